From an optimization exercise on the open Yosys and OpenROAD flow, aimed at small area; shortcuts taken in it are not production practice. The RTL was checked by simulation tests, not by an equivalence proof against the original design. Runs are listed by start time; runs that overlapped did not see each other's results, and the first one shown may already differ from the original design. Some runs may be left out. An edit can pass the tests and still lose a function that they never use.

**design/flow/config.mk**
```make
export PLATFORM = sky130hd
export DESIGN_NAME = nano_trigger
export DESIGN_NICKNAME = nano_trigger
export VERILOG_FILES = /design/flow/design.v
export SDC_FILE = /design/flow/constraint.sdc
export NUM_CORES = 4
export LEC_CHECK = 0
export CAP_MARGIN = 20
export CORE_MARGIN = 2
export CORE_UTILIZATION = 40
export SLEW_MARGIN = 20
export SYNTH_HIERARCHICAL = 1
```
**design/flow/constraint.sdc**
```tcl
create_clock -name core_clock -period 18.0 [get_ports {clk}]
set_input_delay 3.6000 -clock core_clock [delete_from_list [all_inputs] [get_ports {clk}]]
set_output_delay 3.6000 -clock core_clock [all_outputs]
set_load 0.01 [all_outputs]
```
**design/flow/design.v**
```verilog
`timescale 1ns / 1ps
module neuron (
    input clk,
    input rst,
    input [3:0] x1_one,
    input [3:0] x1_two,
    input [3:0] x1_nz,
    input [3:0] x1_neg,
    input [3:0] x2_one,
    input [3:0] x2_two,
    input [3:0] x2_nz,
    input [3:0] x2_neg,
    input [7:0] w1,
    input [7:0] w2,
    input [7:0] b,
    output reg [8:0] y
);
    reg [8:0] u;
    reg [8:0] r;
    wire n0 = (~(x1_one[0] & w1[0])) ^ x1_neg[0];
    wire n1 = (~((x1_one[0] & w1[1]) | (x1_two[0] & w1[0]))) ^ x1_neg[0];
    wire n2 = (~((x1_one[0] & w1[2]) | (x1_two[0] & w1[1]))) ^ x1_neg[0];
    wire n3 = (~((x1_one[0] & w1[3]) | (x1_two[0] & w1[2]))) ^ x1_neg[0];
    wire n4 = (~((x1_one[0] & w1[4]) | (x1_two[0] & w1[3]))) ^ x1_neg[0];
    wire n5 = (~((x1_one[0] & w1[5]) | (x1_two[0] & w1[4]))) ^ x1_neg[0];
    wire n6 = (~((x1_one[0] & w1[6]) | (x1_two[0] & w1[5]))) ^ x1_neg[0];
    wire n7 = (~((x1_one[0] & w1[7]) | (x1_two[0] & w1[6]))) ^ x1_neg[0];
    wire n8 = (x1_nz[0] & w1[7]) ^ x1_neg[0];
    wire n9 = ~x1_neg[0];
    wire n10 = (~(x1_one[1] & w1[0])) ^ x1_neg[1];
    wire n11 = (~((x1_one[1] & w1[1]) | (x1_two[1] & w1[0]))) ^ x1_neg[1];
    wire n12 = (~((x1_one[1] & w1[2]) | (x1_two[1] & w1[1]))) ^ x1_neg[1];
    wire n13 = (~((x1_one[1] & w1[3]) | (x1_two[1] & w1[2]))) ^ x1_neg[1];
    wire n14 = (~((x1_one[1] & w1[4]) | (x1_two[1] & w1[3]))) ^ x1_neg[1];
    wire n15 = (~((x1_one[1] & w1[5]) | (x1_two[1] & w1[4]))) ^ x1_neg[1];
    wire n16 = (~((x1_one[1] & w1[6]) | (x1_two[1] & w1[5]))) ^ x1_neg[1];
    wire n17 = (~((x1_one[1] & w1[7]) | (x1_two[1] & w1[6]))) ^ x1_neg[1];
    wire n18 = (x1_nz[1] & w1[7]) ^ x1_neg[1];
    wire n19 = ~x1_neg[1];
    wire n20 = (~(x1_one[2] & w1[0])) ^ x1_neg[2];
    wire n21 = (~((x1_one[2] & w1[1]) | (x1_two[2] & w1[0]))) ^ x1_neg[2];
    wire n22 = (~((x1_one[2] & w1[2]) | (x1_two[2] & w1[1]))) ^ x1_neg[2];
    wire n23 = (~((x1_one[2] & w1[3]) | (x1_two[2] & w1[2]))) ^ x1_neg[2];
    wire n24 = (~((x1_one[2] & w1[4]) | (x1_two[2] & w1[3]))) ^ x1_neg[2];
    wire n25 = (~((x1_one[2] & w1[5]) | (x1_two[2] & w1[4]))) ^ x1_neg[2];
    wire n26 = (~((x1_one[2] & w1[6]) | (x1_two[2] & w1[5]))) ^ x1_neg[2];
    wire n27 = (~((x1_one[2] & w1[7]) | (x1_two[2] & w1[6]))) ^ x1_neg[2];
    wire n28 = (x1_nz[2] & w1[7]) ^ x1_neg[2];
    wire n29 = ~x1_neg[2];
    wire n30 = (~(x1_one[3] & w1[0])) ^ x1_neg[3];
    wire n31 = (~((x1_one[3] & w1[1]) | (x1_two[3] & w1[0]))) ^ x1_neg[3];
    wire n32 = (~((x1_one[3] & w1[2]) | (x1_two[3] & w1[1]))) ^ x1_neg[3];
    wire n33 = (~((x1_one[3] & w1[3]) | (x1_two[3] & w1[2]))) ^ x1_neg[3];
    wire n34 = (~((x1_one[3] & w1[4]) | (x1_two[3] & w1[3]))) ^ x1_neg[3];
    wire n35 = (~((x1_one[3] & w1[5]) | (x1_two[3] & w1[4]))) ^ x1_neg[3];
    wire n36 = (~((x1_one[3] & w1[6]) | (x1_two[3] & w1[5]))) ^ x1_neg[3];
    wire n37 = (~((x1_one[3] & w1[7]) | (x1_two[3] & w1[6]))) ^ x1_neg[3];
    wire n38 = (x1_nz[3] & w1[7]) ^ x1_neg[3];
    wire n39 = ~x1_neg[3];
    wire n40 = (~(x2_one[0] & w2[0])) ^ x2_neg[0];
    wire n41 = (~((x2_one[0] & w2[1]) | (x2_two[0] & w2[0]))) ^ x2_neg[0];
    wire n42 = (~((x2_one[0] & w2[2]) | (x2_two[0] & w2[1]))) ^ x2_neg[0];
    wire n43 = (~((x2_one[0] & w2[3]) | (x2_two[0] & w2[2]))) ^ x2_neg[0];
    wire n44 = (~((x2_one[0] & w2[4]) | (x2_two[0] & w2[3]))) ^ x2_neg[0];
    wire n45 = (~((x2_one[0] & w2[5]) | (x2_two[0] & w2[4]))) ^ x2_neg[0];
    wire n46 = (~((x2_one[0] & w2[6]) | (x2_two[0] & w2[5]))) ^ x2_neg[0];
    wire n47 = (~((x2_one[0] & w2[7]) | (x2_two[0] & w2[6]))) ^ x2_neg[0];
    wire n48 = (x2_nz[0] & w2[7]) ^ x2_neg[0];
    wire n49 = ~x2_neg[0];
    wire n50 = (~(x2_one[1] & w2[0])) ^ x2_neg[1];
    wire n51 = (~((x2_one[1] & w2[1]) | (x2_two[1] & w2[0]))) ^ x2_neg[1];
    wire n52 = (~((x2_one[1] & w2[2]) | (x2_two[1] & w2[1]))) ^ x2_neg[1];
    wire n53 = (~((x2_one[1] & w2[3]) | (x2_two[1] & w2[2]))) ^ x2_neg[1];
    wire n54 = (~((x2_one[1] & w2[4]) | (x2_two[1] & w2[3]))) ^ x2_neg[1];
    wire n55 = (~((x2_one[1] & w2[5]) | (x2_two[1] & w2[4]))) ^ x2_neg[1];
    wire n56 = (~((x2_one[1] & w2[6]) | (x2_two[1] & w2[5]))) ^ x2_neg[1];
    wire n57 = (~((x2_one[1] & w2[7]) | (x2_two[1] & w2[6]))) ^ x2_neg[1];
    wire n58 = (x2_nz[1] & w2[7]) ^ x2_neg[1];
    wire n59 = ~x2_neg[1];
    wire n60 = (~(x2_one[2] & w2[0])) ^ x2_neg[2];
    wire n61 = (~((x2_one[2] & w2[1]) | (x2_two[2] & w2[0]))) ^ x2_neg[2];
    wire n62 = (~((x2_one[2] & w2[2]) | (x2_two[2] & w2[1]))) ^ x2_neg[2];
    wire n63 = (~((x2_one[2] & w2[3]) | (x2_two[2] & w2[2]))) ^ x2_neg[2];
    wire n64 = (~((x2_one[2] & w2[4]) | (x2_two[2] & w2[3]))) ^ x2_neg[2];
    wire n65 = (~((x2_one[2] & w2[5]) | (x2_two[2] & w2[4]))) ^ x2_neg[2];
    wire n66 = (~((x2_one[2] & w2[6]) | (x2_two[2] & w2[5]))) ^ x2_neg[2];
    wire n67 = (~((x2_one[2] & w2[7]) | (x2_two[2] & w2[6]))) ^ x2_neg[2];
    wire n68 = (x2_nz[2] & w2[7]) ^ x2_neg[2];
    wire n69 = ~x2_neg[2];
    wire n70 = (~(x2_one[3] & w2[0])) ^ x2_neg[3];
    wire n71 = (~((x2_one[3] & w2[1]) | (x2_two[3] & w2[0]))) ^ x2_neg[3];
    wire n72 = (~((x2_one[3] & w2[2]) | (x2_two[3] & w2[1]))) ^ x2_neg[3];
    wire n73 = (~((x2_one[3] & w2[3]) | (x2_two[3] & w2[2]))) ^ x2_neg[3];
    wire n74 = (~((x2_one[3] & w2[4]) | (x2_two[3] & w2[3]))) ^ x2_neg[3];
    wire n75 = (~((x2_one[3] & w2[5]) | (x2_two[3] & w2[4]))) ^ x2_neg[3];
    wire n76 = (~((x2_one[3] & w2[6]) | (x2_two[3] & w2[5]))) ^ x2_neg[3];
    wire n77 = (~((x2_one[3] & w2[7]) | (x2_two[3] & w2[6]))) ^ x2_neg[3];
    wire n78 = (x2_nz[3] & w2[7]) ^ x2_neg[3];
    wire n79 = ~x2_neg[3];
    wire n80 = ~(~n9 & ~n0);
    wire n81 = ~(~n1 & ~n80);
    wire n82, n83;
    fa_cell u_n82 (.a(n19), .b(n2), .c(n10), .s(n82), .co(n83));
    wire n84 = ~(~n81 & ~n82);
    wire n85, n86;
    fa_cell u_n85 (.a(n3), .b(n11), .c(n83), .s(n85), .co(n86));
    wire n87 = ~(~n84 & ~n85);
    wire n88, n89;
    fa_cell u_n88 (.a(n29), .b(n4), .c(n12), .s(n88), .co(n89));
    wire n90, n91;
    fa_cell u_n90 (.a(n20), .b(n88), .c(n86), .s(n90), .co(n91));
    wire n92 = ~(~n87 & ~n90);
    wire n93, n94;
    fa_cell u_n93 (.a(n5), .b(n13), .c(n21), .s(n93), .co(n94));
    wire n95, n96;
    fa_cell u_n95 (.a(n89), .b(n93), .c(n91), .s(n95), .co(n96));
    wire n97 = ~(~n92 & ~n95);
    wire n98, n99;
    fa_cell u_n98 (.a(n39), .b(n6), .c(n14), .s(n98), .co(n99));
    wire n100, n101;
    fa_cell u_n100 (.a(n22), .b(n30), .c(n94), .s(n100), .co(n101));
    wire n102, n103;
    fa_cell u_n102 (.a(n98), .b(n100), .c(n96), .s(n102), .co(n103));
    wire n104 = ~(~n97 & ~n102);
    wire n105 = ~(~n49 & ~n40);
    wire n106 = ~(~n41 & ~n105);
    wire n107, n108;
    fa_cell u_n107 (.a(n59), .b(n42), .c(n50), .s(n107), .co(n108));
    wire n109 = ~(~n106 & ~n107);
    wire n110, n111;
    fa_cell u_n110 (.a(n43), .b(n51), .c(n108), .s(n110), .co(n111));
    wire n112 = ~(~n109 & ~n110);
    wire n113, n114;
    fa_cell u_n113 (.a(n69), .b(n44), .c(n52), .s(n113), .co(n114));
    wire n115, n116;
    fa_cell u_n115 (.a(n60), .b(n113), .c(n111), .s(n115), .co(n116));
    wire n117 = ~(~n112 & ~n115);
    wire n118, n119;
    fa_cell u_n118 (.a(n45), .b(n53), .c(n61), .s(n118), .co(n119));
    wire n120, n121;
    fa_cell u_n120 (.a(n114), .b(n118), .c(n116), .s(n120), .co(n121));
    wire n122 = ~(~n117 & ~n120);
    wire n123, n124;
    fa_cell u_n123 (.a(n79), .b(n46), .c(n54), .s(n123), .co(n124));
    wire n125, n126;
    fa_cell u_n125 (.a(n62), .b(n70), .c(n119), .s(n125), .co(n126));
    wire n127, n128;
    fa_cell u_n127 (.a(n123), .b(n125), .c(n121), .s(n127), .co(n128));
    wire n129 = ~(~n122 & ~n127);
    wire n130, n131;
    ha_cell u_n130 (.a(n7), .b(n15), .s(n130), .co(n131));
    wire n132, n133;
    fa_cell u_n132 (.a(n23), .b(n31), .c(n47), .s(n132), .co(n133));
    wire n134, n135;
    fa_cell u_n134 (.a(n55), .b(n63), .c(n71), .s(n134), .co(n135));
    wire n136, n137;
    fa_cell u_n136 (.a(n130), .b(n99), .c(n124), .s(n136), .co(n137));
    wire n138, n139;
    fa_cell u_n138 (.a(n132), .b(n134), .c(n101), .s(n138), .co(n139));
    wire n140, n141;
    fa_cell u_n140 (.a(n126), .b(n136), .c(n138), .s(n140), .co(n141));
    wire n142, n143;
    fa_cell u_n142 (.a(n140), .b(n103), .c(n128), .s(n142), .co(n143));
    wire n144, n145;
    fa_cell u_n144 (.a(n104), .b(n129), .c(n142), .s(n144), .co(n145));
    wire n146, n147;
    ha_cell u_n146 (.a(n8), .b(n16), .s(n146), .co(n147));
    wire n148, n149;
    fa_cell u_n148 (.a(n24), .b(n32), .c(n48), .s(n148), .co(n149));
    wire n150, n151;
    fa_cell u_n150 (.a(n56), .b(n64), .c(n72), .s(n150), .co(n151));
    wire n152, n153;
    fa_cell u_n152 (.a(n131), .b(n146), .c(n133), .s(n152), .co(n153));
    wire n154, n155;
    fa_cell u_n154 (.a(n135), .b(n148), .c(n150), .s(n154), .co(n155));
    wire n156, n157;
    fa_cell u_n156 (.a(n137), .b(n152), .c(n154), .s(n156), .co(n157));
    wire n158, n159;
    fa_cell u_n158 (.a(n139), .b(n156), .c(n141), .s(n158), .co(n159));
    wire n160, n161;
    fa_cell u_n160 (.a(n158), .b(n143), .c(n145), .s(n160), .co(n161));
    wire n162, n163;
    fa_cell u_n162 (.a(n17), .b(n25), .c(n33), .s(n162), .co(n163));
    wire n164, n165;
    fa_cell u_n164 (.a(n57), .b(n65), .c(n73), .s(n164), .co(n165));
    wire n166, n167;
    fa_cell u_n166 (.a(n147), .b(n149), .c(n151), .s(n166), .co(n167));
    wire n168, n169;
    fa_cell u_n168 (.a(n162), .b(n164), .c(n153), .s(n168), .co(n169));
    wire n170, n171;
    fa_cell u_n170 (.a(n155), .b(n166), .c(n168), .s(n170), .co(n171));
    wire n172, n173;
    fa_cell u_n172 (.a(n157), .b(n170), .c(n159), .s(n172), .co(n173));
    wire n174 = ~(~n172 & ~n161);
    wire n175 = ~(~n172 ^ ~n161);
    wire n176, n177;
    ha_cell u_n176 (.a(n18), .b(n26), .s(n176), .co(n177));
    wire n178, n179;
    fa_cell u_n178 (.a(n34), .b(n58), .c(n66), .s(n178), .co(n179));
    wire n180, n181;
    fa_cell u_n180 (.a(n74), .b(n176), .c(n163), .s(n180), .co(n181));
    wire n182, n183;
    fa_cell u_n182 (.a(n165), .b(n178), .c(n167), .s(n182), .co(n183));
    wire n184, n185;
    fa_cell u_n184 (.a(n180), .b(n169), .c(n182), .s(n184), .co(n185));
    wire n186, n187;
    fa_cell u_n186 (.a(n171), .b(n184), .c(n173), .s(n186), .co(n187));
    wire n188 = ~(~n186 & ~n174);
    wire n189 = ~(~n186 ^ ~n174);
    wire n190, n191;
    fa_cell u_n190 (.a(n27), .b(n35), .c(n67), .s(n190), .co(n191));
    wire n192, n193;
    fa_cell u_n192 (.a(n75), .b(n177), .c(n179), .s(n192), .co(n193));
    wire n194, n195;
    fa_cell u_n194 (.a(n190), .b(n181), .c(n192), .s(n194), .co(n195));
    wire n196, n197;
    fa_cell u_n196 (.a(n183), .b(n194), .c(n185), .s(n196), .co(n197));
    wire n198, n199;
    fa_cell u_n198 (.a(n196), .b(n187), .c(n188), .s(n198), .co(n199));
    wire n200, n201;
    ha_cell u_n200 (.a(n28), .b(n36), .s(n200), .co(n201));
    wire n202, n203;
    fa_cell u_n202 (.a(n68), .b(n76), .c(n200), .s(n202), .co(n203));
    wire n204, n205;
    fa_cell u_n204 (.a(n191), .b(n193), .c(n202), .s(n204), .co(n205));
    wire n206, n207;
    fa_cell u_n206 (.a(n195), .b(n204), .c(n197), .s(n206), .co(n207));
    wire n208 = ~(~n206 & ~n199);
    wire n209 = ~(~n206 ^ ~n199);
    wire n210, n211;
    fa_cell u_n210 (.a(n37), .b(n77), .c(n201), .s(n210), .co(n211));
    wire n212, n213;
    fa_cell u_n212 (.a(n203), .b(n210), .c(n205), .s(n212), .co(n213));
    wire n214, n215;
    fa_cell u_n214 (.a(n212), .b(n207), .c(n208), .s(n214), .co(n215));
    wire n216, n217;
    ha_cell u_n216 (.a(n38), .b(n78), .s(n216), .co(n217));
    wire n218, n219;
    fa_cell u_n218 (.a(n216), .b(n211), .c(n213), .s(n218), .co(n219));
    wire n220 = ~(~n218 & ~n215);
    wire n221 = ~(~n218 ^ ~n215);
    wire n222, n223;
    fa_cell u_n222 (.a(n217), .b(n219), .c(n220), .s(n222), .co(n223));
    wire [8:0] u_next = {n222, n221, n214, n209, n198, n189, n175, n160, n144};
    wire n224 = ~(b[0] | ~u[0]);
    wire n225 = b[0] ^ ~u[0];
    wire n226, n227;
    fa_cell u_n226 (.a(~b[1]), .b(u[1]), .c(n224), .s(n226), .co(n227));
    wire n228, n229;
    fa_cell u_n228 (.a(~b[2]), .b(u[2]), .c(n227), .s(n228), .co(n229));
    wire n230, n231;
    fa_cell u_n230 (.a(~b[3]), .b(u[3]), .c(n229), .s(n230), .co(n231));
    wire n232, n233;
    fa_cell u_n232 (.a(~b[4]), .b(u[4]), .c(n231), .s(n232), .co(n233));
    wire n234, n235;
    fa_cell u_n234 (.a(~b[5]), .b(u[5]), .c(n233), .s(n234), .co(n235));
    wire n236, n237;
    fa_cell u_n236 (.a(~b[6]), .b(u[6]), .c(n235), .s(n236), .co(n237));
    wire n238, n239;
    ha_cell u_n238 (.a(b[7]), .b(u[7]), .s(n238), .co(n239));
    wire n240 = ~(~n238 & ~n237);
    wire n241 = ~(~n238 ^ ~n237);
    wire n242, n243;
    fa_cell u_n242 (.a(~u[8]), .b(n239), .c(n240), .s(n242), .co(n243));
    wire [8:0] r_next = {(~n242 & ~n243), (~n241 & ~n243), (~n236 & ~n243), (~n234 & ~n243), (~n232 & ~n243), (~n230 & ~n243), (~n228 & ~n243), (~n226 & ~n243), (~n225 & ~n243)};
    always @(posedge clk or posedge rst) begin
        if (rst) begin
            u <= 9'd0;
            r <= 9'd0;
            y <= 9'd0;
        end else begin
            u <= u_next;
            r <= r_next;
            y <= r;
        end
    end
endmodule
module fa_cell (
    input a,
    input b,
    input c,
    output s,
    output co
);
    assign s = a ^ b ^ c;
    assign co = (a & b) | (a & c) | (b & c);
endmodule
module ha_cell (
    input a,
    input b,
    output s,
    output co
);
    assign s = a ^ b;
    assign co = a & b;
endmodule
`timescale 1ns / 1ps
module layer_1 (
    input clk,
    input rst,
    input [7:0] input_energy,
    input [7:0] input_isol,
    input [7:0] w1_1,
    input [7:0] w1_2,
    input [7:0] b1,
    input [7:0] w2_1,
    input [7:0] w2_2,
    input [7:0] b2,
    input [7:0] w3_1,
    input [7:0] w3_2,
    input [7:0] b3,
    output [8:0] n1_out,
    output [8:0] n2_out,
    output [8:0] n3_out
);
    wire [3:0] e_one, e_two, e_nz, e_neg, i_one, i_two, i_nz, i_neg;
    booth_enc EE (.x(input_energy), .one(e_one), .two(e_two), .nz(e_nz), .neg(e_neg));
    booth_enc EI (.x(input_isol), .one(i_one), .two(i_two), .nz(i_nz), .neg(i_neg));
    neuron N1 (.clk(clk), .rst(rst), .x1_one(e_one), .x1_two(e_two), .x1_nz(e_nz), .x1_neg(e_neg),
               .x2_one(i_one), .x2_two(i_two), .x2_nz(i_nz), .x2_neg(i_neg), .w1(w1_1), .w2(w1_2), .b(b1), .y(n1_out));
    neuron N2 (.clk(clk), .rst(rst), .x1_one(e_one), .x1_two(e_two), .x1_nz(e_nz), .x1_neg(e_neg),
               .x2_one(i_one), .x2_two(i_two), .x2_nz(i_nz), .x2_neg(i_neg), .w1(w2_1), .w2(w2_2), .b(b2), .y(n2_out));
    neuron N3 (.clk(clk), .rst(rst), .x1_one(e_one), .x1_two(e_two), .x1_nz(e_nz), .x1_neg(e_neg),
               .x2_one(i_one), .x2_two(i_two), .x2_nz(i_nz), .x2_neg(i_neg), .w1(w3_1), .w2(w3_2), .b(b3), .y(n3_out));
endmodule
module booth_enc (
    input [7:0] x,
    output [3:0] one,
    output [3:0] two,
    output [3:0] nz,
    output [3:0] neg
);
    wire [8:0] xe = {x, 1'b0};
    genvar k;
    generate
        for (k = 0; k < 4; k = k + 1) begin : dig
            wire hi = xe[2*k+2] ^ xe[2*k+1];
            assign one[k] = xe[2*k+1] ^ xe[2*k];
            assign two[k] = hi & ~one[k];
            assign nz[k] = hi | one[k];
            assign neg[k] = xe[2*k+2];
        end
    endgenerate
endmodule
`timescale 1ns / 1ps
module layer_2 (
    input [8:0] n1,
    input [8:0] n2,
    input [8:0] n3,
    input [7:0] w1,
    input [7:0] w2,
    input [7:0] w3,
    input [7:0] b,
    output trigger
);
    wire m0 = ~(n1[0] & w1[0]);
    wire m1 = ~(n1[0] & w1[1]);
    wire m2 = ~(n1[0] & w1[2]);
    wire m3 = ~(n1[0] & w1[3]);
    wire m4 = ~(n1[0] & w1[4]);
    wire m5 = ~(n1[0] & w1[5]);
    wire m6 = ~(n1[0] & w1[6]);
    wire m7 = n1[0] & w1[7];
    wire m8 = ~(n1[1] & w1[0]);
    wire m9 = ~(n1[1] & w1[1]);
    wire m10 = ~(n1[1] & w1[2]);
    wire m11 = ~(n1[1] & w1[3]);
    wire m12 = ~(n1[1] & w1[4]);
    wire m13 = ~(n1[1] & w1[5]);
    wire m14 = ~(n1[1] & w1[6]);
    wire m15 = n1[1] & w1[7];
    wire m16 = ~(n1[2] & w1[0]);
    wire m17 = ~(n1[2] & w1[1]);
    wire m18 = ~(n1[2] & w1[2]);
    wire m19 = ~(n1[2] & w1[3]);
    wire m20 = ~(n1[2] & w1[4]);
    wire m21 = ~(n1[2] & w1[5]);
    wire m22 = ~(n1[2] & w1[6]);
    wire m23 = n1[2] & w1[7];
    wire m24 = ~(n1[3] & w1[0]);
    wire m25 = ~(n1[3] & w1[1]);
    wire m26 = ~(n1[3] & w1[2]);
    wire m27 = ~(n1[3] & w1[3]);
    wire m28 = ~(n1[3] & w1[4]);
    wire m29 = ~(n1[3] & w1[5]);
    wire m30 = ~(n1[3] & w1[6]);
    wire m31 = n1[3] & w1[7];
    wire m32 = ~(n1[4] & w1[0]);
    wire m33 = ~(n1[4] & w1[1]);
    wire m34 = ~(n1[4] & w1[2]);
    wire m35 = ~(n1[4] & w1[3]);
    wire m36 = ~(n1[4] & w1[4]);
    wire m37 = ~(n1[4] & w1[5]);
    wire m38 = ~(n1[4] & w1[6]);
    wire m39 = n1[4] & w1[7];
    wire m40 = ~(n1[5] & w1[0]);
    wire m41 = ~(n1[5] & w1[1]);
    wire m42 = ~(n1[5] & w1[2]);
    wire m43 = ~(n1[5] & w1[3]);
    wire m44 = ~(n1[5] & w1[4]);
    wire m45 = ~(n1[5] & w1[5]);
    wire m46 = ~(n1[5] & w1[6]);
    wire m47 = n1[5] & w1[7];
    wire m48 = ~(n1[6] & w1[0]);
    wire m49 = ~(n1[6] & w1[1]);
    wire m50 = ~(n1[6] & w1[2]);
    wire m51 = ~(n1[6] & w1[3]);
    wire m52 = ~(n1[6] & w1[4]);
    wire m53 = ~(n1[6] & w1[5]);
    wire m54 = ~(n1[6] & w1[6]);
    wire m55 = n1[6] & w1[7];
    wire m56 = ~(n1[7] & w1[0]);
    wire m57 = ~((n1[7] & w1[1]) | (n1[8] & w1[0]));
    wire m58 = ~((n1[7] & w1[2]) | (n1[8] & w1[1]));
    wire m59 = ~((n1[7] & w1[3]) | (n1[8] & w1[2]));
    wire m60 = ~((n1[7] & w1[4]) | (n1[8] & w1[3]));
    wire m61 = ~((n1[7] & w1[5]) | (n1[8] & w1[4]));
    wire m62 = ~((n1[7] & w1[6]) | (n1[8] & w1[5]));
    wire m63 = ~((n1[7] & w1[7]) | (n1[8] & w1[6]));
    wire m64 = (n1[7] | n1[8]) & w1[7];
    wire m65 = ~(n2[0] & w2[0]);
    wire m66 = ~(n2[0] & w2[1]);
    wire m67 = ~(n2[0] & w2[2]);
    wire m68 = ~(n2[0] & w2[3]);
    wire m69 = ~(n2[0] & w2[4]);
    wire m70 = ~(n2[0] & w2[5]);
    wire m71 = ~(n2[0] & w2[6]);
    wire m72 = n2[0] & w2[7];
    wire m73 = ~(n2[1] & w2[0]);
    wire m74 = ~(n2[1] & w2[1]);
    wire m75 = ~(n2[1] & w2[2]);
    wire m76 = ~(n2[1] & w2[3]);
    wire m77 = ~(n2[1] & w2[4]);
    wire m78 = ~(n2[1] & w2[5]);
    wire m79 = ~(n2[1] & w2[6]);
    wire m80 = n2[1] & w2[7];
    wire m81 = ~(n2[2] & w2[0]);
    wire m82 = ~(n2[2] & w2[1]);
    wire m83 = ~(n2[2] & w2[2]);
    wire m84 = ~(n2[2] & w2[3]);
    wire m85 = ~(n2[2] & w2[4]);
    wire m86 = ~(n2[2] & w2[5]);
    wire m87 = ~(n2[2] & w2[6]);
    wire m88 = n2[2] & w2[7];
    wire m89 = ~(n2[3] & w2[0]);
    wire m90 = ~(n2[3] & w2[1]);
    wire m91 = ~(n2[3] & w2[2]);
    wire m92 = ~(n2[3] & w2[3]);
    wire m93 = ~(n2[3] & w2[4]);
    wire m94 = ~(n2[3] & w2[5]);
    wire m95 = ~(n2[3] & w2[6]);
    wire m96 = n2[3] & w2[7];
    wire m97 = ~(n2[4] & w2[0]);
    wire m98 = ~(n2[4] & w2[1]);
    wire m99 = ~(n2[4] & w2[2]);
    wire m100 = ~(n2[4] & w2[3]);
    wire m101 = ~(n2[4] & w2[4]);
    wire m102 = ~(n2[4] & w2[5]);
    wire m103 = ~(n2[4] & w2[6]);
    wire m104 = n2[4] & w2[7];
    wire m105 = ~(n2[5] & w2[0]);
    wire m106 = ~(n2[5] & w2[1]);
    wire m107 = ~(n2[5] & w2[2]);
    wire m108 = ~(n2[5] & w2[3]);
    wire m109 = ~(n2[5] & w2[4]);
    wire m110 = ~(n2[5] & w2[5]);
    wire m111 = ~(n2[5] & w2[6]);
    wire m112 = n2[5] & w2[7];
    wire m113 = ~(n2[6] & w2[0]);
    wire m114 = ~(n2[6] & w2[1]);
    wire m115 = ~(n2[6] & w2[2]);
    wire m116 = ~(n2[6] & w2[3]);
    wire m117 = ~(n2[6] & w2[4]);
    wire m118 = ~(n2[6] & w2[5]);
    wire m119 = ~(n2[6] & w2[6]);
    wire m120 = n2[6] & w2[7];
    wire m121 = ~(n2[7] & w2[0]);
    wire m122 = ~((n2[7] & w2[1]) | (n2[8] & w2[0]));
    wire m123 = ~((n2[7] & w2[2]) | (n2[8] & w2[1]));
    wire m124 = ~((n2[7] & w2[3]) | (n2[8] & w2[2]));
    wire m125 = ~((n2[7] & w2[4]) | (n2[8] & w2[3]));
    wire m126 = ~((n2[7] & w2[5]) | (n2[8] & w2[4]));
    wire m127 = ~((n2[7] & w2[6]) | (n2[8] & w2[5]));
    wire m128 = ~((n2[7] & w2[7]) | (n2[8] & w2[6]));
    wire m129 = (n2[7] | n2[8]) & w2[7];
    wire m130 = ~(n3[0] & w3[0]);
    wire m131 = ~(n3[0] & w3[1]);
    wire m132 = ~(n3[0] & w3[2]);
    wire m133 = ~(n3[0] & w3[3]);
    wire m134 = ~(n3[0] & w3[4]);
    wire m135 = ~(n3[0] & w3[5]);
    wire m136 = ~(n3[0] & w3[6]);
    wire m137 = n3[0] & w3[7];
    wire m138 = ~(n3[1] & w3[0]);
    wire m139 = ~(n3[1] & w3[1]);
    wire m140 = ~(n3[1] & w3[2]);
    wire m141 = ~(n3[1] & w3[3]);
    wire m142 = ~(n3[1] & w3[4]);
    wire m143 = ~(n3[1] & w3[5]);
    wire m144 = ~(n3[1] & w3[6]);
    wire m145 = n3[1] & w3[7];
    wire m146 = ~(n3[2] & w3[0]);
    wire m147 = ~(n3[2] & w3[1]);
    wire m148 = ~(n3[2] & w3[2]);
    wire m149 = ~(n3[2] & w3[3]);
    wire m150 = ~(n3[2] & w3[4]);
    wire m151 = ~(n3[2] & w3[5]);
    wire m152 = ~(n3[2] & w3[6]);
    wire m153 = n3[2] & w3[7];
    wire m154 = ~(n3[3] & w3[0]);
    wire m155 = ~(n3[3] & w3[1]);
    wire m156 = ~(n3[3] & w3[2]);
    wire m157 = ~(n3[3] & w3[3]);
    wire m158 = ~(n3[3] & w3[4]);
    wire m159 = ~(n3[3] & w3[5]);
    wire m160 = ~(n3[3] & w3[6]);
    wire m161 = n3[3] & w3[7];
    wire m162 = ~(n3[4] & w3[0]);
    wire m163 = ~(n3[4] & w3[1]);
    wire m164 = ~(n3[4] & w3[2]);
    wire m165 = ~(n3[4] & w3[3]);
    wire m166 = ~(n3[4] & w3[4]);
    wire m167 = ~(n3[4] & w3[5]);
    wire m168 = ~(n3[4] & w3[6]);
    wire m169 = n3[4] & w3[7];
    wire m170 = ~(n3[5] & w3[0]);
    wire m171 = ~(n3[5] & w3[1]);
    wire m172 = ~(n3[5] & w3[2]);
    wire m173 = ~(n3[5] & w3[3]);
    wire m174 = ~(n3[5] & w3[4]);
    wire m175 = ~(n3[5] & w3[5]);
    wire m176 = ~(n3[5] & w3[6]);
    wire m177 = n3[5] & w3[7];
    wire m178 = ~(n3[6] & w3[0]);
    wire m179 = ~(n3[6] & w3[1]);
    wire m180 = ~(n3[6] & w3[2]);
    wire m181 = ~(n3[6] & w3[3]);
    wire m182 = ~(n3[6] & w3[4]);
    wire m183 = ~(n3[6] & w3[5]);
    wire m184 = ~(n3[6] & w3[6]);
    wire m185 = n3[6] & w3[7];
    wire m186 = ~(n3[7] & w3[0]);
    wire m187 = ~((n3[7] & w3[1]) | (n3[8] & w3[0]));
    wire m188 = ~((n3[7] & w3[2]) | (n3[8] & w3[1]));
    wire m189 = ~((n3[7] & w3[3]) | (n3[8] & w3[2]));
    wire m190 = ~((n3[7] & w3[4]) | (n3[8] & w3[3]));
    wire m191 = ~((n3[7] & w3[5]) | (n3[8] & w3[4]));
    wire m192 = ~((n3[7] & w3[6]) | (n3[8] & w3[5]));
    wire m193 = ~((n3[7] & w3[7]) | (n3[8] & w3[6]));
    wire m194 = (n3[7] | n3[8]) & w3[7];
    wire m195 = ~(~m1 & ~m8);
    wire m196, m197;
    fa_cell u_m196 (.a(m2), .b(m9), .c(m16), .s(m196), .co(m197));
    wire m198 = ~(~m195 & ~m196);
    wire m199, m200;
    fa_cell u_m199 (.a(m3), .b(m10), .c(m17), .s(m199), .co(m200));
    wire m201, m202;
    fa_cell u_m201 (.a(m24), .b(m197), .c(m199), .s(m201), .co(m202));
    wire m203 = ~(~m198 & ~m201);
    wire m204, m205;
    fa_cell u_m204 (.a(m4), .b(m11), .c(m18), .s(m204), .co(m205));
    wire m206, m207;
    fa_cell u_m206 (.a(m25), .b(m32), .c(m200), .s(m206), .co(m207));
    wire m208, m209;
    fa_cell u_m208 (.a(m204), .b(m202), .c(m206), .s(m208), .co(m209));
    wire m210 = ~(~m203 & ~m208);
    wire m211, m212;
    fa_cell u_m211 (.a(m5), .b(m12), .c(m19), .s(m211), .co(m212));
    wire m213, m214;
    fa_cell u_m213 (.a(m26), .b(m33), .c(m40), .s(m213), .co(m214));
    wire m215, m216;
    fa_cell u_m215 (.a(m205), .b(m211), .c(m213), .s(m215), .co(m216));
    wire m217, m218;
    fa_cell u_m217 (.a(m207), .b(m215), .c(m209), .s(m217), .co(m218));
    wire m219 = ~(~m210 & ~m217);
    wire m220, m221;
    fa_cell u_m220 (.a(m6), .b(m13), .c(m20), .s(m220), .co(m221));
    wire m222, m223;
    fa_cell u_m222 (.a(m27), .b(m34), .c(m41), .s(m222), .co(m223));
    wire m224, m225;
    fa_cell u_m224 (.a(m48), .b(m212), .c(m214), .s(m224), .co(m225));
    wire m226, m227;
    fa_cell u_m226 (.a(m220), .b(m222), .c(m216), .s(m226), .co(m227));
    wire m228, m229;
    fa_cell u_m228 (.a(m224), .b(m226), .c(m218), .s(m228), .co(m229));
    wire m230 = ~(~m219 & ~m228);
    wire m231 = ~(~m66 & ~m73);
    wire m232, m233;
    fa_cell u_m232 (.a(m67), .b(m74), .c(m81), .s(m232), .co(m233));
    wire m234 = ~(~m231 & ~m232);
    wire m235, m236;
    fa_cell u_m235 (.a(m68), .b(m75), .c(m82), .s(m235), .co(m236));
    wire m237, m238;
    fa_cell u_m237 (.a(m89), .b(m233), .c(m235), .s(m237), .co(m238));
    wire m239 = ~(~m234 & ~m237);
    wire m240, m241;
    fa_cell u_m240 (.a(m69), .b(m76), .c(m83), .s(m240), .co(m241));
    wire m242, m243;
    fa_cell u_m242 (.a(m90), .b(m97), .c(m236), .s(m242), .co(m243));
    wire m244, m245;
    fa_cell u_m244 (.a(m240), .b(m238), .c(m242), .s(m244), .co(m245));
    wire m246 = ~(~m239 & ~m244);
    wire m247, m248;
    fa_cell u_m247 (.a(m70), .b(m77), .c(m84), .s(m247), .co(m248));
    wire m249, m250;
    fa_cell u_m249 (.a(m91), .b(m98), .c(m105), .s(m249), .co(m250));
    wire m251, m252;
    fa_cell u_m251 (.a(m241), .b(m247), .c(m249), .s(m251), .co(m252));
    wire m253, m254;
    fa_cell u_m253 (.a(m243), .b(m251), .c(m245), .s(m253), .co(m254));
    wire m255 = ~(~m246 & ~m253);
    wire m256, m257;
    fa_cell u_m256 (.a(m71), .b(m78), .c(m85), .s(m256), .co(m257));
    wire m258, m259;
    fa_cell u_m258 (.a(m92), .b(m99), .c(m106), .s(m258), .co(m259));
    wire m260, m261;
    fa_cell u_m260 (.a(m113), .b(m248), .c(m250), .s(m260), .co(m261));
    wire m262, m263;
    fa_cell u_m262 (.a(m256), .b(m258), .c(m252), .s(m262), .co(m263));
    wire m264, m265;
    fa_cell u_m264 (.a(m260), .b(m262), .c(m254), .s(m264), .co(m265));
    wire m266 = ~(~m255 & ~m264);
    wire m267 = ~(~m131 & ~m138);
    wire m268, m269;
    fa_cell u_m268 (.a(m132), .b(m139), .c(m146), .s(m268), .co(m269));
    wire m270 = ~(~m267 & ~m268);
    wire m271, m272;
    fa_cell u_m271 (.a(m133), .b(m140), .c(m147), .s(m271), .co(m272));
    wire m273, m274;
    fa_cell u_m273 (.a(m154), .b(m269), .c(m271), .s(m273), .co(m274));
    wire m275 = ~(~m270 & ~m273);
    wire m276, m277;
    fa_cell u_m276 (.a(m134), .b(m141), .c(m148), .s(m276), .co(m277));
    wire m278, m279;
    fa_cell u_m278 (.a(m155), .b(m162), .c(m272), .s(m278), .co(m279));
    wire m280, m281;
    fa_cell u_m280 (.a(m276), .b(m274), .c(m278), .s(m280), .co(m281));
    wire m282 = ~(~m275 & ~m280);
    wire m283, m284;
    fa_cell u_m283 (.a(m135), .b(m142), .c(m149), .s(m283), .co(m284));
    wire m285, m286;
    fa_cell u_m285 (.a(m156), .b(m163), .c(m170), .s(m285), .co(m286));
    wire m287, m288;
    fa_cell u_m287 (.a(m277), .b(m283), .c(m285), .s(m287), .co(m288));
    wire m289, m290;
    fa_cell u_m289 (.a(m279), .b(m287), .c(m281), .s(m289), .co(m290));
    wire m291 = ~(~m282 & ~m289);
    wire m292, m293;
    fa_cell u_m292 (.a(m136), .b(m143), .c(m150), .s(m292), .co(m293));
    wire m294, m295;
    fa_cell u_m294 (.a(m157), .b(m164), .c(m171), .s(m294), .co(m295));
    wire m296, m297;
    fa_cell u_m296 (.a(m178), .b(m284), .c(m286), .s(m296), .co(m297));
    wire m298, m299;
    fa_cell u_m298 (.a(m292), .b(m294), .c(m288), .s(m298), .co(m299));
    wire m300, m301;
    fa_cell u_m300 (.a(m296), .b(m298), .c(m290), .s(m300), .co(m301));
    wire m302 = ~(~m291 & ~m300);
    wire m303, m304;
    fa_cell u_m303 (.a(~b[0]), .b(m7), .c(m14), .s(m303), .co(m304));
    wire m305, m306;
    fa_cell u_m305 (.a(m21), .b(m28), .c(m35), .s(m305), .co(m306));
    wire m307, m308;
    fa_cell u_m307 (.a(m42), .b(m49), .c(m56), .s(m307), .co(m308));
    wire m309, m310;
    fa_cell u_m309 (.a(m72), .b(m79), .c(m86), .s(m309), .co(m310));
    wire m311, m312;
    fa_cell u_m311 (.a(m93), .b(m100), .c(m107), .s(m311), .co(m312));
    wire m313, m314;
    fa_cell u_m313 (.a(m114), .b(m121), .c(m137), .s(m313), .co(m314));
    wire m315, m316;
    fa_cell u_m315 (.a(m144), .b(m151), .c(m158), .s(m315), .co(m316));
    wire m317, m318;
    fa_cell u_m317 (.a(m165), .b(m172), .c(m179), .s(m317), .co(m318));
    wire m319, m320;
    fa_cell u_m319 (.a(m186), .b(m221), .c(m223), .s(m319), .co(m320));
    wire m321, m322;
    fa_cell u_m321 (.a(m257), .b(m259), .c(m293), .s(m321), .co(m322));
    wire m323, m324;
    fa_cell u_m323 (.a(m295), .b(m303), .c(m305), .s(m323), .co(m324));
    wire m325, m326;
    fa_cell u_m325 (.a(m307), .b(m309), .c(m311), .s(m325), .co(m326));
    wire m327, m328;
    fa_cell u_m327 (.a(m313), .b(m315), .c(m317), .s(m327), .co(m328));
    wire m329, m330;
    fa_cell u_m329 (.a(m225), .b(m261), .c(m297), .s(m329), .co(m330));
    wire m331, m332;
    fa_cell u_m331 (.a(m319), .b(m321), .c(m323), .s(m331), .co(m332));
    wire m333, m334;
    fa_cell u_m333 (.a(m325), .b(m327), .c(m227), .s(m333), .co(m334));
    wire m335, m336;
    fa_cell u_m335 (.a(m263), .b(m299), .c(m329), .s(m335), .co(m336));
    wire m337, m338;
    fa_cell u_m337 (.a(m331), .b(m333), .c(m335), .s(m337), .co(m338));
    wire m339, m340;
    fa_cell u_m339 (.a(m229), .b(m265), .c(m301), .s(m339), .co(m340));
    wire m341, m342;
    fa_cell u_m341 (.a(m337), .b(m230), .c(m266), .s(m341), .co(m342));
    wire m343 = (m302 & m339) | (m302 & m341) | (m339 & m341);
    wire m344 = ~(b[1] | ~m15);
    wire m345 = b[1] ^ ~m15;
    wire m346, m347;
    fa_cell u_m346 (.a(m22), .b(m29), .c(m36), .s(m346), .co(m347));
    wire m348, m349;
    fa_cell u_m348 (.a(m43), .b(m50), .c(m57), .s(m348), .co(m349));
    wire m350, m351;
    fa_cell u_m350 (.a(m80), .b(m87), .c(m94), .s(m350), .co(m351));
    wire m352, m353;
    fa_cell u_m352 (.a(m101), .b(m108), .c(m115), .s(m352), .co(m353));
    wire m354, m355;
    fa_cell u_m354 (.a(m122), .b(m145), .c(m152), .s(m354), .co(m355));
    wire m356, m357;
    fa_cell u_m356 (.a(m159), .b(m166), .c(m173), .s(m356), .co(m357));
    wire m358, m359;
    fa_cell u_m358 (.a(m180), .b(m187), .c(m345), .s(m358), .co(m359));
    wire m360, m361;
    fa_cell u_m360 (.a(m304), .b(m306), .c(m308), .s(m360), .co(m361));
    wire m362, m363;
    fa_cell u_m362 (.a(m310), .b(m312), .c(m314), .s(m362), .co(m363));
    wire m364, m365;
    fa_cell u_m364 (.a(m316), .b(m318), .c(m346), .s(m364), .co(m365));
    wire m366, m367;
    fa_cell u_m366 (.a(m348), .b(m350), .c(m352), .s(m366), .co(m367));
    wire m368, m369;
    fa_cell u_m368 (.a(m354), .b(m356), .c(m320), .s(m368), .co(m369));
    wire m370, m371;
    fa_cell u_m370 (.a(m322), .b(m358), .c(m324), .s(m370), .co(m371));
    wire m372, m373;
    fa_cell u_m372 (.a(m326), .b(m328), .c(m360), .s(m372), .co(m373));
    wire m374, m375;
    fa_cell u_m374 (.a(m362), .b(m364), .c(m366), .s(m374), .co(m375));
    wire m376, m377;
    fa_cell u_m376 (.a(m330), .b(m368), .c(m332), .s(m376), .co(m377));
    wire m378, m379;
    fa_cell u_m378 (.a(m370), .b(m372), .c(m374), .s(m378), .co(m379));
    wire m380, m381;
    fa_cell u_m380 (.a(m334), .b(m336), .c(m376), .s(m380), .co(m381));
    wire m382, m383;
    fa_cell u_m382 (.a(m378), .b(m338), .c(m380), .s(m382), .co(m383));
    wire m384, m385;
    fa_cell u_m384 (.a(m340), .b(m342), .c(m382), .s(m384), .co(m385));
    wire m386 = ~(~m343 & ~m384);
    wire m387, m388;
    fa_cell u_m387 (.a(~b[2]), .b(m23), .c(m30), .s(m387), .co(m388));
    wire m389, m390;
    fa_cell u_m389 (.a(m37), .b(m44), .c(m51), .s(m389), .co(m390));
    wire m391, m392;
    fa_cell u_m391 (.a(m58), .b(m88), .c(m95), .s(m391), .co(m392));
    wire m393, m394;
    fa_cell u_m393 (.a(m102), .b(m109), .c(m116), .s(m393), .co(m394));
    wire m395, m396;
    fa_cell u_m395 (.a(m123), .b(m153), .c(m160), .s(m395), .co(m396));
    wire m397, m398;
    fa_cell u_m397 (.a(m167), .b(m174), .c(m181), .s(m397), .co(m398));
    wire m399, m400;
    fa_cell u_m399 (.a(m188), .b(m344), .c(m347), .s(m399), .co(m400));
    wire m401, m402;
    fa_cell u_m401 (.a(m349), .b(m351), .c(m353), .s(m401), .co(m402));
    wire m403, m404;
    fa_cell u_m403 (.a(m355), .b(m357), .c(m387), .s(m403), .co(m404));
    wire m405, m406;
    fa_cell u_m405 (.a(m389), .b(m391), .c(m393), .s(m405), .co(m406));
    wire m407, m408;
    fa_cell u_m407 (.a(m395), .b(m397), .c(m359), .s(m407), .co(m408));
    wire m409, m410;
    fa_cell u_m409 (.a(m361), .b(m363), .c(m365), .s(m409), .co(m410));
    wire m411, m412;
    fa_cell u_m411 (.a(m367), .b(m399), .c(m401), .s(m411), .co(m412));
    wire m413, m414;
    fa_cell u_m413 (.a(m403), .b(m405), .c(m369), .s(m413), .co(m414));
    wire m415, m416;
    fa_cell u_m415 (.a(m407), .b(m371), .c(m373), .s(m415), .co(m416));
    wire m417, m418;
    fa_cell u_m417 (.a(m375), .b(m409), .c(m411), .s(m417), .co(m418));
    wire m419, m420;
    fa_cell u_m419 (.a(m413), .b(m415), .c(m377), .s(m419), .co(m420));
    wire m421, m422;
    fa_cell u_m421 (.a(m417), .b(m379), .c(m381), .s(m421), .co(m422));
    wire m423, m424;
    fa_cell u_m423 (.a(m419), .b(m383), .c(m421), .s(m423), .co(m424));
    wire m425 = (m385 & m423) | (m385 & m386) | (m423 & m386);
    wire m426, m427;
    fa_cell u_m426 (.a(~b[3]), .b(m31), .c(m38), .s(m426), .co(m427));
    wire m428, m429;
    fa_cell u_m428 (.a(m45), .b(m52), .c(m59), .s(m428), .co(m429));
    wire m430, m431;
    fa_cell u_m430 (.a(m96), .b(m103), .c(m110), .s(m430), .co(m431));
    wire m432, m433;
    fa_cell u_m432 (.a(m117), .b(m124), .c(m161), .s(m432), .co(m433));
    wire m434, m435;
    fa_cell u_m434 (.a(m168), .b(m175), .c(m182), .s(m434), .co(m435));
    wire m436, m437;
    fa_cell u_m436 (.a(m189), .b(m388), .c(m390), .s(m436), .co(m437));
    wire m438, m439;
    fa_cell u_m438 (.a(m392), .b(m394), .c(m396), .s(m438), .co(m439));
    wire m440, m441;
    fa_cell u_m440 (.a(m398), .b(m426), .c(m428), .s(m440), .co(m441));
    wire m442, m443;
    fa_cell u_m442 (.a(m430), .b(m432), .c(m434), .s(m442), .co(m443));
    wire m444, m445;
    fa_cell u_m444 (.a(m400), .b(m402), .c(m404), .s(m444), .co(m445));
    wire m446, m447;
    fa_cell u_m446 (.a(m406), .b(m436), .c(m438), .s(m446), .co(m447));
    wire m448, m449;
    fa_cell u_m448 (.a(m440), .b(m442), .c(m408), .s(m448), .co(m449));
    wire m450, m451;
    fa_cell u_m450 (.a(m410), .b(m412), .c(m444), .s(m450), .co(m451));
    wire m452, m453;
    fa_cell u_m452 (.a(m446), .b(m414), .c(m448), .s(m452), .co(m453));
    wire m454, m455;
    fa_cell u_m454 (.a(m416), .b(m418), .c(m450), .s(m454), .co(m455));
    wire m456, m457;
    fa_cell u_m456 (.a(m452), .b(m420), .c(m454), .s(m456), .co(m457));
    wire m458, m459;
    fa_cell u_m458 (.a(m422), .b(m456), .c(m424), .s(m458), .co(m459));
    wire m460 = ~(~m458 & ~m425);
    wire m461, m462;
    fa_cell u_m461 (.a(~b[4]), .b(m39), .c(m46), .s(m461), .co(m462));
    wire m463, m464;
    fa_cell u_m463 (.a(m53), .b(m60), .c(m104), .s(m463), .co(m464));
    wire m465, m466;
    fa_cell u_m465 (.a(m111), .b(m118), .c(m125), .s(m465), .co(m466));
    wire m467, m468;
    fa_cell u_m467 (.a(m169), .b(m176), .c(m183), .s(m467), .co(m468));
    wire m469, m470;
    fa_cell u_m469 (.a(m190), .b(m427), .c(m429), .s(m469), .co(m470));
    wire m471, m472;
    fa_cell u_m471 (.a(m431), .b(m433), .c(m435), .s(m471), .co(m472));
    wire m473, m474;
    fa_cell u_m473 (.a(m461), .b(m463), .c(m465), .s(m473), .co(m474));
    wire m475, m476;
    fa_cell u_m475 (.a(m467), .b(m437), .c(m439), .s(m475), .co(m476));
    wire m477, m478;
    fa_cell u_m477 (.a(m441), .b(m443), .c(m469), .s(m477), .co(m478));
    wire m479, m480;
    fa_cell u_m479 (.a(m471), .b(m473), .c(m445), .s(m479), .co(m480));
    wire m481, m482;
    fa_cell u_m481 (.a(m447), .b(m475), .c(m477), .s(m481), .co(m482));
    wire m483, m484;
    fa_cell u_m483 (.a(m449), .b(m479), .c(m451), .s(m483), .co(m484));
    wire m485, m486;
    fa_cell u_m485 (.a(m481), .b(m453), .c(m455), .s(m485), .co(m486));
    wire m487, m488;
    fa_cell u_m487 (.a(m483), .b(m457), .c(m485), .s(m487), .co(m488));
    wire m489 = (m487 & m459) | (m487 & m460) | (m459 & m460);
    wire m490, m491;
    fa_cell u_m490 (.a(~b[5]), .b(m47), .c(m54), .s(m490), .co(m491));
    wire m492, m493;
    fa_cell u_m492 (.a(m61), .b(m112), .c(m119), .s(m492), .co(m493));
    wire m494, m495;
    fa_cell u_m494 (.a(m126), .b(m177), .c(m184), .s(m494), .co(m495));
    wire m496, m497;
    fa_cell u_m496 (.a(m191), .b(m462), .c(m464), .s(m496), .co(m497));
    wire m498, m499;
    fa_cell u_m498 (.a(m466), .b(m468), .c(m490), .s(m498), .co(m499));
    wire m500, m501;
    fa_cell u_m500 (.a(m492), .b(m494), .c(m470), .s(m500), .co(m501));
    wire m502, m503;
    fa_cell u_m502 (.a(m472), .b(m474), .c(m496), .s(m502), .co(m503));
    wire m504, m505;
    fa_cell u_m504 (.a(m498), .b(m476), .c(m478), .s(m504), .co(m505));
    wire m506, m507;
    fa_cell u_m506 (.a(m500), .b(m502), .c(m480), .s(m506), .co(m507));
    wire m508, m509;
    fa_cell u_m508 (.a(m504), .b(m482), .c(m484), .s(m508), .co(m509));
    wire m510, m511;
    fa_cell u_m510 (.a(m506), .b(m486), .c(m508), .s(m510), .co(m511));
    wire m512 = (m488 & m510) | (m488 & m489) | (m510 & m489);
    wire m513, m514;
    fa_cell u_m513 (.a(~b[6]), .b(m55), .c(m62), .s(m513), .co(m514));
    wire m515, m516;
    fa_cell u_m515 (.a(m120), .b(m127), .c(m185), .s(m515), .co(m516));
    wire m517, m518;
    fa_cell u_m517 (.a(m192), .b(m491), .c(m493), .s(m517), .co(m518));
    wire m519, m520;
    fa_cell u_m519 (.a(m495), .b(m513), .c(m515), .s(m519), .co(m520));
    wire m521, m522;
    fa_cell u_m521 (.a(m497), .b(m499), .c(m517), .s(m521), .co(m522));
    wire m523, m524;
    fa_cell u_m523 (.a(m519), .b(m501), .c(m503), .s(m523), .co(m524));
    wire m525, m526;
    fa_cell u_m525 (.a(m521), .b(m505), .c(m523), .s(m525), .co(m526));
    wire m527, m528;
    fa_cell u_m527 (.a(m507), .b(m525), .c(m509), .s(m527), .co(m528));
    wire m529 = (m511 & m527) | (m511 & m512) | (m527 & m512);
    wire m530, m531;
    fa_cell u_m530 (.a(b[7]), .b(m63), .c(m128), .s(m530), .co(m531));
    wire m532, m533;
    fa_cell u_m532 (.a(m193), .b(m514), .c(m516), .s(m532), .co(m533));
    wire m534, m535;
    fa_cell u_m534 (.a(m530), .b(m518), .c(m520), .s(m534), .co(m535));
    wire m536, m537;
    fa_cell u_m536 (.a(m532), .b(m522), .c(m534), .s(m536), .co(m537));
    wire m538, m539;
    fa_cell u_m538 (.a(m524), .b(m536), .c(m526), .s(m538), .co(m539));
    wire m540 = (m538 & m528) | (m538 & m529) | (m528 & m529);
    wire m541, m542;
    ha_cell u_m541 (.a(m64), .b(m129), .s(m541), .co(m542));
    wire m543, m544;
    fa_cell u_m543 (.a(m194), .b(m541), .c(m531), .s(m543), .co(m544));
    wire m545, m546;
    fa_cell u_m545 (.a(m533), .b(m543), .c(m535), .s(m545), .co(m546));
    wire m547, m548;
    fa_cell u_m547 (.a(m545), .b(m537), .c(m539), .s(m547), .co(m548));
    wire m549 = ~(~m547 & ~m540);
    wire m550, m551;
    ha_cell u_m550 (.a(m542), .b(m544), .s(m550), .co(m551));
    wire m552, m553;
    fa_cell u_m552 (.a(m550), .b(m546), .c(m548), .s(m552), .co(m553));
    wire m554 = ~(~m552 & ~m549);
    wire m555 = (m551 & m553) | (m551 & m554) | (m553 & m554);
    assign trigger = ~m555;
endmodule
`timescale 1ns / 1ps
module nano_trigger (
    input clk,
    input rst,
    input signed [7:0] energy,
    input signed [7:0] isol,
    input signed [7:0] w1_1,
    input signed [7:0] w1_2,
    input signed [7:0] b1,
    input signed [7:0] w2_1,
    input signed [7:0] w2_2,
    input signed [7:0] b2,
    input signed [7:0] w3_1,
    input signed [7:0] w3_2,
    input signed [7:0] b3,
    input signed [7:0] l2_w1,
    input signed [7:0] l2_w2,
    input signed [7:0] l2_w3,
    input signed [7:0] l2_b,
    output trigger
);
    wire [8:0] l1_n1;
    wire [8:0] l1_n2;
    wire [8:0] l1_n3;
    layer_1 L1 (
        .clk(clk),
        .rst(rst),
        .input_energy(energy),
        .input_isol(isol),
        .w1_1(w1_1), .w1_2(w1_2), .b1(b1),
        .w2_1(w2_1), .w2_2(w2_2), .b2(b2),
        .w3_1(w3_1), .w3_2(w3_2), .b3(b3),
        .n1_out(l1_n1),
        .n2_out(l1_n2),
        .n3_out(l1_n3)
    );
    layer_2 L2 (
        .n1(l1_n1),
        .n2(l1_n2),
        .n3(l1_n3),
        .w1(l2_w1), .w2(l2_w2), .w3(l2_w3), .b(l2_b),
        .trigger(trigger)
    );
endmodule
```
**design/flow/run.sh**
```bash
#!/bin/bash
# synth_recipe.tcl (not shown) runs the flow's synth.tcl, then flattens the netlist and writes it again
# the make line also repeats each setting of config.mk as NAME=value (left out here)
make -C /OpenROAD-flow-scripts/flow DESIGN_CONFIG=/design/flow/config.mk WORK_HOME=/design/flow/orfs CLKGATE_MAP_FILE= SYNTH_SCRIPT=/design/flow/synth_recipe.tcl finish
```
==> reports/metrics.cfg, run 1 <==
[synth]
netlist_area_um2=15700
yosysWarnings=7
synth_top_cell_by_area=fa_1
synth-seq-area-share=0.129
synthCells=1415
synth_nets=1928
synth-seq-cells=81
synth_edf_count=0
netlist.area_leader.share=0.450
ys_types=40
avgSynthCellArea_um2=11.1
synth_flop_cell=dfrtp_1
async_flop_share=1.00
synth.area.top_cells=fa_1 45%, dfrtp_1 13%, xnor2_1 9.4%, a22oi_1 7.5%, nand2_1 4.5%

[clock_tree]
ctsHoldBuffers=0
cts_sinks=81
cts_tree=built
worst_skew_pair.late_latency_ps=330
htree_levels=3
cts-resized-gates=0
cts_buffers=9
cts-root-buf=clkbuf_16
cts_setup_buffers=0
clk_pin_slew_ps=60
clock_path_buffers=2

[detailed_routing]
wirelength_um=37600
num_vias=10300
antenna_left=0
first_pass_iters=5
wl_per_cell_um=19.1
drt_iter0_drc=613
remaining_drc_errors=0
viasPerCell=5.23

[floorplanning]
die_area_um2=40800
fp.dieH_um=202
start_util=0.406
num_rows=72
ios=123
die_w_um=202
core_area_um2=38600

[timing]
tightest_slew_ps=963
finalCritPeriodShare=0.726
clock_skew_ps=5.46
rsz0062_at_grt=false
slew_headroom=0.357
setup_ws_ps=4930
fin_crit_ps=13070
tns_ps=0
finalHoldViolations=0
fmax_ghz=0.0765
slew_viol_final=0
setup_viol=0

[critical_path]
crit_type=in -> out
slowest_stage=clkdlybuf4s50_1
crit_path_end_kind=output pin
arrival_ps=9470
critPathBufInv=2
start_kind=primary input
max_stage_delay_ps=690
cp.required_ps=14400
cp_cell_sequence=clkdlybuf4s50_1 > nand2_1 > fa_1 > fa_1 > fa_1 > fa_1 > fa_1 > nor4_1 > nand3_1 > fa_1 > fa_1 > or2_2 > a2111oi_2 > nor2_1 > o211ai_2 > clkdlybuf4s50_1
cp_top_family=adder cells
crit_top_cell=fa_1
cp_max_fo=9

[global_route]
grt_pass1_wl_um=61100
grt_max_degree=32
antenna_found_initial=0
track_usage=0.191
grt_remaining_overflow=0
grt_pass1_vias=11200

[placed_design]
gp_congestion=0.927
pre_cts_ws_ps=4910
placed_cells=1956
port_buffers=122
hpwl_um=31800

[cells_and_area]
area_growth_syn_to_layout_pct=9.51
antenna_cells=0
drive_gt1_frac=0.0653
final_cells=1972
post-route-util=0.444
fin_nets=1962

[run_status]
status=complete, no violations

[hold_path]
min_path_type=reg -> reg

[run]
maxCapViolations=0

## flip-flops by register name (all words and copies together), names as in the netlist
| name | count |
|---|---|
| L1.N2.u | 9 |
| L1.N2.y | 9 |
| L1.N3.u | 9 |
| L1.N1.u | 9 |
| L1.N1.y | 9 |
| L1.N3.r | 9 |
| L1.N1.r | 9 |
| L1.N3.y | 9 |
| L1.N2.r | 9 |
## cell families after synthesis
| group | synth area share |
|---|---|
| AOI/OAI and AO/OA | 0.110 |
| xor gates and xnor gates | 0.117 |
| adders and majority gates | 0.481 |
| buffers and inverters | 0.0815 |
| DFF | 0.129 |
| and+or+nand+nor | 0.0809 |
## worst paths after layout
kind | start | end | slack, ps | depth (start not counted)
max in group asynchronous | rst | L1.N1.u[7]$_DFF_PP0_ | 13420 | 2
hold reg to reg | L1.N1.r[7]$_DFF_PP0_ | L1.N1.y[7]$_DFF_PP0_ | 350 | 0
min in group asynchronous | rst | L1.N2.u[7]$_DFF_PP0_ | 3860 | 2
hold / removal | L1.N1.r[7]$_DFF_PP0_ | L1.N1.y[7]$_DFF_PP0_ | 350 | 0
setup reg to reg | L1.N2.u[0]$_DFF_PP0_ | L1.N2.r[3]$_DFF_PP0_ | 14150 | 12
setup / recovery | l2_w1[2] | trigger | 4930 | 16
## synth_stat cells, types with 8 or more instances
library cell  number
clkbuf_1          30
inv_1             91
ha_1              39
a22oi_2           27
xor2_1            42
dfrtp_1           81
nor2_1            40
fa_1             352
buf_6             46
nand2_1          188
xnor2_1          168
and2_1            20
buf_4             13
a22oi_1          157
buf_2             27
nor4_1             8
inv_2             18
nand2b_1           8
## area by class of cell
type	instances	area (um2)
inverter	109	409
multi-input combinational	1108	12400
tap	518	648
sequential	81	2030
fill	3701	21500
clock buffer	9	225
timing repair buffer	140	1360
clock inverter	7	76.3
## worst register-to-register path, stage by stage, from the launching register on
cell     delay [ps]
dfrtp_1         360
ha_1            190
fa_1            380
fa_1            390
fa_1            380
fa_1            390
fa_1            390
fa_1            390
inv_1            70
ha_1            130
inv_1            40
fa_1            500
nor2_1          160
## metrics by stage
stage / instance area (um2) / hold slack [ps]
floorplan: 15700 / 331
global placement: 16900 / 332
detailed placement: 16900 / 335
CTS: 17200 / 350
global route: 17200 / 359
finish: 17200 / 348
## per-layer routing
metal  routed length, um  global-route usage  vias up
li1                    -                   -     4599
met1               15400               0.249     5385
met2               19800               0.348      297
met3                1690              0.0150       27
met4                 660              0.0420        0
met5                   0                   0        -
## placed cells by master (no fill, tap or decap), types with 6 or more instances in the layout
master | Yosys | layout
inv_1 | 91 | 89
xnor2_1 | 168 | 168
nor3_1 | 6 | 6
and2_1 | 20 | 20
nand2_1 | 188 | 188
inv_2 | 18 | 18
clkdlybuf4s50_1 | 0 | 122
buf_4 | 13 | 18
dfrtp_1 | 81 | 81
nand2b_1 | 8 | 8
xor2_2 | 0 | 6
a22oi_2 | 27 | 27
xor2_1 | 42 | 36
ha_1 | 39 | 39
nor4_1 | 8 | 8
nor2_1 | 40 | 40
and3_1 | 6 | 6
clkbuf_16 | 0 | 9
fa_1 | 352 | 352
o2111ai_1 | 6 | 6
a21oi_1 | 6 | 6
a22oi_1 | 157 | 157
## modules after synthesis (local to each module, per instance), a selection
| module | times used | cells inside | flip-flops and latches |
|---|---|---|---|
| fa_cell | 352 | 1 | 0 |
| booth_enc | 2 | 30 | 0 |
| ha_cell | 20 | 1 | 0 |
| neuron | 3 | 245 | 27 |
| layer_2 | 1 | 248 | 0 |
Power of run 1 is not shown: the default activity estimate is doubtful for this run.
==> run 2, diff against run 1 <==
--- a/design/flow/config.mk
+++ b/design/flow/config.mk
@@ -8,5 +8,6 @@
 export CAP_MARGIN = 20
 export CORE_MARGIN = 2
 export CORE_UTILIZATION = 40
+export CTS_BUF_LIST = sky130_fd_sc_hd__clkbuf_8
 export SLEW_MARGIN = 20
 export SYNTH_HIERARCHICAL = 1
==> run 2 against run 1 <==
  * Still clean on timing, DRC and antenna
  * Synthesized cell count did not move
  * First-iteration DRC count is 4.9% lower
  * Global-route usage about the same
  * Design area down 0.59%
  * Sequential share of layout area up 0.070 points
  * Register-to-register slack about the same
  * Flip-flop and latch count unchanged
  * Via count down 0.13%
  * Non-clock buffer count stayed put
  * Worst hold slack gained 4.7 ps
  * Critical path type unchanged
==> reports/metrics.cfg, run 2 <==
[run_status]
status=complete, no violations

[synth]
synth_edf_count=0  ; unchanged
netlist_area_um2=15700  ; unchanged
synth.area.top_cells=fa_1 45%, dfrtp_1 13%, xnor2_1 9.4%, a22oi_1 7.5%, nand2_1 4.5%
avgSynthCellArea_um2=11.1  ; unchanged
synth_top_cell_by_area=fa_1
synthCells=1415  ; unchanged
yosysMostFrequentCell=fa_1
synth_flop_cell=dfrtp_1
async_flop_share=1.00  ; unchanged
synth-seq-area-share=0.129  ; unchanged
synth_common_cells=352 x fa_1, 188 x nand2_1, 168 x xnor2_1
synth-seq-cells=81  ; unchanged
synth_nets=1928  ; unchanged
yosysWarnings=7  ; unchanged
ys_types=40  ; unchanged
netlist.area_leader.share=0.450  ; unchanged

[global_route]
grt_pass1_wl_um=61000  ; -0.17%
grt_max_degree=32  ; unchanged
antenna_found_initial=0  ; unchanged
grt_remaining_overflow=0  ; unchanged
grt_pass1_vias=11200  ; -0.063%
track_usage=0.192  ; about the same

[floorplanning]
num_rows=72  ; unchanged
core_area_um2=38600  ; unchanged
start_util=0.406  ; unchanged
die_w_um=202  ; unchanged
die_area_um2=40800  ; unchanged
fp.dieH_um=202  ; unchanged
ios=123  ; unchanged

[clock_tree]
clk_pin_slew_ps=90  ; +30 ps
cts_tree=built
cts-root-buf=clkbuf_8
cts_buffers=9  ; unchanged
cts_setup_buffers=0  ; unchanged
htree_levels=3  ; unchanged
worst_skew_pair.late_latency_ps=360  ; +30 ps
cts_sinks=81  ; unchanged
clock_path_buffers=2  ; unchanged
cts-resized-gates=0  ; unchanged
ctsHoldBuffers=0  ; unchanged

[placed_design]
hpwl_um=31800  ; unchanged
port_buffers=122  ; unchanged
gp_congestion=0.927  ; unchanged

[timing]
finalHoldViolations=0  ; unchanged
fmax_ghz=0.0765  ; about the same
fin_crit_ps=13080  ; +6.86 ps
slew_viol_final=0  ; unchanged
finalCritPeriodShare=0.726  ; about the same
tns_ps=0  ; unchanged
tightest_slew_ps=966  ; +3.27 ps
clock_skew_ps=7.11  ; +1.66 ps
slew_headroom=0.355  ; -0.00218
rsz0062_at_grt=false
setup_viol=0  ; unchanged

[hold_path]
min_path_type=reg -> reg
hold-path-cell-count=0  ; unchanged

[critical_path]
max_stage_delay_ps=700  ; about the same
start_kind=primary input
crit_path_end_kind=output pin
slowest_stage=clkdlybuf4s50_1
cp_max_fo=9  ; unchanged
cp_cell_sequence=clkdlybuf4s50_1 > nand2_1 > fa_1 > fa_1 > fa_1 > fa_1 > fa_1 > nor4_1 > nand3_1 > fa_1 > fa_1 > or2_2 > a2111oi_2 > nor2_1 > o211ai_2 > clkdlybuf4s50_1
reg2reg_depth=12  ; unchanged
cp_num_cells=16  ; unchanged
crit_type=in -> out
crit_top_cell=fa_1
arrival_ps=9480  ; about the same
cp.required_ps=14400  ; about the same
cp_top_family=adder cells
critPathBufInv=2  ; unchanged

[cells_and_area]
drive_gt1_frac=0.0653  ; unchanged
layout_common_cells=352 x fa_1, 188 x nand2_1, 168 x xnor2_1
final_common_cell=fa_1
antenna_cells=0  ; unchanged
area_growth_syn_to_layout_pct=8.87
fin_nets=1962  ; unchanged

[detailed_routing]
wirelength_um=37600  ; +0.11%
wl_per_cell_um=19.1  ; +0.11%
remaining_drc_errors=0  ; unchanged
num_vias=10300  ; -0.13%
drt_iter0_drc=583  ; -4.9%
first_pass_iters=5  ; unchanged
antenna_left=0  ; unchanged
viasPerCell=5.22  ; -0.13%

[run]
maxCapViolations=0  ; unchanged

## run 2: path summary, 6_finish.rpt
path	startpoint	end	slack (ps)
max	l2_w1[2]	trigger	4920
min	L1.N1.r[7]$_DFF_PP0_	L1.N1.y[7]$_DFF_PP0_	350
max reg2reg	L1.N2.u[0]$_DFF_PP0_	L1.N2.r[4]$_DFF_PP0_	14150
min reg2reg	L1.N1.r[7]$_DFF_PP0_	L1.N1.y[7]$_DFF_PP0_	350
max in group asynchronous	rst	L1.N1.r[1]$_DFF_PP0_	13450
min in group asynchronous	rst	L1.N2.u[7]$_DFF_PP0_	3810
## run 2: layout make-up
type | instances | area [um2]
fill | 3713 | 21600
multi-input combinational | 1108 | 12400
sequential | 81 | 2030
timing repair buffer | 140 | 1360
tap | 518 | 648
inverter | 109 | 409
clock buffer | 9 | 124
clock inverter | 7 | 76.3
## run 2: per-layer routing
| layer | vias up | part of all wire | track usage | wire length, um |
|---|---|---|---|---|
| met5 | - | 0 | 0 | 0 |
| met4 | 0 | 0.025 | 0.0530 | 950 |
| met3 | 44 | 0.046 | 0.0161 | 1720 |
| met2 | 325 | 0.52 | 0.344 | 19500 |
| met1 | 5332 | 0.41 | 0.248 | 15400 |
| li1 | 4594 | - | - | - |
## run 2: kinds of logic (layout without fill, tap and decap cells)
| logic type | Yosys count | in the layout | share of synthesized area |
|---|---|---|---|
| simple gates | 294 | 294 | 0.0809 |
| compound gates | 213 | 213 | 0.110 |
| flops | 81 | 81 | 0.129 |
| fa+ha+maj | 391 | 391 | 0.481 |
| xor+xnor | 210 | 210 | 0.117 |
| buf+inv | 226 | 265 | 0.0815 |
## run 2: Yosys stat by module (local to each module, per instance), a selection
module | times used | flops+latches | cells inside | area [um2]
neuron | 3 | 27 | 245 | 2270
fa_cell | 352 | 0 | 1 | 20.0
ha_cell | 20 | 0 | 1 | 12.5
layer_2 | 1 | 0 | 248 | 1160
booth_enc | 2 | 0 | 30 | 195
## run 2: per-stage QoR
stage,worst slack (ps),instances,hold WS [ps],util,area (um2)
after floorplan,6160,1415,331,-,15700
after detailed placement,4910,1956,335,0.436,16900
after CTS,4900,1972,355,0.442,17100
after global routing,4550,1972,365,0.442,17100
after global placement,4950,1956,332,0.436,16900
final,4920,1972,353,0.442,17100
Power of run 2 is not shown: the default activity estimate is doubtful for this run.
==> run 3, diff against run 2 <==
==> design/flow/flow/run.sh (new file) <==
#!/bin/bash
# The standard layout (standard.sh), with the input and output port
# buffers made from the smallest buffer cell instead of the one buffer_ports
# picks by default.  The full make output goes to standard_flow.log here.
set -euo pipefail
bash standard.sh "BUFFER_PORTS_ARGS=-buffer_cell sky130_fd_sc_hd__buf_1" finish > standard_flow.log 2>&1
==> design/flow/standard.sh (new file) <==
#!/bin/bash
# synth_recipe.tcl (not shown) runs the flow's synth.tcl, then flattens the netlist and writes it again
# the make line also repeats each setting of config.mk as NAME=value (left out here)
make -C /OpenROAD-flow-scripts/flow DESIGN_CONFIG=/design/flow/config.mk WORK_HOME=/design/flow/orfs CLKGATE_MAP_FILE= SYNTH_SCRIPT=/design/flow/synth_recipe.tcl "${@:-finish}"
--- a/design/flow/config.mk
+++ b/design/flow/config.mk
@@ -8,6 +8,5 @@
 export CAP_MARGIN = 20
 export CORE_MARGIN = 2
 export CORE_UTILIZATION = 40
-export CTS_BUF_LIST = sky130_fd_sc_hd__clkbuf_8
 export SLEW_MARGIN = 20
 export SYNTH_HIERARCHICAL = 1
removed: design/flow/run.sh
==> run 3 against run 2 <==
  * Critical endpoint unchanged
  * Routed wire length decreased by 0.41%
  * Final cell count grew 0.15%
  * Sequential share of layout area increased by 0.45 points
  * Area after synthesis unchanged
  * Highest routed layer is now met5
  * Synthesized cell count unchanged
  * Utilization fell by 1.6 points
  * Clock-buffer cell count is the same
  * Die area did not move
  * Non-clock buffer count grew 3
==> reports/metrics.cfg, run 3 <==
[run_status]
status=complete, no violations

[timing]
setup_ws_ps=5650  ; +731 ps
rsz0062_at_grt=false
holdWs_ps=347  ; -6.09 ps
clock_skew_ps=6.33  ; -0.789 ps
fmax_ghz=0.0810  ; +5.9%
setup_viol=0  ; unchanged
finalCritPeriodShare=0.686  ; -0.0406
tns_ps=0  ; unchanged
finalHoldViolations=0  ; unchanged
tightest_slew_ps=921  ; -45.5 ps
slew_headroom=0.382  ; +0.0272
slew_viol_final=0  ; unchanged
fin_crit_ps=12350  ; -731 ps

[floorplanning]
core_area_um2=38600  ; unchanged
num_rows=72  ; unchanged
fp.dieH_um=202  ; unchanged
die_w_um=202  ; unchanged
ios=123  ; unchanged
die_area_um2=40800  ; unchanged
start_util=0.406  ; unchanged

[clock_tree]
cts_buffers=9  ; unchanged
worst_skew_pair.late_latency_ps=340  ; -20 ps
ctsHoldBuffers=0  ; unchanged
cts-root-buf=clkbuf_16
cts_tree=built
cts_sinks=81  ; unchanged
clk_pin_slew_ps=60  ; -30 ps
cts_setup_buffers=0  ; unchanged
cts-resized-gates=0  ; unchanged
clock_path_buffers=2  ; unchanged
htree_levels=3  ; unchanged

[detailed_routing]
wl_per_cell_um=19.0  ; -0.56%
first_pass_iters=6  ; +1
num_vias=10300  ; +0.20%
wl_met2_um=19900  ; +2.0%
met3_length_um=1850  ; +7.8%
drt_iter0_drc=679  ; +16%
drt-met1-wl_um=15000  ; -2.4%
viasPerCell=5.22  ; about the same
top_layer=met5
antenna_left=0  ; unchanged
remaining_drc_errors=0  ; unchanged
wirelength_um=37500  ; -0.41%

[cells_and_area]
area_growth_syn_to_layout_pct=4.87
fillCellCount=3760  ; +1.3%
antenna_cells=0  ; unchanged
drive_gt1_frac=0.0686  ; +0.00330
layout_common_cells=352 x fa_1, 188 x nand2_1, 168 x xnor2_1
fin_nets=1965  ; +0.15%
ff_latch_area_um2=2030  ; unchanged
final_common_cell=fa_1
multiInputGateArea_um2=12400  ; unchanged

[synth]
async_flop_share=1.00  ; unchanged
synth_common_cells=352 x fa_1, 188 x nand2_1, 168 x xnor2_1
synthCells=1415  ; unchanged
avgSynthCellArea_um2=11.1  ; unchanged
netlist.area_leader.share=0.450  ; unchanged
synth_top_cell_by_area=fa_1
yosysWarnings=7  ; unchanged
synth_edf_count=0  ; unchanged
netlist_area_um2=15700  ; unchanged
yosysMostFrequentCell=fa_1
synth.area.top_cells=fa_1 45%, dfrtp_1 13%, xnor2_1 9.4%, a22oi_1 7.5%, nand2_1 4.5%
synth_flop_cell=dfrtp_1
synth_nets=1928  ; unchanged
synth-seq-cells=81  ; unchanged
ys_types=40  ; unchanged
synth-seq-area-share=0.129  ; unchanged

[critical_path]
arrival_ps=8750  ; -730 ps
start_kind=primary input
worstSetupStartpoint=l2_w1[3]
crit_type=in -> out
r2r_start=L1.N2.u[0]$_DFF_PP0_
crit_path_end_kind=output pin
cp.required_ps=14400  ; about the same
cp_max_fo=9  ; unchanged

[placed_design]
pre_cts_ws_ps=5690  ; +786 ps
hpwl_um=31900  ; +0.20%
port_buffers=122  ; unchanged
gp_congestion=0.917  ; -1.1%

[global_route]
grt_remaining_overflow=0  ; unchanged
track_usage=0.191  ; -0.000287
grt_pass1_wl_um=61100  ; +0.24%
grt_max_degree=32  ; unchanged
antenna_found_initial=1  ; +1
grt_pass1_vias=11300  ; +0.87%

[run]
maxCapViolations=0  ; unchanged

[hold_path]
min_path_type=reg -> reg
min-delay-start=L1.N1.r[5]$_DFF_PP0_

run 3: cell counts after synthesis:
Identical to the previous run, type by type.
run 3: cells by family (layout without fill, tap and decap cells):
kind of cell | count (synthesis) | count (layout) | synth area share
flops | 81 | 81 | 0.129
simple gates | 294 | 294 | 0.0809
xor+xnor | 210 | 210 | 0.117
compound gates | 213 | 213 | 0.110
buf+inv | 226 | 268 | 0.0815
fa+ha+maj | 391 | 391 | 0.481
run 3: area by class of cell:
cell class              count  area share
clock buffers               9      0.0137
inverters                 109      0.0249
flip-flops and latches     81       0.123
well taps                 518      0.0394
clock inverters             7     0.00480
repair buffers            143      0.0381
multi-input cells        1108       0.756
run 3: per-stage QoR:
step / utilization / instances / instance area, um2
final: 0.425 / 1975 / 16400
after CTS: 0.425 / 1974 / 16400
after floorplan: - / 1415 / 15700
after detailed placement: 0.417 / 1958 / 16100
after global placement: 0.417 / 1958 / 16100
after global routing: 0.425 / 1975 / 16400
run 3: modules after synthesis, one instance, submodules excluded, a selection:
module / area, um2 / cells / copies in the design
layer_2: 1160 / 248 / 1
booth_enc: 195 / 30 / 2
ha_cell: 12.5 / 1 / 20
neuron: 2270 / 245 / 3
fa_cell: 20.0 / 1 / 352
run 3: path summary, 6_finish.rpt:
| kind | to | slack [ps] | cells past startpoint |
|---|---|---|---|
| worst max register to register | L1.N2.r[7]$_DFF_PP0_ | 14120 | 12 |
| max in group asynchronous | L1.N2.u[8]$_DFF_PP0_ | 13870 | 2 |
| worst min register to register | L1.N1.y[5]$_DFF_PP0_ | 350 | 0 |
| min in group asynchronous | L1.N3.r[7]$_DFF_PP0_ | 3360 | 2 |
| worst max-delay path | trigger | 5650 | 16 |
| worst min-delay path | L1.N1.y[5]$_DFF_PP0_ | 350 | 0 |
run 3: worst max-delay path, cell delays in order:
cell and delay [ps]:
buf_1 370, nand2_1 160, fa_1 510, fa_1 400
fa_1 420, fa_1 390, fa_1 430, nor4_1 290
nand3_1 170, fa_1 440, fa_1 490, or2_2 300
a2111oi_2 350, nor2_1 100, o211ai_2 150, buf_1 180
run 3: routing by layer:
layer  GRT usage  vias to the layer above
li1            -                     4599
met1       0.246                     5378
met2       0.347                      304
met3      0.0213                       33
met4      0.0412                        2
met5           0                        -
Power of run 3 is not shown: the default activity estimate is doubtful for this run.
==> run 4, diff against run 3 <==
--- a/design/flow/config.mk
+++ b/design/flow/config.mk
@@ -8,5 +8,6 @@
 export CAP_MARGIN = 20
 export CORE_MARGIN = 2
 export CORE_UTILIZATION = 40
+export CTS_BUF_LIST = sky130_fd_sc_hd__clkbuf_8
 export SLEW_MARGIN = 20
 export SYNTH_HIERARCHICAL = 1
==> run 4 against run 3 <==
  * Final cell count unchanged
  * Still clean on timing, DRC and antenna
  * Clock-buffer cell count is the same
  * Non-clock buffer count unchanged
==> reports/metrics.cfg, run 4 <==
[run_status]
status=complete, no violations

[floorplanning]
num_rows=72  ; unchanged
fp.dieH_um=202  ; unchanged
core_area_um2=38600  ; unchanged
ios=123  ; unchanged
die_w_um=202  ; unchanged
die_area_um2=40800  ; unchanged
start_util=0.406  ; unchanged

[synth]
async_flop_share=1.00  ; unchanged
synth-seq-area-share=0.129  ; unchanged
synth_common_cells=352 x fa_1, 188 x nand2_1, 168 x xnor2_1
yosysWarnings=7  ; unchanged
synth_top_cell_by_area=fa_1
synth.area.top_cells=fa_1 45%, dfrtp_1 13%, xnor2_1 9.4%, a22oi_1 7.5%, nand2_1 4.5%
synth_flop_cell=dfrtp_1
synth_edf_count=0  ; unchanged
synth_nets=1928  ; unchanged
synth-seq-cells=81  ; unchanged
netlist.area_leader.share=0.450  ; unchanged
ys_types=40  ; unchanged
synthCells=1415  ; unchanged
netlist_area_um2=15700  ; unchanged
avgSynthCellArea_um2=11.1  ; unchanged
yosysMostFrequentCell=fa_1

[cells_and_area]
antenna_cells=0  ; unchanged
area_growth_syn_to_layout_pct=4.22
post-route-util=0.423  ; -0.00262
final_common_cell=fa_1
drive_gt1_frac=0.0686  ; unchanged
layout_common_cells=352 x fa_1, 188 x nand2_1, 168 x xnor2_1
fin_nets=1965  ; unchanged
fillCellCount=3774  ; +0.37%
stdcell_area_um2=16300  ; -0.62%

[clock_tree]
cts_tree=built
worst_skew_pair.late_latency_ps=360  ; +20 ps
cts_setup_buffers=0  ; unchanged
cts_sinks=81  ; unchanged
htree_levels=3  ; unchanged
cts_buffers=9  ; unchanged
cts-root-buf=clkbuf_8
clock_path_buffers=2  ; unchanged
ctsHoldBuffers=0  ; unchanged
cts-resized-gates=0  ; unchanged
clk_pin_slew_ps=90  ; +30 ps

[hold_path]
min_to=L1.N1.y[5]$_DFF_PP0_
hold-path-cell-count=0  ; unchanged
min-delay-start=L1.N1.r[5]$_DFF_PP0_
min_path_type=reg -> reg

[timing]
rsz0062_at_grt=false
finalCritPeriodShare=0.684  ; -0.00148
tns_ps=0  ; unchanged
finalHoldViolations=0  ; unchanged
tightest_slew_ps=924  ; +2.62 ps
fin_crit_ps=12320  ; -26.6 ps
slew_viol_final=0  ; unchanged
setup_viol=0  ; unchanged
clock_skew_ps=9.20  ; +2.88 ps
fmax_ghz=0.0812  ; +0.22%
slew_headroom=0.380  ; -0.00176

[global_route]
antenna_found_initial=1  ; unchanged
grt_remaining_overflow=0  ; unchanged
track_usage=0.191  ; about the same
grt_max_degree=32  ; unchanged
grt_pass1_wl_um=60900  ; -0.34%
grt_pass1_vias=11200  ; -0.32%

[placed_design]
port_buffers=122  ; unchanged
place_area_um2=16100  ; unchanged
hpwl_um=31900  ; unchanged
gp_congestion=0.917  ; unchanged

[critical_path]
cp_max_fo=9  ; unchanged
crit_type=in -> out
reg2reg_depth=12  ; unchanged
r2r_start=L1.N2.u[0]$_DFF_PP0_
start_kind=primary input
worstReg2RegEnd=L1.N2.r[7]$_DFF_PP0_
arrival_ps=8720  ; -30 ps
cp.required_ps=14400  ; about the same
crit_path_end_kind=output pin
worstSetupStartpoint=l2_w1[2]
ff2ff_setup_slack_ps=14110  ; about the same

[detailed_routing]
drt_iter0_drc=708  ; +4.3%
wl_per_cell_um=19.0  ; about the same
remaining_drc_errors=0  ; unchanged
viasPerCell=5.23  ; +0.22%
num_vias=10300  ; +0.22%
first_pass_iters=6  ; unchanged
antenna_left=0  ; unchanged
wirelength_um=37500  ; about the same

[run]
maxCapViolations=0  ; unchanged

-- run 4: cell counts after synthesis --
Identical to the previous run, type by type.
-- run 4: kinds of logic after synthesis --
logic type | share of synthesized area
xor gates and xnor gates | 0.117
buffers and inverters | 0.0815
adders and majority gates | 0.481
DFF | 0.129
and+or+nand+nor | 0.0809
AOI/OAI and AO/OA | 0.110
-- run 4: modules after synthesis (local to each module, per instance), excerpt --
module	cells	area [um2]	times used
neuron	245	2270	3
layer_2	248	1160	1
booth_enc	30	195	2
fa_cell	1	20.0	352
ha_cell	1	12.5	20
-- run 4: worst max path at each step --
stage,depth (start not counted),endpoint,slack [ps]
finish,16,trigger,5680
global route,16,trigger,5330
CTS,16,trigger,5680
detailed placement,16,trigger,5690
global placement,16,trigger,5710
floorplan,15,trigger,6160
-- run 4: layout make-up --
cell class	instances	area, um2	share of cell area
repair buffers	143	626	0.0383
inverters	109	409	0.0250
multi-input cells	1108	12400	0.761
flip-flops and latches	81	2030	0.124
clock inverters	7	78.8	0.00483
well taps	518	648	0.0397
clock buffers	9	124	0.00758
-- run 4: layer usage --
layer,vias up,wire (um),track usage
li1,4598,-,-
met5,-,13,0
met1,5391,15100,0.247
met2,311,19700,0.342
met4,2,820,0.0512
met3,37,1840,0.0216
-- run 4: worst max-delay path, stage by stage --
cell and delay (ps):
buf_1 360, nand2_1 160, fa_1 470, fa_1 430
fa_1 420, fa_1 390, fa_1 430, nor4_1 290
nand3_1 170, fa_1 440, fa_1 490, or2_2 300
a2111oi_2 350, nor2_1 100, o211ai_2 150, buf_1 180
-- run 4: stage by stage --
step | worst slack, ps | hold slack [ps] | cells
4_1_cts | 5680 | 354 | 1974
3_3_place_gp | 5710 | 333 | 1958
5_1_grt | 5330 | 355 | 1975
6_report | 5680 | 352 | 1975
3_5_place_dp | 5690 | 335 | 1958
2_1_floorplan | 6160 | 331 | 1415
Power of run 4 is not shown: the default activity estimate is doubtful for this run.
==> run 5, diff against run 4 <==
==> design/flow/flow/run.sh (replaced) <==
#!/bin/bash
# The standard layout (standard.sh) with two changes: the input and
# output port buffers use the smallest buffer cell, and clock tree synthesis
# adds no dummy loads.  The full make output goes to standard_flow.log here.
set -euo pipefail
bash standard.sh \
  "BUFFER_PORTS_ARGS=-buffer_cell sky130_fd_sc_hd__buf_1" \
  "CTS_ARGS=-sink_clustering_enable -repair_clock_nets -buf_list sky130_fd_sc_hd__clkbuf_8 -dont_use_dummy_load" \
  finish > standard_flow.log 2>&1
==> run 5 against run 4 <==
  * Maximum frequency about the same
  * Sequential share of layout area increased by 0.060 points
  * Synthesized cell count is the same
  * Critical path type unchanged
  * Critical endpoint unchanged
==> reports/metrics.cfg, run 5 <==
[run_status]
status=complete, no violations

[synth]
synth.area.top_cells=fa_1 45%, dfrtp_1 13%, xnor2_1 9.4%, a22oi_1 7.5%, nand2_1 4.5%
avgSynthCellArea_um2=11.1  ; unchanged
synth-seq-area-share=0.129  ; unchanged
synth_common_cells=352 x fa_1, 188 x nand2_1, 168 x xnor2_1
yosysWarnings=7  ; unchanged
synth_edf_count=0  ; unchanged
synth_top_cell_by_area=fa_1
synthCells=1415  ; unchanged
synth_nets=1928  ; unchanged
synth-seq-cells=81  ; unchanged
ys_types=40  ; unchanged
async_flop_share=1.00  ; unchanged
netlist.area_leader.share=0.450  ; unchanged
yosysMostFrequentCell=fa_1
netlist_area_um2=15700  ; unchanged
synth_flop_cell=dfrtp_1

[hold_path]
min-delay-start=L1.N1.r[5]$_DFF_PP0_
min_path_type=reg -> reg

[run]
maxCapViolations=0  ; unchanged

[detailed_routing]
antenna_left=0  ; unchanged
drt_iter0_drc=644  ; -9.0%
wirelength_um=37500  ; +0.11%
wl_per_cell_um=19.1  ; +0.47%
num_vias=10400  ; +0.13%
first_pass_iters=5  ; -1
viasPerCell=5.26  ; +0.48%
remaining_drc_errors=0  ; unchanged

[critical_path]
cp.required_ps=14400  ; about the same
cp_max_fo=9  ; unchanged
critPathBufInv=2  ; unchanged
r2r_start=L1.N2.u[0]$_DFF_PP0_
cp_top_family=adder cells
max_stage_delay_ps=510  ; +20 ps
cp_cell_sequence=buf_1 > nand2_1 > fa_1 > fa_1 > fa_1 > fa_1 > fa_1 > nor4_1 > nand3_1 > fa_1 > fa_1 > or2_2 > a2111oi_2 > nor2_1 > o211ai_2 > buf_1
crit_type=in -> out
crit_path_end_kind=output pin
slowest_stage=fa_1
worstSetupStartpoint=l2_w1[3]
arrival_ps=8730  ; about the same
crit_top_cell=fa_1
start_kind=primary input

[floorplanning]
core_area_um2=38600  ; unchanged
start_util=0.406  ; unchanged
num_rows=72  ; unchanged
fp.dieH_um=202  ; unchanged
die_area_um2=40800  ; unchanged
ios=123  ; unchanged
die_w_um=202  ; unchanged

[clock_tree]
cts_tree=built
htree_levels=3  ; unchanged
worst_skew_pair.late_latency_ps=360  ; about the same
cts_sinks=81  ; unchanged
clock_path_buffers=2  ; unchanged
clk_pin_slew_ps=70  ; -20 ps
cts-resized-gates=0  ; unchanged
ctsHoldBuffers=0  ; unchanged
cts-root-buf=clkbuf_8
cts_setup_buffers=0  ; unchanged
cts_buffers=9  ; unchanged

[global_route]
antenna_found_initial=1  ; unchanged
grt_max_degree=32  ; unchanged
grt_remaining_overflow=0  ; unchanged
grt_pass1_vias=11300  ; +0.089%
grt_pass1_wl_um=61000  ; about the same
track_usage=0.191  ; about the same

[cells_and_area]
fillCellCount=3782  ; +0.21%
antenna_cells=0  ; unchanged
ff_latch_area_um2=2030  ; unchanged
layout_common_cells=352 x fa_1, 188 x nand2_1, 168 x xnor2_1
multiInputGateArea_um2=12400  ; unchanged
final_common_cell=fa_1
drive_gt1_frac=0.0641  ; -0.00450
area_growth_syn_to_layout_pct=3.72
fin_nets=1965  ; unchanged

[timing]
setup_viol=0  ; unchanged
finalHoldViolations=0  ; unchanged
holdWs_ps=339  ; -12.9 ps
fmax_ghz=0.0811  ; about the same
fin_crit_ps=12330  ; +9.28 ps
tightest_slew_ps=923  ; -0.920 ps
slew_viol_final=0  ; unchanged
finalCritPeriodShare=0.685  ; about the same
tns_ps=0  ; unchanged
slew_headroom=0.381  ; +0.000617
clock_skew_ps=26.3  ; +17.1 ps
rsz0062_at_grt=false

[placed_design]
port_buffers=122  ; unchanged
gp_congestion=0.917  ; unchanged
hpwl_um=31900  ; unchanged

-- run 5: cell counts after synthesis --
Identical to the previous run, type by type.
-- run 5: metrics by stage --
step / utilization / cells / worst slack, ps / cell area, um2
floorplan: - / 1415 / 6160 / 15700
global placement: 0.417 / 1958 / 5710 / 16100
detailed placement: 0.417 / 1958 / 5690 / 16100
CTS: 0.420 / 1967 / 5680 / 16200
global route: 0.421 / 1968 / 5330 / 16300
finish: 0.421 / 1968 / 5670 / 16300
-- run 5: path summary, 6_finish.rpt --
path / endpoint / slack (ps) / cells past startpoint
setup / recovery: trigger / 5670 / 16
hold / removal: L1.N1.y[5]$_DFF_PP0_ / 340 / 0
setup reg to reg: L1.N2.r[7]$_DFF_PP0_ / 14120 / 12
hold reg to reg: L1.N1.y[5]$_DFF_PP0_ / 340 / 0
max in group asynchronous: L1.N2.r[2]$_DFF_PP0_ / 13860 / 2
min in group asynchronous: L1.N3.r[7]$_DFF_PP0_ / 3330 / 2
-- run 5: per-module statistics from Yosys, one instance, submodules excluded, a selection --
module | cells inside | flip-flops and latches | cell area (um2) | times used
neuron | 245 | 27 | 2270 | 3
layer_2 | 248 | 0 | 1160 | 1
booth_enc | 30 | 0 | 195 | 2
fa_cell | 1 | 0 | 20.0 | 352
ha_cell | 1 | 0 | 12.5 | 20
-- run 5: layer usage --
layer / global-route usage / vias to the layer above / wire length (um)
li1: - / 4589 / -
met3: 0.0211 / 52 / 1900
met4: 0.0504 / 2 / 913
met2: 0.342 / 330 / 19700
met5: 0 / - / 13
met1: 0.247 / 5379 / 15000
-- run 5: cells by family after synthesis --
| kind of cell | share of synthesized area |
|---|---|
| compound gates | 0.110 |
| fa+ha+maj | 0.481 |
| simple gates | 0.0809 |
| buf+inv | 0.0815 |
| xor+xnor | 0.117 |
| flops | 0.129 |
-- run 5: final cells by class --
type / count / area share
Multi-Input combinational cell: 1108 / 0.764
Sequential cell: 81 / 0.125
Tap cell: 518 / 0.0399
Timing Repair Buffer: 143 / 0.0385
Inverter: 109 / 0.0252
Clock buffer: 9 / 0.00762
-- run 5: worst register-to-register path, stage by stage, from the launching register on --
cell and delay [ps]:
dfrtp_1 370, ha_1 190, fa_1 380, fa_1 410, fa_1 400, fa_1 390, fa_1 390, fa_1 360
inv_1 70, ha_1 140, inv_1 50, fa_1 500, nor2b_1 160
Power of run 5 is not shown: the default activity estimate is doubtful for this run.
==> run 6, diff against run 5 <==
==> design/flow/config.mk (replaced) <==
export PLATFORM = sky130hd
export DESIGN_NAME = nano_trigger
export DESIGN_NICKNAME = nano_trigger
export VERILOG_FILES = /design/flow/design.v
export SDC_FILE = /design/flow/constraint.sdc
export NUM_CORES = 4
export LEC_CHECK = 0
export CAP_MARGIN = 10
export CORE_MARGIN = 2
export CORE_UTILIZATION = 60
export CTS_BUF_LIST = sky130_fd_sc_hd__clkbuf_8
export SLEW_MARGIN = 10
export SYNTH_HIERARCHICAL = 1
==> run 6 against run 5 <==
  * Still clean on timing, DRC and antenna
  * Clock skew is 9.2 ps lower
  * Flip-flop and latch count stayed put
  * Utilization is 20 points higher
  * Clock-buffer cell count stayed put
  * First-iteration DRC count is 4.3% lower
  * Synthesized cell count stayed put
  * Die area is 33% lower
  * Critical path type unchanged
  * Largest cell class unchanged
==> reports/metrics.cfg, run 6 <==
[run_status]
status=complete, no violations

[synth]
yosysWarnings=7  ; unchanged
synth_nets=1928  ; unchanged
synth-seq-cells=81  ; unchanged
async_flop_share=1.00  ; unchanged
synth.area.top_cells=fa_1 45%, dfrtp_1 13%, xnor2_1 9.4%, a22oi_1 7.5%, nand2_1 4.5%
avgSynthCellArea_um2=11.1  ; unchanged
synth-seq-area-share=0.129  ; unchanged
ys_types=40  ; unchanged
netlist.area_leader.share=0.450  ; unchanged
yosysMostFrequentCell=fa_1
synth_edf_count=0  ; unchanged
synthCells=1415  ; unchanged
synth_top_cell_by_area=fa_1
synth_common_cells=352 x fa_1, 188 x nand2_1, 168 x xnor2_1
netlist_area_um2=15700  ; unchanged
synth_flop_cell=dfrtp_1

[critical_path]
crit_end=trigger
max_stage_delay_ps=510  ; about the same
cp_cell_sequence=buf_1 > nand2_1 > fa_1 > fa_1 > fa_1 > fa_1 > fa_1 > nor4_1 > nand3_1 > fa_1 > fa_1 > or2_2 > a2111oi_2 > nor2_1 > o211ai_2 > buf_1
reg2reg_depth=12  ; unchanged
cp_top_family=adder cells
slowest_stage=fa_1
arrival_ps=8740  ; about the same
crit_top_cell=fa_1
cp_max_fo=9  ; unchanged
start_kind=primary input
critPathBufInv=2  ; unchanged
crit_type=in -> out
crit_path_end_kind=output pin
worstSetupStartpoint=l2_w2[3]
cp_num_cells=16  ; unchanged
worstReg2RegEnd=L1.N1.r[0]$_DFF_PP0_
cp.required_ps=14400  ; about the same
r2r_start=L1.N1.u[0]$_DFF_PP0_
ff2ff_setup_slack_ps=14130  ; about the same

[floorplanning]
fp.dieH_um=166  ; -18%
ios=123  ; unchanged
die_area_um2=27400  ; -33%
die_w_um=166  ; -18%
start_util=0.607  ; +0.201
num_rows=59  ; -18%
core_area_um2=25800  ; -33%

[cells_and_area]
multiInputGateArea_um2=12400  ; unchanged
area_growth_syn_to_layout_pct=2.12
fin_nets=1963  ; -0.10%
antenna_cells=0  ; unchanged
fillCellCount=2230  ; -41%
ff_latch_area_um2=2030  ; unchanged
drive_gt1_frac=0.0628  ; -0.00129
layout_common_cells=352 x fa_1, 188 x nand2_1, 168 x xnor2_1
final_common_cell=fa_1

[timing]
finalHoldViolations=0  ; unchanged
tightest_slew_ps=983  ; +60.6 ps
slew_headroom=0.344  ; -0.0373
slew_viol_final=0  ; unchanged
clock_skew_ps=17.0  ; -9.23 ps
tns_ps=0  ; unchanged
fin_crit_ps=12340  ; +11.0 ps
fmax_ghz=0.0810  ; about the same
rsz0062_at_grt=false
setup_viol=0  ; unchanged
finalCritPeriodShare=0.686  ; about the same

[placed_design]
gp_congestion=0.886  ; -3.4%
port_buffers=122  ; unchanged
hpwl_um=30600  ; -4.0%

[global_route]
met1_usage=0.368  ; +0.121
track_usage=0.280  ; +0.0884
top_usage_layer=met2
use_met2=0.484  ; +0.142
antenna_found_initial=0  ; -1
grt_max_degree=32  ; unchanged
grt_remaining_overflow=0  ; unchanged
met3_usage=0.0284  ; +0.00731
grt_pass1_wl_um=60500  ; -0.77%
grt_pass1_vias=11200  ; -0.79%

[detailed_routing]
viasPerCell=5.73  ; +8.9%
drt_iter0_drc=616  ; -4.3%
antenna_left=0  ; unchanged
first_pass_iters=8  ; +3
num_vias=10200  ; -1.3%
remaining_drc_errors=0  ; unchanged
wl_per_cell_um=20.2  ; +6.1%
wirelength_um=36100  ; -3.9%

[hold_path]
min_path_type=reg -> reg

[clock_tree]
ctsHoldBuffers=0  ; unchanged
cts-resized-gates=0  ; unchanged
cts_tree=built
cts-root-buf=clkbuf_8
cts_setup_buffers=0  ; unchanged
clock_path_buffers=2  ; unchanged
cts_sinks=81  ; unchanged
clk_pin_slew_ps=90  ; +20 ps
htree_levels=3  ; unchanged
worst_skew_pair.late_latency_ps=350  ; about the same
cts_buffers=9  ; unchanged

[run]
maxCapViolations=0  ; unchanged

==> run 6: changes by cell type in the layout (fill, tap and decap cells not counted) <==
cell      before  now
buf_4         20   19
clkinv_1       1    0
inv_1         90   91
buf_8          1    0
==> run 6: area by class of cell <==
cell class / instances / area share
Inverter: 109 / 0.0256
Tap cell: 335 / 0.0262
Multi-Input combinational cell: 1108 / 0.776
Sequential cell: 81 / 0.127
Clock buffer: 9 / 0.00774
Timing Repair Buffer: 141 / 0.0377
==> run 6: stage by stage <==
step                      cell area [um2]  cells  worst slack [ps]   util  hold slack, ps
after floorplan                     15700   1415              6160      -             331
after CTS                           16000   1783              5670  0.620             328
after detailed placement            15900   1774              5670  0.615             335
after global routing                16000   1783              5420  0.620             345
after global placement              15900   1774              5730  0.615             331
final                               16000   1783              5660  0.620             329
==> run 6: worst min path at each step <==
stage | slack (ps) | to | start | cells after the start
final | 330 | L1.N3.y[6]$_DFF_PP0_ | L1.N3.r[6]$_DFF_PP0_ | 0
after global routing | 350 | L1.N3.y[6]$_DFF_PP0_ | L1.N3.r[6]$_DFF_PP0_ | 0
after CTS | 330 | L1.N3.y[6]$_DFF_PP0_ | L1.N3.r[6]$_DFF_PP0_ | 0
after detailed placement | 330 | L1.N1.y[1]$_DFF_PP0_ | L1.N1.r[1]$_DFF_PP0_ | 0
after global placement | 330 | L1.N3.y[8]$_DFF_PP0_ | L1.N3.r[8]$_DFF_PP0_ | 0
after floorplan | 330 | L1.N1.y[0]$_DFF_PP0_ | L1.N1.r[0]$_DFF_PP0_ | 0
==> run 6: per-layer routing <==
layer / wire (um) / up-vias
met3: 1540 / 57
met2: 18600 / 305
li1: - / 4590
met1: 14400 / 5266
met4: 1470 / 0
met5: 0 / -
==> run 6: cell families (layout without fill, tap and decap cells) <==
kind of cell,Yosys count,count (layout),share of synthesized area
AOI/OAI and AO/OA,213,213,0.110
xor gates and xnor gates,210,210,0.117
adders and majority gates,391,391,0.481
buffers and inverters,226,259,0.0815
DFF,81,81,0.129
and+or+nand+nor,294,294,0.0809
==> run 6: worst reg2reg max path, stage by stage, from the launching register on <==
cell and delay (ps):
dfrtp_1 390, ha_1 190, fa_1 370, fa_1 380
fa_1 390, fa_1 390, fa_1 390, fa_1 360
inv_1 60, ha_1 140, inv_1 50, fa_1 510
nor2_1 170
==> run 6: modules after synthesis (local to each module, per instance), excerpt <==
module     times used  cells
fa_cell           352      1
booth_enc           2     30
ha_cell            20      1
neuron              3    245
layer_2             1    248
Power of run 6 is not shown: the default activity estimate is doubtful for this run.
==> run 7, diff against run 6 <==
==> design/flow/design.v (replaced) <==
`timescale 1ns / 1ps
module neuron (
    input clk,
    input rst,
    input [2:0] x1_p1,
    input [2:0] x1_p2,
    input [2:0] x1_m1,
    input [2:0] x1_m1n,
    input [2:0] x1_nz,
    input x1_one3,
    input x1_two3,
    input x1_nz3,
    input x1_neg3,
    input x1_neg3n,
    input [2:0] x2_p1,
    input [2:0] x2_p2,
    input [2:0] x2_m1,
    input [2:0] x2_m1n,
    input [2:0] x2_nz,
    input x2_one3,
    input x2_two3,
    input x2_nz3,
    input x2_neg3,
    input x2_neg3n,
    input [7:0] w1,
    input [7:0] w2,
    input [7:0] b,
    output reg [8:0] y
);
    reg [8:0] u;
    reg [8:0] r;
    wire [7:0] w1n = ~w1;
    wire [7:0] w2n = ~w2;
    wire n0 = ~((x1_p1[0] & w1[0]) | (x1_m1[0] & w1n[0]));
    wire n1;
    sel3 u_n1 (.a1(x1_p1[0]), .a2(w1[1]), .b1(x1_p2[0]), .b2(w1[0]), .c1(x1_m1[0]), .c2(w1n[1]), .y(n1));
    wire n2;
    sel3 u_n2 (.a1(x1_p1[0]), .a2(w1[2]), .b1(x1_p2[0]), .b2(w1[1]), .c1(x1_m1[0]), .c2(w1n[2]), .y(n2));
    wire n3;
    sel3 u_n3 (.a1(x1_p1[0]), .a2(w1[3]), .b1(x1_p2[0]), .b2(w1[2]), .c1(x1_m1[0]), .c2(w1n[3]), .y(n3));
    wire n4;
    sel3 u_n4 (.a1(x1_p1[0]), .a2(w1[4]), .b1(x1_p2[0]), .b2(w1[3]), .c1(x1_m1[0]), .c2(w1n[4]), .y(n4));
    wire n5;
    sel3 u_n5 (.a1(x1_p1[0]), .a2(w1[5]), .b1(x1_p2[0]), .b2(w1[4]), .c1(x1_m1[0]), .c2(w1n[5]), .y(n5));
    wire n6;
    sel3 u_n6 (.a1(x1_p1[0]), .a2(w1[6]), .b1(x1_p2[0]), .b2(w1[5]), .c1(x1_m1[0]), .c2(w1n[6]), .y(n6));
    wire n7;
    sel3 u_n7 (.a1(x1_p1[0]), .a2(w1[7]), .b1(x1_p2[0]), .b2(w1[6]), .c1(x1_m1[0]), .c2(w1n[7]), .y(n7));
    wire n8 = (x1_nz[0] & w1[7]) | (x1_m1[0] & w1n[7]);
    wire n9 = ~((x1_p1[1] & w1[0]) | (x1_m1[1] & w1n[0]));
    wire n10;
    sel3 u_n10 (.a1(x1_p1[1]), .a2(w1[1]), .b1(x1_p2[1]), .b2(w1[0]), .c1(x1_m1[1]), .c2(w1n[1]), .y(n10));
    wire n11;
    sel3 u_n11 (.a1(x1_p1[1]), .a2(w1[2]), .b1(x1_p2[1]), .b2(w1[1]), .c1(x1_m1[1]), .c2(w1n[2]), .y(n11));
    wire n12;
    sel3 u_n12 (.a1(x1_p1[1]), .a2(w1[3]), .b1(x1_p2[1]), .b2(w1[2]), .c1(x1_m1[1]), .c2(w1n[3]), .y(n12));
    wire n13;
    sel3 u_n13 (.a1(x1_p1[1]), .a2(w1[4]), .b1(x1_p2[1]), .b2(w1[3]), .c1(x1_m1[1]), .c2(w1n[4]), .y(n13));
    wire n14;
    sel3 u_n14 (.a1(x1_p1[1]), .a2(w1[5]), .b1(x1_p2[1]), .b2(w1[4]), .c1(x1_m1[1]), .c2(w1n[5]), .y(n14));
    wire n15;
    sel3 u_n15 (.a1(x1_p1[1]), .a2(w1[6]), .b1(x1_p2[1]), .b2(w1[5]), .c1(x1_m1[1]), .c2(w1n[6]), .y(n15));
    wire n16;
    sel3 u_n16 (.a1(x1_p1[1]), .a2(w1[7]), .b1(x1_p2[1]), .b2(w1[6]), .c1(x1_m1[1]), .c2(w1n[7]), .y(n16));
    wire n17 = (x1_nz[1] & w1[7]) | (x1_m1[1] & w1n[7]);
    wire n18 = ~((x1_p1[2] & w1[0]) | (x1_m1[2] & w1n[0]));
    wire n19;
    sel3 u_n19 (.a1(x1_p1[2]), .a2(w1[1]), .b1(x1_p2[2]), .b2(w1[0]), .c1(x1_m1[2]), .c2(w1n[1]), .y(n19));
    wire n20;
    sel3 u_n20 (.a1(x1_p1[2]), .a2(w1[2]), .b1(x1_p2[2]), .b2(w1[1]), .c1(x1_m1[2]), .c2(w1n[2]), .y(n20));
    wire n21;
    sel3 u_n21 (.a1(x1_p1[2]), .a2(w1[3]), .b1(x1_p2[2]), .b2(w1[2]), .c1(x1_m1[2]), .c2(w1n[3]), .y(n21));
    wire n22;
    sel3 u_n22 (.a1(x1_p1[2]), .a2(w1[4]), .b1(x1_p2[2]), .b2(w1[3]), .c1(x1_m1[2]), .c2(w1n[4]), .y(n22));
    wire n23;
    sel3 u_n23 (.a1(x1_p1[2]), .a2(w1[5]), .b1(x1_p2[2]), .b2(w1[4]), .c1(x1_m1[2]), .c2(w1n[5]), .y(n23));
    wire n24;
    sel3 u_n24 (.a1(x1_p1[2]), .a2(w1[6]), .b1(x1_p2[2]), .b2(w1[5]), .c1(x1_m1[2]), .c2(w1n[6]), .y(n24));
    wire n25;
    sel3 u_n25 (.a1(x1_p1[2]), .a2(w1[7]), .b1(x1_p2[2]), .b2(w1[6]), .c1(x1_m1[2]), .c2(w1n[7]), .y(n25));
    wire n26 = (x1_nz[2] & w1[7]) | (x1_m1[2] & w1n[7]);
    wire n27 = (~(x1_one3 & w1[0])) ^ x1_neg3;
    wire n28 = (~((x1_one3 & w1[1]) | (x1_two3 & w1[0]))) ^ x1_neg3;
    wire n29 = (~((x1_one3 & w1[2]) | (x1_two3 & w1[1]))) ^ x1_neg3;
    wire n30 = (~((x1_one3 & w1[3]) | (x1_two3 & w1[2]))) ^ x1_neg3;
    wire n31 = (~((x1_one3 & w1[4]) | (x1_two3 & w1[3]))) ^ x1_neg3;
    wire n32 = (~((x1_one3 & w1[5]) | (x1_two3 & w1[4]))) ^ x1_neg3;
    wire n33 = (~((x1_one3 & w1[6]) | (x1_two3 & w1[5]))) ^ x1_neg3;
    wire n34 = (~((x1_one3 & w1[7]) | (x1_two3 & w1[6]))) ^ x1_neg3;
    wire n35 = (x1_nz3 & w1[7]) ^ x1_neg3;
    wire n36 = ~((x2_p1[0] & w2[0]) | (x2_m1[0] & w2n[0]));
    wire n37;
    sel3 u_n37 (.a1(x2_p1[0]), .a2(w2[1]), .b1(x2_p2[0]), .b2(w2[0]), .c1(x2_m1[0]), .c2(w2n[1]), .y(n37));
    wire n38;
    sel3 u_n38 (.a1(x2_p1[0]), .a2(w2[2]), .b1(x2_p2[0]), .b2(w2[1]), .c1(x2_m1[0]), .c2(w2n[2]), .y(n38));
    wire n39;
    sel3 u_n39 (.a1(x2_p1[0]), .a2(w2[3]), .b1(x2_p2[0]), .b2(w2[2]), .c1(x2_m1[0]), .c2(w2n[3]), .y(n39));
    wire n40;
    sel3 u_n40 (.a1(x2_p1[0]), .a2(w2[4]), .b1(x2_p2[0]), .b2(w2[3]), .c1(x2_m1[0]), .c2(w2n[4]), .y(n40));
    wire n41;
    sel3 u_n41 (.a1(x2_p1[0]), .a2(w2[5]), .b1(x2_p2[0]), .b2(w2[4]), .c1(x2_m1[0]), .c2(w2n[5]), .y(n41));
    wire n42;
    sel3 u_n42 (.a1(x2_p1[0]), .a2(w2[6]), .b1(x2_p2[0]), .b2(w2[5]), .c1(x2_m1[0]), .c2(w2n[6]), .y(n42));
    wire n43;
    sel3 u_n43 (.a1(x2_p1[0]), .a2(w2[7]), .b1(x2_p2[0]), .b2(w2[6]), .c1(x2_m1[0]), .c2(w2n[7]), .y(n43));
    wire n44 = (x2_nz[0] & w2[7]) | (x2_m1[0] & w2n[7]);
    wire n45 = ~((x2_p1[1] & w2[0]) | (x2_m1[1] & w2n[0]));
    wire n46;
    sel3 u_n46 (.a1(x2_p1[1]), .a2(w2[1]), .b1(x2_p2[1]), .b2(w2[0]), .c1(x2_m1[1]), .c2(w2n[1]), .y(n46));
    wire n47;
    sel3 u_n47 (.a1(x2_p1[1]), .a2(w2[2]), .b1(x2_p2[1]), .b2(w2[1]), .c1(x2_m1[1]), .c2(w2n[2]), .y(n47));
    wire n48;
    sel3 u_n48 (.a1(x2_p1[1]), .a2(w2[3]), .b1(x2_p2[1]), .b2(w2[2]), .c1(x2_m1[1]), .c2(w2n[3]), .y(n48));
    wire n49;
    sel3 u_n49 (.a1(x2_p1[1]), .a2(w2[4]), .b1(x2_p2[1]), .b2(w2[3]), .c1(x2_m1[1]), .c2(w2n[4]), .y(n49));
    wire n50;
    sel3 u_n50 (.a1(x2_p1[1]), .a2(w2[5]), .b1(x2_p2[1]), .b2(w2[4]), .c1(x2_m1[1]), .c2(w2n[5]), .y(n50));
    wire n51;
    sel3 u_n51 (.a1(x2_p1[1]), .a2(w2[6]), .b1(x2_p2[1]), .b2(w2[5]), .c1(x2_m1[1]), .c2(w2n[6]), .y(n51));
    wire n52;
    sel3 u_n52 (.a1(x2_p1[1]), .a2(w2[7]), .b1(x2_p2[1]), .b2(w2[6]), .c1(x2_m1[1]), .c2(w2n[7]), .y(n52));
    wire n53 = (x2_nz[1] & w2[7]) | (x2_m1[1] & w2n[7]);
    wire n54 = ~((x2_p1[2] & w2[0]) | (x2_m1[2] & w2n[0]));
    wire n55;
    sel3 u_n55 (.a1(x2_p1[2]), .a2(w2[1]), .b1(x2_p2[2]), .b2(w2[0]), .c1(x2_m1[2]), .c2(w2n[1]), .y(n55));
    wire n56;
    sel3 u_n56 (.a1(x2_p1[2]), .a2(w2[2]), .b1(x2_p2[2]), .b2(w2[1]), .c1(x2_m1[2]), .c2(w2n[2]), .y(n56));
    wire n57;
    sel3 u_n57 (.a1(x2_p1[2]), .a2(w2[3]), .b1(x2_p2[2]), .b2(w2[2]), .c1(x2_m1[2]), .c2(w2n[3]), .y(n57));
    wire n58;
    sel3 u_n58 (.a1(x2_p1[2]), .a2(w2[4]), .b1(x2_p2[2]), .b2(w2[3]), .c1(x2_m1[2]), .c2(w2n[4]), .y(n58));
    wire n59;
    sel3 u_n59 (.a1(x2_p1[2]), .a2(w2[5]), .b1(x2_p2[2]), .b2(w2[4]), .c1(x2_m1[2]), .c2(w2n[5]), .y(n59));
    wire n60;
    sel3 u_n60 (.a1(x2_p1[2]), .a2(w2[6]), .b1(x2_p2[2]), .b2(w2[5]), .c1(x2_m1[2]), .c2(w2n[6]), .y(n60));
    wire n61;
    sel3 u_n61 (.a1(x2_p1[2]), .a2(w2[7]), .b1(x2_p2[2]), .b2(w2[6]), .c1(x2_m1[2]), .c2(w2n[7]), .y(n61));
    wire n62 = (x2_nz[2] & w2[7]) | (x2_m1[2] & w2n[7]);
    wire n63 = (~(x2_one3 & w2[0])) ^ x2_neg3;
    wire n64 = (~((x2_one3 & w2[1]) | (x2_two3 & w2[0]))) ^ x2_neg3;
    wire n65 = (~((x2_one3 & w2[2]) | (x2_two3 & w2[1]))) ^ x2_neg3;
    wire n66 = (~((x2_one3 & w2[3]) | (x2_two3 & w2[2]))) ^ x2_neg3;
    wire n67 = (~((x2_one3 & w2[4]) | (x2_two3 & w2[3]))) ^ x2_neg3;
    wire n68 = (~((x2_one3 & w2[5]) | (x2_two3 & w2[4]))) ^ x2_neg3;
    wire n69 = (~((x2_one3 & w2[6]) | (x2_two3 & w2[5]))) ^ x2_neg3;
    wire n70 = (~((x2_one3 & w2[7]) | (x2_two3 & w2[6]))) ^ x2_neg3;
    wire n71 = (x2_nz3 & w2[7]) ^ x2_neg3;
    wire n72;
    g_or u_n72 (.a(x1_m1n[0]), .b(n0), .y(n72));
    wire n73;
    g_or u_n73 (.a(n1), .b(n72), .y(n73));
    wire n74, n75;
    fa_cell u_n74 (.a(x1_m1n[1]), .b(n2), .c(n9), .s(n74), .co(n75));
    wire n76;
    g_or u_n76 (.a(n73), .b(n74), .y(n76));
    wire n77, n78;
    fa_cell u_n77 (.a(n3), .b(n10), .c(n75), .s(n77), .co(n78));
    wire n79;
    g_or u_n79 (.a(n76), .b(n77), .y(n79));
    wire n80, n81;
    fa_cell u_n80 (.a(x1_m1n[2]), .b(n4), .c(n11), .s(n80), .co(n81));
    wire n82, n83;
    fa_cell u_n82 (.a(n18), .b(n80), .c(n78), .s(n82), .co(n83));
    wire n84;
    g_or u_n84 (.a(n79), .b(n82), .y(n84));
    wire n85, n86;
    fa_cell u_n85 (.a(n5), .b(n12), .c(n19), .s(n85), .co(n86));
    wire n87, n88;
    fa_cell u_n87 (.a(n81), .b(n85), .c(n83), .s(n87), .co(n88));
    wire n89;
    g_or u_n89 (.a(n84), .b(n87), .y(n89));
    wire n90, n91;
    fa_cell u_n90 (.a(x1_neg3n), .b(n6), .c(n13), .s(n90), .co(n91));
    wire n92, n93;
    fa_cell u_n92 (.a(n20), .b(n27), .c(n86), .s(n92), .co(n93));
    wire n94, n95;
    fa_cell u_n94 (.a(n90), .b(n92), .c(n88), .s(n94), .co(n95));
    wire n96;
    g_or u_n96 (.a(n89), .b(n94), .y(n96));
    wire n97;
    g_or u_n97 (.a(x2_m1n[0]), .b(n36), .y(n97));
    wire n98;
    g_or u_n98 (.a(n37), .b(n97), .y(n98));
    wire n99, n100;
    fa_cell u_n99 (.a(x2_m1n[1]), .b(n38), .c(n45), .s(n99), .co(n100));
    wire n101;
    g_or u_n101 (.a(n98), .b(n99), .y(n101));
    wire n102, n103;
    fa_cell u_n102 (.a(n39), .b(n46), .c(n100), .s(n102), .co(n103));
    wire n104;
    g_or u_n104 (.a(n101), .b(n102), .y(n104));
    wire n105, n106;
    fa_cell u_n105 (.a(x2_m1n[2]), .b(n40), .c(n47), .s(n105), .co(n106));
    wire n107, n108;
    fa_cell u_n107 (.a(n54), .b(n105), .c(n103), .s(n107), .co(n108));
    wire n109;
    g_or u_n109 (.a(n104), .b(n107), .y(n109));
    wire n110, n111;
    fa_cell u_n110 (.a(n41), .b(n48), .c(n55), .s(n110), .co(n111));
    wire n112, n113;
    fa_cell u_n112 (.a(n106), .b(n110), .c(n108), .s(n112), .co(n113));
    wire n114;
    g_or u_n114 (.a(n109), .b(n112), .y(n114));
    wire n115, n116;
    fa_cell u_n115 (.a(x2_neg3n), .b(n42), .c(n49), .s(n115), .co(n116));
    wire n117, n118;
    fa_cell u_n117 (.a(n56), .b(n63), .c(n111), .s(n117), .co(n118));
    wire n119, n120;
    fa_cell u_n119 (.a(n115), .b(n117), .c(n113), .s(n119), .co(n120));
    wire n121;
    g_or u_n121 (.a(n114), .b(n119), .y(n121));
    wire n122, n123;
    ha_cell u_n122 (.a(n7), .b(n14), .s(n122), .co(n123));
    wire n124, n125;
    fa_cell u_n124 (.a(n21), .b(n28), .c(n43), .s(n124), .co(n125));
    wire n126, n127;
    fa_cell u_n126 (.a(n50), .b(n57), .c(n64), .s(n126), .co(n127));
    wire n128, n129;
    fa_cell u_n128 (.a(n122), .b(n91), .c(n116), .s(n128), .co(n129));
    wire n130, n131;
    fa_cell u_n130 (.a(n124), .b(n126), .c(n93), .s(n130), .co(n131));
    wire n132, n133;
    fa_cell u_n132 (.a(n118), .b(n128), .c(n130), .s(n132), .co(n133));
    wire n134, n135;
    fa_cell u_n134 (.a(n132), .b(n95), .c(n120), .s(n134), .co(n135));
    wire n136, n137;
    fa_cell u_n136 (.a(n96), .b(n121), .c(n134), .s(n136), .co(n137));
    wire n138, n139;
    ha_cell u_n138 (.a(n8), .b(n15), .s(n138), .co(n139));
    wire n140, n141;
    fa_cell u_n140 (.a(n22), .b(n29), .c(n44), .s(n140), .co(n141));
    wire n142, n143;
    fa_cell u_n142 (.a(n51), .b(n58), .c(n65), .s(n142), .co(n143));
    wire n144, n145;
    fa_cell u_n144 (.a(n123), .b(n138), .c(n125), .s(n144), .co(n145));
    wire n146, n147;
    fa_cell u_n146 (.a(n127), .b(n140), .c(n142), .s(n146), .co(n147));
    wire n148, n149;
    fa_cell u_n148 (.a(n129), .b(n144), .c(n146), .s(n148), .co(n149));
    wire n150, n151;
    fa_cell u_n150 (.a(n131), .b(n148), .c(n133), .s(n150), .co(n151));
    wire n152, n153;
    fa_cell u_n152 (.a(n150), .b(n135), .c(n137), .s(n152), .co(n153));
    wire n154, n155;
    fa_cell u_n154 (.a(n16), .b(n23), .c(n30), .s(n154), .co(n155));
    wire n156, n157;
    fa_cell u_n156 (.a(n52), .b(n59), .c(n66), .s(n156), .co(n157));
    wire n158, n159;
    fa_cell u_n158 (.a(n139), .b(n141), .c(n143), .s(n158), .co(n159));
    wire n160, n161;
    fa_cell u_n160 (.a(n154), .b(n156), .c(n145), .s(n160), .co(n161));
    wire n162, n163;
    fa_cell u_n162 (.a(n147), .b(n158), .c(n160), .s(n162), .co(n163));
    wire n164, n165;
    fa_cell u_n164 (.a(n149), .b(n162), .c(n151), .s(n164), .co(n165));
    wire n166;
    g_or u_n166 (.a(n164), .b(n153), .y(n166));
    wire n167;
    g_xnor u_n167 (.a(n164), .b(n153), .y(n167));
    wire n168, n169;
    ha_cell u_n168 (.a(n17), .b(n24), .s(n168), .co(n169));
    wire n170, n171;
    fa_cell u_n170 (.a(n31), .b(n53), .c(n60), .s(n170), .co(n171));
    wire n172, n173;
    fa_cell u_n172 (.a(n67), .b(n168), .c(n155), .s(n172), .co(n173));
    wire n174, n175;
    fa_cell u_n174 (.a(n157), .b(n170), .c(n159), .s(n174), .co(n175));
    wire n176, n177;
    fa_cell u_n176 (.a(n172), .b(n161), .c(n174), .s(n176), .co(n177));
    wire n178, n179;
    fa_cell u_n178 (.a(n163), .b(n176), .c(n165), .s(n178), .co(n179));
    wire n180;
    g_or u_n180 (.a(n178), .b(n166), .y(n180));
    wire n181;
    g_xnor u_n181 (.a(n178), .b(n166), .y(n181));
    wire n182, n183;
    fa_cell u_n182 (.a(n25), .b(n32), .c(n61), .s(n182), .co(n183));
    wire n184, n185;
    fa_cell u_n184 (.a(n68), .b(n169), .c(n171), .s(n184), .co(n185));
    wire n186, n187;
    fa_cell u_n186 (.a(n182), .b(n173), .c(n184), .s(n186), .co(n187));
    wire n188, n189;
    fa_cell u_n188 (.a(n175), .b(n186), .c(n177), .s(n188), .co(n189));
    wire n190, n191;
    fa_cell u_n190 (.a(n188), .b(n179), .c(n180), .s(n190), .co(n191));
    wire n192, n193;
    ha_cell u_n192 (.a(n26), .b(n33), .s(n192), .co(n193));
    wire n194, n195;
    fa_cell u_n194 (.a(n62), .b(n69), .c(n192), .s(n194), .co(n195));
    wire n196, n197;
    fa_cell u_n196 (.a(n183), .b(n185), .c(n194), .s(n196), .co(n197));
    wire n198, n199;
    fa_cell u_n198 (.a(n187), .b(n196), .c(n189), .s(n198), .co(n199));
    wire n200;
    g_or u_n200 (.a(n198), .b(n191), .y(n200));
    wire n201;
    g_xnor u_n201 (.a(n198), .b(n191), .y(n201));
    wire n202, n203;
    fa_cell u_n202 (.a(n34), .b(n70), .c(n193), .s(n202), .co(n203));
    wire n204, n205;
    fa_cell u_n204 (.a(n195), .b(n202), .c(n197), .s(n204), .co(n205));
    wire n206, n207;
    fa_cell u_n206 (.a(n204), .b(n199), .c(n200), .s(n206), .co(n207));
    wire n208, n209;
    ha_cell u_n208 (.a(n35), .b(n71), .s(n208), .co(n209));
    wire n210, n211;
    fa_cell u_n210 (.a(n208), .b(n203), .c(n205), .s(n210), .co(n211));
    wire n212;
    g_or u_n212 (.a(n210), .b(n207), .y(n212));
    wire n213;
    g_xnor u_n213 (.a(n210), .b(n207), .y(n213));
    wire n214, n215;
    fa_cell u_n214 (.a(n209), .b(n211), .c(n212), .s(n214), .co(n215));
    wire [8:0] u_next = {n214, n213, n206, n201, n190, n181, n167, n152, n136};
    wire n216;
    g_orn u_n216 (.a(b[0]), .b(u[0]), .y(n216));
    wire n217;
    g_xnor u_n217 (.a(b[0]), .b(u[0]), .y(n217));
    wire n218, n219;
    fa_cell u_n218 (.a(b[1]), .b(~u[1]), .c(n216), .s(n218), .co(n219));
    wire n220, n221;
    fa_cell u_n220 (.a(b[2]), .b(~u[2]), .c(n219), .s(n220), .co(n221));
    wire n222, n223;
    fa_cell u_n222 (.a(b[3]), .b(~u[3]), .c(n221), .s(n222), .co(n223));
    wire n224, n225;
    fa_cell u_n224 (.a(b[4]), .b(~u[4]), .c(n223), .s(n224), .co(n225));
    wire n226, n227;
    fa_cell u_n226 (.a(b[5]), .b(~u[5]), .c(n225), .s(n226), .co(n227));
    wire n228, n229;
    fa_cell u_n228 (.a(b[6]), .b(~u[6]), .c(n227), .s(n228), .co(n229));
    wire n230, n231;
    ha_cell u_n230 (.a(b[7]), .b(u[7]), .s(n230), .co(n231));
    wire n232;
    g_orn u_n232 (.a(n230), .b(n229), .y(n232));
    wire n233;
    g_xor u_n233 (.a(n230), .b(n229), .y(n233));
    wire n234, n235;
    fa_cell u_n234 (.a(~u[8]), .b(n231), .c(n232), .s(n234), .co(n235));
    wire s_neg = n235;
    wire [8:0] r_next = {(~n234 & ~s_neg), (~n233 & ~s_neg), (n228 & ~s_neg), (n226 & ~s_neg), (n224 & ~s_neg), (n222 & ~s_neg), (n220 & ~s_neg), (n218 & ~s_neg), (~n217 & ~s_neg)};
    always @(posedge clk or posedge rst) begin
        if (rst) begin
            u <= 9'd0;
            r <= 9'd0;
            y <= 9'd0;
        end else begin
            u <= u_next;
            r <= r_next;
            y <= r;
        end
    end
endmodule
module relu_sign (
    input s9,
    input [8:0] z,
    output neg
);
    assign neg = s9 & ~(z[8] & ~(|z[7:0]));
endmodule
module fa_cell (
    input a,
    input b,
    input c,
    output s,
    output co
);
    assign s = a ^ b ^ c;
    assign co = (a & b) | (a & c) | (b & c);
endmodule
module ha_cell (
    input a,
    input b,
    output s,
    output co
);
    assign s = a ^ b;
    assign co = a & b;
endmodule
module sel3 (
    input a1,
    input a2,
    input b1,
    input b2,
    input c1,
    input c2,
    output y
);
    assign y = ~((a1 & a2) | (b1 & b2) | (c1 & c2));
endmodule
module g_or (
    input a,
    input b,
    output y
);
    assign y = a | b;
endmodule
module g_xor (
    input a,
    input b,
    output y
);
    assign y = a ^ b;
endmodule
module g_xnor (
    input a,
    input b,
    output y
);
    assign y = ~(a ^ b);
endmodule
module g_orn (
    input a,
    input b,
    output y
);
    assign y = a | ~b;
endmodule
`timescale 1ns / 1ps
module layer_1 (
    input clk,
    input rst,
    input [7:0] input_energy,
    input [7:0] input_isol,
    input [7:0] w1_1,
    input [7:0] w1_2,
    input [7:0] b1,
    input [7:0] w2_1,
    input [7:0] w2_2,
    input [7:0] b2,
    input [7:0] w3_1,
    input [7:0] w3_2,
    input [7:0] b3,
    output [8:0] n1_out,
    output [8:0] n2_out,
    output [8:0] n3_out
);
    wire [2:0] e_p1, e_p2, e_m1, e_m1n, e_nz, i_p1, i_p2, i_m1, i_m1n, i_nz;
    wire e_one3, e_two3, e_nz3, e_neg3, e_neg3n, i_one3, i_two3, i_nz3, i_neg3, i_neg3n;
    rec_enc EE (.x(input_energy), .p1(e_p1), .p2(e_p2), .m1(e_m1), .m1n(e_m1n), .nz(e_nz),
                .one3(e_one3), .two3(e_two3), .nz3(e_nz3), .neg3(e_neg3), .neg3n(e_neg3n));
    rec_enc EI (.x(input_isol), .p1(i_p1), .p2(i_p2), .m1(i_m1), .m1n(i_m1n), .nz(i_nz),
                .one3(i_one3), .two3(i_two3), .nz3(i_nz3), .neg3(i_neg3), .neg3n(i_neg3n));
    neuron N1 (.clk(clk), .rst(rst),
        .x1_p1(e_p1), .x1_p2(e_p2), .x1_m1(e_m1), .x1_m1n(e_m1n), .x1_nz(e_nz),
        .x1_one3(e_one3), .x1_two3(e_two3), .x1_nz3(e_nz3), .x1_neg3(e_neg3), .x1_neg3n(e_neg3n),
        .x2_p1(i_p1), .x2_p2(i_p2), .x2_m1(i_m1), .x2_m1n(i_m1n), .x2_nz(i_nz),
        .x2_one3(i_one3), .x2_two3(i_two3), .x2_nz3(i_nz3), .x2_neg3(i_neg3), .x2_neg3n(i_neg3n),
        .w1(w1_1), .w2(w1_2), .b(b1), .y(n1_out));
    neuron N2 (.clk(clk), .rst(rst),
        .x1_p1(e_p1), .x1_p2(e_p2), .x1_m1(e_m1), .x1_m1n(e_m1n), .x1_nz(e_nz),
        .x1_one3(e_one3), .x1_two3(e_two3), .x1_nz3(e_nz3), .x1_neg3(e_neg3), .x1_neg3n(e_neg3n),
        .x2_p1(i_p1), .x2_p2(i_p2), .x2_m1(i_m1), .x2_m1n(i_m1n), .x2_nz(i_nz),
        .x2_one3(i_one3), .x2_two3(i_two3), .x2_nz3(i_nz3), .x2_neg3(i_neg3), .x2_neg3n(i_neg3n),
        .w1(w2_1), .w2(w2_2), .b(b2), .y(n2_out));
    neuron N3 (.clk(clk), .rst(rst),
        .x1_p1(e_p1), .x1_p2(e_p2), .x1_m1(e_m1), .x1_m1n(e_m1n), .x1_nz(e_nz),
        .x1_one3(e_one3), .x1_two3(e_two3), .x1_nz3(e_nz3), .x1_neg3(e_neg3), .x1_neg3n(e_neg3n),
        .x2_p1(i_p1), .x2_p2(i_p2), .x2_m1(i_m1), .x2_m1n(i_m1n), .x2_nz(i_nz),
        .x2_one3(i_one3), .x2_two3(i_two3), .x2_nz3(i_nz3), .x2_neg3(i_neg3), .x2_neg3n(i_neg3n),
        .w1(w3_1), .w2(w3_2), .b(b3), .y(n3_out));
endmodule
module rec_enc (
    input [7:0] x,
    output [2:0] p1,
    output [2:0] p2,
    output [2:0] m1,
    output [2:0] m1n,
    output [2:0] nz,
    output one3,
    output two3,
    output nz3,
    output neg3,
    output neg3n
);
    wire [3:0] c;
    assign p1[0] = ~x[1] & x[0];
    assign m1[0] = x[1] & x[0];
    assign m1n[0] = ~m1[0];
    assign p2[0] = x[1] & ~x[0];
    assign nz[0] = p1[0] | p2[0];
    assign c[1] = m1[0];
    genvar k;
    generate
        for (k = 1; k < 3; k = k + 1) begin : dig
            wire a = x[2*k+1];
            wire bb = x[2*k];
            wire h, ab;
            g_xor xh (.a(bb), .b(c[k]), .y(h));
            g_xor xab (.a(a), .b(bb), .y(ab));
            assign p1[k] = ~a & h;
            assign m1[k] = a & h;
            assign m1n[k] = ~m1[k];
            assign p2[k] = ~h & ab;
            assign nz[k] = p1[k] | p2[k];
            assign c[k+1] = a & (bb | c[k]);
        end
    endgenerate
    wire hi;
    g_xor xhi (.a(x[7]), .b(x[6]), .y(hi));
    g_xor xone (.a(x[6]), .b(c[3]), .y(one3));
    assign two3 = hi & ~one3;
    assign nz3 = hi | one3;
    assign neg3 = x[7];
    assign neg3n = ~x[7];
endmodule
`timescale 1ns / 1ps
module layer_2 (
    input [8:0] n1,
    input [8:0] n2,
    input [8:0] n3,
    input [7:0] w1,
    input [7:0] w2,
    input [7:0] w3,
    input [7:0] b,
    output trigger
);
    wire m0 = ~(n1[0] & w1[0]);
    wire m1 = ~(n1[0] & w1[1]);
    wire m2 = ~(n1[0] & w1[2]);
    wire m3 = ~(n1[0] & w1[3]);
    wire m4 = ~(n1[0] & w1[4]);
    wire m5 = ~(n1[0] & w1[5]);
    wire m6 = ~(n1[0] & w1[6]);
    wire m7 = n1[0] & w1[7];
    wire m8 = ~(n1[1] & w1[0]);
    wire m9 = ~(n1[1] & w1[1]);
    wire m10 = ~(n1[1] & w1[2]);
    wire m11 = ~(n1[1] & w1[3]);
    wire m12 = ~(n1[1] & w1[4]);
    wire m13 = ~(n1[1] & w1[5]);
    wire m14 = ~(n1[1] & w1[6]);
    wire m15 = n1[1] & w1[7];
    wire m16 = ~(n1[2] & w1[0]);
    wire m17 = ~(n1[2] & w1[1]);
    wire m18 = ~(n1[2] & w1[2]);
    wire m19 = ~(n1[2] & w1[3]);
    wire m20 = ~(n1[2] & w1[4]);
    wire m21 = ~(n1[2] & w1[5]);
    wire m22 = ~(n1[2] & w1[6]);
    wire m23 = n1[2] & w1[7];
    wire m24 = ~(n1[3] & w1[0]);
    wire m25 = ~(n1[3] & w1[1]);
    wire m26 = ~(n1[3] & w1[2]);
    wire m27 = ~(n1[3] & w1[3]);
    wire m28 = ~(n1[3] & w1[4]);
    wire m29 = ~(n1[3] & w1[5]);
    wire m30 = ~(n1[3] & w1[6]);
    wire m31 = n1[3] & w1[7];
    wire m32 = ~(n1[4] & w1[0]);
    wire m33 = ~(n1[4] & w1[1]);
    wire m34 = ~(n1[4] & w1[2]);
    wire m35 = ~(n1[4] & w1[3]);
    wire m36 = ~(n1[4] & w1[4]);
    wire m37 = ~(n1[4] & w1[5]);
    wire m38 = ~(n1[4] & w1[6]);
    wire m39 = n1[4] & w1[7];
    wire m40 = ~(n1[5] & w1[0]);
    wire m41 = ~(n1[5] & w1[1]);
    wire m42 = ~(n1[5] & w1[2]);
    wire m43 = ~(n1[5] & w1[3]);
    wire m44 = ~(n1[5] & w1[4]);
    wire m45 = ~(n1[5] & w1[5]);
    wire m46 = ~(n1[5] & w1[6]);
    wire m47 = n1[5] & w1[7];
    wire m48 = ~(n1[6] & w1[0]);
    wire m49 = ~(n1[6] & w1[1]);
    wire m50 = ~(n1[6] & w1[2]);
    wire m51 = ~(n1[6] & w1[3]);
    wire m52 = ~(n1[6] & w1[4]);
    wire m53 = ~(n1[6] & w1[5]);
    wire m54 = ~(n1[6] & w1[6]);
    wire m55 = n1[6] & w1[7];
    wire m56 = ~(n1[7] & w1[0]);
    wire m57 = ~((n1[7] & w1[1]) | (n1[8] & w1[0]));
    wire m58 = ~((n1[7] & w1[2]) | (n1[8] & w1[1]));
    wire m59 = ~((n1[7] & w1[3]) | (n1[8] & w1[2]));
    wire m60 = ~((n1[7] & w1[4]) | (n1[8] & w1[3]));
    wire m61 = ~((n1[7] & w1[5]) | (n1[8] & w1[4]));
    wire m62 = ~((n1[7] & w1[6]) | (n1[8] & w1[5]));
    wire m63 = ~((n1[7] & w1[7]) | (n1[8] & w1[6]));
    wire m64 = (n1[7] | n1[8]) & w1[7];
    wire m65 = ~(n2[0] & w2[0]);
    wire m66 = ~(n2[0] & w2[1]);
    wire m67 = ~(n2[0] & w2[2]);
    wire m68 = ~(n2[0] & w2[3]);
    wire m69 = ~(n2[0] & w2[4]);
    wire m70 = ~(n2[0] & w2[5]);
    wire m71 = ~(n2[0] & w2[6]);
    wire m72 = n2[0] & w2[7];
    wire m73 = ~(n2[1] & w2[0]);
    wire m74 = ~(n2[1] & w2[1]);
    wire m75 = ~(n2[1] & w2[2]);
    wire m76 = ~(n2[1] & w2[3]);
    wire m77 = ~(n2[1] & w2[4]);
    wire m78 = ~(n2[1] & w2[5]);
    wire m79 = ~(n2[1] & w2[6]);
    wire m80 = n2[1] & w2[7];
    wire m81 = ~(n2[2] & w2[0]);
    wire m82 = ~(n2[2] & w2[1]);
    wire m83 = ~(n2[2] & w2[2]);
    wire m84 = ~(n2[2] & w2[3]);
    wire m85 = ~(n2[2] & w2[4]);
    wire m86 = ~(n2[2] & w2[5]);
    wire m87 = ~(n2[2] & w2[6]);
    wire m88 = n2[2] & w2[7];
    wire m89 = ~(n2[3] & w2[0]);
    wire m90 = ~(n2[3] & w2[1]);
    wire m91 = ~(n2[3] & w2[2]);
    wire m92 = ~(n2[3] & w2[3]);
    wire m93 = ~(n2[3] & w2[4]);
    wire m94 = ~(n2[3] & w2[5]);
    wire m95 = ~(n2[3] & w2[6]);
    wire m96 = n2[3] & w2[7];
    wire m97 = ~(n2[4] & w2[0]);
    wire m98 = ~(n2[4] & w2[1]);
    wire m99 = ~(n2[4] & w2[2]);
    wire m100 = ~(n2[4] & w2[3]);
    wire m101 = ~(n2[4] & w2[4]);
    wire m102 = ~(n2[4] & w2[5]);
    wire m103 = ~(n2[4] & w2[6]);
    wire m104 = n2[4] & w2[7];
    wire m105 = ~(n2[5] & w2[0]);
    wire m106 = ~(n2[5] & w2[1]);
    wire m107 = ~(n2[5] & w2[2]);
    wire m108 = ~(n2[5] & w2[3]);
    wire m109 = ~(n2[5] & w2[4]);
    wire m110 = ~(n2[5] & w2[5]);
    wire m111 = ~(n2[5] & w2[6]);
    wire m112 = n2[5] & w2[7];
    wire m113 = ~(n2[6] & w2[0]);
    wire m114 = ~(n2[6] & w2[1]);
    wire m115 = ~(n2[6] & w2[2]);
    wire m116 = ~(n2[6] & w2[3]);
    wire m117 = ~(n2[6] & w2[4]);
    wire m118 = ~(n2[6] & w2[5]);
    wire m119 = ~(n2[6] & w2[6]);
    wire m120 = n2[6] & w2[7];
    wire m121 = ~(n2[7] & w2[0]);
    wire m122 = ~((n2[7] & w2[1]) | (n2[8] & w2[0]));
    wire m123 = ~((n2[7] & w2[2]) | (n2[8] & w2[1]));
    wire m124 = ~((n2[7] & w2[3]) | (n2[8] & w2[2]));
    wire m125 = ~((n2[7] & w2[4]) | (n2[8] & w2[3]));
    wire m126 = ~((n2[7] & w2[5]) | (n2[8] & w2[4]));
    wire m127 = ~((n2[7] & w2[6]) | (n2[8] & w2[5]));
    wire m128 = ~((n2[7] & w2[7]) | (n2[8] & w2[6]));
    wire m129 = (n2[7] | n2[8]) & w2[7];
    wire m130 = ~(n3[0] & w3[0]);
    wire m131 = ~(n3[0] & w3[1]);
    wire m132 = ~(n3[0] & w3[2]);
    wire m133 = ~(n3[0] & w3[3]);
    wire m134 = ~(n3[0] & w3[4]);
    wire m135 = ~(n3[0] & w3[5]);
    wire m136 = ~(n3[0] & w3[6]);
    wire m137 = n3[0] & w3[7];
    wire m138 = ~(n3[1] & w3[0]);
    wire m139 = ~(n3[1] & w3[1]);
    wire m140 = ~(n3[1] & w3[2]);
    wire m141 = ~(n3[1] & w3[3]);
    wire m142 = ~(n3[1] & w3[4]);
    wire m143 = ~(n3[1] & w3[5]);
    wire m144 = ~(n3[1] & w3[6]);
    wire m145 = n3[1] & w3[7];
    wire m146 = ~(n3[2] & w3[0]);
    wire m147 = ~(n3[2] & w3[1]);
    wire m148 = ~(n3[2] & w3[2]);
    wire m149 = ~(n3[2] & w3[3]);
    wire m150 = ~(n3[2] & w3[4]);
    wire m151 = ~(n3[2] & w3[5]);
    wire m152 = ~(n3[2] & w3[6]);
    wire m153 = n3[2] & w3[7];
    wire m154 = ~(n3[3] & w3[0]);
    wire m155 = ~(n3[3] & w3[1]);
    wire m156 = ~(n3[3] & w3[2]);
    wire m157 = ~(n3[3] & w3[3]);
    wire m158 = ~(n3[3] & w3[4]);
    wire m159 = ~(n3[3] & w3[5]);
    wire m160 = ~(n3[3] & w3[6]);
    wire m161 = n3[3] & w3[7];
    wire m162 = ~(n3[4] & w3[0]);
    wire m163 = ~(n3[4] & w3[1]);
    wire m164 = ~(n3[4] & w3[2]);
    wire m165 = ~(n3[4] & w3[3]);
    wire m166 = ~(n3[4] & w3[4]);
    wire m167 = ~(n3[4] & w3[5]);
    wire m168 = ~(n3[4] & w3[6]);
    wire m169 = n3[4] & w3[7];
    wire m170 = ~(n3[5] & w3[0]);
    wire m171 = ~(n3[5] & w3[1]);
    wire m172 = ~(n3[5] & w3[2]);
    wire m173 = ~(n3[5] & w3[3]);
    wire m174 = ~(n3[5] & w3[4]);
    wire m175 = ~(n3[5] & w3[5]);
    wire m176 = ~(n3[5] & w3[6]);
    wire m177 = n3[5] & w3[7];
    wire m178 = ~(n3[6] & w3[0]);
    wire m179 = ~(n3[6] & w3[1]);
    wire m180 = ~(n3[6] & w3[2]);
    wire m181 = ~(n3[6] & w3[3]);
    wire m182 = ~(n3[6] & w3[4]);
    wire m183 = ~(n3[6] & w3[5]);
    wire m184 = ~(n3[6] & w3[6]);
    wire m185 = n3[6] & w3[7];
    wire m186 = ~(n3[7] & w3[0]);
    wire m187 = ~((n3[7] & w3[1]) | (n3[8] & w3[0]));
    wire m188 = ~((n3[7] & w3[2]) | (n3[8] & w3[1]));
    wire m189 = ~((n3[7] & w3[3]) | (n3[8] & w3[2]));
    wire m190 = ~((n3[7] & w3[4]) | (n3[8] & w3[3]));
    wire m191 = ~((n3[7] & w3[5]) | (n3[8] & w3[4]));
    wire m192 = ~((n3[7] & w3[6]) | (n3[8] & w3[5]));
    wire m193 = ~((n3[7] & w3[7]) | (n3[8] & w3[6]));
    wire m194 = (n3[7] | n3[8]) & w3[7];
    wire m195;
    g_or u_m195 (.a(m1), .b(m8), .y(m195));
    wire m196, m197;
    fa_cell u_m196 (.a(m2), .b(m9), .c(m16), .s(m196), .co(m197));
    wire m198;
    g_or u_m198 (.a(m195), .b(m196), .y(m198));
    wire m199, m200;
    fa_cell u_m199 (.a(m3), .b(m10), .c(m17), .s(m199), .co(m200));
    wire m201, m202;
    fa_cell u_m201 (.a(m24), .b(m197), .c(m199), .s(m201), .co(m202));
    wire m203;
    g_or u_m203 (.a(m198), .b(m201), .y(m203));
    wire m204, m205;
    fa_cell u_m204 (.a(m4), .b(m11), .c(m18), .s(m204), .co(m205));
    wire m206, m207;
    fa_cell u_m206 (.a(m25), .b(m32), .c(m200), .s(m206), .co(m207));
    wire m208, m209;
    fa_cell u_m208 (.a(m204), .b(m202), .c(m206), .s(m208), .co(m209));
    wire m210;
    g_or u_m210 (.a(m203), .b(m208), .y(m210));
    wire m211, m212;
    fa_cell u_m211 (.a(m5), .b(m12), .c(m19), .s(m211), .co(m212));
    wire m213, m214;
    fa_cell u_m213 (.a(m26), .b(m33), .c(m40), .s(m213), .co(m214));
    wire m215, m216;
    fa_cell u_m215 (.a(m205), .b(m211), .c(m213), .s(m215), .co(m216));
    wire m217, m218;
    fa_cell u_m217 (.a(m207), .b(m215), .c(m209), .s(m217), .co(m218));
    wire m219;
    g_or u_m219 (.a(m210), .b(m217), .y(m219));
    wire m220, m221;
    fa_cell u_m220 (.a(m6), .b(m13), .c(m20), .s(m220), .co(m221));
    wire m222, m223;
    fa_cell u_m222 (.a(m27), .b(m34), .c(m41), .s(m222), .co(m223));
    wire m224, m225;
    fa_cell u_m224 (.a(m48), .b(m212), .c(m214), .s(m224), .co(m225));
    wire m226, m227;
    fa_cell u_m226 (.a(m220), .b(m222), .c(m216), .s(m226), .co(m227));
    wire m228, m229;
    fa_cell u_m228 (.a(m224), .b(m226), .c(m218), .s(m228), .co(m229));
    wire m230;
    g_or u_m230 (.a(m219), .b(m228), .y(m230));
    wire m231;
    g_or u_m231 (.a(m66), .b(m73), .y(m231));
    wire m232, m233;
    fa_cell u_m232 (.a(m67), .b(m74), .c(m81), .s(m232), .co(m233));
    wire m234;
    g_or u_m234 (.a(m231), .b(m232), .y(m234));
    wire m235, m236;
    fa_cell u_m235 (.a(m68), .b(m75), .c(m82), .s(m235), .co(m236));
    wire m237, m238;
    fa_cell u_m237 (.a(m89), .b(m233), .c(m235), .s(m237), .co(m238));
    wire m239;
    g_or u_m239 (.a(m234), .b(m237), .y(m239));
    wire m240, m241;
    fa_cell u_m240 (.a(m69), .b(m76), .c(m83), .s(m240), .co(m241));
    wire m242, m243;
    fa_cell u_m242 (.a(m90), .b(m97), .c(m236), .s(m242), .co(m243));
    wire m244, m245;
    fa_cell u_m244 (.a(m240), .b(m238), .c(m242), .s(m244), .co(m245));
    wire m246;
    g_or u_m246 (.a(m239), .b(m244), .y(m246));
    wire m247, m248;
    fa_cell u_m247 (.a(m70), .b(m77), .c(m84), .s(m247), .co(m248));
    wire m249, m250;
    fa_cell u_m249 (.a(m91), .b(m98), .c(m105), .s(m249), .co(m250));
    wire m251, m252;
    fa_cell u_m251 (.a(m241), .b(m247), .c(m249), .s(m251), .co(m252));
    wire m253, m254;
    fa_cell u_m253 (.a(m243), .b(m251), .c(m245), .s(m253), .co(m254));
    wire m255;
    g_or u_m255 (.a(m246), .b(m253), .y(m255));
    wire m256, m257;
    fa_cell u_m256 (.a(m71), .b(m78), .c(m85), .s(m256), .co(m257));
    wire m258, m259;
    fa_cell u_m258 (.a(m92), .b(m99), .c(m106), .s(m258), .co(m259));
    wire m260, m261;
    fa_cell u_m260 (.a(m113), .b(m248), .c(m250), .s(m260), .co(m261));
    wire m262, m263;
    fa_cell u_m262 (.a(m256), .b(m258), .c(m252), .s(m262), .co(m263));
    wire m264, m265;
    fa_cell u_m264 (.a(m260), .b(m262), .c(m254), .s(m264), .co(m265));
    wire m266;
    g_or u_m266 (.a(m255), .b(m264), .y(m266));
    wire m267;
    g_or u_m267 (.a(m131), .b(m138), .y(m267));
    wire m268, m269;
    fa_cell u_m268 (.a(m132), .b(m139), .c(m146), .s(m268), .co(m269));
    wire m270;
    g_or u_m270 (.a(m267), .b(m268), .y(m270));
    wire m271, m272;
    fa_cell u_m271 (.a(m133), .b(m140), .c(m147), .s(m271), .co(m272));
    wire m273, m274;
    fa_cell u_m273 (.a(m154), .b(m269), .c(m271), .s(m273), .co(m274));
    wire m275;
    g_or u_m275 (.a(m270), .b(m273), .y(m275));
    wire m276, m277;
    fa_cell u_m276 (.a(m134), .b(m141), .c(m148), .s(m276), .co(m277));
    wire m278, m279;
    fa_cell u_m278 (.a(m155), .b(m162), .c(m272), .s(m278), .co(m279));
    wire m280, m281;
    fa_cell u_m280 (.a(m276), .b(m274), .c(m278), .s(m280), .co(m281));
    wire m282;
    g_or u_m282 (.a(m275), .b(m280), .y(m282));
    wire m283, m284;
    fa_cell u_m283 (.a(m135), .b(m142), .c(m149), .s(m283), .co(m284));
    wire m285, m286;
    fa_cell u_m285 (.a(m156), .b(m163), .c(m170), .s(m285), .co(m286));
    wire m287, m288;
    fa_cell u_m287 (.a(m277), .b(m283), .c(m285), .s(m287), .co(m288));
    wire m289, m290;
    fa_cell u_m289 (.a(m279), .b(m287), .c(m281), .s(m289), .co(m290));
    wire m291;
    g_or u_m291 (.a(m282), .b(m289), .y(m291));
    wire m292, m293;
    fa_cell u_m292 (.a(m136), .b(m143), .c(m150), .s(m292), .co(m293));
    wire m294, m295;
    fa_cell u_m294 (.a(m157), .b(m164), .c(m171), .s(m294), .co(m295));
    wire m296, m297;
    fa_cell u_m296 (.a(m178), .b(m284), .c(m286), .s(m296), .co(m297));
    wire m298, m299;
    fa_cell u_m298 (.a(m292), .b(m294), .c(m288), .s(m298), .co(m299));
    wire m300, m301;
    fa_cell u_m300 (.a(m296), .b(m298), .c(m290), .s(m300), .co(m301));
    wire m302;
    g_or u_m302 (.a(m291), .b(m300), .y(m302));
    wire m303, m304;
    fa_cell u_m303 (.a(m7), .b(m14), .c(m21), .s(m303), .co(m304));
    wire m305, m306;
    fa_cell u_m305 (.a(m28), .b(m35), .c(m42), .s(m305), .co(m306));
    wire m307, m308;
    fa_cell u_m307 (.a(m49), .b(m56), .c(m72), .s(m307), .co(m308));
    wire m309, m310;
    fa_cell u_m309 (.a(m79), .b(m86), .c(m93), .s(m309), .co(m310));
    wire m311, m312;
    fa_cell u_m311 (.a(m100), .b(m107), .c(m114), .s(m311), .co(m312));
    wire m313, m314;
    fa_cell u_m313 (.a(m121), .b(m137), .c(m144), .s(m313), .co(m314));
    wire m315, m316;
    fa_cell u_m315 (.a(m151), .b(m158), .c(m165), .s(m315), .co(m316));
    wire m317, m318;
    fa_cell u_m317 (.a(m172), .b(m179), .c(m186), .s(m317), .co(m318));
    wire m319, m320;
    fa_cell u_m319 (.a(m221), .b(m223), .c(m257), .s(m319), .co(m320));
    wire m321, m322;
    fa_cell u_m321 (.a(m259), .b(m293), .c(m295), .s(m321), .co(m322));
    wire m323, m324;
    fa_cell u_m323 (.a(m303), .b(m305), .c(m307), .s(m323), .co(m324));
    wire m325, m326;
    fa_cell u_m325 (.a(m309), .b(m311), .c(m313), .s(m325), .co(m326));
    wire m327, m328;
    fa_cell u_m327 (.a(~b[0]), .b(m315), .c(m317), .s(m327), .co(m328));
    wire m329, m330;
    fa_cell u_m329 (.a(m225), .b(m261), .c(m297), .s(m329), .co(m330));
    wire m331, m332;
    fa_cell u_m331 (.a(m319), .b(m321), .c(m323), .s(m331), .co(m332));
    wire m333, m334;
    fa_cell u_m333 (.a(m325), .b(m327), .c(m227), .s(m333), .co(m334));
    wire m335, m336;
    fa_cell u_m335 (.a(m263), .b(m299), .c(m329), .s(m335), .co(m336));
    wire m337, m338;
    fa_cell u_m337 (.a(m331), .b(m333), .c(m335), .s(m337), .co(m338));
    wire m339, m340;
    fa_cell u_m339 (.a(m229), .b(m265), .c(m301), .s(m339), .co(m340));
    wire m341, m342;
    fa_cell u_m341 (.a(m337), .b(m230), .c(m266), .s(m341), .co(m342));
    wire m343 = (m302 & m339) | (m302 & m341) | (m339 & m341);
    wire m344;
    g_orn u_m344 (.a(b[1]), .b(m15), .y(m344));
    wire m345;
    g_xnor u_m345 (.a(b[1]), .b(m15), .y(m345));
    wire m346, m347;
    fa_cell u_m346 (.a(m22), .b(m29), .c(m36), .s(m346), .co(m347));
    wire m348, m349;
    fa_cell u_m348 (.a(m43), .b(m50), .c(m57), .s(m348), .co(m349));
    wire m350, m351;
    fa_cell u_m350 (.a(m80), .b(m87), .c(m94), .s(m350), .co(m351));
    wire m352, m353;
    fa_cell u_m352 (.a(m101), .b(m108), .c(m115), .s(m352), .co(m353));
    wire m354, m355;
    fa_cell u_m354 (.a(m122), .b(m145), .c(m152), .s(m354), .co(m355));
    wire m356, m357;
    fa_cell u_m356 (.a(m159), .b(m166), .c(m173), .s(m356), .co(m357));
    wire m358, m359;
    fa_cell u_m358 (.a(m180), .b(m187), .c(m345), .s(m358), .co(m359));
    wire m360, m361;
    fa_cell u_m360 (.a(m304), .b(m306), .c(m308), .s(m360), .co(m361));
    wire m362, m363;
    fa_cell u_m362 (.a(m310), .b(m312), .c(m314), .s(m362), .co(m363));
    wire m364, m365;
    fa_cell u_m364 (.a(m316), .b(m318), .c(m346), .s(m364), .co(m365));
    wire m366, m367;
    fa_cell u_m366 (.a(m348), .b(m350), .c(m352), .s(m366), .co(m367));
    wire m368, m369;
    fa_cell u_m368 (.a(m354), .b(m356), .c(m358), .s(m368), .co(m369));
    wire m370, m371;
    fa_cell u_m370 (.a(m320), .b(m322), .c(m324), .s(m370), .co(m371));
    wire m372, m373;
    fa_cell u_m372 (.a(m326), .b(m328), .c(m360), .s(m372), .co(m373));
    wire m374, m375;
    fa_cell u_m374 (.a(m362), .b(m364), .c(m366), .s(m374), .co(m375));
    wire m376, m377;
    fa_cell u_m376 (.a(m330), .b(m368), .c(m332), .s(m376), .co(m377));
    wire m378, m379;
    fa_cell u_m378 (.a(m370), .b(m372), .c(m374), .s(m378), .co(m379));
    wire m380, m381;
    fa_cell u_m380 (.a(m334), .b(m336), .c(m376), .s(m380), .co(m381));
    wire m382, m383;
    fa_cell u_m382 (.a(m378), .b(m338), .c(m380), .s(m382), .co(m383));
    wire m384, m385;
    fa_cell u_m384 (.a(m340), .b(m342), .c(m382), .s(m384), .co(m385));
    wire m386;
    g_or u_m386 (.a(m343), .b(m384), .y(m386));
    wire m387, m388;
    fa_cell u_m387 (.a(m23), .b(m30), .c(m37), .s(m387), .co(m388));
    wire m389, m390;
    fa_cell u_m389 (.a(m44), .b(m51), .c(m58), .s(m389), .co(m390));
    wire m391, m392;
    fa_cell u_m391 (.a(m88), .b(m95), .c(m102), .s(m391), .co(m392));
    wire m393, m394;
    fa_cell u_m393 (.a(m109), .b(m116), .c(m123), .s(m393), .co(m394));
    wire m395, m396;
    fa_cell u_m395 (.a(m153), .b(m160), .c(m167), .s(m395), .co(m396));
    wire m397, m398;
    fa_cell u_m397 (.a(m174), .b(m181), .c(m188), .s(m397), .co(m398));
    wire m399, m400;
    fa_cell u_m399 (.a(m347), .b(m349), .c(m351), .s(m399), .co(m400));
    wire m401, m402;
    fa_cell u_m401 (.a(m353), .b(m355), .c(m357), .s(m401), .co(m402));
    wire m403, m404;
    fa_cell u_m403 (.a(m387), .b(m389), .c(m391), .s(m403), .co(m404));
    wire m405, m406;
    fa_cell u_m405 (.a(m393), .b(m395), .c(m397), .s(m405), .co(m406));
    wire m407, m408;
    fa_cell u_m407 (.a(m359), .b(m361), .c(m363), .s(m407), .co(m408));
    wire m409, m410;
    fa_cell u_m409 (.a(m365), .b(m367), .c(m399), .s(m409), .co(m410));
    wire m411, m412;
    fa_cell u_m411 (.a(m401), .b(m403), .c(m405), .s(m411), .co(m412));
    wire m413, m414;
    fa_cell u_m413 (.a(m369), .b(m371), .c(m373), .s(m413), .co(m414));
    wire m415, m416;
    fa_cell u_m415 (.a(m407), .b(m375), .c(m409), .s(m415), .co(m416));
    wire m417, m418;
    fa_cell u_m417 (.a(b[2]), .b(m344), .c(~m411), .s(m417), .co(m418));
    wire m419, m420;
    fa_cell u_m419 (.a(m413), .b(m377), .c(m415), .s(m419), .co(m420));
    wire m421, m422;
    fa_cell u_m421 (.a(m379), .b(m381), .c(m419), .s(m421), .co(m422));
    wire m423, m424;
    fa_cell u_m423 (.a(~m417), .b(m383), .c(m421), .s(m423), .co(m424));
    wire m425 = (m385 & m423) | (m385 & m386) | (m423 & m386);
    wire m426, m427;
    fa_cell u_m426 (.a(m31), .b(m38), .c(m45), .s(m426), .co(m427));
    wire m428, m429;
    fa_cell u_m428 (.a(m52), .b(m59), .c(m96), .s(m428), .co(m429));
    wire m430, m431;
    fa_cell u_m430 (.a(m103), .b(m110), .c(m117), .s(m430), .co(m431));
    wire m432, m433;
    fa_cell u_m432 (.a(m124), .b(m161), .c(m168), .s(m432), .co(m433));
    wire m434, m435;
    fa_cell u_m434 (.a(m175), .b(m182), .c(m189), .s(m434), .co(m435));
    wire m436, m437;
    fa_cell u_m436 (.a(m388), .b(m390), .c(m392), .s(m436), .co(m437));
    wire m438, m439;
    fa_cell u_m438 (.a(m394), .b(m396), .c(m398), .s(m438), .co(m439));
    wire m440, m441;
    fa_cell u_m440 (.a(m426), .b(m428), .c(m430), .s(m440), .co(m441));
    wire m442, m443;
    fa_cell u_m442 (.a(~b[3]), .b(m432), .c(m434), .s(m442), .co(m443));
    wire m444, m445;
    fa_cell u_m444 (.a(m400), .b(m402), .c(m404), .s(m444), .co(m445));
    wire m446, m447;
    fa_cell u_m446 (.a(m406), .b(m436), .c(m438), .s(m446), .co(m447));
    wire m448, m449;
    fa_cell u_m448 (.a(m440), .b(m442), .c(m408), .s(m448), .co(m449));
    wire m450, m451;
    fa_cell u_m450 (.a(m410), .b(m412), .c(m444), .s(m450), .co(m451));
    wire m452, m453;
    fa_cell u_m452 (.a(m446), .b(m414), .c(m448), .s(m452), .co(m453));
    wire m454, m455;
    fa_cell u_m454 (.a(m416), .b(m450), .c(~m418), .s(m454), .co(m455));
    wire m456, m457;
    fa_cell u_m456 (.a(m452), .b(m420), .c(m454), .s(m456), .co(m457));
    wire m458, m459;
    fa_cell u_m458 (.a(m422), .b(m456), .c(m424), .s(m458), .co(m459));
    wire m460;
    g_or u_m460 (.a(m458), .b(m425), .y(m460));
    wire m461, m462;
    fa_cell u_m461 (.a(m39), .b(m46), .c(m53), .s(m461), .co(m462));
    wire m463, m464;
    fa_cell u_m463 (.a(m60), .b(m104), .c(m111), .s(m463), .co(m464));
    wire m465, m466;
    fa_cell u_m465 (.a(m118), .b(m125), .c(m169), .s(m465), .co(m466));
    wire m467, m468;
    fa_cell u_m467 (.a(m176), .b(m183), .c(m190), .s(m467), .co(m468));
    wire m469, m470;
    fa_cell u_m469 (.a(m427), .b(m429), .c(m431), .s(m469), .co(m470));
    wire m471, m472;
    fa_cell u_m471 (.a(m433), .b(m435), .c(m461), .s(m471), .co(m472));
    wire m473, m474;
    fa_cell u_m473 (.a(m463), .b(m465), .c(m467), .s(m473), .co(m474));
    wire m475, m476;
    fa_cell u_m475 (.a(m437), .b(m439), .c(m441), .s(m475), .co(m476));
    wire m477, m478;
    fa_cell u_m477 (.a(m443), .b(m469), .c(m471), .s(m477), .co(m478));
    wire m479, m480;
    fa_cell u_m479 (.a(m473), .b(m445), .c(m447), .s(m479), .co(m480));
    wire m481, m482;
    fa_cell u_m481 (.a(m475), .b(m477), .c(m449), .s(m481), .co(m482));
    wire m483, m484;
    fa_cell u_m483 (.a(~b[4]), .b(m479), .c(m451), .s(m483), .co(m484));
    wire m485, m486;
    fa_cell u_m485 (.a(m481), .b(m453), .c(m455), .s(m485), .co(m486));
    wire m487, m488;
    fa_cell u_m487 (.a(m483), .b(m457), .c(m485), .s(m487), .co(m488));
    wire m489 = (m487 & m459) | (m487 & m460) | (m459 & m460);
    wire m490, m491;
    fa_cell u_m490 (.a(m47), .b(m54), .c(m61), .s(m490), .co(m491));
    wire m492, m493;
    fa_cell u_m492 (.a(m112), .b(m119), .c(m126), .s(m492), .co(m493));
    wire m494, m495;
    fa_cell u_m494 (.a(m177), .b(m184), .c(m191), .s(m494), .co(m495));
    wire m496, m497;
    fa_cell u_m496 (.a(m462), .b(m464), .c(m466), .s(m496), .co(m497));
    wire m498, m499;
    fa_cell u_m498 (.a(m468), .b(m490), .c(m492), .s(m498), .co(m499));
    wire m500, m501;
    fa_cell u_m500 (.a(m494), .b(m470), .c(m472), .s(m500), .co(m501));
    wire m502, m503;
    fa_cell u_m502 (.a(m474), .b(m496), .c(m498), .s(m502), .co(m503));
    wire m504, m505;
    fa_cell u_m504 (.a(m476), .b(m478), .c(m500), .s(m504), .co(m505));
    wire m506, m507;
    fa_cell u_m506 (.a(m502), .b(m480), .c(m504), .s(m506), .co(m507));
    wire m508, m509;
    fa_cell u_m508 (.a(m482), .b(m484), .c(m506), .s(m508), .co(m509));
    wire m510, m511;
    fa_cell u_m510 (.a(~b[5]), .b(m486), .c(m508), .s(m510), .co(m511));
    wire m512 = (m488 & m510) | (m488 & m489) | (m510 & m489);
    wire m513, m514;
    fa_cell u_m513 (.a(m55), .b(m62), .c(m120), .s(m513), .co(m514));
    wire m515, m516;
    fa_cell u_m515 (.a(m127), .b(m185), .c(m192), .s(m515), .co(m516));
    wire m517, m518;
    fa_cell u_m517 (.a(m491), .b(m493), .c(m495), .s(m517), .co(m518));
    wire m519, m520;
    fa_cell u_m519 (.a(~b[6]), .b(m513), .c(m515), .s(m519), .co(m520));
    wire m521, m522;
    fa_cell u_m521 (.a(m497), .b(m499), .c(m517), .s(m521), .co(m522));
    wire m523, m524;
    fa_cell u_m523 (.a(m519), .b(m501), .c(m503), .s(m523), .co(m524));
    wire m525, m526;
    fa_cell u_m525 (.a(m521), .b(m505), .c(m523), .s(m525), .co(m526));
    wire m527, m528;
    fa_cell u_m527 (.a(m507), .b(m525), .c(m509), .s(m527), .co(m528));
    wire m529 = (m511 & m527) | (m511 & m512) | (m527 & m512);
    wire m530, m531;
    fa_cell u_m530 (.a(b[7]), .b(m63), .c(m128), .s(m530), .co(m531));
    wire m532, m533;
    fa_cell u_m532 (.a(m193), .b(m514), .c(m516), .s(m532), .co(m533));
    wire m534, m535;
    fa_cell u_m534 (.a(m530), .b(m518), .c(m520), .s(m534), .co(m535));
    wire m536, m537;
    fa_cell u_m536 (.a(m532), .b(m522), .c(m534), .s(m536), .co(m537));
    wire m538, m539;
    fa_cell u_m538 (.a(m524), .b(m536), .c(m526), .s(m538), .co(m539));
    wire m540 = (m538 & m528) | (m538 & m529) | (m528 & m529);
    wire m541, m542;
    ha_cell u_m541 (.a(m64), .b(m129), .s(m541), .co(m542));
    wire m543, m544;
    fa_cell u_m543 (.a(m194), .b(m541), .c(m531), .s(m543), .co(m544));
    wire m545, m546;
    fa_cell u_m545 (.a(m533), .b(m543), .c(m535), .s(m545), .co(m546));
    wire m547, m548;
    fa_cell u_m547 (.a(m545), .b(m537), .c(m539), .s(m547), .co(m548));
    wire m549;
    g_or u_m549 (.a(m547), .b(m540), .y(m549));
    wire m550, m551;
    ha_cell u_m550 (.a(m542), .b(m544), .s(m550), .co(m551));
    wire m552, m553;
    fa_cell u_m552 (.a(m550), .b(m546), .c(m548), .s(m552), .co(m553));
    wire m554;
    g_or u_m554 (.a(m552), .b(m549), .y(m554));
    wire m555 = (m551 & m553) | (m551 & m554) | (m553 & m554);
    assign trigger = ~m555;
endmodule
`timescale 1ns / 1ps
module nano_trigger (
    input clk,
    input rst,
    input signed [7:0] energy,
    input signed [7:0] isol,
    input signed [7:0] w1_1,
    input signed [7:0] w1_2,
    input signed [7:0] b1,
    input signed [7:0] w2_1,
    input signed [7:0] w2_2,
    input signed [7:0] b2,
    input signed [7:0] w3_1,
    input signed [7:0] w3_2,
    input signed [7:0] b3,
    input signed [7:0] l2_w1,
    input signed [7:0] l2_w2,
    input signed [7:0] l2_w3,
    input signed [7:0] l2_b,
    output trigger
);
    wire [8:0] l1_n1;
    wire [8:0] l1_n2;
    wire [8:0] l1_n3;
    layer_1 L1 (
        .clk(clk),
        .rst(rst),
        .input_energy(energy),
        .input_isol(isol),
        .w1_1(w1_1), .w1_2(w1_2), .b1(b1),
        .w2_1(w2_1), .w2_2(w2_2), .b2(b2),
        .w3_1(w3_1), .w3_2(w3_2), .b3(b3),
        .n1_out(l1_n1),
        .n2_out(l1_n2),
        .n3_out(l1_n3)
    );
    layer_2 L2 (
        .n1(l1_n1),
        .n2(l1_n2),
        .n3(l1_n3),
        .w1(l2_w1), .w2(l2_w2), .w3(l2_w3), .b(l2_b),
        .trigger(trigger)
    );
endmodule
==> run 7 against run 6 <==
  * Still clean on timing, DRC and antenna
  * Area after synthesis is 7.2% lower
  * Synthesized cell count is 13% lower
  * Utilization is 3.2 points higher
  * Critical endpoint unchanged
  * Highest routed layer unchanged
==> reports/metrics.cfg, run 7 <==
[synth]
synth_nets=1735  ; -10%
synth_xor_xnor_area_share=0.0512  ; -0.0662
yosysWarnings=7  ; unchanged
synth-seq-cells=81  ; unchanged
synth_compound_area_frac=0.126  ; +0.0157
synth_flop_cell=dfrtp_1
synth_mux_area_frac=0.0263  ; +0.0263
synth_fa_ha_area_frac=0.509  ; +0.0280
netlist.area_leader.share=0.484  ; +0.0347
async_flop_share=1.00  ; unchanged
yosysMostFrequentCell=fa_1
netlist_area_um2=14600  ; -7.2%
synth_edf_count=0  ; unchanged
synthCells=1235  ; -13%
avgSynthCellArea_um2=11.8  ; +6.4%
ys_types=32  ; -20%
synth_top_cell_by_area=fa_1
synthSimpleGateAreaFrac=0.107  ; +0.0258
synth-seq-area-share=0.139  ; +0.00997
synth_top_family_by_area=adder cells
synth.area.top_cells=fa_1 48%, dfrtp_1 14%, a222oi_1 8.7%, nand2_1 4.2%, xor2_1 3.8%
synth_common_cells=352 x fa_1, 163 x nand2_1, 126 x a222oi_1

[global_route]
antenna_found_initial=1  ; +1
track_usage=0.298  ; +0.0182
grt_pass1_wl_um=59000  ; -2.5%
grt_max_degree=30  ; -6.3%
grt_pass1_vias=11100  ; -0.40%
grt_remaining_overflow=0  ; unchanged

[clock_tree]
cts-root-buf=clkbuf_8
htree_levels=3  ; unchanged
ctsHoldBuffers=0  ; unchanged
worst_skew_pair.late_latency_ps=370  ; +20 ps
clk_pin_slew_ps=90  ; about the same
cts_buffers=9  ; unchanged
clock_path_buffers=2  ; unchanged
cts_tree=built
cts_sinks=81  ; unchanged
cts-resized-gates=0  ; unchanged
cts_setup_buffers=0  ; unchanged

[floorplanning]
fp.dieH_um=160  ; -3.6%
num_rows=56  ; -5.1%
core_area_um2=23600  ; -8.6%
die_area_um2=25500  ; -7.0%
ios=123  ; unchanged
start_util=0.616  ; +0.00963
die_w_um=160  ; -3.6%

[detailed_routing]
num_vias=10400  ; +1.4%
met3_length_um=2620  ; +70%
wl_per_cell_um=21.9  ; +8.3%
remaining_drc_errors=0  ; unchanged
wl_met2_um=18800  ; +0.60%
viasPerCell=6.28  ; +9.5%
drt-met1-wl_um=13100  ; -8.9%
first_pass_iters=16  ; +8
antenna_left=0  ; unchanged
drt_iter0_drc=1532  ; +150%
top_layer=met4
wirelength_um=36200  ; +0.32%

[timing]
rsz0062_at_grt=false
fmax_ghz=0.0744  ; -8.2%
finalCritPeriodShare=0.747  ; +0.0610
slew_headroom=0.345  ; +0.00120
fin_crit_ps=13440  ; +1100 ps
tns_ps=0  ; unchanged
finalHoldViolations=0  ; unchanged
setup_viol=0  ; unchanged
slew_viol_final=0  ; unchanged
tightest_slew_ps=981  ; -1.80 ps
clock_skew_ps=30.2  ; +13.2 ps

[critical_path]
cp.required_ps=14400  ; about the same
cp_max_fo=9  ; unchanged
crit_path_end_kind=output pin
arrival_ps=9840  ; +1100 ps
crit_type=in -> out
start_kind=primary input

[hold_path]
min_path_type=reg -> reg

[cells_and_area]
fillCellCount=2000  ; -10%
layout_common_cells=352 x fa_1, 163 x nand2_1, 126 x a222oi_1
final_common_cell=fa_1
fin_nets=1833  ; -6.6%
area_growth_syn_to_layout_pct=5.74
drive_gt1_frac=0.0428  ; -0.0200

[placed_design]
port_buffers=122  ; unchanged
hpwl_um=29500  ; -3.7%
gp_congestion=0.906  ; +2.2%

[run_status]
status=complete, no violations

[run]
maxCapViolations=0  ; unchanged

-- run 7: cell types whose count changed after synthesis, moves of 25 or more --
cell and delta:
nor2_1 -30, or2_1 +80, a22oi_2 -27, nand2_1 -25, xnor2_1 -146, a222oi_1 +126, buf_6 -40, a22oi_1 -94
-- run 7: critical path: stages --
cell	delay (ps)
buf_1	320
nand2_1	150
fa_1	470
fa_1	480
fa_1	570
fa_1	430
fa_1	470
fa_1	460
fa_1	440
or2_1	240
maj3_1	340
or2_1	250
maj3_2	340
a221oi_2	230
nor3_1	70
or2_1	220
or2_1	230
a21o_1	180
o21ai_0	150
buf_1	200
-- run 7: final cells by class --
cell class	count	area (um2)	share of cell area
multi-input combinational	1016	11900	0.775
clock buffer	9	124	0.00805
antenna	1	2.50	0.000163
sequential	81	2030	0.132
inverter	88	330	0.0215
tap	319	399	0.0259
timing repair buffer	137	573	0.0372
-- run 7: routing by layer --
metal | GRT usage | vias to the layer above
li1 | - | 4477
met1 | 0.380 | 5219
met2 | 0.516 | 584
met3 | 0.0366 | 85
met4 | 0.132 | 0
met5 | 0 | -
-- run 7: cell families after synthesis --
kind of cell               count (synthesis)
muxes                                     36
AOI/OAI and AO/OA                        201
xor gates and xnor gates                  85
buffers and inverters                    138
and+or+nand+nor                          313
adders and majority gates                381
DFF                                       81
-- run 7: stage by stage --
stage	hold slack, ps	std cells	util	instance area (um2)	setup WS, ps
finish	321	1651	0.652	15400	4560
global route	332	1651	0.652	15400	4300
CTS	326	1650	0.652	15400	4560
detailed placement	335	1641	0.646	15300	4550
global placement	332	1641	0.646	15300	4600
floorplan	331	1235	-	14600	5140
-- run 7: final timing paths --
path	from	endpoint	slack, ps	cells past startpoint
max	l2_w1[5]	trigger	4560	20
min	L1.N1.r[7]$_DFF_PP0_	L1.N1.y[7]$_DFF_PP0_	320	0
max reg2reg	L1.N2.u[0]$_DFF_PP0_	L1.N2.r[6]$_DFF_PP0_	14480	10
min reg2reg	L1.N1.r[7]$_DFF_PP0_	L1.N1.y[7]$_DFF_PP0_	320	0
max in group asynchronous	rst	L1.N2.u[0]$_DFF_PP0_	13780	2
min in group asynchronous	rst	L1.N1.y[7]$_DFF_PP0_	3580	2
-- run 7: Yosys stat by module, one instance, submodules excluded, excerpt --
module | area, um2 | times used | cells | flops+latches
layer_2 | 1090 | 1 | 239 | 0
rec_enc | 168 | 2 | 24 | 0
sel3 | 10.0 | 126 | 1 | 0
neuron | 1260 | 3 | 112 | 27
g_xnor | 8.76 | 16 | 1 | 0
g_xor | 8.76 | 15 | 1 | 0
g_or | 6.26 | 76 | 1 | 0
ha_cell | 12.5 | 20 | 1 | 0
Power of run 7 is not shown: the default activity estimate is doubtful for this run.
==> run 8, diff against run 7 <==
==> design/flow/flow/run.sh (replaced) <==
#!/bin/bash
# The standard layout (standard.sh) with three changes: the input and
# output port buffers use the smallest buffer cell, clock tree synthesis adds
# no dummy loads, and it clusters up to 30 flip-flops per leaf buffer.  The
# full make output goes to standard_flow.log here.
set -euo pipefail
bash standard.sh \
  "BUFFER_PORTS_ARGS=-buffer_cell sky130_fd_sc_hd__buf_1" \
  "CTS_ARGS=-sink_clustering_enable -repair_clock_nets -buf_list sky130_fd_sc_hd__clkbuf_8 -sink_clustering_size 30 -sink_clustering_max_diameter 200 -dont_use_dummy_load" \
  finish > standard_flow.log 2>&1
--- a/design/flow/config.mk
+++ b/design/flow/config.mk
@@ -5,9 +5,11 @@
 export SDC_FILE = /design/flow/constraint.sdc
 export NUM_CORES = 4
 export LEC_CHECK = 0
-export CAP_MARGIN = 10
+export CAP_MARGIN = 5
 export CORE_MARGIN = 2
 export CORE_UTILIZATION = 60
 export CTS_BUF_LIST = sky130_fd_sc_hd__clkbuf_8
-export SLEW_MARGIN = 10
+export CTS_CLUSTER_DIAMETER = 200
+export CTS_CLUSTER_SIZE = 30
+export SLEW_MARGIN = 5
 export SYNTH_HIERARCHICAL = 1
==> run 8 against run 7 <==
  * Final cell count unchanged
  * Clock-buffer cell count unchanged
  * Flip-flop and latch count did not move
  * Critical path depth unchanged
  * Maximum frequency unchanged
  * Routed wire length is the same
  * Utilization unchanged
  * Non-clock buffer count unchanged
  * Register-to-register slack is essentially flat
==> reports/metrics.cfg, run 8 <==
[floorplanning]
die_area_um2=25500  ; unchanged
die_w_um=160  ; unchanged
ios=123  ; unchanged
start_util=0.616  ; unchanged
fp.dieH_um=160  ; unchanged
num_rows=56  ; unchanged
core_area_um2=23600  ; unchanged

[synth]
synth-seq-cells=81  ; unchanged
async_flop_share=1.00  ; unchanged
synth_top_cell_by_area=fa_1
ys_types=32  ; unchanged
synth_common_cells=352 x fa_1, 163 x nand2_1, 126 x a222oi_1
netlist.area_leader.share=0.484  ; unchanged
synth_flop_cell=dfrtp_1
synth_nets=1735  ; unchanged
synth-seq-area-share=0.139  ; unchanged
yosysMostFrequentCell=fa_1
yosysWarnings=7  ; unchanged
netlist_area_um2=14600  ; unchanged
synth.area.top_cells=fa_1 48%, dfrtp_1 14%, a222oi_1 8.7%, nand2_1 4.2%, xor2_1 3.8%
avgSynthCellArea_um2=11.8  ; unchanged
synth_edf_count=0  ; unchanged
synthCells=1235  ; unchanged

[timing]
slew_headroom=0.345  ; unchanged
rsz0062_at_grt=false
tns_ps=0  ; unchanged
tightest_slew_ps=981  ; unchanged
setup_viol=0  ; unchanged
fmax_ghz=0.0744  ; unchanged
clock_skew_ps=30.2  ; unchanged
fin_crit_ps=13440  ; unchanged
finalCritPeriodShare=0.747  ; unchanged
finalHoldViolations=0  ; unchanged
slew_viol_final=0  ; unchanged

[run]
maxCapViolations=0  ; unchanged

[critical_path]
crit_path_end_kind=output pin
cp_max_fo=9  ; unchanged
critPathBufInv=2  ; unchanged
crit_type=in -> out
max_stage_delay_ps=570  ; about the same
cp.required_ps=14400  ; about the same
crit_top_cell=fa_1
arrival_ps=9840  ; about the same
slowest_stage=fa_1
cp_cell_sequence=buf_1 > nand2_1 > fa_1 > fa_1 > fa_1 > fa_1 > fa_1 > fa_1 > fa_1 > or2_1 > maj3_1 > or2_1 > maj3_2 > a221oi_2 > nor3_1 > or2_1 > or2_1 > a21o_1 > o21ai_0 > buf_1
start_kind=primary input
cp_top_family=adder cells

[placed_design]
hpwl_um=29500  ; unchanged
port_buffers=122  ; unchanged
gp_congestion=0.906  ; unchanged

[clock_tree]
clock_path_buffers=2  ; unchanged
cts_tree=built
cts_buffers=9  ; unchanged
htree_levels=3  ; unchanged
cts_setup_buffers=0  ; unchanged
cts-root-buf=clkbuf_8
clk_pin_slew_ps=90  ; about the same
ctsHoldBuffers=0  ; unchanged
cts_sinks=81  ; unchanged
cts-resized-gates=0  ; unchanged
worst_skew_pair.late_latency_ps=370  ; about the same

[global_route]
grt_pass1_vias=11100  ; unchanged
grt_remaining_overflow=0  ; unchanged
antenna_found_initial=1  ; unchanged
track_usage=0.298  ; unchanged
grt_pass1_wl_um=59000  ; unchanged
grt_max_degree=30  ; unchanged

[detailed_routing]
num_vias=10400  ; unchanged
remaining_drc_errors=0  ; unchanged
drt_iter0_drc=1532  ; unchanged
viasPerCell=6.28  ; unchanged
wirelength_um=36200  ; unchanged
first_pass_iters=16  ; unchanged
antenna_left=0  ; unchanged
wl_per_cell_um=21.9  ; unchanged

[cells_and_area]
multiInputGateArea_um2=11900  ; unchanged
layout_common_cells=352 x fa_1, 163 x nand2_1, 126 x a222oi_1
ff_latch_area_um2=2030  ; unchanged
area_growth_syn_to_layout_pct=5.74  ; unchanged
fin_nets=1833  ; unchanged
drive_gt1_frac=0.0428  ; unchanged
fillCellCount=2000  ; unchanged
final_common_cell=fa_1

[hold_path]
min_path_type=reg -> reg

[run_status]
status=complete, no violations

[run 8: logic make-up (layout without fill, tap and decap cells)]
group | after synthesis | after routing | share of synthesized area
AOI/OAI and AO/OA | 201 | 201 | 0.126
xor gates and xnor gates | 85 | 85 | 0.0512
DFF | 81 | 81 | 0.139
adders and majority gates | 381 | 381 | 0.509
and+or+nand+nor | 313 | 313 | 0.107
other | 0 | 1 | 0
buffers and inverters | 138 | 234 | 0.0418
muxes | 36 | 36 | 0.0263
[run 8: metal layers]
layer	wire, um	GRT usage	part of all wire	vias to the layer above
li1	-	-	-	4477
met1	13100	0.380	0.36	5219
met2	18800	0.516	0.52	584
met3	2620	0.0366	0.072	85
met4	1690	0.132	0.047	0
met5	0	0	0	-
[run 8: final timing paths]
check,depth (start not counted),start,endpoint,slack [ps]
max,20,l2_w1[5],trigger,4560
min,0,L1.N1.r[7]$_DFF_PP0_,L1.N1.y[7]$_DFF_PP0_,320
max reg2reg,10,L1.N2.u[0]$_DFF_PP0_,L1.N2.r[6]$_DFF_PP0_,14480
min reg2reg,0,L1.N1.r[7]$_DFF_PP0_,L1.N1.y[7]$_DFF_PP0_,320
max in group asynchronous,2,rst,L1.N2.u[0]$_DFF_PP0_,13780
min in group asynchronous,2,rst,L1.N1.y[7]$_DFF_PP0_,3580
[run 8: area by class of cell]
cell class | count | area share
multi-input combinational | 1016 | 0.775
sequential | 81 | 0.132
timing repair buffer | 137 | 0.0372
tap | 319 | 0.0259
inverter | 88 | 0.0215
clock buffer | 9 | 0.00805
antenna | 1 | 0.000163
[run 8: stage by stage]
step           area (um2)  hold slack, ps  worst slack [ps]  std cells   util
6_report            15400             321              4560       1651  0.652
5_1_grt             15400             332              4300       1651  0.652
4_1_cts             15400             326              4560       1650  0.652
3_5_place_dp        15300             335              4550       1641  0.646
3_3_place_gp        15300             332              4600       1641  0.646
2_1_floorplan       14600             331              5140       1235      -
[run 8: modules after synthesis, one instance, submodules excluded, a selection]
module	flops+latches	cell area, um2
neuron	27	1260
layer_2	0	1090
rec_enc	0	168
fa_cell	0	20.0
ha_cell	0	12.5
sel3	0	10.0
g_xnor	0	8.76
g_xor	0	8.76
g_or	0	6.26
g_orn	0	6.26
Power of run 8 is not shown: the default activity estimate is doubtful for this run.
==> run 9, diff against run 8 <==
==> design/flow/flow/run.sh (replaced) <==
#!/bin/bash
# The standard layout (standard.sh) with two changes: the input and
# output port buffers use the smallest buffer cell, and clock tree synthesis
# adds no dummy loads.  The full make output goes to standard_flow.log here.
set -euo pipefail
bash standard.sh \
  "BUFFER_PORTS_ARGS=-buffer_cell sky130_fd_sc_hd__buf_1" \
  "CTS_ARGS=-sink_clustering_enable -repair_clock_nets -buf_list sky130_fd_sc_hd__clkbuf_8 -dont_use_dummy_load" \
  finish > standard_flow.log 2>&1
==> design/flow/config.mk (replaced) <==
export PLATFORM = sky130hd
export DESIGN_NAME = nano_trigger
export DESIGN_NICKNAME = nano_trigger
export VERILOG_FILES = /design/flow/design.v
export SDC_FILE = /design/flow/constraint.sdc
export NUM_CORES = 4
export LEC_CHECK = 0
export CAP_MARGIN = 10
export CORE_MARGIN = 2
export CORE_UTILIZATION = 50
export CTS_BUF_LIST = sky130_fd_sc_hd__clkbuf_8
export SLEW_MARGIN = 10
export SYNTH_HIERARCHICAL = 1
==> run 9 against run 8 <==
  * Non-clock buffer count shrank 1
  * Utilization shrank 11 points
  * Clock skew shrank 17 ps
  * Still clean
  * Flip-flop and latch count is the same
  * Register-to-register slack lost 30 ps
  * Die area grew 19%
  * Largest cell class unchanged
  * Critical path depth is the same
==> reports/metrics.cfg, run 9 <==
[run_status]
status=complete, no violations

[clock_tree]
cts-root-buf=clkbuf_8
clk_pin_slew_ps=80  ; about the same
cts_sinks=81  ; unchanged
cts_buffers=9  ; unchanged
cts-resized-gates=0  ; unchanged
clock_path_buffers=2  ; unchanged
worst_skew_pair.late_latency_ps=360  ; about the same
cts_tree=built
ctsHoldBuffers=0  ; unchanged
cts_setup_buffers=0  ; unchanged
htree_levels=3  ; unchanged

[global_route]
met1_usage=0.321  ; -0.0586
grt_remaining_overflow=0  ; unchanged
grt_pass1_wl_um=60100  ; +1.9%
met3_usage=0.0215  ; -0.0151
antenna_found_initial=0  ; -1
grt_max_degree=31  ; +3.3%
top_usage_layer=met2
use_met2=0.460  ; -0.0556
track_usage=0.255  ; -0.0428
grt_pass1_vias=11100  ; -0.13%

[synth]
synthCells=1235  ; unchanged
synth-seq-area-share=0.139  ; unchanged
synth-seq-cells=81  ; unchanged
yosysWarnings=7  ; unchanged
synth_common_cells=352 x fa_1, 163 x nand2_1, 126 x a222oi_1
netlist_area_um2=14600  ; unchanged
synth_top_cell_by_area=fa_1
synth_nets=1735  ; unchanged
synth_edf_count=0  ; unchanged
synth_flop_cell=dfrtp_1
netlist.area_leader.share=0.484  ; unchanged
synth.area.top_cells=fa_1 48%, dfrtp_1 14%, a222oi_1 8.7%, nand2_1 4.2%, xor2_1 3.8%
yosysMostFrequentCell=fa_1
avgSynthCellArea_um2=11.8  ; unchanged
async_flop_share=1.00  ; unchanged
ys_types=32  ; unchanged

[floorplanning]
start_util=0.507  ; -0.109
core_area_um2=28700  ; +22%
die_w_um=175  ; +9.3%
num_rows=62  ; +11%
fp.dieH_um=175  ; +9.3%
die_area_um2=30500  ; +19%
ios=123  ; unchanged

[timing]
fin_crit_ps=13440  ; +3.42 ps
setup_viol=0  ; unchanged
finalHoldViolations=0  ; unchanged
fmax_ghz=0.0744  ; about the same
clock_skew_ps=13.3  ; -16.9 ps
tns_ps=0  ; unchanged
slew_viol_final=0  ; unchanged
finalCritPeriodShare=0.747  ; about the same
tightest_slew_ps=1060  ; +75.3 ps
slew_headroom=0.295  ; -0.0503
rsz0062_at_grt=false

[detailed_routing]
num_vias=10400  ; +0.52%
wirelength_um=37500  ; +3.5%
remaining_drc_errors=0  ; unchanged
first_pass_iters=15  ; -1
wl_per_cell_um=21.9  ; -0.33%
antenna_left=0  ; unchanged
viasPerCell=6.08  ; -3.2%
drt_iter0_drc=1581  ; +3.2%

[hold_path]
hold-path-cell-count=0  ; unchanged
min_path_type=reg -> reg
min_to=L1.N2.y[5]$_DFF_PP0_
min-delay-start=L1.N2.r[5]$_DFF_PP0_

[critical_path]
cp.required_ps=14400  ; about the same
ff2ff_setup_slack_ps=14450  ; -30 ps
worstReg2RegEnd=L1.N3.r[8]$_DFF_PP0_
crit_type=in -> out
cp_max_fo=9  ; unchanged
crit_path_end_kind=output pin
r2r_start=L1.N3.u[0]$_DFF_PP0_
start_kind=primary input
arrival_ps=9840  ; about the same
reg2reg_depth=10  ; unchanged

[run]
maxCapViolations=0  ; unchanged

[cells_and_area]
area_growth_syn_to_layout_pct=6.23
fillCellCount=2649  ; +32%
drive_gt1_frac=0.0421  ; -0.000720
final_common_cell=fa_1
layout_common_cells=352 x fa_1, 163 x nand2_1, 126 x a222oi_1
multiInputGateArea_um2=11900  ; unchanged
antenna_cells=0  ; -1
fin_nets=1832  ; -0.055%
ff_latch_area_um2=2030  ; unchanged

[placed_design]
gp_congestion=0.889  ; -1.8%
port_buffers=122  ; unchanged
hpwl_um=30300  ; +2.9%

==> run 9: kinds of logic after synthesis <==
| group | share of synthesized area |
|---|---|
| compound gates | 0.126 |
| xor+xnor | 0.0512 |
| flops | 0.139 |
| fa+ha+maj | 0.509 |
| mux | 0.0263 |
| simple gates | 0.107 |
| buf+inv | 0.0418 |
==> run 9: area by class of cell <==
type                       count  share of cell area
multi-input combinational   1016               0.772
clock buffer                   9             0.00801
tap                          384              0.0311
timing repair buffer         136              0.0366
sequential                    81               0.131
inverter                      88              0.0214
==> run 9: per-module statistics from Yosys (local to each module, per instance), excerpt <==
| module | cells | flip-flops and latches | area, um2 |
|---|---|---|---|
| neuron | 112 | 27 | 1260 |
| layer_2 | 239 | 0 | 1090 |
| rec_enc | 24 | 0 | 168 |
| sel3 | 1 | 0 | 10.0 |
| g_xnor | 1 | 0 | 8.76 |
| g_xor | 1 | 0 | 8.76 |
| g_or | 1 | 0 | 6.26 |
==> run 9: stage by stage <==
step,std cells,hold slack (ps),area (um2),setup slack (ps),utilization
2_1_floorplan,1235,331,14600,5140,-
3_3_place_gp,1705,334,15300,4550,0.534
3_5_place_dp,1705,335,15300,4540,0.534
4_1_cts,1714,339,15500,4530,0.539
5_1_grt,1714,345,15500,4320,0.539
6_report,1714,335,15500,4560,0.539
==> run 9: metal layers <==
layer	part of all wire	wire [um]
met3	0.067	2510
met2	0.53	19900
met1	0.36	13700
met5	0	0
met4	0.038	1410
==> run 9: worst max-delay path: stages <==
cell and delay [ps]:
buf_1 330, nand2_1 150, fa_1 460, fa_1 490, fa_1 500, fa_1 570
fa_1 430, fa_1 510, fa_1 400, or2_1 240, maj3_1 340, or2_1 250
maj3_2 340, a221oi_2 240, nor3_1 70, or2_1 220, or2_1 230, a21o_1 170
o21ai_0 120, buf_1 190
==> run 9: how the worst max path moves through the flow <==
stage / startpoint / endpoint / slack, ps / cells after the start
after floorplan: l2_w1[6] / trigger / 5140 / 19
after global placement: l2_w1[5] / trigger / 4550 / 20
after detailed placement: l2_w1[5] / trigger / 4540 / 20
after CTS: l2_w1[5] / trigger / 4530 / 20
after global routing: l2_w1[5] / trigger / 4320 / 20
final: l2_w1[5] / trigger / 4560 / 20
Power of run 9 is not shown: the default activity estimate is doubtful for this run.
==> run 10, diff against run 9 <==
--- a/design/flow/design.v
+++ b/design/flow/design.v
@@ -46,7 +46,8 @@
     sel3 u_n6 (.a1(x1_p1[0]), .a2(w1[6]), .b1(x1_p2[0]), .b2(w1[5]), .c1(x1_m1[0]), .c2(w1n[6]), .y(n6));
     wire n7;
     sel3 u_n7 (.a1(x1_p1[0]), .a2(w1[7]), .b1(x1_p2[0]), .b2(w1[6]), .c1(x1_m1[0]), .c2(w1n[7]), .y(n7));
-    wire n8 = (x1_nz[0] & w1[7]) | (x1_m1[0] & w1n[7]);
+    wire n8;
+    ao22 u_n8 (.a1(x1_nz[0]), .a2(w1[7]), .b1(x1_m1[0]), .b2(w1n[7]), .y(n8));
     wire n9 = ~((x1_p1[1] & w1[0]) | (x1_m1[1] & w1n[0]));
     wire n10;
     sel3 u_n10 (.a1(x1_p1[1]), .a2(w1[1]), .b1(x1_p2[1]), .b2(w1[0]), .c1(x1_m1[1]), .c2(w1n[1]), .y(n10));
@@ -62,7 +63,8 @@
     sel3 u_n15 (.a1(x1_p1[1]), .a2(w1[6]), .b1(x1_p2[1]), .b2(w1[5]), .c1(x1_m1[1]), .c2(w1n[6]), .y(n15));
     wire n16;
     sel3 u_n16 (.a1(x1_p1[1]), .a2(w1[7]), .b1(x1_p2[1]), .b2(w1[6]), .c1(x1_m1[1]), .c2(w1n[7]), .y(n16));
-    wire n17 = (x1_nz[1] & w1[7]) | (x1_m1[1] & w1n[7]);
+    wire n17;
+    ao22 u_n17 (.a1(x1_nz[1]), .a2(w1[7]), .b1(x1_m1[1]), .b2(w1n[7]), .y(n17));
     wire n18 = ~((x1_p1[2] & w1[0]) | (x1_m1[2] & w1n[0]));
     wire n19;
     sel3 u_n19 (.a1(x1_p1[2]), .a2(w1[1]), .b1(x1_p2[2]), .b2(w1[0]), .c1(x1_m1[2]), .c2(w1n[1]), .y(n19));
@@ -78,7 +80,8 @@
     sel3 u_n24 (.a1(x1_p1[2]), .a2(w1[6]), .b1(x1_p2[2]), .b2(w1[5]), .c1(x1_m1[2]), .c2(w1n[6]), .y(n24));
     wire n25;
     sel3 u_n25 (.a1(x1_p1[2]), .a2(w1[7]), .b1(x1_p2[2]), .b2(w1[6]), .c1(x1_m1[2]), .c2(w1n[7]), .y(n25));
-    wire n26 = (x1_nz[2] & w1[7]) | (x1_m1[2] & w1n[7]);
+    wire n26;
+    ao22 u_n26 (.a1(x1_nz[2]), .a2(w1[7]), .b1(x1_m1[2]), .b2(w1n[7]), .y(n26));
     wire n27 = (~(x1_one3 & w1[0])) ^ x1_neg3;
     wire n28 = (~((x1_one3 & w1[1]) | (x1_two3 & w1[0]))) ^ x1_neg3;
     wire n29 = (~((x1_one3 & w1[2]) | (x1_two3 & w1[1]))) ^ x1_neg3;
@@ -103,7 +106,8 @@
     sel3 u_n42 (.a1(x2_p1[0]), .a2(w2[6]), .b1(x2_p2[0]), .b2(w2[5]), .c1(x2_m1[0]), .c2(w2n[6]), .y(n42));
     wire n43;
     sel3 u_n43 (.a1(x2_p1[0]), .a2(w2[7]), .b1(x2_p2[0]), .b2(w2[6]), .c1(x2_m1[0]), .c2(w2n[7]), .y(n43));
-    wire n44 = (x2_nz[0] & w2[7]) | (x2_m1[0] & w2n[7]);
+    wire n44;
+    ao22 u_n44 (.a1(x2_nz[0]), .a2(w2[7]), .b1(x2_m1[0]), .b2(w2n[7]), .y(n44));
     wire n45 = ~((x2_p1[1] & w2[0]) | (x2_m1[1] & w2n[0]));
     wire n46;
     sel3 u_n46 (.a1(x2_p1[1]), .a2(w2[1]), .b1(x2_p2[1]), .b2(w2[0]), .c1(x2_m1[1]), .c2(w2n[1]), .y(n46));
@@ -119,7 +123,8 @@
     sel3 u_n51 (.a1(x2_p1[1]), .a2(w2[6]), .b1(x2_p2[1]), .b2(w2[5]), .c1(x2_m1[1]), .c2(w2n[6]), .y(n51));
     wire n52;
     sel3 u_n52 (.a1(x2_p1[1]), .a2(w2[7]), .b1(x2_p2[1]), .b2(w2[6]), .c1(x2_m1[1]), .c2(w2n[7]), .y(n52));
-    wire n53 = (x2_nz[1] & w2[7]) | (x2_m1[1] & w2n[7]);
+    wire n53;
+    ao22 u_n53 (.a1(x2_nz[1]), .a2(w2[7]), .b1(x2_m1[1]), .b2(w2n[7]), .y(n53));
     wire n54 = ~((x2_p1[2] & w2[0]) | (x2_m1[2] & w2n[0]));
     wire n55;
     sel3 u_n55 (.a1(x2_p1[2]), .a2(w2[1]), .b1(x2_p2[2]), .b2(w2[0]), .c1(x2_m1[2]), .c2(w2n[1]), .y(n55));
@@ -135,7 +140,8 @@
     sel3 u_n60 (.a1(x2_p1[2]), .a2(w2[6]), .b1(x2_p2[2]), .b2(w2[5]), .c1(x2_m1[2]), .c2(w2n[6]), .y(n60));
     wire n61;
     sel3 u_n61 (.a1(x2_p1[2]), .a2(w2[7]), .b1(x2_p2[2]), .b2(w2[6]), .c1(x2_m1[2]), .c2(w2n[7]), .y(n61));
-    wire n62 = (x2_nz[2] & w2[7]) | (x2_m1[2] & w2n[7]);
+    wire n62;
+    ao22 u_n62 (.a1(x2_nz[2]), .a2(w2[7]), .b1(x2_m1[2]), .b2(w2n[7]), .y(n62));
     wire n63 = (~(x2_one3 & w2[0])) ^ x2_neg3;
     wire n64 = (~((x2_one3 & w2[1]) | (x2_two3 & w2[0]))) ^ x2_neg3;
     wire n65 = (~((x2_one3 & w2[2]) | (x2_two3 & w2[1]))) ^ x2_neg3;
@@ -146,29 +152,29 @@
     wire n70 = (~((x2_one3 & w2[7]) | (x2_two3 & w2[6]))) ^ x2_neg3;
     wire n71 = (x2_nz3 & w2[7]) ^ x2_neg3;
     wire n72;
-    g_or u_n72 (.a(x1_m1n[0]), .b(n0), .y(n72));
+    g_nor u_n72 (.a(x1_m1n[0]), .b(n0), .y(n72));
     wire n73;
-    g_or u_n73 (.a(n1), .b(n72), .y(n73));
+    g_orn u_n73 (.a(n1), .b(n72), .y(n73));
     wire n74, n75;
     fa_cell u_n74 (.a(x1_m1n[1]), .b(n2), .c(n9), .s(n74), .co(n75));
     wire n76;
-    g_or u_n76 (.a(n73), .b(n74), .y(n76));
+    g_nor u_n76 (.a(n73), .b(n74), .y(n76));
     wire n77, n78;
     fa_cell u_n77 (.a(n3), .b(n10), .c(n75), .s(n77), .co(n78));
     wire n79;
-    g_or u_n79 (.a(n76), .b(n77), .y(n79));
+    g_orn u_n79 (.a(n77), .b(n76), .y(n79));
     wire n80, n81;
     fa_cell u_n80 (.a(x1_m1n[2]), .b(n4), .c(n11), .s(n80), .co(n81));
     wire n82, n83;
     fa_cell u_n82 (.a(n18), .b(n80), .c(n78), .s(n82), .co(n83));
     wire n84;
-    g_or u_n84 (.a(n79), .b(n82), .y(n84));
+    g_nor u_n84 (.a(n79), .b(n82), .y(n84));
     wire n85, n86;
     fa_cell u_n85 (.a(n5), .b(n12), .c(n19), .s(n85), .co(n86));
     wire n87, n88;
     fa_cell u_n87 (.a(n81), .b(n85), .c(n83), .s(n87), .co(n88));
     wire n89;
-    g_or u_n89 (.a(n84), .b(n87), .y(n89));
+    g_orn u_n89 (.a(n87), .b(n84), .y(n89));
     wire n90, n91;
     fa_cell u_n90 (.a(x1_neg3n), .b(n6), .c(n13), .s(n90), .co(n91));
     wire n92, n93;
@@ -176,31 +182,31 @@
     wire n94, n95;
     fa_cell u_n94 (.a(n90), .b(n92), .c(n88), .s(n94), .co(n95));
     wire n96;
-    g_or u_n96 (.a(n89), .b(n94), .y(n96));
+    g_nor u_n96 (.a(n89), .b(n94), .y(n96));
     wire n97;
-    g_or u_n97 (.a(x2_m1n[0]), .b(n36), .y(n97));
+    g_nor u_n97 (.a(x2_m1n[0]), .b(n36), .y(n97));
     wire n98;
-    g_or u_n98 (.a(n37), .b(n97), .y(n98));
+    g_orn u_n98 (.a(n37), .b(n97), .y(n98));
     wire n99, n100;
     fa_cell u_n99 (.a(x2_m1n[1]), .b(n38), .c(n45), .s(n99), .co(n100));
     wire n101;
-    g_or u_n101 (.a(n98), .b(n99), .y(n101));
+    g_nor u_n101 (.a(n98), .b(n99), .y(n101));
     wire n102, n103;
     fa_cell u_n102 (.a(n39), .b(n46), .c(n100), .s(n102), .co(n103));
     wire n104;
-    g_or u_n104 (.a(n101), .b(n102), .y(n104));
+    g_orn u_n104 (.a(n102), .b(n101), .y(n104));
     wire n105, n106;
     fa_cell u_n105 (.a(x2_m1n[2]), .b(n40), .c(n47), .s(n105), .co(n106));
     wire n107, n108;
     fa_cell u_n107 (.a(n54), .b(n105), .c(n103), .s(n107), .co(n108));
     wire n109;
-    g_or u_n109 (.a(n104), .b(n107), .y(n109));
+    g_nor u_n109 (.a(n104), .b(n107), .y(n109));
     wire n110, n111;
     fa_cell u_n110 (.a(n41), .b(n48), .c(n55), .s(n110), .co(n111));
     wire n112, n113;
     fa_cell u_n112 (.a(n106), .b(n110), .c(n108), .s(n112), .co(n113));
     wire n114;
-    g_or u_n114 (.a(n109), .b(n112), .y(n114));
+    g_orn u_n114 (.a(n112), .b(n109), .y(n114));
     wire n115, n116;
     fa_cell u_n115 (.a(x2_neg3n), .b(n42), .c(n49), .s(n115), .co(n116));
     wire n117, n118;
@@ -208,7 +214,7 @@
     wire n119, n120;
     fa_cell u_n119 (.a(n115), .b(n117), .c(n113), .s(n119), .co(n120));
     wire n121;
-    g_or u_n121 (.a(n114), .b(n119), .y(n121));
+    g_nor u_n121 (.a(n114), .b(n119), .y(n121));
     wire n122, n123;
     ha_cell u_n122 (.a(n7), .b(n14), .s(n122), .co(n123));
     wire n124, n125;
@@ -224,7 +230,7 @@
     wire n134, n135;
     fa_cell u_n134 (.a(n132), .b(n95), .c(n120), .s(n134), .co(n135));
     wire n136, n137;
-    fa_cell u_n136 (.a(n96), .b(n121), .c(n134), .s(n136), .co(n137));
+    fa_cell u_n136 (.a(n96), .b(n121), .c(~n134), .s(n136), .co(n137));
     wire n138, n139;
     ha_cell u_n138 (.a(n8), .b(n15), .s(n138), .co(n139));
     wire n140, n141;
@@ -240,7 +246,7 @@
     wire n150, n151;
     fa_cell u_n150 (.a(n131), .b(n148), .c(n133), .s(n150), .co(n151));
     wire n152, n153;
-    fa_cell u_n152 (.a(n150), .b(n135), .c(n137), .s(n152), .co(n153));
+    fa_cell u_n152 (.a(n150), .b(n135), .c(~n137), .s(n152), .co(n153));
     wire n154, n155;
     fa_cell u_n154 (.a(n16), .b(n23), .c(n30), .s(n154), .co(n155));
     wire n156, n157;
@@ -311,7 +317,7 @@
     g_xnor u_n213 (.a(n210), .b(n207), .y(n213));
     wire n214, n215;
     fa_cell u_n214 (.a(n209), .b(n211), .c(n212), .s(n214), .co(n215));
-    wire [8:0] u_next = {n214, n213, n206, n201, n190, n181, n167, n152, n136};
+    wire [8:0] u_next = {n214, n213, n206, n201, n190, n181, n167, n152, ~n136};
     wire n216;
     g_orn u_n216 (.a(b[0]), .b(u[0]), .y(n216));
     wire n217;
@@ -376,6 +382,15 @@
     assign s = a ^ b;
     assign co = a & b;
 endmodule
+module ao22 (
+    input a1,
+    input a2,
+    input b1,
+    input b2,
+    output y
+);
+    assign y = (a1 & a2) | (b1 & b2);
+endmodule
 module sel3 (
     input a1,
     input a2,
@@ -394,6 +409,13 @@
 );
     assign y = a | b;
 endmodule
+module g_nor (
+    input a,
+    input b,
+    output y
+);
+    assign y = ~(a | b);
+endmodule
 module g_xor (
     input a,
     input b,
@@ -710,17 +732,17 @@
     wire m193 = ~((n3[7] & w3[7]) | (n3[8] & w3[6]));
     wire m194 = (n3[7] | n3[8]) & w3[7];
     wire m195;
-    g_or u_m195 (.a(m1), .b(m8), .y(m195));
+    g_nor u_m195 (.a(m1), .b(m8), .y(m195));
     wire m196, m197;
     fa_cell u_m196 (.a(m2), .b(m9), .c(m16), .s(m196), .co(m197));
     wire m198;
-    g_or u_m198 (.a(m195), .b(m196), .y(m198));
+    g_orn u_m198 (.a(m196), .b(m195), .y(m198));
     wire m199, m200;
     fa_cell u_m199 (.a(m3), .b(m10), .c(m17), .s(m199), .co(m200));
     wire m201, m202;
     fa_cell u_m201 (.a(m24), .b(m197), .c(m199), .s(m201), .co(m202));
     wire m203;
-    g_or u_m203 (.a(m198), .b(m201), .y(m203));
+    g_nor u_m203 (.a(m198), .b(m201), .y(m203));
     wire m204, m205;
     fa_cell u_m204 (.a(m4), .b(m11), .c(m18), .s(m204), .co(m205));
     wire m206, m207;
@@ -728,7 +750,7 @@
     wire m208, m209;
     fa_cell u_m208 (.a(m204), .b(m202), .c(m206), .s(m208), .co(m209));
     wire m210;
-    g_or u_m210 (.a(m203), .b(m208), .y(m210));
+    g_orn u_m210 (.a(m208), .b(m203), .y(m210));
     wire m211, m212;
     fa_cell u_m211 (.a(m5), .b(m12), .c(m19), .s(m211), .co(m212));
     wire m213, m214;
@@ -738,7 +760,7 @@
     wire m217, m218;
     fa_cell u_m217 (.a(m207), .b(m215), .c(m209), .s(m217), .co(m218));
     wire m219;
-    g_or u_m219 (.a(m210), .b(m217), .y(m219));
+    g_nor u_m219 (.a(m210), .b(m217), .y(m219));
     wire m220, m221;
     fa_cell u_m220 (.a(m6), .b(m13), .c(m20), .s(m220), .co(m221));
     wire m222, m223;
@@ -750,19 +772,19 @@
     wire m228, m229;
     fa_cell u_m228 (.a(m224), .b(m226), .c(m218), .s(m228), .co(m229));
     wire m230;
-    g_or u_m230 (.a(m219), .b(m228), .y(m230));
+    g_orn u_m230 (.a(m228), .b(m219), .y(m230));
     wire m231;
-    g_or u_m231 (.a(m66), .b(m73), .y(m231));
+    g_nor u_m231 (.a(m66), .b(m73), .y(m231));
     wire m232, m233;
     fa_cell u_m232 (.a(m67), .b(m74), .c(m81), .s(m232), .co(m233));
     wire m234;
-    g_or u_m234 (.a(m231), .b(m232), .y(m234));
+    g_orn u_m234 (.a(m232), .b(m231), .y(m234));
     wire m235, m236;
     fa_cell u_m235 (.a(m68), .b(m75), .c(m82), .s(m235), .co(m236));
     wire m237, m238;
     fa_cell u_m237 (.a(m89), .b(m233), .c(m235), .s(m237), .co(m238));
     wire m239;
-    g_or u_m239 (.a(m234), .b(m237), .y(m239));
+    g_nor u_m239 (.a(m234), .b(m237), .y(m239));
     wire m240, m241;
     fa_cell u_m240 (.a(m69), .b(m76), .c(m83), .s(m240), .co(m241));
     wire m242, m243;
@@ -770,7 +792,7 @@
     wire m244, m245;
     fa_cell u_m244 (.a(m240), .b(m238), .c(m242), .s(m244), .co(m245));
     wire m246;
-    g_or u_m246 (.a(m239), .b(m244), .y(m246));
+    g_orn u_m246 (.a(m244), .b(m239), .y(m246));
     wire m247, m248;
     fa_cell u_m247 (.a(m70), .b(m77), .c(m84), .s(m247), .co(m248));
     wire m249, m250;
@@ -780,7 +802,7 @@
     wire m253, m254;
     fa_cell u_m253 (.a(m243), .b(m251), .c(m245), .s(m253), .co(m254));
     wire m255;
-    g_or u_m255 (.a(m246), .b(m253), .y(m255));
+    g_nor u_m255 (.a(m246), .b(m253), .y(m255));
     wire m256, m257;
     fa_cell u_m256 (.a(m71), .b(m78), .c(m85), .s(m256), .co(m257));
     wire m258, m259;
@@ -792,19 +814,19 @@
     wire m264, m265;
     fa_cell u_m264 (.a(m260), .b(m262), .c(m254), .s(m264), .co(m265));
     wire m266;
-    g_or u_m266 (.a(m255), .b(m264), .y(m266));
+    g_orn u_m266 (.a(m264), .b(m255), .y(m266));
     wire m267;
-    g_or u_m267 (.a(m131), .b(m138), .y(m267));
+    g_nor u_m267 (.a(m131), .b(m138), .y(m267));
     wire m268, m269;
     fa_cell u_m268 (.a(m132), .b(m139), .c(m146), .s(m268), .co(m269));
     wire m270;
-    g_or u_m270 (.a(m267), .b(m268), .y(m270));
+    g_orn u_m270 (.a(m268), .b(m267), .y(m270));
     wire m271, m272;
     fa_cell u_m271 (.a(m133), .b(m140), .c(m147), .s(m271), .co(m272));
     wire m273, m274;
     fa_cell u_m273 (.a(m154), .b(m269), .c(m271), .s(m273), .co(m274));
     wire m275;
-    g_or u_m275 (.a(m270), .b(m273), .y(m275));
+    g_nor u_m275 (.a(m270), .b(m273), .y(m275));
     wire m276, m277;
     fa_cell u_m276 (.a(m134), .b(m141), .c(m148), .s(m276), .co(m277));
     wire m278, m279;
@@ -812,7 +834,7 @@
     wire m280, m281;
     fa_cell u_m280 (.a(m276), .b(m274), .c(m278), .s(m280), .co(m281));
     wire m282;
-    g_or u_m282 (.a(m275), .b(m280), .y(m282));
+    g_orn u_m282 (.a(m280), .b(m275), .y(m282));
     wire m283, m284;
     fa_cell u_m283 (.a(m135), .b(m142), .c(m149), .s(m283), .co(m284));
     wire m285, m286;
@@ -822,7 +844,7 @@
     wire m289, m290;
     fa_cell u_m289 (.a(m279), .b(m287), .c(m281), .s(m289), .co(m290));
     wire m291;
-    g_or u_m291 (.a(m282), .b(m289), .y(m291));
+    g_nor u_m291 (.a(m282), .b(m289), .y(m291));
     wire m292, m293;
     fa_cell u_m292 (.a(m136), .b(m143), .c(m150), .s(m292), .co(m293));
     wire m294, m295;
@@ -834,7 +856,7 @@
     wire m300, m301;
     fa_cell u_m300 (.a(m296), .b(m298), .c(m290), .s(m300), .co(m301));
     wire m302;
-    g_or u_m302 (.a(m291), .b(m300), .y(m302));
+    g_orn u_m302 (.a(m300), .b(m291), .y(m302));
     wire m303, m304;
     fa_cell u_m303 (.a(m7), .b(m14), .c(m21), .s(m303), .co(m304));
     wire m305, m306;
@@ -921,7 +943,7 @@
     wire m384, m385;
     fa_cell u_m384 (.a(m340), .b(m342), .c(m382), .s(m384), .co(m385));
     wire m386;
-    g_or u_m386 (.a(m343), .b(m384), .y(m386));
+    g_nor u_m386 (.a(m343), .b(m384), .y(m386));
     wire m387, m388;
     fa_cell u_m387 (.a(m23), .b(m30), .c(m37), .s(m387), .co(m388));
     wire m389, m390;
@@ -960,7 +982,7 @@
     fa_cell u_m421 (.a(m379), .b(m381), .c(m419), .s(m421), .co(m422));
     wire m423, m424;
     fa_cell u_m423 (.a(~m417), .b(m383), .c(m421), .s(m423), .co(m424));
-    wire m425 = (m385 & m423) | (m385 & m386) | (m423 & m386);
+    wire m425 = (m385 & m423) | (m385 & ~m386) | (m423 & ~m386);
     wire m426, m427;
     fa_cell u_m426 (.a(m31), .b(m38), .c(m45), .s(m426), .co(m427));
     wire m428, m429;
@@ -996,7 +1018,7 @@
     wire m458, m459;
     fa_cell u_m458 (.a(m422), .b(m456), .c(m424), .s(m458), .co(m459));
     wire m460;
-    g_or u_m460 (.a(m458), .b(m425), .y(m460));
+    g_nor u_m460 (.a(m458), .b(m425), .y(m460));
     wire m461, m462;
     fa_cell u_m461 (.a(m39), .b(m46), .c(m53), .s(m461), .co(m462));
     wire m463, m464;
@@ -1025,7 +1047,7 @@
     fa_cell u_m485 (.a(m481), .b(m453), .c(m455), .s(m485), .co(m486));
     wire m487, m488;
     fa_cell u_m487 (.a(m483), .b(m457), .c(m485), .s(m487), .co(m488));
-    wire m489 = (m487 & m459) | (m487 & m460) | (m459 & m460);
+    wire m489 = (m487 & m459) | (m487 & ~m460) | (m459 & ~m460);
     wire m490, m491;
     fa_cell u_m490 (.a(m47), .b(m54), .c(m61), .s(m490), .co(m491));
     wire m492, m493;
@@ -1086,13 +1108,13 @@
     wire m547, m548;
     fa_cell u_m547 (.a(m545), .b(m537), .c(m539), .s(m547), .co(m548));
     wire m549;
-    g_or u_m549 (.a(m547), .b(m540), .y(m549));
+    g_nor u_m549 (.a(m547), .b(m540), .y(m549));
     wire m550, m551;
     ha_cell u_m550 (.a(m542), .b(m544), .s(m550), .co(m551));
     wire m552, m553;
     fa_cell u_m552 (.a(m550), .b(m546), .c(m548), .s(m552), .co(m553));
     wire m554;
-    g_or u_m554 (.a(m552), .b(m549), .y(m554));
+    g_orn u_m554 (.a(m552), .b(m549), .y(m554));
     wire m555 = (m551 & m553) | (m551 & m554) | (m553 & m554);
     assign trigger = ~m555;
 endmodule
==> run 10 against run 9 <==
  * Still clean
  * Flip-flop and latch count unchanged
  * Non-clock buffer count is the same
  * Worst setup slack improved by 530 ps
  * Maximum frequency rose by 4.1%
  * Via count down 0.30%
  * Worst hold slack better by 2.4 ps
  * Routed wire length is 1.2% lower
==> reports/metrics.cfg, run 10 <==
[run_status]
status=complete, no violations

[global_route]
grt_pass1_wl_um=60800  ; +1.1%
grt_max_degree=31  ; unchanged
track_usage=0.258  ; +0.00254
grt_pass1_vias=11100  ; +0.42%
antenna_found_initial=2  ; +2
grt_remaining_overflow=0  ; unchanged

[critical_path]
crit_top_cell=fa_1
worstReg2RegEnd=L1.N3.r[8]$_DFF_PP0_
start_kind=primary input
crit_type=in -> out
cp_top_family=adder cells
critPathBufInv=3  ; +1
crit_path_end_kind=output pin
reg2reg_depth=10  ; unchanged
ff2ff_setup_slack_ps=14490  ; +40 ps
cp_max_fo=9  ; unchanged
worstSetupStartpoint=l2_w1[2]
slowest_stage=fa_1
cp_cell_sequence=buf_1 > nand2_1 > fa_1 > fa_1 > fa_1 > fa_1 > fa_1 > fa_1 > fa_1 > nor2_1 > inv_1 > maj3_1 > nor2_1 > a21bo_2 > a221oi_2 > nor3_1 > nor2_1 > nand2b_1 > a21o_1 > o21ai_0 > buf_1
r2r_start=L1.N3.u[0]$_DFF_PP0_
cp.required_ps=14400  ; about the same
max_stage_delay_ps=580  ; about the same
arrival_ps=9310  ; -530 ps

[cells_and_area]
layout_common_cells=352 x fa_1, 163 x nand2_1, 126 x a222oi_1
final_common_cell=fa_1
fin_nets=1842  ; +0.55%
stdcell_area_um2=15400  ; -0.59%
post-route-util=0.538  ; about the same
area_growth_syn_to_layout_pct=6.31  ; about the same
drive_gt1_frac=0.0276  ; -0.0145

[clock_tree]
cts_setup_buffers=0  ; unchanged
cts_tree=built
clock_path_buffers=2  ; unchanged
cts_sinks=81  ; unchanged
htree_levels=3  ; unchanged
cts-root-buf=clkbuf_8
worst_skew_pair.late_latency_ps=350  ; about the same
ctsHoldBuffers=0  ; unchanged
clk_pin_slew_ps=80  ; about the same
cts-resized-gates=0  ; unchanged
cts_buffers=9  ; unchanged

[synth]
netlist_area_um2=14500  ; -0.66%
synth_edf_count=0  ; unchanged
avgSynthCellArea_um2=11.6  ; -1.5%
synth_nets=1745  ; +0.58%
synth_flop_cell=dfrtp_1
synth-seq-cells=81  ; unchanged
synth_top_cell_by_area=fa_1
async_flop_share=1.00  ; unchanged
ys_types=32  ; unchanged
yosysMostFrequentCell=fa_1
synth_common_cells=352 x fa_1, 163 x nand2_1, 126 x a222oi_1
synthCells=1245  ; +0.81%
synth-seq-area-share=0.140  ; +0.000928
synth.area.top_cells=fa_1 49%, dfrtp_1 14%, a222oi_1 8.7%, nand2_1 4.2%, xor2_1 3.8%
netlist.area_leader.share=0.487  ; +0.00323
yosysWarnings=7  ; unchanged

[floorplanning]
core_area_um2=28500  ; -0.54%
die_w_um=174  ; -0.33%
ios=123  ; unchanged
die_area_um2=30300  ; -0.65%
fp.dieH_um=174  ; -0.33%
start_util=0.506  ; -0.000619
num_rows=62  ; unchanged

[timing]
rsz0062_at_grt=false
slew_headroom=0.339  ; +0.0443
setup_viol=0  ; unchanged
fin_crit_ps=12910  ; -528 ps
setup_ws_ps=5090  ; +528 ps
slew_viol_final=0  ; unchanged
finalHoldViolations=0  ; unchanged
fmax_ghz=0.0774  ; +4.1%
finalCritPeriodShare=0.717  ; -0.0293
tightest_slew_ps=990  ; -66.3 ps
tns_ps=0  ; unchanged
clock_skew_ps=18.5  ; +5.19 ps

[detailed_routing]
drt_iter0_drc=1346  ; -15%
antenna_left=0  ; unchanged
viasPerCell=6.02  ; -0.99%
wl_per_cell_um=21.4  ; -1.9%
wirelength_um=37000  ; -1.2%
first_pass_iters=17  ; +2
remaining_drc_errors=0  ; unchanged
num_vias=10400  ; -0.30%

[placed_design]
port_buffers=122  ; unchanged
place_area_um2=15200  ; -0.63%
hpwl_um=30300  ; about the same
pre_cts_ws_ps=5050  ; +515 ps
gp_congestion=0.880  ; -0.97%

[hold_path]
min_to=L1.N2.y[5]$_DFF_PP0_
min_path_type=reg -> reg
min-delay-start=L1.N2.r[5]$_DFF_PP0_
hold-path-cell-count=0  ; unchanged

[run]
maxCapViolations=0  ; unchanged

==> run 10: worst max path at each step <==
stage	to	slack (ps)	cells after the start
after floorplan	trigger	5740	20
after global placement	trigger	5090	21
after detailed placement	trigger	5050	21
after CTS	trigger	5050	21
after global routing	trigger	4770	21
final	trigger	5090	21
==> run 10: worst reg2reg max path, delay by kind of cell (launching register included) <==
family	cells	cell delay [ps]
AND/OR/NAND/NOR	3	300
adder cells (fa/ha/maj)	7	2750
flip-flops	1	380
==> run 10: Yosys stat by module, one instance, submodules excluded, excerpt <==
module	times used	cell area, um2
neuron	3	1200
layer_2	1	1090
fa_cell	352	20.0
sel3	126	10.0
g_xor	15	8.76
g_xnor	16	8.76
ao22	18	8.76
g_orn	35	6.26
g_or	12	6.26
g_nor	36	3.75
==> run 10: kinds of logic after synthesis <==
family,after synthesis,synth area share
buf+inv,148,0.0447
compound gates,221,0.139
xor+xnor,85,0.0515
flops,81,0.140
fa+ha+maj,380,0.511
simple gates,312,0.101
mux,18,0.0125
==> run 10: layout make-up <==
| type | count | area (um2) |
|---|---|---|
| fill | 2630 | 13200 |
| sequential | 81 | 2030 |
| tap | 384 | 480 |
| multi-input combinational | 1016 | 11800 |
| timing repair buffer | 136 | 566 |
| antenna | 2 | 5.00 |
| clock buffer | 9 | 124 |
| inverter | 98 | 368 |
==> run 10: through the flow <==
step,hold slack [ps],std cells
after floorplan,331,1245
after global placement,332,1715
after detailed placement,335,1715
after CTS,341,1724
after global routing,349,1726
final,337,1726
==> run 10: routing by layer <==
layer,wire length [um],up-vias,track usage
met2,19800,510,0.464
met3,2300,58,0.0230
met4,1340,0,0.103
li1,-,4518,-
met5,0,-,0
met1,13600,5302,0.321
Power of run 10 is not shown: the default activity estimate is doubtful for this run.
==> run 11, diff against run 10 <==
--- a/design/flow/config.mk
+++ b/design/flow/config.mk
@@ -7,7 +7,7 @@
 export LEC_CHECK = 0
 export CAP_MARGIN = 10
 export CORE_MARGIN = 2
-export CORE_UTILIZATION = 50
+export CORE_UTILIZATION = 60
 export CTS_BUF_LIST = sky130_fd_sc_hd__clkbuf_8
 export SLEW_MARGIN = 10
 export SYNTH_HIERARCHICAL = 1
==> run 11 against run 10 <==
  * Die area fell by 16%
  * Global-route usage is 3.7 points higher
  * Synthesized cell count stayed put
  * Maximum frequency is 0.51% higher
  * First-iteration DRC count rose by 23%
  * Flip-flop and latch count did not move
  * Sequential share of layout area up 0.059 points
  * Routed wire length shrank 2.2%
  * Clock-buffer cell count is the same
  * Area after synthesis is the same
==> reports/metrics.cfg, run 11 <==
[detailed_routing]
wl_per_cell_um=21.8  ; +1.6%
viasPerCell=6.24  ; +3.7%
first_pass_iters=13  ; -4
num_vias=10400  ; -0.13%
remaining_drc_errors=0  ; unchanged
wirelength_um=36200  ; -2.2%
drt_iter0_drc=1650  ; +23%
antenna_left=0  ; unchanged

[run]
maxCapViolations=0  ; unchanged

[critical_path]
cp.required_ps=14400  ; about the same
arrival_ps=9250  ; -60 ps
cp_max_fo=9  ; unchanged
worstReg2RegEnd=L1.N1.r[5]$_DFF_PP0_
r2r_start=L1.N1.u[0]$_DFF_PP0_
ff2ff_setup_slack_ps=14470  ; -20 ps
reg2reg_depth=10  ; unchanged
start_kind=primary input
crit_type=in -> out
crit_path_end_kind=output pin

[timing]
finalCritPeriodShare=0.714  ; -0.00365
tns_ps=0  ; unchanged
holdWs_ps=321  ; -16.2 ps
slew_viol_final=0  ; unchanged
fin_crit_ps=12850  ; -65.8 ps
setup_viol=0  ; unchanged
finalHoldViolations=0  ; unchanged
tightest_slew_ps=1010  ; +14.9 ps
clock_skew_ps=21.0  ; +2.47 ps
rsz0062_at_grt=false
fmax_ghz=0.0778  ; +0.51%
slew_headroom=0.329  ; -0.00994

[synth]
synth_flop_cell=dfrtp_1
netlist.area_leader.share=0.487  ; unchanged
synth.area.top_cells=fa_1 49%, dfrtp_1 14%, a222oi_1 8.7%, nand2_1 4.2%, xor2_1 3.8%
synth_edf_count=0  ; unchanged
ys_types=32  ; unchanged
yosysWarnings=7  ; unchanged
yosysMostFrequentCell=fa_1
synth_nets=1745  ; unchanged
netlist_area_um2=14500  ; unchanged
synth_common_cells=352 x fa_1, 163 x nand2_1, 126 x a222oi_1
synth_top_cell_by_area=fa_1
synth-seq-cells=81  ; unchanged
avgSynthCellArea_um2=11.6  ; unchanged
async_flop_share=1.00  ; unchanged
synth-seq-area-share=0.140  ; unchanged
synthCells=1245  ; unchanged

[cells_and_area]
area_growth_syn_to_layout_pct=5.83
multiInputGateArea_um2=11800  ; unchanged
post-route-util=0.650  ; +0.112
final_common_cell=fa_1
stdcell_area_um2=15300  ; -0.45%
layout_common_cells=352 x fa_1, 163 x nand2_1, 126 x a222oi_1
fin_nets=1844  ; +0.11%
fillCellCount=1982  ; -25%
drive_gt1_frac=0.0291  ; +0.00145
ff_latch_area_um2=2030  ; unchanged

[clock_tree]
cts_sinks=81  ; unchanged
clk_pin_slew_ps=80  ; about the same
cts-root-buf=clkbuf_8
cts_buffers=9  ; unchanged
cts-resized-gates=0  ; unchanged
worst_skew_pair.late_latency_ps=350  ; about the same
cts_tree=built
ctsHoldBuffers=0  ; unchanged
htree_levels=3  ; unchanged
cts_setup_buffers=0  ; unchanged
clock_path_buffers=2  ; unchanged

[global_route]
grt_pass1_vias=10800  ; -2.9%
grt_max_degree=30  ; -3.2%
grt_pass1_wl_um=58100  ; -4.5%
track_usage=0.294  ; +0.0366
antenna_found_initial=1  ; -1
grt_remaining_overflow=0  ; unchanged

[floorplanning]
start_util=0.614  ; +0.108
fp.dieH_um=159  ; -8.5%
die_area_um2=25400  ; -16%
die_w_um=159  ; -8.5%
ios=123  ; unchanged
core_area_um2=23500  ; -18%
num_rows=56  ; -9.7%

[hold_path]
min-delay-start=L1.N1.r[5]$_DFF_PP0_
min_to=L1.N1.y[5]$_DFF_PP0_
hold-path-cell-count=0  ; unchanged
min_path_type=reg -> reg

[placed_design]
gp_congestion=0.906  ; +2.9%
port_buffers=122  ; unchanged
place_area_um2=15200  ; -0.44%
hpwl_um=29400  ; -2.8%

[run_status]
status=complete, no violations

==> run 11: cell counts after synthesis <==
No cell type changed its count.
==> run 11: cells by family after synthesis <==
kind of cell | Yosys count | share of synthesized area
AO/OA/AOI/OAI | 221 | 0.139
XOR/XNOR | 85 | 0.0515
adder cells (fa/ha/maj) | 380 | 0.511
buffers and inverters | 148 | 0.0447
flip-flops | 81 | 0.140
multiplexers | 18 | 0.0125
AND/OR/NAND/NOR | 312 | 0.101
==> run 11: worst max-delay path, stage by stage <==
cell	delay (ps)
buf_1	310
nand2_1	140
fa_1	460
fa_1	480
fa_1	590
fa_1	450
fa_1	480
fa_1	460
fa_1	450
nor2_1	110
inv_1	50
maj3_1	340
nor2_1	160
a21bo_2	240
a221oi_2	210
nor3_1	70
nor2_1	100
nand2b_1	70
a21o_1	170
o21ai_0	70
buf_1	210
==> run 11: layer usage <==
layer / part of all wire / GRT usage
met4: 0.028 / 0.0901
met5: 0 / 0
met1: 0.37 / 0.378
met3: 0.071 / 0.0289
met2: 0.53 / 0.533
==> run 11: area by class of cell <==
class,instances,area share
Antenna cell,1,0.000164
Clock buffer,9,0.00810
Inverter,98,0.0240
Multi-Input combinational cell,1016,0.771
Sequential cell,81,0.132
Tap cell,319,0.0261
Timing Repair Buffer,138,0.0379
==> run 11: worst max-delay path by stage <==
stage	start	end	slack [ps]	depth (start not counted)
final	l2_w1[5]	trigger	5150	21
after global routing	l2_w1[5]	trigger	4870	21
after CTS	l2_w1[5]	trigger	5120	21
after detailed placement	l2_w1[5]	trigger	5130	21
after global placement	l2_w1[5]	trigger	5200	21
after floorplan	l2_w1[6]	trigger	5740	20
==> run 11: stage by stage <==
stage | std cells | worst slack [ps]
6_report | 1662 | 5150
5_1_grt | 1662 | 4870
4_1_cts | 1661 | 5120
3_5_place_dp | 1652 | 5130
3_3_place_gp | 1652 | 5200
2_1_floorplan | 1245 | 5740
==> run 11: Yosys stat by module, one instance, submodules excluded, excerpt <==
module,times used,flops+latches,cells
g_nor,36,0,1
g_xor,15,0,1
g_orn,35,0,1
g_xnor,16,0,1
fa_cell,352,0,1
ha_cell,20,0,1
neuron,3,27,109
g_or,12,0,1
layer_2,1,0,240
ao22,18,0,1
Power of run 11 is not shown: the default activity estimate is doubtful for this run.

-- port drivers added, routing unchanged --
No port has a modelled driver above. Below, the same layouts with a new extraction and two added sets of constraints. Step 1 assumes that a clkbuf_16 drives the clock port and a buf_2 every other input. Step 2 times the ports against the registers' clock, not the clock port: input delays grow and output delays shrink by t, the midpoint of the rising clock arrivals with the driver on. Slacks: ideal / step 1 / step 2; pairs: ideal / step 1.
run	shift t [ns]	setup WS [ns]	hold WS [ns]
run 1	0.371	4.930 / 4.895 / 4.895	0.348 / 0.348 / 0.348
run 2	0.391	4.923 / 4.887 / 4.887	0.353 / 0.353 / 0.353
run 3	0.380	5.654 / 5.605 / 5.605	0.347 / 0.347 / 0.347
run 4	0.398	5.681 / 5.635 / 5.635	0.352 / 0.352 / 0.352
run 5	0.381	5.672 / 5.622 / 5.622	0.339 / 0.339 / 0.339
run 6	0.379	5.661 / 5.628 / 5.628	0.329 / 0.329 / 0.329
run 7	0.387	4.562 / 4.521 / 4.521	0.321 / 0.321 / 0.321
run 8	0.387	4.562 / 4.521 / 4.521	0.321 / 0.321 / 0.321
run 9	0.393	4.558 / 4.524 / 4.524	0.335 / 0.335 / 0.335
run 10	0.382	5.087 / 5.065 / 5.065	0.337 / 0.337 / 0.337
run 11	0.385	5.152 / 5.114 / 5.114	0.321 / 0.321 / 0.321
After both steps setup and hold are still met in every run listed. The setup slack of run 5, which loses most, moves by -0.050 ns with the drivers and by -0.050 ns with both steps.
